Background: an optimization exercise with open tools, aiming at small area, a short achievable clock period and few clock cycles per item. Do not read the settings as production practice.
RTL that was checked went through simulation tests only; none was proved equivalent to the original.
The runs stand in the order in which they began. Some may have run side by side, so a run need not build on the results above it, and the first need not be the original design.
The series may have gaps, and a smaller design here may also do less where the tests do not look.
Function not checked in runs 2 and 3: the RTL went through the layout flow alone.
The flow treats the clock pin as an ideal source, which a real chip does not have.
Power and IR drop assume default switching activity.

## design.v

```verilog
module buffer_block #(
    parameter DEPTH = 256
) (
    input clk,
    input reset,
    input enable,
    input [7:0] data_in,
    input [12:0] image_width,
    output [7:0] pixel_1,
    output [7:0] pixel_2,
    output [7:0] pixel_3,
    output [7:0] pixel_4,
    output [7:0] pixel_5,
    output [7:0] pixel_6,
    output [7:0] pixel_7,
    output [7:0] pixel_8,
    output [7:0] pixel_9
);
reg [12:0] addr;
reg [7:0] bottom_sr [2:0];
reg [7:0] middle_sr [2:0];
reg [7:0] top_sr    [2:0];
wire [7:0] first_pb_out;
wire [7:0] second_pb_out;
assign pixel_1 = top_sr[2];
assign pixel_2 = top_sr[1];
assign pixel_3 = top_sr[0];
assign pixel_4 = middle_sr[2];
assign pixel_5 = middle_sr[1];
assign pixel_6 = middle_sr[0];
assign pixel_7 = bottom_sr[2];
assign pixel_8 = bottom_sr[1];
assign pixel_9 = bottom_sr[0];
block_ram #(.DEPTH(DEPTH)) first_pixel_buffer (
    .clk(clk),
    .enable(enable),
    .addr(addr),
    .d_in(bottom_sr[2]),
    .d_out(first_pb_out)
);
block_ram #(.DEPTH(DEPTH)) second_pixel_buffer (
    .clk(clk),
    .enable(enable),
    .addr(addr),
    .d_in(middle_sr[2]),
    .d_out(second_pb_out)
);
always @(posedge clk or negedge reset) begin
    if (reset == 1'b0) begin
        addr     <= 13'd0;
    end else if (enable == 1'b1) begin
        if (addr == image_width - 5) begin
            addr <= 13'd0;
        end else begin
            addr <= addr + 13'd1;
        end
    end
end
always @(posedge clk) begin
    if (enable == 1'b1) begin
        {bottom_sr[2], bottom_sr[1], bottom_sr[0]} <= {bottom_sr[1], bottom_sr[0], data_in};
        {middle_sr[2], middle_sr[1], middle_sr[0]} <= {middle_sr[1], middle_sr[0], first_pb_out};
        {top_sr[2], top_sr[1], top_sr[0]}          <= {top_sr[1], top_sr[0], second_pb_out};
    end
end
endmodule
module block_ram #(
    parameter DEPTH = 256
) (
    input clk,
    input enable,
    input [12:0] addr,
    input [7:0] d_in,
    output [7:0] d_out
);
reg [7:0] out_reg;
reg [7:0] mem_block [DEPTH-1:0];
assign d_out = out_reg;
always @(posedge clk) begin
    if (enable == 1'b1) begin
        out_reg <= mem_block[addr[$clog2(DEPTH)-1:0]];
        mem_block[addr[$clog2(DEPTH)-1:0]] <= d_in;
    end
end
endmodule
module convolution (
    input clk,
    input reset,
    input enable,
    input [7:0] pixel_1,
    input [7:0] pixel_2,
    input [7:0] pixel_3,
    input [7:0] pixel_4,
    input [7:0] pixel_5,
    input [7:0] pixel_6,
    input [7:0] pixel_7,
    input [7:0] pixel_8,
    input [7:0] pixel_9,
    input [8:0] kernel_1,
    input [8:0] kernel_2,
    input [8:0] kernel_3,
    input [8:0] kernel_4,
    input [8:0] kernel_5,
    input [8:0] kernel_6,
    input [8:0] kernel_7,
    input [8:0] kernel_8,
    input [8:0] kernel_9,
    output       busy,
    output       data_rdy,
    output [7:0] data_out
);
reg        [3:0] count;
reg signed [8:0] pixel_sel;
reg signed [8:0] kernel_sel;
reg signed [20:0] sum;
reg [7:0] out;
reg       rdy;
wire signed [17:0] mul;
wire signed [20:0] total;
wire [11:0] quotient;
assign data_out = out;
assign data_rdy = rdy;
assign busy = (count != 4'd0);
assign total = sum + {{3{mul[17]}}, mul};
assign quotient = total[11:0] / 12'd9;
multiplier mul_unit (
    .num1(pixel_sel),
    .num2(kernel_sel),
    .out(mul)
);
always @(posedge clk or negedge reset) begin
    if (reset == 1'b0) begin
        count <= 4'd0;
        sum <= 21'd0;
        out <= 8'd0;
        rdy <= 1'b0;
    end else begin
        rdy <= 1'b0;
        if (count == 4'd0) begin
            if (enable == 1'b1) begin
                sum <= 21'd0;
                count <= 4'd1;
            end
        end else if (count < 4'd9) begin
            sum <= total;
            count <= count + 4'd1;
        end else begin
            if (total[20])
                out <= 8'd0;
            else if (total > 21'sd2303)
                out <= 8'd255;
            else
                out <= quotient[7:0];
            rdy <= 1'b1;
            count <= 4'd0;
        end
    end
end
always @(count,
         pixel_1, pixel_2, pixel_3, pixel_4, pixel_5, pixel_6, pixel_7, pixel_8, pixel_9,
         kernel_1, kernel_2, kernel_3, kernel_4, kernel_5, kernel_6, kernel_7, kernel_8, kernel_9)
    begin
    case (count)
        4'd1 : begin
            pixel_sel = {1'b0, pixel_1};
            kernel_sel = kernel_1;
        end
        4'd2 : begin
            pixel_sel = {1'b0, pixel_2};
            kernel_sel = kernel_2;
        end
        4'd3 : begin
            pixel_sel = {1'b0, pixel_3};
            kernel_sel = kernel_3;
        end
        4'd4 : begin
            pixel_sel = {1'b0, pixel_4};
            kernel_sel = kernel_4;
        end
        4'd5 : begin
            pixel_sel = {1'b0, pixel_5};
            kernel_sel = kernel_5;
        end
        4'd6 : begin
            pixel_sel = {1'b0, pixel_6};
            kernel_sel = kernel_6;
        end
        4'd7 : begin
            pixel_sel = {1'b0, pixel_7};
            kernel_sel = kernel_7;
        end
        4'd8 : begin
            pixel_sel = {1'b0, pixel_8};
            kernel_sel = kernel_8;
        end
        4'd9 : begin
            pixel_sel = {1'b0, pixel_9};
            kernel_sel = kernel_9;
        end
        default: begin
            pixel_sel = {1'b0, pixel_1};
            kernel_sel = kernel_1;
        end
    endcase
end
endmodule
module multiplier (
    input  signed [8:0]  num1,
    input  signed [8:0]  num2,
    output signed [17:0] out
);
reg signed [17:0] res;
assign out = res;
always @(*) begin
    res = num1 * num2;
end
endmodule
module image_filter (
    input clk,
    input reset,
    input        in_valid,
    output       in_ready,
    input  [7:0] in_pixel,
    input [12:0] image_width,
    input [10:0] image_height,
    input [8:0] kernel_1,
    input [8:0] kernel_2,
    input [8:0] kernel_3,
    input [8:0] kernel_4,
    input [8:0] kernel_5,
    input [8:0] kernel_6,
    input [8:0] kernel_7,
    input [8:0] kernel_8,
    input [8:0] kernel_9,
    output       out_valid,
    output [7:0] out_pixel
);
reg [12:0] cnt_cols;
reg [10:0] cnt_rows;
wire accept;
wire window_valid;
wire conv_busy;
wire [7:0] pixel_1;
wire [7:0] pixel_2;
wire [7:0] pixel_3;
wire [7:0] pixel_4;
wire [7:0] pixel_5;
wire [7:0] pixel_6;
wire [7:0] pixel_7;
wire [7:0] pixel_8;
wire [7:0] pixel_9;
assign in_ready = ~conv_busy;
assign accept = in_valid & ~conv_busy;
assign window_valid = (cnt_cols >= 13'd2) && (cnt_rows >= 11'd2);
always @(posedge clk or negedge reset) begin
    if (reset == 1'b0) begin
        cnt_cols <= 13'd0;
        cnt_rows <= 11'd0;
    end else if (accept == 1'b1) begin
        if (cnt_cols == image_width - 13'd1) begin
            cnt_cols <= 13'd0;
            if (cnt_rows == image_height - 11'd1)
                cnt_rows <= 11'd0;
            else
                cnt_rows <= cnt_rows + 11'd1;
        end else begin
            cnt_cols <= cnt_cols + 13'd1;
        end
    end
end
buffer_block #(.DEPTH(256)) buffer_unit (
    .clk(clk),
    .reset(reset),
    .enable(accept),
    .data_in(in_pixel),
    .image_width(image_width),
    .pixel_1(pixel_1), .pixel_2(pixel_2), .pixel_3(pixel_3),
    .pixel_4(pixel_4), .pixel_5(pixel_5), .pixel_6(pixel_6),
    .pixel_7(pixel_7), .pixel_8(pixel_8), .pixel_9(pixel_9)
);
convolution conv_unit (
    .clk(clk),
    .reset(reset),
    .enable(accept & window_valid),
    .pixel_1(pixel_1), .pixel_2(pixel_2), .pixel_3(pixel_3),
    .pixel_4(pixel_4), .pixel_5(pixel_5), .pixel_6(pixel_6),
    .pixel_7(pixel_7), .pixel_8(pixel_8), .pixel_9(pixel_9),
    .kernel_1(kernel_1), .kernel_2(kernel_2), .kernel_3(kernel_3),
    .kernel_4(kernel_4), .kernel_5(kernel_5), .kernel_6(kernel_6),
    .kernel_7(kernel_7), .kernel_8(kernel_8), .kernel_9(kernel_9),
    .busy(conv_busy),
    .data_rdy(out_valid),
    .data_out(out_pixel)
);
endmodule
```

## run.sh

```bash
#!/bin/bash
# synth_recipe.tcl (not shown) runs the flow's synth.tcl, then flattens the netlist and writes it again
# the make line also repeats each setting of config.mk as NAME=value (left out here)
make -C /OpenROAD-flow-scripts/flow DESIGN_CONFIG=/design/flow/config.mk WORK_HOME=/design/flow/orfs CLKGATE_MAP_FILE= SYNTH_SCRIPT=/design/flow/synth_recipe.tcl finish
```

## config.mk

```make
export PLATFORM = sky130hd
export DESIGN_NAME = image_filter
export DESIGN_NICKNAME = image_filter
export VERILOG_FILES = /design/flow/design.v
export SDC_FILE = /design/flow/constraint.sdc
export NUM_CORES = 4
export LEC_CHECK = 0
export CAP_MARGIN = 20
export CORE_MARGIN = 2
export CORE_UTILIZATION = 45
export PLACE_DENSITY = 0.6
export SLEW_MARGIN = 20
```

## constraint.sdc

```tcl
create_clock -name core_clock -period 11.5 [get_ports {clk}]
set_input_delay 2.3000 -clock core_clock [delete_from_list [all_inputs] [get_ports {clk}]]
set_output_delay 2.3000 -clock core_clock [all_outputs]
set_load 0.01 [all_outputs]
```

==> results of run 1 <==
-- cells in the mapped netlist (27+ instances only) --
master    instances  area share (%)
edfxtp_1       4184              74
dfrtp_1          71             1.1
inv_1            87            0.19
mux4_2         1302              17
and2_1           29            0.11
buf_1           106            0.24
nor2_1          345            0.77
xor2_1           42            0.22
clkbuf_1        289            0.64
a22oi_1          77            0.34
ha_1             87            0.64
o21ai_0          58            0.17
nand2_1         168            0.37
xnor2_1          73            0.38
nand4_1          54            0.20
nor3_1           30           0.089
a21oi_1          58            0.17
mux2_2           27            0.18
fa_1             44            0.52
nand3_1          83            0.25
nor2b_1          42            0.16
-- worst paths after layout --
path | slack, ns | depth (start not counted) | endpoint | startpoint
max | 0.50 | 38 | conv_unit.out[0]$_DFFE_PN0P_ | kernel_7[5]
min | 0.41 | 0 | buffer_unit.top_sr[1][2]$_DFFE_PP_ | buffer_unit.top_sr[0][2]$_DFFE_PP_
max reg2reg | 0.70 | 42 | conv_unit.out[0]$_DFFE_PN0P_ | conv_unit.count[2]$_DFFE_PN0P_
min reg2reg | 0.41 | 0 | buffer_unit.top_sr[1][2]$_DFFE_PP_ | buffer_unit.top_sr[0][2]$_DFFE_PP_
max in group asynchronous | 9.50 | 1 | buffer_unit.addr[5]$_DFFE_PN0P_ | reset
min in group asynchronous | 1.36 | 1 | conv_unit.sum[1]$_DFFE_PN0P_ | reset
-- cell type report --
type,count,area [um^2]
Fill cell,28800,179000
Clock buffer,538,11400
Timing Repair Buffer,601,5250
Tap cell,4972,6220
Sequential cell,4255,127000
Antenna cell,22,55.1
Inverter,88,335
Multi-Input combinational cell,2818,40300
Clock inverter,256,2330
-- what timing repair did --
item,CTS,global route
endpoints found under the hold margin,0,0
setup buffers,0,3
setup endpoints to repair,0,2
resized for setup,0,5
-- routing by layer --
layer / global-route usage (%) / wire, um
met1: 32.4 / 178000
met2: 37.6 / 215000
met3: 4.47 / 37300
met4: 7.76 / 16400
met5: 0 / 93
-- logic make-up (layout without fill, tap and decap cells) --
kind of cell | count (synthesis) | count (layout) | synth area share [%]
DFF | 4255 | 4255 | 75.5
muxes | 1342 | 1342 | 17.6
and+or+nand+nor | 849 | 849 | 2.34
buffers and inverters | 500 | 1483 | 1.15
AOI/OAI and AO/OA | 376 | 376 | 1.59
adders and majority gates | 133 | 133 | 1.18
xor gates and xnor gates | 118 | 118 | 0.626
other | 0 | 22 | 0
-- metrics by stage --
stage	setup TNS (ns)	utilization [%]	hold WS, ns
floorplan	-1.32	-	0.400
global placement	-0.953	48.1	0.407
detailed placement	-1.01	48.1	0.412
CTS	0	51.8	0.409
global route	0	51.9	0.422
finish	0	51.9	0.408
-- critical path: cells and delay by family --
| family | cells | cell delay (ns) |
|---|---|---|
| adder cells (fa/ha/maj) | 8 | 3.39 |
| multiplexers | 1 | 0.34 |
| XOR/XNOR | 2 | 0.30 |
| AND/OR/NAND/NOR | 13 | 2.37 |
| buffers and inverters | 2 | 0.46 |
| AO/OA/AOI/OAI | 12 | 2.73 |
-- placed cells by master (no fill, tap or decap), types with 30 or more instances in the layout --
| cell | Yosys | layout |
|---|---|---|
| o21ai_0 | 58 | 56 |
| buf_4 | 4 | 437 |
| clkbuf_16 | 0 | 437 |
| dfrtp_1 | 71 | 65 |
| xor2_1 | 42 | 42 |
| edfxtp_1 | 4184 | 4184 |
| nand2_1 | 168 | 165 |
| clkdlybuf4s50_1 | 0 | 124 |
| a21oi_1 | 58 | 55 |
| clkbuf_1 | 289 | 96 |
| bufinv_16 | 0 | 30 |
| xnor2_1 | 73 | 70 |
| ha_1 | 87 | 84 |
| clkinv_1 | 1 | 97 |
| nor2_4 | 0 | 30 |
| nand4_1 | 54 | 54 |
| nand3_1 | 83 | 71 |
| clkinv_2 | 0 | 88 |
| fa_1 | 44 | 42 |
| nor2b_1 | 42 | 39 |
| inv_1 | 87 | 86 |
| mux4_2 | 1302 | 1302 |
| a22oi_1 | 77 | 77 |
| nor2_2 | 1 | 163 |
| nor2_1 | 345 | 153 |
==> qor.yml, run 1 <==
outcome: "no timing/DRC/antenna violations"
critical-path-max-stage-delay_ns: 0.55
cap_violations: 0
syn-cell-area_um2: 169000
pin_count: 126
crit_path_start_kind: "input pin"
syn2layout_area_growth_pct: 14.5
cts_num_sinks: 4255
first_global_vias: 83000
layout-drive-gt1-share_pct: 31.4
grt_usage_pct: 23.4
dieWidth_um: 616
worstSetupEndpointType: "flop"
port_buffers: 125
rsz0062_at_grt: "no"
die-area_um2: 380000
dp_cells: 12700
tightest_slew_ns: 1.44
place_congestion: 0.856
synth_edf_count: 4184
num_vias: 82800
post_dp_cell_area_um2: 179000
setup_violations: 0
crit_type: "in -> reg"
crit_required_ns: 12.40
grt_max_degree: 233
hold_viol_final: 0
initial_core_util_pct: 45.3
period_needed_ns: 11.00
cts_buffers: 431
hold_buffers: 0
drtIter0Drc: 10000
dpl.hpwl_um: 263000
synthCells: 7573
viasPerCell: 6.11
drtPass1Iterations: 6
syn_nets: 7820
ys_seq_area_share_pct: 75.5
wl_per_cell_um: 33.0
fin_crit_sh_pct: 95.7
final_cells: 13600
route.detailed.drc: 0
ys_types: 101
cp_common_cell: "fa_1"
nets: 8442
wirelength_um: 446000
synth-main-ff-cell: "edfxtp_1"
antenna_found_initial: 23
cts_max_level: 5
synth_warnings: 11
ant_nets: 0
ys_ff_latch: 4255
coreArea_um2: 373000
cpMaxStageDelayCell: "fa_1"
pre_cts_ws_ns: -0.507
worst-endpoint-arrival_ns: 11.90
path_max_fanout: 7
num_rows: 224
cts_root_buf: "clkbuf_16"
fin_area_um2: 193000
grt_overflow_total: 0
avgSynthCellArea_um2: 22.3
clock_latency_ns: 1.01
max_freq_ghz: 0.0909
setup_slack_ns: 0.500
clkTransAtPathRegs_ns: 0.06
cts_tree: "yes"
hp-class: "reg -> reg"
slew_violations: 0
skew_ns: 0.0900
relSlewSlack_pct: 4.21
async_reset_ff_share_pct: 1.67
cts.path.max_buffers: 4
dieHeight_um: 616
grt_pass1_wl_um: 632000
Testbench counts, summed over its fixed seeds: cycles 347,508, items 33,706.
Power of run 1 is not shown: default switching activity piles up to over one toggle a cycle in this logic, so the estimate is an artifact.
==> run 2: too many edits to list; what changed since run 1 <==
design.v: 295 -> 4304 lines; modules unchanged: 0
  buffer_block: edited, 66 -> 48 lines
  line_delay: new, 40 lines
  convolution: edited, 121 -> 4109 lines, shown in part
  image_filter: edited, 78 -> 107 lines
  removed: block_ram, multiplier
==> module buffer_block as of run 2 <==
module buffer_block (
    input clk,
    input enable,
    input [7:0] len_sel,       
    input  [7:0] data_in,      
    output [7:0] pixel_1,
    output [7:0] pixel_2,
    output [7:0] pixel_3,
    output [7:0] pixel_4,
    output [7:0] pixel_5,
    output [7:0] pixel_6,
    output [7:0] pixel_7,
    output [7:0] pixel_8
);
reg [7:0] b1, b2;
reg [7:0] m0, m1, m2;
reg [7:0] t0, t1, t2;
wire [7:0] line_a_out;
wire [7:0] line_b_out;
assign pixel_1 = t2;
assign pixel_2 = t1;
assign pixel_3 = t0;
assign pixel_4 = m2;
assign pixel_5 = m1;
assign pixel_6 = m0;
assign pixel_7 = b2;
assign pixel_8 = b1;
line_delay line_a (
    .clk(clk), .enable(enable), .len_sel(len_sel),
    .d_in(b2), .d_out(line_a_out)
);
line_delay line_b (
    .clk(clk), .enable(enable), .len_sel(len_sel),
    .d_in(m2), .d_out(line_b_out)
);
always @(posedge clk) begin
    if (enable == 1'b1) begin
        b1 <= data_in;
        b2 <= b1;
        m0 <= line_a_out;
        m1 <= m0;
        m2 <= m1;
        t0 <= line_b_out;
        t1 <= t0;
        t2 <= t1;
    end
end
endmodule
==> module line_delay as of run 2 <==
module line_delay (
    input clk,
    input enable,
    input [7:0] len_sel,
    input [7:0] d_in,
    output [7:0] d_out
);
reg [7:0] f0, f1;
reg [128*8-1:0] s7;
reg [64*8-1:0]  s6;
reg [32*8-1:0]  s5;
reg [16*8-1:0]  s4;
reg [8*8-1:0]   s3;
reg [4*8-1:0]   s2;
reg [2*8-1:0]   s1;
reg [7:0]       s0;
wire [7:0] o7 = len_sel[7] ? s7[128*8-1 -: 8] : d_in;
wire [7:0] o6 = len_sel[6] ? s6[64*8-1 -: 8]  : o7;
wire [7:0] o5 = len_sel[5] ? s5[32*8-1 -: 8]  : o6;
wire [7:0] o4 = len_sel[4] ? s4[16*8-1 -: 8]  : o5;
wire [7:0] o3 = len_sel[3] ? s3[8*8-1 -: 8]   : f0;
wire [7:0] o2 = len_sel[2] ? s2[4*8-1 -: 8]   : o3;
wire [7:0] o1 = len_sel[1] ? s1[2*8-1 -: 8]   : o2;
wire [7:0] o0 = len_sel[0] ? s0               : o1;
assign d_out = f1;
always @(posedge clk) begin
    if (enable == 1'b1) begin
        s7 <= {s7[127*8-1:0], d_in};
        s6 <= {s6[63*8-1:0], o7};
        s5 <= {s5[31*8-1:0], o6};
        s4 <= {s4[15*8-1:0], o5};
        f0 <= o4;
        s3 <= {s3[7*8-1:0], f0};
        s2 <= {s2[3*8-1:0], o3};
        s1 <= {s1[7:0], o2};
        s0 <= o1;
        f1 <= o0;
    end
end
endmodule
==> module convolution, changes in run 2, first 118 of 4175 lines <==
@@ -22,3 +22,2 @@
     input [8:0] kernel_9,
-    output       busy,
     output       data_rdy,
@@ -26,95 +25,4084 @@
 );
-reg        [3:0] count;
-reg signed [8:0] pixel_sel;
-reg signed [8:0] kernel_sel;
-reg signed [20:0] sum;
+reg v1, v2, v3, v4;
+reg [20:0] sum;
 reg [7:0] out;
-reg       rdy;
-wire signed [17:0] mul;
-wire signed [20:0] total;
-wire [11:0] quotient;
+wire [20:0] row_a;
+wire [20:0] row_b;
+wire [11:0] clipped = sum[11:0];
+wire [22:0] scaled = clipped * 11'd1821;
+assign data_rdy = v4;
 assign data_out = out;
-assign data_rdy = rdy;
-assign busy = (count != 4'd0);
-assign total = sum + {{3{mul[17]}}, mul};
-assign quotient = total[11:0] / 12'd9;
-multiplier mul_unit (
-    .num1(pixel_sel),
-    .num2(kernel_sel),
-    .out(mul)
-);
+wire pp1;
+wire pp2;
+wire pp3;
+wire pp4;
+wire pp5;
+wire pp6;
+wire pp7;
+wire pp8;
+wire pp9;
+wire pp10;
+wire pp11;
+wire pp12;
+wire pp13;
+wire pp14;
+wire pp15;
+wire pp16;
+wire pp17;
+wire pp18;
+wire pp19;
+wire pp20;
+wire pp21;
+wire pp22;
+wire pp23;
+wire pp24;
+wire pp25;
+wire pp26;
+wire pp27;
+wire pp28;
+wire pp29;
+wire pp30;
+wire pp31;
+wire pp32;
+wire pp33;
+wire pp34;
+wire pp35;
+wire pp36;
+wire pp37;
+wire pp38;
+wire pp39;
+wire pp40;
+wire pp41;
+wire pp42;
+wire pp43;
+wire pp44;
+wire pp45;
+wire pp46;
+wire pp47;
+wire pp48;
+wire pp49;
+wire pp50;
+wire pp51;
+wire pp52;
+wire pp53;
+wire pp54;
+wire pp55;
+wire pp56;
+wire pp57;
+wire pp58;
+wire pp59;
+wire pp60;
+wire pp61;
+wire pp62;
+wire pp63;
+wire pp64;
+wire pp65;
+wire pp66;
+wire pp67;
+wire pp68;
+wire pp69;
+wire pp70;
+wire pp71;
+wire pp72;
+wire pp73;
+wire pp74;
+wire pp75;
+wire pp76;
+wire pp77;
+wire pp78;
+wire pp79;
+wire pp80;
+wire pp81;
+wire pp82;
+wire pp83;
+wire pp84;
+wire pp85;
+wire pp86;
==> module image_filter as of run 2 <==
module image_filter (
    input clk,
    input reset,
    input        in_valid,
    output       in_ready,
    input  [7:0] in_pixel,
    input [12:0] image_width,
    input [10:0] image_height,
    input [8:0] kernel_1,
    input [8:0] kernel_2,
    input [8:0] kernel_3,
    input [8:0] kernel_4,
    input [8:0] kernel_5,
    input [8:0] kernel_6,
    input [8:0] kernel_7,
    input [8:0] kernel_8,
    input [8:0] kernel_9,
    output       out_valid,
    output [7:0] out_pixel
);
reg [7:0]  len_sel;
reg [8:0]  last_col;
reg [10:0] last_row;
reg [8:0]  k1, k2, k3, k4, k5, k6, k7, k8, k9;
reg        ready;
reg        pix_vld;
reg [7:0]  pix_in;
reg [8:0]  cnt_cols;
reg [10:0] cnt_rows;
reg        col_ge2;
reg        row_ge2;
wire accept = in_valid & ready;
wire col_last = (cnt_cols == last_col);
wire row_last = (cnt_rows == last_row);
wire [7:0] pixel_1;
wire [7:0] pixel_2;
wire [7:0] pixel_3;
wire [7:0] pixel_4;
wire [7:0] pixel_5;
wire [7:0] pixel_6;
wire [7:0] pixel_7;
wire [7:0] pixel_8;
assign in_ready = ready;
always @(posedge clk) begin
    len_sel  <= image_width[7:0] - 8'd5;
    last_col <= image_width[8:0] - 9'd1;
    last_row <= image_height - 11'd1;
    k1 <= kernel_1; k2 <= kernel_2; k3 <= kernel_3;
    k4 <= kernel_4; k5 <= kernel_5; k6 <= kernel_6;
    k7 <= kernel_7; k8 <= kernel_8; k9 <= kernel_9;
    if (accept == 1'b1)
        pix_in <= in_pixel;
end
always @(posedge clk or negedge reset) begin
    if (reset == 1'b0) begin
        ready    <= 1'b0;
        pix_vld  <= 1'b0;
        cnt_cols <= 9'd0;
        cnt_rows <= 11'd0;
        col_ge2  <= 1'b0;
        row_ge2  <= 1'b0;
    end else begin
        ready   <= 1'b1;
        pix_vld <= accept;
        if (pix_vld == 1'b1) begin
            if (col_last) begin
                cnt_cols <= 9'd0;
                col_ge2  <= 1'b0;
                if (row_last) begin
                    cnt_rows <= 11'd0;
                    row_ge2  <= 1'b0;
                end else begin
                    cnt_rows <= cnt_rows + 11'd1;
                    if (cnt_rows == 11'd1)
                        row_ge2 <= 1'b1;
                end
            end else begin
                cnt_cols <= cnt_cols + 9'd1;
                if (cnt_cols == 9'd1)
                    col_ge2 <= 1'b1;
            end
        end
    end
end
buffer_block buffer_unit (
    .clk(clk),
    .enable(pix_vld),
    .len_sel(len_sel),
    .data_in(pix_in),
    .pixel_1(pixel_1), .pixel_2(pixel_2), .pixel_3(pixel_3),
    .pixel_4(pixel_4), .pixel_5(pixel_5), .pixel_6(pixel_6),
    .pixel_7(pixel_7), .pixel_8(pixel_8)
);
convolution conv_unit (
    .clk(clk),
    .reset(reset),
    .enable(pix_vld & col_ge2 & row_ge2),
    .pixel_1(pixel_1), .pixel_2(pixel_2), .pixel_3(pixel_3),
    .pixel_4(pixel_4), .pixel_5(pixel_5), .pixel_6(pixel_6),
    .pixel_7(pixel_7), .pixel_8(pixel_8), .pixel_9(pix_in),
    .kernel_1(k1), .kernel_2(k2), .kernel_3(k3),
    .kernel_4(k4), .kernel_5(k5), .kernel_6(k6),
    .kernel_7(k7), .kernel_8(k8), .kernel_9(k9),
    .data_rdy(out_valid),
    .data_out(out_pixel)
);
endmodule
==> run 2 against run 1 <==
Net effect: hold slack got worse by 0.076 ns; clock skew fell by 0.036 ns; utilization fell by 0.64 points; area after synthesis fell by 7.7%; setup slack improved by 5.8 ns; routed wire length fell by 44%; non-clock buffer count fell by 438; critical path depth fell by 21; clock-buffer cell count fell by 19; largest cell class unchanged.
==> qor.yml, run 2 <==
synth_warnings: 4  # -7
synth_top_area_share_pct: 80.7  # +6.2 points
layout-drive-gt1-share_pct: 10.0  # -21 points
cpMaxStageDelayCell: "fa_1"
grt_overflow_total: 0  # unchanged
wl_met3_um: 12700  # -66%
pwr-share-comb_pct: 23.3
ys_types: 60  # -41%
cts-resized-gates: 0  # unchanged
crit_family: "adder cells"
tightest_slew_ns: 1.20  # -0.233 ns
cap_violations: 0  # unchanged
critical-path-max-stage-delay_ns: 0.53  # -0.02 ns
slew_violations: 0  # unchanged
worstRegToRegCells: 17  # -60%
fillers: 27100  # -6.1%
max_freq_ghz: 0.191  # +110%
synthCells: 7049  # -6.9%
outcome: "no timing/DRC/antenna violations"
top_layer: "met4"
ys_ff_latch: 4477  # +5.2%
num_rows: 216  # -3.6%
port_buffers: 121  # -3.2%
synth-main-ff-cell: "edfxtp_1"
grt_usage_pct: 14.4  # -9.0 points
pin_count: 126  # unchanged
viasPerCell: 4.76  # -22%
power.static_leakage_uw: 0.0558
path_buf_inv: 6  # +4
hold_viol_final: 0  # unchanged
wl_met1_um: 118000  # -33%
hp-class: "reg -> reg"
whs_endpoint: "conv_unit.t2_2_0$_DFF_P_"
skew_ns: 0.0544  # -0.0356 ns
syn_nets: 7912  # +1.2%
coreArea_um2: 345000  # -7.3%
reg2reg_from: "conv_unit.sum[9]$_DFF_P_"
avgSynthCellArea_um2: 22.1  # -0.89%
synth_common_cells: "edfxtp_1, inv_1, fa_1"
num_vias: 59800  # -28%
layout_commonest_cell: "edfxtp_1"
route.detailed.drc: 0  # unchanged
tns_ns: 0  # unchanged
p_per_area_nw_per_um2: 241
grt_max_degree: 220  # -5.6%
dieWidth_um: 592  # -3.9%
wl_per_cell_um: 19.9  # -40%
cts_buffers: 430  # -0.23%
vdd_ir_drop_max_mv: 0.481
synth_edf_count: 4184  # unchanged
syn-cell-area_um2: 156000  # -7.7%
relSlewSlack_pct: 19.8  # +16 points
dpl.hpwl_um: 153000  # -42%
setup_slack_ns: 6.27  # +5.77 ns
async_reset_ff_share_pct: 0.625  # -1.0 points
cp.depth: 17  # -55%
multi_input_area_um2: 21300  # -47%
ys_seq_area_share_pct: 84.5  # +9.1 points
pre_cts_ws_ns: 6.29  # +6.79 ns
worst-endpoint-arrival_ns: 6.04  # -5.86 ns
p_sw_uw: 12200
r2r-end: "conv_unit.out[4]$_SDFF_PP0_"
syn2layout_area_growth_pct: 13.6
p_sw_share_pct: 28.6
wirelength_um: 250000  # -44%
drtPass1Iterations: 5  # -1
crit_required_ns: 12.31  # -0.09 ns
wl_met2_um: 112000  # -48%
clock_latency_ns: 0.94  # -0.07 ns
layout_common_cells: "edfxtp_1, inv_1, fa_1"
worstSetupEndpointType: "flop"
post-cts-setup-buffers: 0  # unchanged
crit_type: "reg -> reg"
drtIter0Drc: 5558  # -45%
first_global_vias: 62300  # -25%
synth_area_leader_cell: "edfxtp_1"
hold_buffers: 0  # unchanged
period_needed_ns: 5.23  # -5.77 ns
intPower_uw: 30400
clkTransAtPathRegs_ns: 0.06  # about the same
hold_depth: 0  # unchanged
cts_max_level: 5  # unchanged
path_cells: "inv_1, fa_1, inv_1, ha_1, inv_1, fa_1, inv_1, fa_1, inv_1, fa_1, inv_1, ha_1, a21oi_1, o21ai_0, o41a_1, or3_1, a41o_1"
cp_common_cell: "inv_1"
fin_crit_sh_pct: 45.5  # -50 points
grt_pass1_wl_um: 383000  # -39%
pwr-share-clk_pct: 32.2
initial_core_util_pct: 45.1  # -0.20 points
rrSetupSlack_ns: 6.27  # +5.57 ns
place_congestion: 0.850  # -0.74%
cts_root_buf: "clkbuf_16"
ant_nets: 0  # unchanged
synthTopCellsByArea: "edfxtp_1, fa_1, dfxtp_1"
crit_path_start_kind: "flop"
setup_violations: 0  # unchanged
cts.path.max_buffers: 4  # unchanged
synth.most_common_cell: "edfxtp_1"
worstHoldStart: "conv_unit.t1_2_0$_DFF_P_"
cts_num_sinks: 4477  # +5.2%
cts_tree: "yes"
nets: 8460  # +0.21%
seq_power_share_pct: 44.5
ff_latch_area_um2: 132000  # +3.3%
die-area_um2: 351000  # -7.7%
dieHeight_um: 592  # -3.9%
antenna_found_initial: 13  # -43%
path_max_fanout: 5  # -2
rsz0062_at_grt: "no"
## run 2: cell types whose count changed in the layout (fill, tap and decap cells not counted), sizes merged, moves of 101 or more
cell	previous run	this run
mux4	1302	0
fa	44	648
inv	99	696
and2	30	464
buf	477	43
nor2	346	35
dfxtp	0	265
mux2	28	129
## run 2: kinds of logic after synthesis
logic type / synth area share (%)
compound gates: 0.362
xor+xnor: 0.399
fa+ha+maj: 9.13
buf+inv: 1.75
flops: 84.5
mux: 0.946
other cells: 0.00241
simple gates: 2.87
## run 2: power groups by stage
stage / Combinational (uW) / Clock [uW] / Sequential [uW]
2_1_floorplan: 6850 / 0 / 20100
3_3_place_gp: 10300 / 0 / 19300
3_5_place_dp: 10200 / 0 / 19300
4_1_cts: 10300 / 14200 / 19000
5_1_grt: 11700 / 14800 / 19000
6_report: 9920 / 13700 / 18900
## run 2: layout make-up
cell class / count / area share, %
sequential: 4477 / 74.4
multi-input combinational: 1850 / 12.1
clock buffer: 519 / 6.34
tap: 4578 / 3.24
clock inverter: 278 / 1.49
inverter: 675 / 1.43
timing repair buffer: 163 / 1.01
antenna: 15 / 0.0212
## run 2: worst max path at each step
stage / from / to / slack, ns
4_1_cts: conv_unit.sum[7]$_DFF_P_ / conv_unit.out[4]$_SDFF_PP0_ / 6.26
5_1_grt: conv_unit.sum[7]$_DFF_P_ / conv_unit.out[3]$_SDFF_PP0_ / 5.98
3_5_place_dp: conv_unit.sum[7]$_DFF_P_ / conv_unit.out[4]$_SDFF_PP0_ / 6.29
3_3_place_gp: conv_unit.sum[7]$_DFF_P_ / conv_unit.out[4]$_SDFF_PP0_ / 6.28
6_report: conv_unit.sum[9]$_DFF_P_ / conv_unit.out[4]$_SDFF_PP0_ / 6.27
2_1_floorplan: pix_vld$_DFF_PN0_ / cnt_rows[4]$_DFFE_PN0P_ / -18.82
## run 2: worst register-to-register path: stages, from the launching register on
cell     delay, ns
dfxtp_1       0.50
inv_1         0.22
fa_1          0.53
inv_1         0.04
ha_1          0.30
inv_1         0.07
fa_1          0.53
inv_1         0.05
fa_1          0.53
inv_1         0.05
fa_1          0.53
inv_1         0.05
ha_1          0.35
a21oi_1       0.15
o21ai_0       0.18
o41a_1        0.41
or3_1         0.36
a41o_1        0.25
## run 2: stage by stage
step / total power (uW) / hold slack (ns) / std cells / utilization, % / area [um^2]
finish: 42600 / 0.332 / 12600 / 51.2 / 177000
floorplan: 26900 / 0.310 / 7049 / - / 156000
global route: 45600 / 0.347 / 12500 / 51.2 / 177000
global placement: 29500 / 0.325 / 11700 / 47.2 / 163000
CTS: 43400 / 0.337 / 12500 / 51.2 / 177000
detailed placement: 29500 / 0.316 / 11700 / 47.2 / 163000
## run 2: per-layer routing
metal / vias to the layer above / GRT usage (%)
met5: - / 0
met4: 0 / 4.49
met3: 427 / 2.63
met2: 1168 / 21.2
met1: 31400 / 21.9
li1: 26800 / -
==> inputs of run 3 (changes only) <==
--- a/config.mk
+++ b/config.mk
@@ -10,2 +10,4 @@
 export CORE_UTILIZATION = 45
+export CTS_CLUSTER_DIAMETER = 80
+export CTS_CLUSTER_SIZE = 32
 export PLACE_DENSITY = 0.6
==> run 3 against run 2 <==
Net effect: total power decreased by 13%; design area decreased by 4.6%; clock power decreased by 41%; sequential power about the same; largest power group unchanged; non-clock buffer count increased by 2; utilization decreased by 2.3 points; routed wire length decreased by 2.7%; hold slack improved by 0.0053 ns; via count decreased by 3.3%; synthesized cell count unchanged; largest cell class unchanged.
==> qor.yml, run 3 <==
worstSetupEndpointType: "flop"
synth_warnings: 4  # unchanged
clkTransAtPathRegs_ns: 0.11  # +0.05 ns
clock_latency_ns: 0.90  # -0.04 ns
synth-main-ff-cell: "edfxtp_1"
p_per_area_nw_per_um2: 218  # -9.3%
period_needed_ns: 5.23  # -0.00607 ns
first_global_vias: 59300  # -4.9%
cts_tree: "yes"
ys_ff_latch: 4477  # unchanged
hold_buffers: 0  # unchanged
layout-drive-gt1-share_pct: 5.71  # -4.3 points
coreArea_um2: 345000  # unchanged
dpl.hpwl_um: 153000  # unchanged
post_dp_cell_area_um2: 163000  # unchanged
worstRegToRegCells: 17  # unchanged
initial_core_util_pct: 45.1  # unchanged
dieHeight_um: 592  # unchanged
async_reset_ff_share_pct: 0.625  # unchanged
cts-resized-gates: 0  # unchanged
fin_area_um2: 169000  # -4.6%
cts_buffers: 184  # -57%
synth_area_leader_cell: "edfxtp_1"
hold_viol_final: 0  # unchanged
cts_max_level: 4  # -1
tns_ns: 0  # unchanged
synthCells: 7049  # unchanged
syn2layout_area_growth_pct: 8.45
cts.path.max_buffers: 4  # unchanged
wirelength_um: 243000  # -2.7%
hp-class: "reg -> reg"
synthTopCellsByArea: "edfxtp_1, fa_1, dfxtp_1"
synth_edf_count: 4184  # unchanged
crit_required_ns: 12.26  # -0.05 ns
path_max_fanout: 6  # +1
grt_max_degree: 220  # unchanged
setup_violations: 0  # unchanged
fillers: 27700  # +2.4%
layout_common_cells: "edfxtp_1, inv_1, fa_1"
cap_violations: 0  # unchanged
drtIter0Drc: 5807  # +4.5%
fin_crit_sh_pct: 45.4  # -0.053 points
avgSynthCellArea_um2: 22.1  # unchanged
relSlewSlack_pct: 19.7  # -0.072 points
ys_types: 60  # unchanged
nets: 8216  # -2.9%
skew_ns: 0.0640  # +0.00959 ns
vdd_ir_drop_max_mv: 0.483  # +0.41%
synth.most_common_cell: "edfxtp_1"
hold_depth: 0  # unchanged
pin_count: 126  # unchanged
max_freq_ghz: 0.191  # +0.12%
worst-endpoint-arrival_ns: 5.99  # -0.05 ns
cts_root_buf: "clkbuf_16"
power.static_leakage_uw: 0.0518  # -7.1%
antenna_found_initial: 14  # +1
grt_usage_pct: 14.0  # -0.41 points
synth_top_area_share_pct: 80.7  # unchanged
ant_nets: 0  # unchanged
route.detailed.drc: 0  # unchanged
crit_path_start_kind: "flop"
outcome: "no timing/DRC/antenna violations"
die-area_um2: 351000  # unchanged
grt_overflow_total: 0  # unchanged
num_rows: 216  # unchanged
syn-cell-area_um2: 156000  # unchanged
layout_commonest_cell: "edfxtp_1"
cts_num_sinks: 4477  # unchanged
post-cts-setup-buffers: 0  # unchanged
wl_per_cell_um: 20.2  # +1.6%
ys_seq_area_share_pct: 84.5  # unchanged
port_buffers: 121  # unchanged
dieWidth_um: 592  # unchanged
crit_type: "reg -> reg"
slew_violations: 0  # unchanged
place_congestion: 0.850  # unchanged
grt_pass1_wl_um: 371000  # -3.1%
num_vias: 57800  # -3.3%
viasPerCell: 4.81  # +0.94%
tightest_slew_ns: 1.20  # +0.00108 ns
drtPass1Iterations: 5  # unchanged
rsz0062_at_grt: "no"
syn_nets: 7912  # unchanged
synth_common_cells: "edfxtp_1, inv_1, fa_1"
## run 3: cell families (layout without fill, tap and decap cells)
logic type / after synthesis / count (layout) / share of synthesized area, %
flops: 4477 / 4477 / 84.5
simple gates: 817 / 817 / 2.87
fa+ha+maj: 747 / 747 / 9.13
buf+inv: 722 / 1110 / 1.75
mux: 131 / 131 / 0.946
compound gates: 83 / 83 / 0.362
xor+xnor: 71 / 71 / 0.399
other cells: 1 / 14 / 0.00241
## run 3: where the power goes
| part | internal (uW) | leakage (uW) | switching, uW |
|---|---|---|---|
| Combinational | 4050 | 0.0128 | 5870 |
| Sequential | 18500 | 0.0363 | 402 |
| Clock | 3220 | 0.00277 | 4810 |
| Total | 25800 | 0.0518 | 11100 |
## run 3: final timing paths
check                      slack (ns)                           to                     start
min                              0.34     conv_unit.t2_3_0$_DFF_P_  conv_unit.t1_3_0$_DFF_P_
max in group asynchronous        9.34            pix_vld$_DFF_PN0_                     reset
max                              6.27  conv_unit.out[4]$_SDFF_PP0_  conv_unit.sum[7]$_DFF_P_
min reg2reg                      0.34     conv_unit.t2_3_0$_DFF_P_  conv_unit.t1_3_0$_DFF_P_
min in group asynchronous        1.48      cnt_rows[2]$_DFFE_PN0P_                     reset
max reg2reg                      6.27  conv_unit.out[4]$_SDFF_PP0_  conv_unit.sum[7]$_DFF_P_
## run 3: metrics by stage
step / total power [uW] / setup WS [ns] / std cells / utilization, % / hold WS, ns
4_1_cts: 37600 / 6.25 / 12000 / 48.9 / 0.349
3_5_place_dp: 29500 / 6.29 / 11700 / 47.2 / 0.316
5_1_grt: 39600 / 5.97 / 12000 / 48.9 / 0.356
2_1_floorplan: 26900 / -18.82 / 7049 / - / 0.310
6_report: 36900 / 6.27 / 12000 / 48.9 / 0.338
3_3_place_gp: 29500 / 6.28 / 11700 / 47.2 / 0.325
## run 3: final cells by class
type | count | area (um^2) | share of cell area (%)
well taps | 4578 | 5730 | 3.39
clock buffers | 216 | 4850 | 2.87
diodes | 13 | 32.5 | 0.0193
inverters | 675 | 2530 | 1.50
clock inverters | 54 | 911 | 0.539
multi-input cells | 1850 | 21300 | 12.6
flip-flops and latches | 4477 | 132000 | 78.0
repair buffers | 165 | 1820 | 1.08
## run 3: routing by layer
metal | global-route usage (%) | wire length [um] | up-vias
met5 | 0 | 0 | -
met4 | 3.78 | 6800 | 0
met3 | 1.91 | 9860 | 320
met2 | 21.0 | 110000 | 878
met1 | 21.6 | 117000 | 30700
li1 | - | - | 25900
## run 3: worst max-delay path: stages (launching register included)
cell,delay (ns)
dfxtp_1,0.56
inv_1,0.12
fa_1,0.55
inv_1,0.04
ha_1,0.31
inv_1,0.07
fa_1,0.53
inv_1,0.05
fa_1,0.53
inv_1,0.05
fa_1,0.54
inv_1,0.05
ha_1,0.35
a21oi_1,0.15
o21ai_0,0.18
o41a_1,0.41
or3_1,0.36
a41o_1,0.25
==> inputs of run 4 (changes only) <==
--- a/design.v
+++ b/design.v
@@ -113,10 +113,16 @@
 );
-reg v1, v2, v3, v4;
-reg [20:0] sum;
-reg [7:0] out;
+reg v1, v2, v3, v4, v5;
+reg [20:0] sum;         
+reg        sum_neg;     
+reg        sum_big;     
+reg [7:0]  q_a;         
+reg [7:0]  q_b;
+reg        q_c;         
+reg [7:0]  out;
 wire [20:0] row_a;
 wire [20:0] row_b;
-wire [11:0] clipped = sum[11:0];
-wire [22:0] scaled = clipped * 11'd1821;
-assign data_rdy = v4;
+wire [19:0] div_a;
+wire [19:0] div_b;
+wire [12:0] div_low = {1'b0, div_a[11:0]} + {1'b0, div_b[11:0]};
+assign data_rdy = v5;
 assign data_out = out;
@@ -2018,2 +2024,60 @@
 wire c1896;
+wire s1897;
+wire c1898;
+wire s1899;
+wire c1900;
+wire s1901;
+wire c1902;
+wire s1903;
+wire c1904;
+wire s1905;
+wire c1906;
+wire s1907;
+wire c1908;
+wire s1909;
+wire c1910;
+wire s1911;
+wire c1912;
+wire s1913;
+wire c1914;
+wire s1915;
+wire c1916;
+wire s1917;
+wire c1918;
+wire s1919;
+wire c1920;
+wire s1921;
+wire c1922;
+wire s1923;
+wire c1924;
+wire s1925;
+wire c1926;
+wire s1927;
+wire c1928;
+wire s1929;
+wire c1930;
+wire s1931;
+wire c1932;
+wire s1933;
+wire c1934;
+wire s1935;
+wire c1936;
+wire s1937;
+wire c1938;
+wire s1939;
+wire c1940;
+wire s1941;
+wire c1942;
+wire s1943;
+wire c1944;
+wire s1945;
+wire c1946;
+wire s1947;
+wire c1948;
+wire s1949;
+wire c1950;
+wire s1951;
+wire c1952;
+wire s1953;
+wire c1954;
 reg t1_0_0;
@@ -2022,4 +2086,7 @@
 reg t1_2_0;
+reg t1_2_1;
+reg t1_2_2;
 reg t1_3_0;
 reg t1_3_1;
+reg t1_3_2;
 reg t1_4_0;
@@ -2027,2 +2094,5 @@
 reg t1_4_2;
+reg t1_4_3;
+reg t1_4_4;
+reg t1_4_5;
 reg t1_5_0;
@@ -2033,2 +2103,4 @@
 reg t1_5_5;
+reg t1_5_6;
+reg t1_5_7;
 reg t1_6_0;
@@ -2039,2 +2111,6 @@
 reg t1_6_5;
+reg t1_6_6;
+reg t1_6_7;
+reg t1_6_8;
+reg t1_6_9;
 reg t1_7_0;
@@ -2046,2 +2122,5 @@
 reg t1_7_6;
+reg t1_7_7;
+reg t1_7_8;
+reg t1_7_9;
 reg t1_8_0;
@@ -2054,2 +2133,7 @@
 reg t1_8_7;
+reg t1_8_8;
+reg t1_8_9;
+reg t1_8_10;
+reg t1_8_11;
+reg t1_8_12;
 reg t1_9_0;
@@ -2064,2 +2148,6 @@
 reg t1_9_9;
+reg t1_9_10;
+reg t1_9_11;
+reg t1_9_12;
+reg t1_9_13;
 reg t1_10_0;
@@ -2073,2 +2161,8 @@
 reg t1_10_8;
+reg t1_10_9;
+reg t1_10_10;
+reg t1_10_11;
+reg t1_10_12;
+reg t1_10_13;
+reg t1_10_14;
 reg t1_11_0;
@@ -2082,2 +2176,5 @@
 reg t1_11_8;
+reg t1_11_9;
+reg t1_11_10;
+reg t1_11_11;
 reg t1_12_0;
@@ -2090,2 +2187,6 @@
 reg t1_12_7;
+reg t1_12_8;
+reg t1_12_9;
+reg t1_12_10;
+reg t1_12_11;
 reg t1_13_0;
@@ -2097,2 +2198,4 @@
 reg t1_13_6;
+reg t1_13_7;
+reg t1_13_8;
 reg t1_14_0;
@@ -2103,2 +2206,3 @@
 reg t1_14_5;
+reg t1_14_6;
 reg t1_15_0;
@@ -2108,2 +2212,4 @@
 reg t1_15_4;
+reg t1_15_5;
+reg t1_15_6;
 reg t1_16_0;
@@ -2114,3 +2220,2 @@
 reg t1_17_1;
-reg t1_17_2;
 reg t1_18_0;
@@ -2126,12 +2231,23 @@
 reg t2_7_0;
+reg t2_7_1;
+reg t2_7_2;
 reg t2_8_0;
+reg t2_8_1;
 reg t2_9_0;
 reg t2_9_1;
+reg t2_9_2;
 reg t2_10_0;
 reg t2_10_1;
+reg t2_10_2;
 reg t2_11_0;
 reg t2_11_1;
+reg t2_11_2;
 reg t2_12_0;
+reg t2_12_1;
+reg t2_12_2;
+reg t2_12_3;
 reg t2_13_0;
 reg t2_13_1;
+reg t2_13_2;
+reg t2_13_3;
 reg t2_14_0;
@@ -2140,6 +2256,7 @@
 reg t2_15_1;
+reg t2_15_2;
 reg t2_16_0;
+reg t2_16_1;
 reg t2_17_0;
 reg t2_17_1;
-reg t2_17_2;
 reg t2_18_0;
@@ -3819,138 +3936,138 @@
 assign c1672 = (c1548 & c1368) | (c1548 & 1'b1) | (c1368 & 1'b1);
-assign s1673 = s1549 ^ s1095 ^ s1097;
-assign c1674 = (s1549 & s1095) | (s1549 & s1097) | (s1095 & s1097);
-assign s1675 = c1550 ^ s1551 ^ s1553;
-assign c1676 = (c1550 & s1551) | (c1550 & s1553) | (s1551 & s1553);
-assign s1677 = c1552 ^ c1554 ^ s1555;
-assign c1678 = (c1552 & c1554) | (c1552 & s1555) | (c1554 & s1555);
-assign s1679 = s1557 ^ s1559 ^ s1129;
-assign c1680 = (s1557 & s1559) | (s1557 & s1129) | (s1559 & s1129);
-assign s1681 = c1556 ^ c1558 ^ c1560;
-assign c1682 = (c1556 & c1558) | (c1556 & c1560) | (c1558 & c1560);
-assign s1683 = s1561 ^ s1563 ^ s1565;
-assign c1684 = (s1561 & s1563) | (s1561 & s1565) | (s1563 & s1565);
-assign s1685 = c1562 ^ c1564 ^ c1566;
-assign c1686 = (c1562 & c1564) | (c1562 & c1566) | (c1564 & c1566);
-assign s1687 = c1568 ^ s1569 ^ s1571;
-assign c1688 = (c1568 & s1569) | (c1568 & s1571) | (s1569 & s1571);
-assign s1689 = s1573 ^ s1575 ^ s1417;
-assign c1690 = (s1573 & s1575) | (s1573 & s1417) | (s1575 & s1417);
-assign s1691 = c1570 ^ c1572 ^ c1574;
-assign c1692 = (c1570 & c1572) | (c1570 & c1574) | (c1572 & c1574);
-assign s1693 = c1576 ^ s1577 ^ s1579;
-assign c1694 = (c1576 & s1577) | (c1576 & s1579) | (s1577 & s1579);
-assign s1695 = s1581 ^ s1583 ^ s1585;
-assign c1696 = (s1581 & s1583) | (s1581 & s1585) | (s1583 & s1585);
-assign s1697 = c1578 ^ c1580 ^ c1582;
-assign c1698 = (c1578 & c1580) | (c1578 & c1582) | (c1580 & c1582);
-assign s1699 = c1584 ^ c1586 ^ c1588;
-assign c1700 = (c1584 & c1586) | (c1584 & c1588) | (c1586 & c1588);
-assign s1701 = s1589 ^ s1591 ^ s1593;
-assign c1702 = (s1589 & s1591) | (s1589 & s1593) | (s1591 & s1593);
-assign s1703 = s1595 ^ s1597 ^ s1599;
-assign c1704 = (s1595 & s1597) | (s1595 & s1599) | (s1597 & s1599);
-assign s1705 = c1590 ^ c1592 ^ c1594;
-assign c1706 = (c1590 & c1592) | (c1590 & c1594) | (c1592 & c1594);
-assign s1707 = c1596 ^ c1598 ^ c1600;
-assign c1708 = (c1596 & c1598) | (c1596 & c1600) | (c1598 & c1600);
-assign s1709 = c1602 ^ s1603 ^ s1605;
-assign c1710 = (c1602 & s1603) | (c1602 & s1605) | (s1603 & s1605);
-assign s1711 = s1607 ^ s1609 ^ s1611;
-assign c1712 = (s1607 & s1609) | (s1607 & s1611) | (s1609 & s1611);
-assign s1713 = c1604 ^ c1606 ^ c1608;
-assign c1714 = (c1604 & c1606) | (c1604 & c1608) | (c1606 & c1608);
-assign s1715 = c1610 ^ c1612 ^ c1614;
-assign c1716 = (c1610 & c1612) | (c1610 & c1614) | (c1612 & c1614);
-assign s1717 = c1616 ^ s1617 ^ s1619;
-assign c1718 = (c1616 & s1617) | (c1616 & s1619) | (s1617 & s1619);
-assign s1719 = s1621 ^ s1623 ^ s1625;
-assign c1720 = (s1621 & s1623) | (s1621 & s1625) | (s1623 & s1625);
-assign s1721 = s1627 ^ s1495 ^ s1295;
-assign c1722 = (s1627 & s1495) | (s1627 & s1295) | (s1495 & s1295);
-assign s1723 = c1618 ^ c1620 ^ c1622;
-assign c1724 = (c1618 & c1620) | (c1618 & c1622) | (c1620 & c1622);
-assign s1725 = c1624 ^ c1626 ^ c1628;
-assign c1726 = (c1624 & c1626) | (c1624 & c1628) | (c1626 & c1628);
-assign s1727 = s1629 ^ s1631 ^ s1633;
-assign c1728 = (s1629 & s1631) | (s1629 & s1633) | (s1631 & s1633);
-assign s1729 = s1635 ^ s1637 ^ s1639;
-assign c1730 = (s1635 & s1637) | (s1635 & s1639) | (s1637 & s1639);
-assign s1731 = c1630 ^ c1632 ^ c1634;
-assign c1732 = (c1630 & c1632) | (c1630 & c1634) | (c1632 & c1634);
-assign s1733 = c1636 ^ c1638 ^ c1640;
-assign c1734 = (c1636 & c1638) | (c1636 & c1640) | (c1638 & c1640);
-assign s1735 = s1641 ^ s1643 ^ s1645;
-assign c1736 = (s1641 & s1643) | (s1641 & s1645) | (s1643 & s1645);
-assign s1737 = s1647 ^ s1649 ^ s1335;
-assign c1738 = (s1647 & s1649) | (s1647 & s1335) | (s1649 & s1335);
-assign s1739 = c1642 ^ c1644 ^ c1646;
-assign c1740 = (c1642 & c1644) | (c1642 & c1646) | (c1644 & c1646);
-assign s1741 = c1648 ^ c1650 ^ s1651;
-assign c1742 = (c1648 & c1650) | (c1648 & s1651) | (c1650 & s1651);
-assign s1743 = s1653 ^ s1655 ^ s1657;
-assign c1744 = (s1653 & s1655) | (s1653 & s1657) | (s1655 & s1657);
-assign s1745 = c1652 ^ c1654 ^ c1656;
-assign c1746 = (c1652 & c1654) | (c1652 & c1656) | (c1654 & c1656);
-assign s1747 = c1658 ^ s1659 ^ s1661;
-assign c1748 = (c1658 & s1659) | (c1658 & s1661) | (s1659 & s1661);
-assign s1749 = c1660 ^ c1662 ^ c1664;
-assign c1750 = (c1660 & c1662) | (c1660 & c1664) | (c1662 & c1664);
-assign s1751 = s1665 ^ s1667 ^ s1363;
-assign c1752 = (s1665 & s1667) | (s1665 & s1363) | (s1667 & s1363);
-assign s1753 = c1666 ^ c1668 ^ s1669;
-assign c1754 = (c1666 & c1668) | (c1666 & s1669) | (c1668 & s1669);
-assign s1755 = t1_4_0 ^ t1_4_1 ^ t1_4_2;
-assign c1756 = (t1_4_0 & t1_4_1) | (t1_4_0 & t1_4_2) | (t1_4_1 & t1_4_2);
-assign s1757 = t1_5_0 ^ t1_5_1 ^ t1_5_2;
-assign c1758 = (t1_5_0 & t1_5_1) | (t1_5_0 & t1_5_2) | (t1_5_1 & t1_5_2);
-assign s1759 = t1_5_3 ^ t1_5_4 ^ t1_5_5;
-assign c1760 = (t1_5_3 & t1_5_4) | (t1_5_3 & t1_5_5) | (t1_5_4 & t1_5_5);
-assign s1761 = t1_6_0 ^ t1_6_1 ^ t1_6_2;
-assign c1762 = (t1_6_0 & t1_6_1) | (t1_6_0 & t1_6_2) | (t1_6_1 & t1_6_2);
-assign s1763 = t1_6_3 ^ t1_6_4 ^ t1_6_5;
-assign c1764 = (t1_6_3 & t1_6_4) | (t1_6_3 & t1_6_5) | (t1_6_4 & t1_6_5);
-assign s1765 = t1_7_0 ^ t1_7_1 ^ t1_7_2;
-assign c1766 = (t1_7_0 & t1_7_1) | (t1_7_0 & t1_7_2) | (t1_7_1 & t1_7_2);
-assign s1767 = t1_7_3 ^ t1_7_4 ^ t1_7_5;
-assign c1768 = (t1_7_3 & t1_7_4) | (t1_7_3 & t1_7_5) | (t1_7_4 & t1_7_5);
-assign s1769 = t1_8_0 ^ t1_8_1 ^ t1_8_2;
-assign c1770 = (t1_8_0 & t1_8_1) | (t1_8_0 & t1_8_2) | (t1_8_1 & t1_8_2);
-assign s1771 = t1_8_3 ^ t1_8_4 ^ t1_8_5;
-assign c1772 = (t1_8_3 & t1_8_4) | (t1_8_3 & t1_8_5) | (t1_8_4 & t1_8_5);
-assign s1773 = t1_9_0 ^ t1_9_1 ^ t1_9_2;
-assign c1774 = (t1_9_0 & t1_9_1) | (t1_9_0 & t1_9_2) | (t1_9_1 & t1_9_2);
-assign s1775 = t1_9_3 ^ t1_9_4 ^ t1_9_5;
-assign c1776 = (t1_9_3 & t1_9_4) | (t1_9_3 & t1_9_5) | (t1_9_4 & t1_9_5);
-assign s1777 = t1_9_6 ^ t1_9_7 ^ t1_9_8;
-assign c1778 = (t1_9_6 & t1_9_7) | (t1_9_6 & t1_9_8) | (t1_9_7 & t1_9_8);
-assign s1779 = t1_10_0 ^ t1_10_1 ^ t1_10_2;
-assign c1780 = (t1_10_0 & t1_10_1) | (t1_10_0 & t1_10_2) | (t1_10_1 & t1_10_2);
-assign s1781 = t1_10_3 ^ t1_10_4 ^ t1_10_5;
-assign c1782 = (t1_10_3 & t1_10_4) | (t1_10_3 & t1_10_5) | (t1_10_4 & t1_10_5);
-assign s1783 = t1_10_6 ^ t1_10_7 ^ t1_10_8;
-assign c1784 = (t1_10_6 & t1_10_7) | (t1_10_6 & t1_10_8) | (t1_10_7 & t1_10_8);
-assign s1785 = t1_11_0 ^ t1_11_1 ^ t1_11_2;
-assign c1786 = (t1_11_0 & t1_11_1) | (t1_11_0 & t1_11_2) | (t1_11_1 & t1_11_2);
-assign s1787 = t1_11_3 ^ t1_11_4 ^ t1_11_5;
-assign c1788 = (t1_11_3 & t1_11_4) | (t1_11_3 & t1_11_5) | (t1_11_4 & t1_11_5);
-assign s1789 = t1_11_6 ^ t1_11_7 ^ t1_11_8;
-assign c1790 = (t1_11_6 & t1_11_7) | (t1_11_6 & t1_11_8) | (t1_11_7 & t1_11_8);
-assign s1791 = t1_12_0 ^ t1_12_1 ^ t1_12_2;
-assign c1792 = (t1_12_0 & t1_12_1) | (t1_12_0 & t1_12_2) | (t1_12_1 & t1_12_2);
-assign s1793 = t1_12_3 ^ t1_12_4 ^ t1_12_5;
-assign c1794 = (t1_12_3 & t1_12_4) | (t1_12_3 & t1_12_5) | (t1_12_4 & t1_12_5);
-assign s1795 = t1_13_0 ^ t1_13_1 ^ t1_13_2;
-assign c1796 = (t1_13_0 & t1_13_1) | (t1_13_0 & t1_13_2) | (t1_13_1 & t1_13_2);
-assign s1797 = t1_13_3 ^ t1_13_4 ^ t1_13_5;
-assign c1798 = (t1_13_3 & t1_13_4) | (t1_13_3 & t1_13_5) | (t1_13_4 & t1_13_5);
-assign s1799 = t1_14_0 ^ t1_14_1 ^ t1_14_2;
-assign c1800 = (t1_14_0 & t1_14_1) | (t1_14_0 & t1_14_2) | (t1_14_1 & t1_14_2);
-assign s1801 = t1_14_3 ^ t1_14_4 ^ t1_14_5;
-assign c1802 = (t1_14_3 & t1_14_4) | (t1_14_3 & t1_14_5) | (t1_14_4 & t1_14_5);
-assign s1803 = t1_15_0 ^ t1_15_1 ^ t1_15_2;
-assign c1804 = (t1_15_0 & t1_15_1) | (t1_15_0 & t1_15_2) | (t1_15_1 & t1_15_2);
-assign s1805 = t1_16_0 ^ t1_16_1 ^ t1_16_2;
-assign c1806 = (t1_16_0 & t1_16_1) | (t1_16_0 & t1_16_2) | (t1_16_1 & t1_16_2);
-assign s1807 = t1_17_0 ^ t1_17_1 ^ t1_17_2;
-assign c1808 = (t1_17_0 & t1_17_1) | (t1_17_0 & t1_17_2) | (t1_17_1 & t1_17_2);
+assign s1673 = t1_2_0 ^ t1_2_1 ^ t1_2_2;
+assign c1674 = (t1_2_0 & t1_2_1) | (t1_2_0 & t1_2_2) | (t1_2_1 & t1_2_2);
+assign s1675 = t1_3_0 ^ t1_3_1 ^ t1_3_2;
+assign c1676 = (t1_3_0 & t1_3_1) | (t1_3_0 & t1_3_2) | (t1_3_1 & t1_3_2);
+assign s1677 = t1_4_0 ^ t1_4_1 ^ t1_4_2;
+assign c1678 = (t1_4_0 & t1_4_1) | (t1_4_0 & t1_4_2) | (t1_4_1 & t1_4_2);
+assign s1679 = t1_4_3 ^ t1_4_4 ^ t1_4_5;
+assign c1680 = (t1_4_3 & t1_4_4) | (t1_4_3 & t1_4_5) | (t1_4_4 & t1_4_5);
+assign s1681 = t1_5_0 ^ t1_5_1 ^ t1_5_2;
+assign c1682 = (t1_5_0 & t1_5_1) | (t1_5_0 & t1_5_2) | (t1_5_1 & t1_5_2);
+assign s1683 = t1_5_3 ^ t1_5_4 ^ t1_5_5;
+assign c1684 = (t1_5_3 & t1_5_4) | (t1_5_3 & t1_5_5) | (t1_5_4 & t1_5_5);
+assign s1685 = t1_6_0 ^ t1_6_1 ^ t1_6_2;
+assign c1686 = (t1_6_0 & t1_6_1) | (t1_6_0 & t1_6_2) | (t1_6_1 & t1_6_2);
+assign s1687 = t1_6_3 ^ t1_6_4 ^ t1_6_5;
+assign c1688 = (t1_6_3 & t1_6_4) | (t1_6_3 & t1_6_5) | (t1_6_4 & t1_6_5);
+assign s1689 = t1_6_6 ^ t1_6_7 ^ t1_6_8;
+assign c1690 = (t1_6_6 & t1_6_7) | (t1_6_6 & t1_6_8) | (t1_6_7 & t1_6_8);
+assign s1691 = t1_7_0 ^ t1_7_1 ^ t1_7_2;
+assign c1692 = (t1_7_0 & t1_7_1) | (t1_7_0 & t1_7_2) | (t1_7_1 & t1_7_2);
+assign s1693 = t1_7_3 ^ t1_7_4 ^ t1_7_5;
+assign c1694 = (t1_7_3 & t1_7_4) | (t1_7_3 & t1_7_5) | (t1_7_4 & t1_7_5);
+assign s1695 = t1_7_6 ^ t1_7_7 ^ t1_7_8;
+assign c1696 = (t1_7_6 & t1_7_7) | (t1_7_6 & t1_7_8) | (t1_7_7 & t1_7_8);
+assign s1697 = t1_8_0 ^ t1_8_1 ^ t1_8_2;
+assign c1698 = (t1_8_0 & t1_8_1) | (t1_8_0 & t1_8_2) | (t1_8_1 & t1_8_2);
+assign s1699 = t1_8_3 ^ t1_8_4 ^ t1_8_5;
+assign c1700 = (t1_8_3 & t1_8_4) | (t1_8_3 & t1_8_5) | (t1_8_4 & t1_8_5);
+assign s1701 = t1_8_6 ^ t1_8_7 ^ t1_8_8;
+assign c1702 = (t1_8_6 & t1_8_7) | (t1_8_6 & t1_8_8) | (t1_8_7 & t1_8_8);
+assign s1703 = t1_8_9 ^ t1_8_10 ^ t1_8_11;
+assign c1704 = (t1_8_9 & t1_8_10) | (t1_8_9 & t1_8_11) | (t1_8_10 & t1_8_11);
+assign s1705 = t1_9_0 ^ t1_9_1 ^ t1_9_2;
+assign c1706 = (t1_9_0 & t1_9_1) | (t1_9_0 & t1_9_2) | (t1_9_1 & t1_9_2);
+assign s1707 = t1_9_3 ^ t1_9_4 ^ t1_9_5;
+assign c1708 = (t1_9_3 & t1_9_4) | (t1_9_3 & t1_9_5) | (t1_9_4 & t1_9_5);
+assign s1709 = t1_9_6 ^ t1_9_7 ^ t1_9_8;
+assign c1710 = (t1_9_6 & t1_9_7) | (t1_9_6 & t1_9_8) | (t1_9_7 & t1_9_8);
+assign s1711 = t1_9_9 ^ t1_9_10 ^ t1_9_11;
+assign c1712 = (t1_9_9 & t1_9_10) | (t1_9_9 & t1_9_11) | (t1_9_10 & t1_9_11);
+assign s1713 = t1_10_0 ^ t1_10_1 ^ t1_10_2;
+assign c1714 = (t1_10_0 & t1_10_1) | (t1_10_0 & t1_10_2) | (t1_10_1 & t1_10_2);
+assign s1715 = t1_10_3 ^ t1_10_4 ^ t1_10_5;
+assign c1716 = (t1_10_3 & t1_10_4) | (t1_10_3 & t1_10_5) | (t1_10_4 & t1_10_5);
+assign s1717 = t1_10_6 ^ t1_10_7 ^ t1_10_8;
+assign c1718 = (t1_10_6 & t1_10_7) | (t1_10_6 & t1_10_8) | (t1_10_7 & t1_10_8);
+assign s1719 = t1_10_9 ^ t1_10_10 ^ t1_10_11;
+assign c1720 = (t1_10_9 & t1_10_10) | (t1_10_9 & t1_10_11) | (t1_10_10 & t1_10_11);
+assign s1721 = t1_10_12 ^ t1_10_13 ^ t1_10_14;
+assign c1722 = (t1_10_12 & t1_10_13) | (t1_10_12 & t1_10_14) | (t1_10_13 & t1_10_14);
+assign s1723 = t1_11_0 ^ t1_11_1 ^ t1_11_2;
+assign c1724 = (t1_11_0 & t1_11_1) | (t1_11_0 & t1_11_2) | (t1_11_1 & t1_11_2);
+assign s1725 = t1_11_3 ^ t1_11_4 ^ t1_11_5;
+assign c1726 = (t1_11_3 & t1_11_4) | (t1_11_3 & t1_11_5) | (t1_11_4 & t1_11_5);
+assign s1727 = t1_11_6 ^ t1_11_7 ^ t1_11_8;
+assign c1728 = (t1_11_6 & t1_11_7) | (t1_11_6 & t1_11_8) | (t1_11_7 & t1_11_8);
+assign s1729 = t1_11_9 ^ t1_11_10 ^ t1_11_11;
+assign c1730 = (t1_11_9 & t1_11_10) | (t1_11_9 & t1_11_11) | (t1_11_10 & t1_11_11);
+assign s1731 = t1_12_0 ^ t1_12_1 ^ t1_12_2;
+assign c1732 = (t1_12_0 & t1_12_1) | (t1_12_0 & t1_12_2) | (t1_12_1 & t1_12_2);
+assign s1733 = t1_12_3 ^ t1_12_4 ^ t1_12_5;
+assign c1734 = (t1_12_3 & t1_12_4) | (t1_12_3 & t1_12_5) | (t1_12_4 & t1_12_5);
+assign s1735 = t1_12_6 ^ t1_12_7 ^ t1_12_8;
+assign c1736 = (t1_12_6 & t1_12_7) | (t1_12_6 & t1_12_8) | (t1_12_7 & t1_12_8);
+assign s1737 = t1_12_9 ^ t1_12_10 ^ t1_12_11;
+assign c1738 = (t1_12_9 & t1_12_10) | (t1_12_9 & t1_12_11) | (t1_12_10 & t1_12_11);
+assign s1739 = t1_13_0 ^ t1_13_1 ^ t1_13_2;
+assign c1740 = (t1_13_0 & t1_13_1) | (t1_13_0 & t1_13_2) | (t1_13_1 & t1_13_2);
+assign s1741 = t1_13_3 ^ t1_13_4 ^ t1_13_5;
+assign c1742 = (t1_13_3 & t1_13_4) | (t1_13_3 & t1_13_5) | (t1_13_4 & t1_13_5);
+assign s1743 = t1_13_6 ^ t1_13_7 ^ t1_13_8;
+assign c1744 = (t1_13_6 & t1_13_7) | (t1_13_6 & t1_13_8) | (t1_13_7 & t1_13_8);
+assign s1745 = t1_14_0 ^ t1_14_1 ^ t1_14_2;
+assign c1746 = (t1_14_0 & t1_14_1) | (t1_14_0 & t1_14_2) | (t1_14_1 & t1_14_2);
+assign s1747 = t1_14_3 ^ t1_14_4 ^ t1_14_5;
+assign c1748 = (t1_14_3 & t1_14_4) | (t1_14_3 & t1_14_5) | (t1_14_4 & t1_14_5);
+assign s1749 = t1_15_0 ^ t1_15_1 ^ t1_15_2;
+assign c1750 = (t1_15_0 & t1_15_1) | (t1_15_0 & t1_15_2) | (t1_15_1 & t1_15_2);
+assign s1751 = t1_15_3 ^ t1_15_4 ^ t1_15_5;
+assign c1752 = (t1_15_3 & t1_15_4) | (t1_15_3 & t1_15_5) | (t1_15_4 & t1_15_5);
+assign s1753 = t1_16_0 ^ t1_16_1 ^ t1_16_2;
+assign c1754 = (t1_16_0 & t1_16_1) | (t1_16_0 & t1_16_2) | (t1_16_1 & t1_16_2);
+assign s1755 = c1676 ^ s1677 ^ s1679;
+assign c1756 = (c1676 & s1677) | (c1676 & s1679) | (s1677 & s1679);
+assign s1757 = c1678 ^ c1680 ^ s1681;
+assign c1758 = (c1678 & c1680) | (c1678 & s1681) | (c1680 & s1681);
+assign s1759 = s1683 ^ t1_5_6 ^ t1_5_7;
+assign c1760 = (s1683 & t1_5_6) | (s1683 & t1_5_7) | (t1_5_6 & t1_5_7);
+assign s1761 = c1682 ^ c1684 ^ s1685;
+assign c1762 = (c1682 & c1684) | (c1682 & s1685) | (c1684 & s1685);
+assign s1763 = s1687 ^ s1689 ^ t1_6_9;
+assign c1764 = (s1687 & s1689) | (s1687 & t1_6_9) | (s1689 & t1_6_9);
+assign s1765 = c1686 ^ c1688 ^ c1690;
+assign c1766 = (c1686 & c1688) | (c1686 & c1690) | (c1688 & c1690);
+assign s1767 = s1691 ^ s1693 ^ s1695;
+assign c1768 = (s1691 & s1693) | (s1691 & s1695) | (s1693 & s1695);
+assign s1769 = c1692 ^ c1694 ^ c1696;
+assign c1770 = (c1692 & c1694) | (c1692 & c1696) | (c1694 & c1696);
+assign s1771 = s1697 ^ s1699 ^ s1701;
+assign c1772 = (s1697 & s1699) | (s1697 & s1701) | (s1699 & s1701);
+assign s1773 = c1698 ^ c1700 ^ c1702;
+assign c1774 = (c1698 & c1700) | (c1698 & c1702) | (c1700 & c1702);
+assign s1775 = c1704 ^ s1705 ^ s1707;
+assign c1776 = (c1704 & s1705) | (c1704 & s1707) | (s1705 & s1707);
+assign s1777 = s1709 ^ s1711 ^ t1_9_12;
+assign c1778 = (s1709 & s1711) | (s1709 & t1_9_12) | (s1711 & t1_9_12);
+assign s1779 = c1706 ^ c1708 ^ c1710;
+assign c1780 = (c1706 & c1708) | (c1706 & c1710) | (c1708 & c1710);
+assign s1781 = c1712 ^ s1713 ^ s1715;
+assign c1782 = (c1712 & s1713) | (c1712 & s1715) | (s1713 & s1715);
+assign s1783 = s1717 ^ s1719 ^ s1721;
+assign c1784 = (s1717 & s1719) | (s1717 & s1721) | (s1719 & s1721);
+assign s1785 = c1714 ^ c1716 ^ c1718;
+assign c1786 = (c1714 & c1716) | (c1714 & c1718) | (c1716 & c1718);
+assign s1787 = c1720 ^ c1722 ^ s1723;
+assign c1788 = (c1720 & c1722) | (c1720 & s1723) | (c1722 & s1723);
+assign s1789 = s1725 ^ s1727 ^ s1729;
+assign c1790 = (s1725 & s1727) | (s1725 & s1729) | (s1727 & s1729);
+assign s1791 = c1724 ^ c1726 ^ c1728;
+assign c1792 = (c1724 & c1726) | (c1724 & c1728) | (c1726 & c1728);
+assign s1793 = c1730 ^ s1731 ^ s1733;
+assign c1794 = (c1730 & s1731) | (c1730 & s1733) | (s1731 & s1733);
+assign s1795 = c1732 ^ c1734 ^ c1736;
+assign c1796 = (c1732 & c1734) | (c1732 & c1736) | (c1734 & c1736);
+assign s1797 = c1738 ^ s1739 ^ s1741;
+assign c1798 = (c1738 & s1739) | (c1738 & s1741) | (s1739 & s1741);
+assign s1799 = c1740 ^ c1742 ^ c1744;
+assign c1800 = (c1740 & c1742) | (c1740 & c1744) | (c1742 & c1744);
+assign s1801 = s1745 ^ s1747 ^ t1_14_6;
+assign c1802 = (s1745 & s1747) | (s1745 & t1_14_6) | (s1747 & t1_14_6);
+assign s1803 = c1746 ^ c1748 ^ s1749;
+assign c1804 = (c1746 & c1748) | (c1746 & s1749) | (c1748 & s1749);
+assign s1805 = c1750 ^ c1752 ^ s1753;
+assign c1806 = (c1750 & c1752) | (c1750 & s1753) | (c1752 & s1753);
+assign s1807 = c1754 ^ t1_17_0 ^ t1_17_1;
+assign c1808 = (c1754 & t1_17_0) | (c1754 & t1_17_1) | (t1_17_0 & t1_17_1);
 assign s1809 = c1756 ^ s1757 ^ s1759;
@@ -3963,8 +4080,8 @@
 assign c1816 = (c1766 & c1768) | (c1766 & s1769) | (c1768 & s1769);
-assign s1817 = s1771 ^ t1_8_6 ^ t1_8_7;
-assign c1818 = (s1771 & t1_8_6) | (s1771 & t1_8_7) | (t1_8_6 & t1_8_7);
+assign s1817 = s1771 ^ s1703 ^ t1_8_12;
+assign c1818 = (s1771 & s1703) | (s1771 & t1_8_12) | (s1703 & t1_8_12);
 assign s1819 = c1770 ^ c1772 ^ s1773;
 assign c1820 = (c1770 & c1772) | (c1770 & s1773) | (c1772 & s1773);
-assign s1821 = s1775 ^ s1777 ^ t1_9_9;
-assign c1822 = (s1775 & s1777) | (s1775 & t1_9_9) | (s1777 & t1_9_9);
+assign s1821 = s1775 ^ s1777 ^ t1_9_13;
+assign c1822 = (s1775 & s1777) | (s1775 & t1_9_13) | (s1777 & t1_9_13);
 assign s1823 = c1774 ^ c1776 ^ c1778;
@@ -3979,4 +4096,4 @@
 assign c1832 = (c1786 & c1788) | (c1786 & c1790) | (c1788 & c1790);
-assign s1833 = s1791 ^ s1793 ^ t1_12_6;
-assign c1834 = (s1791 & s1793) | (s1791 & t1_12_6) | (s1793 & t1_12_6);
+assign s1833 = s1791 ^ s1793 ^ s1735;
+assign c1834 = (s1791 & s1793) | (s1791 & s1735) | (s1793 & s1735);
 assign s1835 = c1792 ^ c1794 ^ s1795;
@@ -4009,4 +4126,4 @@
 assign c1862 = (c1836 & s1837) | (c1836 & s1801) | (s1837 & s1801);
-assign s1863 = c1838 ^ s1839 ^ t1_15_3;
-assign c1864 = (c1838 & s1839) | (c1838 & t1_15_3) | (s1839 & t1_15_3);
+assign s1863 = c1838 ^ s1839 ^ s1751;
+assign c1864 = (c1838 & s1839) | (c1838 & s1751) | (s1839 & s1751);
 assign s1865 = c1840 ^ s1841 ^ 1'b1;
@@ -4015,26 +4132,26 @@
 assign c1868 = (c1842 & c1806) | (c1842 & s1807) | (c1806 & s1807);
-assign s1869 = c1846 ^ s1847 ^ t1_7_6;
-assign c1870 = (c1846 & s1847) | (c1846 & t1_7_6) | (s1847 & t1_7_6);
-assign s1871 = c1850 ^ s1851 ^ s1821;
-assign c1872 = (c1850 & s1851) | (c1850 & s1821) | (s1851 & s1821);
-assign s1873 = c1852 ^ s1853 ^ s1825;
-assign c1874 = (c1852 & s1853) | (c1852 & s1825) | (s1853 & s1825);
-assign s1875 = c1854 ^ s1855 ^ s1829;
-assign c1876 = (c1854 & s1855) | (c1854 & s1829) | (s1855 & s1829);
-assign s1877 = c1856 ^ s1857 ^ s1833;
-assign c1878 = (c1856 & s1857) | (c1856 & s1833) | (s1857 & s1833);
-assign s1879 = c1858 ^ s1859 ^ s1797;
-assign c1880 = (c1858 & s1859) | (c1858 & s1797) | (s1859 & s1797);
-assign s1881 = c1862 ^ s1863 ^ t1_15_4;
-assign c1882 = (c1862 & s1863) | (c1862 & t1_15_4) | (s1863 & t1_15_4);
-assign s1883 = c1870 ^ c1848 ^ s1849;
-assign c1884 = (c1870 & c1848) | (c1870 & s1849) | (c1848 & s1849);
-assign s1885 = c1876 ^ s1877 ^ t1_12_7;
-assign c1886 = (c1876 & s1877) | (c1876 & t1_12_7) | (s1877 & t1_12_7);
-assign s1887 = c1878 ^ s1879 ^ t1_13_6;
-assign c1888 = (c1878 & s1879) | (c1878 & t1_13_6) | (s1879 & t1_13_6);
-assign s1889 = c1880 ^ c1860 ^ s1861;
-assign c1890 = (c1880 & c1860) | (c1880 & s1861) | (c1860 & s1861);
-assign s1891 = c1882 ^ c1864 ^ s1865;
-assign c1892 = (c1882 & c1864) | (c1882 & s1865) | (c1864 & s1865);
+assign s1869 = t2_12_0 ^ t2_12_1;
+assign c1870 = t2_12_0 & t2_12_1;
+assign s1871 = t2_13_0 ^ t2_13_1 ^ t2_13_2;
+assign c1872 = (t2_13_0 & t2_13_1) | (t2_13_0 & t2_13_2) | (t2_13_1 & t2_13_2);
+assign s1873 = t2_7_0 ^ t2_7_1;
+assign c1874 = t2_7_0 & t2_7_1;
+assign s1875 = t2_8_0 ^ t2_8_1;
+assign c1876 = t2_8_0 & t2_8_1;
+assign s1877 = t2_9_0 ^ t2_9_1 ^ t2_9_2;
+assign c1878 = (t2_9_0 & t2_9_1) | (t2_9_0 & t2_9_2) | (t2_9_1 & t2_9_2);
+assign s1879 = t2_10_0 ^ t2_10_1 ^ t2_10_2;
+assign c1880 = (t2_10_0 & t2_10_1) | (t2_10_0 & t2_10_2) | (t2_10_1 & t2_10_2);
+assign s1881 = t2_11_0 ^ t2_11_1 ^ t2_11_2;
+assign c1882 = (t2_11_0 & t2_11_1) | (t2_11_0 & t2_11_2) | (t2_11_1 & t2_11_2);
+assign s1883 = t2_12_2 ^ t2_12_3 ^ s1869;
+assign c1884 = (t2_12_2 & t2_12_3) | (t2_12_2 & s1869) | (t2_12_3 & s1869);
+assign s1885 = t2_13_3 ^ s1871 ^ c1870;
+assign c1886 = (t2_13_3 & s1871) | (t2_13_3 & c1870) | (s1871 & c1870);
+assign s1887 = t2_14_0 ^ t2_14_1 ^ c1872;
+assign c1888 = (t2_14_0 & t2_14_1) | (t2_14_0 & c1872) | (t2_14_1 & c1872);
+assign s1889 = t2_15_0 ^ t2_15_1 ^ t2_15_2;
+assign c1890 = (t2_15_0 & t2_15_1) | (t2_15_0 & t2_15_2) | (t2_15_1 & t2_15_2);
+assign s1891 = t2_16_0 ^ t2_16_1;
+assign c1892 = t2_16_0 & t2_16_1;
 assign s1893 = t2_17_0 ^ t2_17_1;
@@ -4043,4 +4160,64 @@
 assign c1896 = t2_18_0 & t2_18_1;
-assign row_a = {1'b1, t2_19_0, c1894, t2_17_2, t2_16_0, t2_15_0, t2_14_0, t2_13_0, t2_12_0, t2_11_0, t2_10_0, t2_9_0, t2_8_0, t2_7_0, t2_6_0, t2_5_0, t2_4_0, t2_3_0, t2_2_0, t2_1_0, t2_0_0};
-assign row_b = {1'b0, c1896, s1895, s1893, 1'b0, t2_15_1, t2_14_1, t2_13_1, 1'b0, t2_11_1, t2_10_1, t2_9_1, 1'b0, 1'b0, 1'b0, 1'b0, 1'b0, t2_3_1, 1'b0, t2_1_1, 1'b0};
+assign s1897 = ~sum[0] ^ sum[3];
+assign c1898 = ~sum[0] & sum[3];
+assign s1899 = ~sum[1] ^ sum[4];
+assign c1900 = ~sum[1] & sum[4];
+assign s1901 = ~sum[2] ^ sum[5] ^ ~sum[8];
+assign c1902 = (~sum[2] & sum[5]) | (~sum[2] & ~sum[8]) | (sum[5] & ~sum[8]);
+assign s1903 = sum[0] ^ ~sum[3] ^ sum[6];
+assign c1904 = (sum[0] & ~sum[3]) | (sum[0] & sum[6]) | (~sum[3] & sum[6]);
+assign s1905 = sum[1] ^ ~sum[4] ^ sum[7];
+assign c1906 = (sum[1] & ~sum[4]) | (sum[1] & sum[7]) | (~sum[4] & sum[7]);
+assign s1907 = sum[2] ^ ~sum[5] ^ sum[8];
+assign c1908 = (sum[2] & ~sum[5]) | (sum[2] & sum[8]) | (~sum[5] & sum[8]);
+assign s1909 = sum[3] ^ ~sum[6] ^ sum[9];
+assign c1910 = (sum[3] & ~sum[6]) | (sum[3] & sum[9]) | (~sum[6] & sum[9]);
+assign s1911 = sum[4] ^ ~sum[7] ^ sum[10];
+assign c1912 = (sum[4] & ~sum[7]) | (sum[4] & sum[10]) | (~sum[7] & sum[10]);
+assign s1913 = sum[5] ^ ~sum[8] ^ sum[11];
+assign c1914 = (sum[5] & ~sum[8]) | (sum[5] & sum[11]) | (~sum[8] & sum[11]);
+assign s1915 = sum[6] ^ ~sum[9];
+assign c1916 = sum[6] & ~sum[9];
+assign s1917 = sum[7] ^ ~sum[10];
+assign c1918 = sum[7] & ~sum[10];
+assign s1919 = sum[8] ^ ~sum[11];
+assign c1920 = sum[8] & ~sum[11];
+assign s1921 = sum[0] ^ ~sum[3];
+assign c1922 = sum[0] & ~sum[3];
+assign s1923 = sum[1] ^ ~sum[4] ^ 1'b1;
+assign c1924 = (sum[1] & ~sum[4]) | (sum[1] & 1'b1) | (~sum[4] & 1'b1);
+assign s1925 = sum[2] ^ ~sum[5];
+assign c1926 = sum[2] & ~sum[5];
+assign s1927 = ~sum[6] ^ 1'b1 ^ s1897;
+assign c1928 = (~sum[6] & 1'b1) | (~sum[6] & s1897) | (1'b1 & s1897);
+assign s1929 = ~sum[7] ^ s1899 ^ c1898;
+assign c1930 = (~sum[7] & s1899) | (~sum[7] & c1898) | (s1899 & c1898);
+assign s1931 = 1'b1 ^ s1901 ^ c1900;
+assign c1932 = (1'b1 & s1901) | (1'b1 & c1900) | (s1901 & c1900);
+assign s1933 = ~sum[9] ^ s1903 ^ c1902;
+assign c1934 = (~sum[9] & s1903) | (~sum[9] & c1902) | (s1903 & c1902);
+assign s1935 = ~sum[10] ^ s1905 ^ c1904;
+assign c1936 = (~sum[10] & s1905) | (~sum[10] & c1904) | (s1905 & c1904);
+assign s1937 = ~sum[11] ^ s1907 ^ c1906;
+assign c1938 = (~sum[11] & s1907) | (~sum[11] & c1906) | (s1907 & c1906);
+assign s1939 = 1'b1 ^ s1909 ^ c1908;
+assign c1940 = (1'b1 & s1909) | (1'b1 & c1908) | (s1909 & c1908);
+assign s1941 = 1'b1 ^ s1911 ^ c1910;
+assign c1942 = (1'b1 & s1911) | (1'b1 & c1910) | (s1911 & c1910);
+assign s1943 = 1'b1 ^ s1913 ^ c1912;
+assign c1944 = (1'b1 & s1913) | (1'b1 & c1912) | (s1913 & c1912);
+assign s1945 = 1'b1 ^ s1915 ^ c1914;
+assign c1946 = (1'b1 & s1915) | (1'b1 & c1914) | (s1915 & c1914);
+assign s1947 = 1'b1 ^ s1917 ^ c1916;
+assign c1948 = (1'b1 & s1917) | (1'b1 & c1916) | (s1917 & c1916);
+assign s1949 = 1'b1 ^ s1919 ^ c1918;
+assign c1950 = (1'b1 & s1919) | (1'b1 & c1918) | (s1919 & c1918);
+assign s1951 = sum[9] ^ c1920;
+assign c1952 = sum[9] & c1920;
+assign s1953 = sum[10] ^ 1'b1;
+assign c1954 = sum[10] & 1'b1;
+assign row_a = {1'b1, t2_19_0, s1895, s1893, s1891, s1889, s1887, s1885, s1883, s1881, s1879, s1877, s1875, t2_7_2, t2_6_0, t2_5_0, t2_4_0, t2_3_0, t2_2_0, t2_1_0, t2_0_0};
+assign row_b = {1'b0, c1896, c1894, c1892, c1890, c1888, c1886, c1884, c1882, c1880, c1878, c1876, c1874, s1873, 1'b0, 1'b0, 1'b0, t2_3_1, 1'b0, t2_1_1, 1'b0};
+assign div_a = {s1953, s1951, s1949, s1947, s1945, s1943, s1941, s1939, s1937, s1935, s1933, s1931, s1929, s1927, s1925, s1923, 1'b1, ~sum[2], ~sum[1], ~sum[0]};
+assign div_b = {c1952, c1950, c1948, c1946, c1944, c1942, c1940, c1938, c1936, c1934, c1932, c1930, c1928, c1926, c1924, c1922, s1921, 1'b0, 1'b0, 1'b1};
 always @(posedge clk or negedge reset) begin
@@ -4051,2 +4228,3 @@
         v4 <= 1'b0;
+        v5 <= 1'b0;
     end else begin
@@ -4056,2 +4234,3 @@
         v4 <= v3;
+        v5 <= v4;
     end
@@ -4062,96 +4241,137 @@
     t1_1_1 <= s1087;
-    t1_2_0 <= s1673;
-    t1_3_0 <= c1674;
-    t1_3_1 <= s1675;
-    t1_4_0 <= c1676;
-    t1_4_1 <= s1677;
-    t1_4_2 <= s1679;
-    t1_5_0 <= c1678;
-    t1_5_1 <= c1680;
-    t1_5_2 <= s1681;
-    t1_5_3 <= s1683;
-    t1_5_4 <= s1567;
-    t1_5_5 <= s1151;
-    t1_6_0 <= c1682;
-    t1_6_1 <= c1684;
-    t1_6_2 <= s1685;
-    t1_6_3 <= s1687;
-    t1_6_4 <= s1689;
-    t1_6_5 <= s1419;
-    t1_7_0 <= c1686;
-    t1_7_1 <= c1688;
-    t1_7_2 <= c1690;
-    t1_7_3 <= s1691;
-    t1_7_4 <= s1693;
-    t1_7_5 <= s1695;
-    t1_7_6 <= s1587;
-    t1_8_0 <= c1692;
-    t1_8_1 <= c1694;
-    t1_8_2 <= c1696;
-    t1_8_3 <= s1697;
-    t1_8_4 <= s1699;
-    t1_8_5 <= s1701;
-    t1_8_6 <= s1703;
-    t1_8_7 <= s1601;
-    t1_9_0 <= c1698;
-    t1_9_1 <= c1700;
-    t1_9_2 <= c1702;
-    t1_9_3 <= c1704;
-    t1_9_4 <= s1705;
-    t1_9_5 <= s1707;
-    t1_9_6 <= s1709;
-    t1_9_7 <= s1711;
-    t1_9_8 <= s1613;
-    t1_9_9 <= s1615;
-    t1_10_0 <= c1706;
-    t1_10_1 <= c1708;
-    t1_10_2 <= c1710;
-    t1_10_3 <= c1712;
-    t1_10_4 <= s1713;
-    t1_10_5 <= s1715;
-    t1_10_6 <= s1717;
-    t1_10_7 <= s1719;
-    t1_10_8 <= s1721;
-    t1_11_0 <= c1714;
-    t1_11_1 <= c1716;
-    t1_11_2 <= c1718;
-    t1_11_3 <= c1720;
-    t1_11_4 <= c1722;
-    t1_11_5 <= s1723;
-    t1_11_6 <= s1725;
-    t1_11_7 <= s1727;
-    t1_11_8 <= s1729;
-    t1_12_0 <= c1724;
-    t1_12_1 <= c1726;
-    t1_12_2 <= c1728;
-    t1_12_3 <= c1730;
-    t1_12_4 <= s1731;
-    t1_12_5 <= s1733;
-    t1_12_6 <= s1735;
-    t1_12_7 <= s1737;
-    t1_13_0 <= c1732;
-    t1_13_1 <= c1734;
-    t1_13_2 <= c1736;
-    t1_13_3 <= c1738;
-    t1_13_4 <= s1739;
-    t1_13_5 <= s1741;
-    t1_13_6 <= s1743;
-    t1_14_0 <= c1740;
-    t1_14_1 <= c1742;
-    t1_14_2 <= c1744;
-    t1_14_3 <= s1745;
-    t1_14_4 <= s1747;
-    t1_14_5 <= s1663;
-    t1_15_0 <= c1746;
-    t1_15_1 <= c1748;
-    t1_15_2 <= s1749;
-    t1_15_3 <= s1751;
-    t1_15_4 <= s1365;
-    t1_16_0 <= c1750;
-    t1_16_1 <= c1752;
-    t1_16_2 <= s1753;
+    t1_2_0 <= s1549;
+    t1_2_1 <= s1095;
+    t1_2_2 <= s1097;
+    t1_3_0 <= c1550;
+    t1_3_1 <= s1551;
+    t1_3_2 <= s1553;
+    t1_4_0 <= c1552;
+    t1_4_1 <= c1554;
+    t1_4_2 <= s1555;
+    t1_4_3 <= s1557;
+    t1_4_4 <= s1559;
+    t1_4_5 <= s1129;
+    t1_5_0 <= c1556;
+    t1_5_1 <= c1558;
+    t1_5_2 <= c1560;
+    t1_5_3 <= s1561;
+    t1_5_4 <= s1563;
+    t1_5_5 <= s1565;
+    t1_5_6 <= s1567;
+    t1_5_7 <= s1151;
+    t1_6_0 <= c1562;
+    t1_6_1 <= c1564;
+    t1_6_2 <= c1566;
+    t1_6_3 <= c1568;
+    t1_6_4 <= s1569;
+    t1_6_5 <= s1571;
+    t1_6_6 <= s1573;
+    t1_6_7 <= s1575;
+    t1_6_8 <= s1417;
+    t1_6_9 <= s1419;
+    t1_7_0 <= c1570;
+    t1_7_1 <= c1572;
+    t1_7_2 <= c1574;
+    t1_7_3 <= c1576;
+    t1_7_4 <= s1577;
+    t1_7_5 <= s1579;
+    t1_7_6 <= s1581;
+    t1_7_7 <= s1583;
+    t1_7_8 <= s1585;
+    t1_7_9 <= s1587;
+    t1_8_0 <= c1578;
+    t1_8_1 <= c1580;
+    t1_8_2 <= c1582;
+    t1_8_3 <= c1584;
+    t1_8_4 <= c1586;
+    t1_8_5 <= c1588;
+    t1_8_6 <= s1589;
+    t1_8_7 <= s1591;
+    t1_8_8 <= s1593;
+    t1_8_9 <= s1595;
+    t1_8_10 <= s1597;
+    t1_8_11 <= s1599;
+    t1_8_12 <= s1601;
+    t1_9_0 <= c1590;
+    t1_9_1 <= c1592;
+    t1_9_2 <= c1594;
+    t1_9_3 <= c1596;
+    t1_9_4 <= c1598;
+    t1_9_5 <= c1600;
+    t1_9_6 <= c1602;
+    t1_9_7 <= s1603;
+    t1_9_8 <= s1605;
+    t1_9_9 <= s1607;
+    t1_9_10 <= s1609;
+    t1_9_11 <= s1611;
+    t1_9_12 <= s1613;
+    t1_9_13 <= s1615;
+    t1_10_0 <= c1604;
+    t1_10_1 <= c1606;
+    t1_10_2 <= c1608;
+    t1_10_3 <= c1610;
+    t1_10_4 <= c1612;
+    t1_10_5 <= c1614;
+    t1_10_6 <= c1616;
+    t1_10_7 <= s1617;
+    t1_10_8 <= s1619;
+    t1_10_9 <= s1621;
+    t1_10_10 <= s1623;
+    t1_10_11 <= s1625;
+    t1_10_12 <= s1627;
+    t1_10_13 <= s1495;
+    t1_10_14 <= s1295;
+    t1_11_0 <= c1618;
+    t1_11_1 <= c1620;
+    t1_11_2 <= c1622;
+    t1_11_3 <= c1624;
+    t1_11_4 <= c1626;
+    t1_11_5 <= c1628;
+    t1_11_6 <= s1629;
+    t1_11_7 <= s1631;
+    t1_11_8 <= s1633;
+    t1_11_9 <= s1635;
+    t1_11_10 <= s1637;
+    t1_11_11 <= s1639;
+    t1_12_0 <= c1630;
+    t1_12_1 <= c1632;
+    t1_12_2 <= c1634;
+    t1_12_3 <= c1636;
+    t1_12_4 <= c1638;
+    t1_12_5 <= c1640;
+    t1_12_6 <= s1641;
+    t1_12_7 <= s1643;
+    t1_12_8 <= s1645;
+    t1_12_9 <= s1647;
+    t1_12_10 <= s1649;
+    t1_12_11 <= s1335;
+    t1_13_0 <= c1642;
+    t1_13_1 <= c1644;
+    t1_13_2 <= c1646;
+    t1_13_3 <= c1648;
+    t1_13_4 <= c1650;
+    t1_13_5 <= s1651;
+    t1_13_6 <= s1653;
+    t1_13_7 <= s1655;
+    t1_13_8 <= s1657;
+    t1_14_0 <= c1652;
+    t1_14_1 <= c1654;
+    t1_14_2 <= c1656;
+    t1_14_3 <= c1658;
+    t1_14_4 <= s1659;
+    t1_14_5 <= s1661;
+    t1_14_6 <= s1663;
+    t1_15_0 <= c1660;
+    t1_15_1 <= c1662;
+    t1_15_2 <= c1664;
+    t1_15_3 <= s1665;
+    t1_15_4 <= s1667;
+    t1_15_5 <= s1363;
+    t1_15_6 <= s1365;
+    t1_16_0 <= c1666;
+    t1_16_1 <= c1668;
+    t1_16_2 <= s1669;
     t1_16_3 <= s1367;
-    t1_17_0 <= c1754;
-    t1_17_1 <= c1670;
-    t1_17_2 <= s1671;
+    t1_17_0 <= c1670;
+    t1_17_1 <= s1671;
     t1_18_0 <= c1672;
@@ -4160,5 +4380,5 @@
     t2_1_1 <= t1_1_1;
-    t2_2_0 <= t1_2_0;
-    t2_3_0 <= t1_3_0;
-    t2_3_1 <= t1_3_1;
+    t2_2_0 <= s1673;
+    t2_3_0 <= c1674;
+    t2_3_1 <= s1675;
     t2_4_0 <= s1755;
@@ -4166,21 +4386,33 @@
     t2_6_0 <= s1845;
-    t2_7_0 <= s1869;
-    t2_8_0 <= s1883;
-    t2_9_0 <= c1884;
-    t2_9_1 <= s1871;
-    t2_10_0 <= c1872;
-    t2_10_1 <= s1873;
-    t2_11_0 <= c1874;
-    t2_11_1 <= s1875;
-    t2_12_0 <= s1885;
-    t2_13_0 <= c1886;
-    t2_13_1 <= s1887;
-    t2_14_0 <= c1888;
-    t2_14_1 <= s1889;
-    t2_15_0 <= c1890;
-    t2_15_1 <= s1881;
-    t2_16_0 <= s1891;
-    t2_17_0 <= c1892;
-    t2_17_1 <= c1866;
-    t2_17_2 <= s1867;
+    t2_7_0 <= c1846;
+    t2_7_1 <= s1847;
+    t2_7_2 <= t1_7_9;
+    t2_8_0 <= c1848;
+    t2_8_1 <= s1849;
+    t2_9_0 <= c1850;
+    t2_9_1 <= s1851;
+    t2_9_2 <= s1821;
+    t2_10_0 <= c1852;
+    t2_10_1 <= s1853;
+    t2_10_2 <= s1825;
+    t2_11_0 <= c1854;
+    t2_11_1 <= s1855;
+    t2_11_2 <= s1829;
+    t2_12_0 <= c1856;
+    t2_12_1 <= s1857;
+    t2_12_2 <= s1833;
+    t2_12_3 <= s1737;
+    t2_13_0 <= c1858;
+    t2_13_1 <= s1859;
+    t2_13_2 <= s1797;
+    t2_13_3 <= s1743;
+    t2_14_0 <= c1860;
+    t2_14_1 <= s1861;
+    t2_15_0 <= c1862;
+    t2_15_1 <= s1863;
+    t2_15_2 <= t1_15_6;
+    t2_16_0 <= c1864;
+    t2_16_1 <= s1865;
+    t2_17_0 <= c1866;
+    t2_17_1 <= s1867;
     t2_18_0 <= c1868;
@@ -4189,8 +4421,13 @@
     sum <= row_a + row_b;
-    if (sum[20])
+    sum_neg <= sum[20];
+    sum_big <= ~sum[20] & ((|sum[19:12]) | (sum[11] & (|sum[10:8])));
+    q_a <= div_a[19:12];
+    q_b <= div_b[19:12];
+    q_c <= div_low[12];
+    if (sum_neg)
         out <= 8'd0;
-    else if (sum > 21'd2303)
+    else if (sum_big)
         out <= 8'd255;
     else
-        out <= scaled[21:14];
+        out <= q_a + q_b + {7'd0, q_c};
 end
==> run 4 against run 3 <==
Net effect: utilization hardly changed; first-iteration DRC count is 2.0% lower; synthesized cell count rose by 0.57%; still clean; cell count is essentially flat; largest cell class unchanged.
==> qor.yml, run 4 <==
outcome: "no timing/DRC/antenna violations"
worstHoldStart: "conv_unit.t1_15_6$_DFF_P_"
rsz0062_at_grt: "no"
die-area_um2: 352000  # +0.24%
whs_endpoint: "conv_unit.t2_15_2$_DFF_P_"
cts_root_buf: "clkbuf_16"
synth.most_common_cell: "edfxtp_1"
fillers: 27400  # -1.2%
grt_overflow_total: 0  # unchanged
clock_latency_ns: 0.92  # +0.02 ns
path_cells: "clkdlybuf4s50_1"
syn_nets: 7896  # -0.20%
period_needed_ns: 4.26  # -0.962 ns
clkTransAtPathRegs_ns: 0.11  # about the same
synthTopCellsByArea: "edfxtp_1, fa_1, dfxtp_1"
cpMaxStageDelayCell: "clkdlybuf4s50_1"
cts_num_sinks: 4550  # +1.6%
ff_latch_area_um2: 133000  # +1.1%
synth_common_cells: "edfxtp_1, inv_1, fa_1"
dpl.hpwl_um: 151000  # -1.5%
synth_area_leader_cell: "edfxtp_1"
worst-endpoint-arrival_ns: 1.96  # -4.03 ns
cts.path.max_buffers: 4  # unchanged
cp.depth: 1  # -16
drtIter0Drc: 5690  # -2.0%
viasPerCell: 4.80  # -0.26%
cts_tree: "yes"
ys_seq_area_share_pct: 85.3  # +0.73 points
crit_type: "reg -> out"
initial_core_util_pct: 45.2  # +0.075 points
worstRegToRegCells: 3  # -14
port_buffers: 121  # unchanged
critical-path-max-stage-delay_ns: 0.61  # +0.05 ns
relSlewSlack_pct: 15.1  # -4.6 points
grt_max_degree: 211  # -4.1%
cts_buffers: 184  # unchanged
synthCells: 7089  # +0.57%
tightest_slew_ns: 1.27  # +0.0687 ns
crit_family: "buffers and inverters"
dieWidth_um: 593  # +0.12%
ys_ff_latch: 4550  # +1.6%
avgSynthCellArea_um2: 22.0  # -0.32%
synth_edf_count: 4184  # unchanged
dp_cells: 11700  # +0.017%
ys_types: 54  # -10%
path_max_fanout: 1  # -5
wirelength_um: 238000  # -2.0%
crit_required_ns: 9.20  # -3.06 ns
syn2layout_area_growth_pct: 8.24
antenna_found_initial: 13  # -1
pin_count: 126  # unchanged
power.static_leakage_uw: 0.0519  # +0.19%
first_global_vias: 59100  # -0.25%
fin_crit_sh_pct: 37.1  # -8.4 points
hold_buffers: 0  # unchanged
place_congestion: 0.838  # -1.3%
r2r-end: "buffer_unit.line_a.s7[783]$_DFFE_PP_"
drtPass1Iterations: 6  # +1
hp-class: "reg -> reg"
dieHeight_um: 593  # +0.12%
post-cts-setup-buffers: 0  # unchanged
nets: 8159  # -0.69%
num_rows: 216  # unchanged
coreArea_um2: 346000  # about the same
worstSetupEndpointType: "output port"
ant_nets: 0  # unchanged
skew_ns: 0.0598  # -0.00418 ns
synth_warnings: 4  # unchanged
grt_usage_pct: 13.7  # -0.28 points
reg2reg_from: "pix_vld$_DFF_PN0_"
wl_per_cell_um: 19.8  # -2.0%
vdd_ir_drop_max_mv: 0.225  # -53%
max_freq_ghz: 0.235  # +23%
syn-cell-area_um2: 156000  # +0.24%
synth_top_area_share_pct: 80.5  # -0.20 points
tns_ns: 0  # unchanged
cts_max_level: 4  # unchanged
synth-main-ff-cell: "edfxtp_1"
final_cells: 12000  # +0.091%
setup_slack_ns: 7.24  # +0.962 ns
slew_violations: 0  # unchanged
grt_pass1_wl_um: 365000  # -1.7%
multi_input_area_um2: 20100  # -5.9%
layout_commonest_cell: "edfxtp_1"
hold_depth: 0  # unchanged
layout_common_cells: "edfxtp_1, inv_1, fa_1"
crit_path_start_kind: "flop"
async_reset_ff_share_pct: 0.637  # +0.012 points
hold_viol_final: 0  # unchanged
cts-resized-gates: 0  # unchanged
cap_violations: 0  # unchanged
num_vias: 57700  # -0.17%
pre_cts_ws_ns: 7.47  # +1.18 ns
p_per_area_nw_per_um2: 195  # -11%
layout-drive-gt1-share_pct: 5.85  # +0.14 points
setup_violations: 0  # unchanged
path_buf_inv: 1  # -5
rrSetupSlack_ns: 7.35  # +1.08 ns
route.detailed.drc: 0  # unchanged
-- run 4: cell count changes in the layout (fill, tap and decap cells not counted), moves of 23 or more --
cell | previous run | this run
fa_1 | 648 | 625
and2_1 | 464 | 264
dfxtp_1 | 265 | 336
nand2_1 | 221 | 417
mux2_2 | 129 | 68
ha_1 | 99 | 66
mux2_4 | 0 | 60
-- run 4: report_power, final --
group          total, uW  switching [uW]  internal, uW
combinational       5660            3390          2270
sequential         19300             397         18900
clock               8070            4890          3180
-- run 4: how the worst max path moves through the flow --
stage	from	end	slack [ns]
global placement	pix_vld$_DFF_PN0_	buffer_unit.line_b.s7[430]$_DFFE_PP_	7.60
global route	conv_unit.v5$_DFF_PN0_	out_valid	7.07
finish	conv_unit.v5$_DFF_PN0_	out_valid	7.24
detailed placement	pix_vld$_DFF_PN0_	buffer_unit.line_a.s7[813]$_DFFE_PP_	7.47
floorplan	pix_vld$_DFF_PN0_	cnt_rows[8]$_DFFE_PN0P_	-21.23
CTS	conv_unit.v5$_DFF_PN0_	out_valid	7.03
-- run 4: cell type report --
cell class	count	share of cell area, %
Clock buffer	217	2.84
Clock inverter	68	0.578
Timing Repair Buffer	169	1.03
Sequential cell	4550	78.8
Antenna cell	10	0.0148
Multi-Input combinational cell	1780	11.9
Inverter	667	1.48
Tap cell	4578	3.39
-- run 4: worst reg2reg max path: cells and delay by family (launching register included) --
kind | cells | cell delay [ns]
DFF | 1 | 0.97
buffers and inverters | 3 | 2.47
-- run 4: logic make-up after synthesis --
logic type	count (synthesis)	synth area share, %
AND/OR/NAND/NOR	794	2.46
AO/OA/AOI/OAI	99	0.412
XOR/XNOR	66	0.370
flip-flops	4550	85.3
buffers and inverters	759	1.86
other	1	0.00240
adder cells (fa/ha/maj)	691	8.54
multiplexers	129	1.07
-- run 4: per-layer routing --
metal,vias up,share of wire [%],track usage (%)
li1,25900,-,-
met2,923,45,20.4
met3,306,4.4,2.36
met1,30600,48,20.9
met5,-,0.0055,0
met4,2,2.7,3.80
-- run 4: through the flow --
stage / area (um^2) / hold slack, ns / total power (uW) / utilization (%)
6_report: 169000 / 0.328 / 33000 / 48.9
5_1_grt: 169000 / 0.332 / 34800 / 48.9
4_1_cts: 169000 / 0.327 / 33600 / 48.9
3_5_place_dp: 163000 / 0.314 / 25500 / 47.2
3_3_place_gp: 163000 / 0.320 / 25400 / 47.2
2_1_floorplan: 156000 / 0.310 / 23800 / -
Testbench counts for the RTL of run 4, summed over its fixed seeds: cycles 44,250, items 33,706.
==> inputs of run 5 (changes only) <==
--- a/design.v
+++ b/design.v
@@ -2086,7 +2086,4 @@
 reg t1_2_0;
-reg t1_2_1;
-reg t1_2_2;
 reg t1_3_0;
 reg t1_3_1;
-reg t1_3_2;
 reg t1_4_0;
@@ -2094,5 +2091,2 @@
 reg t1_4_2;
-reg t1_4_3;
-reg t1_4_4;
-reg t1_4_5;
 reg t1_5_0;
@@ -2103,4 +2097,2 @@
 reg t1_5_5;
-reg t1_5_6;
-reg t1_5_7;
 reg t1_6_0;
@@ -2111,6 +2103,2 @@
 reg t1_6_5;
-reg t1_6_6;
-reg t1_6_7;
-reg t1_6_8;
-reg t1_6_9;
 reg t1_7_0;
@@ -2122,5 +2110,2 @@
 reg t1_7_6;
-reg t1_7_7;
-reg t1_7_8;
-reg t1_7_9;
 reg t1_8_0;
@@ -2133,7 +2118,2 @@
 reg t1_8_7;
-reg t1_8_8;
-reg t1_8_9;
-reg t1_8_10;
-reg t1_8_11;
-reg t1_8_12;
 reg t1_9_0;
@@ -2148,6 +2128,2 @@
 reg t1_9_9;
-reg t1_9_10;
-reg t1_9_11;
-reg t1_9_12;
-reg t1_9_13;
 reg t1_10_0;
@@ -2161,8 +2137,2 @@
 reg t1_10_8;
-reg t1_10_9;
-reg t1_10_10;
-reg t1_10_11;
-reg t1_10_12;
-reg t1_10_13;
-reg t1_10_14;
 reg t1_11_0;
@@ -2176,5 +2146,2 @@
 reg t1_11_8;
-reg t1_11_9;
-reg t1_11_10;
-reg t1_11_11;
 reg t1_12_0;
@@ -2187,6 +2154,2 @@
 reg t1_12_7;
-reg t1_12_8;
-reg t1_12_9;
-reg t1_12_10;
-reg t1_12_11;
 reg t1_13_0;
@@ -2198,4 +2161,2 @@
 reg t1_13_6;
-reg t1_13_7;
-reg t1_13_8;
 reg t1_14_0;
@@ -2206,3 +2167,2 @@
 reg t1_14_5;
-reg t1_14_6;
 reg t1_15_0;
@@ -2212,4 +2172,2 @@
 reg t1_15_4;
-reg t1_15_5;
-reg t1_15_6;
 reg t1_16_0;
@@ -2220,2 +2178,3 @@
 reg t1_17_1;
+reg t1_17_2;
 reg t1_18_0;
@@ -3936,138 +3895,138 @@
 assign c1672 = (c1548 & c1368) | (c1548 & 1'b1) | (c1368 & 1'b1);
-assign s1673 = t1_2_0 ^ t1_2_1 ^ t1_2_2;
-assign c1674 = (t1_2_0 & t1_2_1) | (t1_2_0 & t1_2_2) | (t1_2_1 & t1_2_2);
-assign s1675 = t1_3_0 ^ t1_3_1 ^ t1_3_2;
-assign c1676 = (t1_3_0 & t1_3_1) | (t1_3_0 & t1_3_2) | (t1_3_1 & t1_3_2);
-assign s1677 = t1_4_0 ^ t1_4_1 ^ t1_4_2;
-assign c1678 = (t1_4_0 & t1_4_1) | (t1_4_0 & t1_4_2) | (t1_4_1 & t1_4_2);
-assign s1679 = t1_4_3 ^ t1_4_4 ^ t1_4_5;
-assign c1680 = (t1_4_3 & t1_4_4) | (t1_4_3 & t1_4_5) | (t1_4_4 & t1_4_5);
-assign s1681 = t1_5_0 ^ t1_5_1 ^ t1_5_2;
-assign c1682 = (t1_5_0 & t1_5_1) | (t1_5_0 & t1_5_2) | (t1_5_1 & t1_5_2);
-assign s1683 = t1_5_3 ^ t1_5_4 ^ t1_5_5;
-assign c1684 = (t1_5_3 & t1_5_4) | (t1_5_3 & t1_5_5) | (t1_5_4 & t1_5_5);
-assign s1685 = t1_6_0 ^ t1_6_1 ^ t1_6_2;
-assign c1686 = (t1_6_0 & t1_6_1) | (t1_6_0 & t1_6_2) | (t1_6_1 & t1_6_2);
-assign s1687 = t1_6_3 ^ t1_6_4 ^ t1_6_5;
-assign c1688 = (t1_6_3 & t1_6_4) | (t1_6_3 & t1_6_5) | (t1_6_4 & t1_6_5);
-assign s1689 = t1_6_6 ^ t1_6_7 ^ t1_6_8;
-assign c1690 = (t1_6_6 & t1_6_7) | (t1_6_6 & t1_6_8) | (t1_6_7 & t1_6_8);
-assign s1691 = t1_7_0 ^ t1_7_1 ^ t1_7_2;
-assign c1692 = (t1_7_0 & t1_7_1) | (t1_7_0 & t1_7_2) | (t1_7_1 & t1_7_2);
-assign s1693 = t1_7_3 ^ t1_7_4 ^ t1_7_5;
-assign c1694 = (t1_7_3 & t1_7_4) | (t1_7_3 & t1_7_5) | (t1_7_4 & t1_7_5);
-assign s1695 = t1_7_6 ^ t1_7_7 ^ t1_7_8;
-assign c1696 = (t1_7_6 & t1_7_7) | (t1_7_6 & t1_7_8) | (t1_7_7 & t1_7_8);
-assign s1697 = t1_8_0 ^ t1_8_1 ^ t1_8_2;
-assign c1698 = (t1_8_0 & t1_8_1) | (t1_8_0 & t1_8_2) | (t1_8_1 & t1_8_2);
-assign s1699 = t1_8_3 ^ t1_8_4 ^ t1_8_5;
-assign c1700 = (t1_8_3 & t1_8_4) | (t1_8_3 & t1_8_5) | (t1_8_4 & t1_8_5);
-assign s1701 = t1_8_6 ^ t1_8_7 ^ t1_8_8;
-assign c1702 = (t1_8_6 & t1_8_7) | (t1_8_6 & t1_8_8) | (t1_8_7 & t1_8_8);
-assign s1703 = t1_8_9 ^ t1_8_10 ^ t1_8_11;
-assign c1704 = (t1_8_9 & t1_8_10) | (t1_8_9 & t1_8_11) | (t1_8_10 & t1_8_11);
-assign s1705 = t1_9_0 ^ t1_9_1 ^ t1_9_2;
-assign c1706 = (t1_9_0 & t1_9_1) | (t1_9_0 & t1_9_2) | (t1_9_1 & t1_9_2);
-assign s1707 = t1_9_3 ^ t1_9_4 ^ t1_9_5;
-assign c1708 = (t1_9_3 & t1_9_4) | (t1_9_3 & t1_9_5) | (t1_9_4 & t1_9_5);
-assign s1709 = t1_9_6 ^ t1_9_7 ^ t1_9_8;
-assign c1710 = (t1_9_6 & t1_9_7) | (t1_9_6 & t1_9_8) | (t1_9_7 & t1_9_8);
-assign s1711 = t1_9_9 ^ t1_9_10 ^ t1_9_11;
-assign c1712 = (t1_9_9 & t1_9_10) | (t1_9_9 & t1_9_11) | (t1_9_10 & t1_9_11);
-assign s1713 = t1_10_0 ^ t1_10_1 ^ t1_10_2;
-assign c1714 = (t1_10_0 & t1_10_1) | (t1_10_0 & t1_10_2) | (t1_10_1 & t1_10_2);
-assign s1715 = t1_10_3 ^ t1_10_4 ^ t1_10_5;
-assign c1716 = (t1_10_3 & t1_10_4) | (t1_10_3 & t1_10_5) | (t1_10_4 & t1_10_5);
-assign s1717 = t1_10_6 ^ t1_10_7 ^ t1_10_8;
-assign c1718 = (t1_10_6 & t1_10_7) | (t1_10_6 & t1_10_8) | (t1_10_7 & t1_10_8);
-assign s1719 = t1_10_9 ^ t1_10_10 ^ t1_10_11;
-assign c1720 = (t1_10_9 & t1_10_10) | (t1_10_9 & t1_10_11) | (t1_10_10 & t1_10_11);
-assign s1721 = t1_10_12 ^ t1_10_13 ^ t1_10_14;
-assign c1722 = (t1_10_12 & t1_10_13) | (t1_10_12 & t1_10_14) | (t1_10_13 & t1_10_14);
-assign s1723 = t1_11_0 ^ t1_11_1 ^ t1_11_2;
-assign c1724 = (t1_11_0 & t1_11_1) | (t1_11_0 & t1_11_2) | (t1_11_1 & t1_11_2);
-assign s1725 = t1_11_3 ^ t1_11_4 ^ t1_11_5;
-assign c1726 = (t1_11_3 & t1_11_4) | (t1_11_3 & t1_11_5) | (t1_11_4 & t1_11_5);
-assign s1727 = t1_11_6 ^ t1_11_7 ^ t1_11_8;
-assign c1728 = (t1_11_6 & t1_11_7) | (t1_11_6 & t1_11_8) | (t1_11_7 & t1_11_8);
-assign s1729 = t1_11_9 ^ t1_11_10 ^ t1_11_11;
-assign c1730 = (t1_11_9 & t1_11_10) | (t1_11_9 & t1_11_11) | (t1_11_10 & t1_11_11);
-assign s1731 = t1_12_0 ^ t1_12_1 ^ t1_12_2;
-assign c1732 = (t1_12_0 & t1_12_1) | (t1_12_0 & t1_12_2) | (t1_12_1 & t1_12_2);
-assign s1733 = t1_12_3 ^ t1_12_4 ^ t1_12_5;
-assign c1734 = (t1_12_3 & t1_12_4) | (t1_12_3 & t1_12_5) | (t1_12_4 & t1_12_5);
-assign s1735 = t1_12_6 ^ t1_12_7 ^ t1_12_8;
-assign c1736 = (t1_12_6 & t1_12_7) | (t1_12_6 & t1_12_8) | (t1_12_7 & t1_12_8);
-assign s1737 = t1_12_9 ^ t1_12_10 ^ t1_12_11;
-assign c1738 = (t1_12_9 & t1_12_10) | (t1_12_9 & t1_12_11) | (t1_12_10 & t1_12_11);
-assign s1739 = t1_13_0 ^ t1_13_1 ^ t1_13_2;
-assign c1740 = (t1_13_0 & t1_13_1) | (t1_13_0 & t1_13_2) | (t1_13_1 & t1_13_2);
-assign s1741 = t1_13_3 ^ t1_13_4 ^ t1_13_5;
-assign c1742 = (t1_13_3 & t1_13_4) | (t1_13_3 & t1_13_5) | (t1_13_4 & t1_13_5);
-assign s1743 = t1_13_6 ^ t1_13_7 ^ t1_13_8;
-assign c1744 = (t1_13_6 & t1_13_7) | (t1_13_6 & t1_13_8) | (t1_13_7 & t1_13_8);
-assign s1745 = t1_14_0 ^ t1_14_1 ^ t1_14_2;
-assign c1746 = (t1_14_0 & t1_14_1) | (t1_14_0 & t1_14_2) | (t1_14_1 & t1_14_2);
-assign s1747 = t1_14_3 ^ t1_14_4 ^ t1_14_5;
-assign c1748 = (t1_14_3 & t1_14_4) | (t1_14_3 & t1_14_5) | (t1_14_4 & t1_14_5);
-assign s1749 = t1_15_0 ^ t1_15_1 ^ t1_15_2;
-assign c1750 = (t1_15_0 & t1_15_1) | (t1_15_0 & t1_15_2) | (t1_15_1 & t1_15_2);
-assign s1751 = t1_15_3 ^ t1_15_4 ^ t1_15_5;
-assign c1752 = (t1_15_3 & t1_15_4) | (t1_15_3 & t1_15_5) | (t1_15_4 & t1_15_5);
-assign s1753 = t1_16_0 ^ t1_16_1 ^ t1_16_2;
-assign c1754 = (t1_16_0 & t1_16_1) | (t1_16_0 & t1_16_2) | (t1_16_1 & t1_16_2);
-assign s1755 = c1676 ^ s1677 ^ s1679;
-assign c1756 = (c1676 & s1677) | (c1676 & s1679) | (s1677 & s1679);
-assign s1757 = c1678 ^ c1680 ^ s1681;
-assign c1758 = (c1678 & c1680) | (c1678 & s1681) | (c1680 & s1681);
-assign s1759 = s1683 ^ t1_5_6 ^ t1_5_7;
-assign c1760 = (s1683 & t1_5_6) | (s1683 & t1_5_7) | (t1_5_6 & t1_5_7);
-assign s1761 = c1682 ^ c1684 ^ s1685;
-assign c1762 = (c1682 & c1684) | (c1682 & s1685) | (c1684 & s1685);
-assign s1763 = s1687 ^ s1689 ^ t1_6_9;
-assign c1764 = (s1687 & s1689) | (s1687 & t1_6_9) | (s1689 & t1_6_9);
-assign s1765 = c1686 ^ c1688 ^ c1690;
-assign c1766 = (c1686 & c1688) | (c1686 & c1690) | (c1688 & c1690);
-assign s1767 = s1691 ^ s1693 ^ s1695;
-assign c1768 = (s1691 & s1693) | (s1691 & s1695) | (s1693 & s1695);
-assign s1769 = c1692 ^ c1694 ^ c1696;
-assign c1770 = (c1692 & c1694) | (c1692 & c1696) | (c1694 & c1696);
-assign s1771 = s1697 ^ s1699 ^ s1701;
-assign c1772 = (s1697 & s1699) | (s1697 & s1701) | (s1699 & s1701);
-assign s1773 = c1698 ^ c1700 ^ c1702;
-assign c1774 = (c1698 & c1700) | (c1698 & c1702) | (c1700 & c1702);
-assign s1775 = c1704 ^ s1705 ^ s1707;
-assign c1776 = (c1704 & s1705) | (c1704 & s1707) | (s1705 & s1707);
-assign s1777 = s1709 ^ s1711 ^ t1_9_12;
-assign c1778 = (s1709 & s1711) | (s1709 & t1_9_12) | (s1711 & t1_9_12);
-assign s1779 = c1706 ^ c1708 ^ c1710;
-assign c1780 = (c1706 & c1708) | (c1706 & c1710) | (c1708 & c1710);
-assign s1781 = c1712 ^ s1713 ^ s1715;
-assign c1782 = (c1712 & s1713) | (c1712 & s1715) | (s1713 & s1715);
-assign s1783 = s1717 ^ s1719 ^ s1721;
-assign c1784 = (s1717 & s1719) | (s1717 & s1721) | (s1719 & s1721);
-assign s1785 = c1714 ^ c1716 ^ c1718;
-assign c1786 = (c1714 & c1716) | (c1714 & c1718) | (c1716 & c1718);
-assign s1787 = c1720 ^ c1722 ^ s1723;
-assign c1788 = (c1720 & c1722) | (c1720 & s1723) | (c1722 & s1723);
-assign s1789 = s1725 ^ s1727 ^ s1729;
-assign c1790 = (s1725 & s1727) | (s1725 & s1729) | (s1727 & s1729);
-assign s1791 = c1724 ^ c1726 ^ c1728;
-assign c1792 = (c1724 & c1726) | (c1724 & c1728) | (c1726 & c1728);
-assign s1793 = c1730 ^ s1731 ^ s1733;
-assign c1794 = (c1730 & s1731) | (c1730 & s1733) | (s1731 & s1733);
-assign s1795 = c1732 ^ c1734 ^ c1736;
-assign c1796 = (c1732 & c1734) | (c1732 & c1736) | (c1734 & c1736);
-assign s1797 = c1738 ^ s1739 ^ s1741;
-assign c1798 = (c1738 & s1739) | (c1738 & s1741) | (s1739 & s1741);
-assign s1799 = c1740 ^ c1742 ^ c1744;
-assign c1800 = (c1740 & c1742) | (c1740 & c1744) | (c1742 & c1744);
-assign s1801 = s1745 ^ s1747 ^ t1_14_6;
-assign c1802 = (s1745 & s1747) | (s1745 & t1_14_6) | (s1747 & t1_14_6);
-assign s1803 = c1746 ^ c1748 ^ s1749;
-assign c1804 = (c1746 & c1748) | (c1746 & s1749) | (c1748 & s1749);
-assign s1805 = c1750 ^ c1752 ^ s1753;
-assign c1806 = (c1750 & c1752) | (c1750 & s1753) | (c1752 & s1753);
-assign s1807 = c1754 ^ t1_17_0 ^ t1_17_1;
-assign c1808 = (c1754 & t1_17_0) | (c1754 & t1_17_1) | (t1_17_0 & t1_17_1);
+assign s1673 = s1549 ^ s1095 ^ s1097;
+assign c1674 = (s1549 & s1095) | (s1549 & s1097) | (s1095 & s1097);
+assign s1675 = c1550 ^ s1551 ^ s1553;
+assign c1676 = (c1550 & s1551) | (c1550 & s1553) | (s1551 & s1553);
+assign s1677 = c1552 ^ c1554 ^ s1555;
+assign c1678 = (c1552 & c1554) | (c1552 & s1555) | (c1554 & s1555);
+assign s1679 = s1557 ^ s1559 ^ s1129;
+assign c1680 = (s1557 & s1559) | (s1557 & s1129) | (s1559 & s1129);
+assign s1681 = c1556 ^ c1558 ^ c1560;
+assign c1682 = (c1556 & c1558) | (c1556 & c1560) | (c1558 & c1560);
+assign s1683 = s1561 ^ s1563 ^ s1565;
+assign c1684 = (s1561 & s1563) | (s1561 & s1565) | (s1563 & s1565);
+assign s1685 = c1562 ^ c1564 ^ c1566;
+assign c1686 = (c1562 & c1564) | (c1562 & c1566) | (c1564 & c1566);
+assign s1687 = c1568 ^ s1569 ^ s1571;
+assign c1688 = (c1568 & s1569) | (c1568 & s1571) | (s1569 & s1571);
+assign s1689 = s1573 ^ s1575 ^ s1417;
+assign c1690 = (s1573 & s1575) | (s1573 & s1417) | (s1575 & s1417);
+assign s1691 = c1570 ^ c1572 ^ c1574;
+assign c1692 = (c1570 & c1572) | (c1570 & c1574) | (c1572 & c1574);
+assign s1693 = c1576 ^ s1577 ^ s1579;
+assign c1694 = (c1576 & s1577) | (c1576 & s1579) | (s1577 & s1579);
+assign s1695 = s1581 ^ s1583 ^ s1585;
+assign c1696 = (s1581 & s1583) | (s1581 & s1585) | (s1583 & s1585);
+assign s1697 = c1578 ^ c1580 ^ c1582;
+assign c1698 = (c1578 & c1580) | (c1578 & c1582) | (c1580 & c1582);
+assign s1699 = c1584 ^ c1586 ^ c1588;
+assign c1700 = (c1584 & c1586) | (c1584 & c1588) | (c1586 & c1588);
+assign s1701 = s1589 ^ s1591 ^ s1593;
+assign c1702 = (s1589 & s1591) | (s1589 & s1593) | (s1591 & s1593);
+assign s1703 = s1595 ^ s1597 ^ s1599;
+assign c1704 = (s1595 & s1597) | (s1595 & s1599) | (s1597 & s1599);
+assign s1705 = c1590 ^ c1592 ^ c1594;
+assign c1706 = (c1590 & c1592) | (c1590 & c1594) | (c1592 & c1594);
+assign s1707 = c1596 ^ c1598 ^ c1600;
+assign c1708 = (c1596 & c1598) | (c1596 & c1600) | (c1598 & c1600);
+assign s1709 = c1602 ^ s1603 ^ s1605;
+assign c1710 = (c1602 & s1603) | (c1602 & s1605) | (s1603 & s1605);
+assign s1711 = s1607 ^ s1609 ^ s1611;
+assign c1712 = (s1607 & s1609) | (s1607 & s1611) | (s1609 & s1611);
+assign s1713 = c1604 ^ c1606 ^ c1608;
+assign c1714 = (c1604 & c1606) | (c1604 & c1608) | (c1606 & c1608);
+assign s1715 = c1610 ^ c1612 ^ c1614;
+assign c1716 = (c1610 & c1612) | (c1610 & c1614) | (c1612 & c1614);
+assign s1717 = c1616 ^ s1617 ^ s1619;
+assign c1718 = (c1616 & s1617) | (c1616 & s1619) | (s1617 & s1619);
+assign s1719 = s1621 ^ s1623 ^ s1625;
+assign c1720 = (s1621 & s1623) | (s1621 & s1625) | (s1623 & s1625);
+assign s1721 = s1627 ^ s1495 ^ s1295;
+assign c1722 = (s1627 & s1495) | (s1627 & s1295) | (s1495 & s1295);
+assign s1723 = c1618 ^ c1620 ^ c1622;
+assign c1724 = (c1618 & c1620) | (c1618 & c1622) | (c1620 & c1622);
+assign s1725 = c1624 ^ c1626 ^ c1628;
+assign c1726 = (c1624 & c1626) | (c1624 & c1628) | (c1626 & c1628);
+assign s1727 = s1629 ^ s1631 ^ s1633;
+assign c1728 = (s1629 & s1631) | (s1629 & s1633) | (s1631 & s1633);
+assign s1729 = s1635 ^ s1637 ^ s1639;
+assign c1730 = (s1635 & s1637) | (s1635 & s1639) | (s1637 & s1639);
+assign s1731 = c1630 ^ c1632 ^ c1634;
+assign c1732 = (c1630 & c1632) | (c1630 & c1634) | (c1632 & c1634);
+assign s1733 = c1636 ^ c1638 ^ c1640;
+assign c1734 = (c1636 & c1638) | (c1636 & c1640) | (c1638 & c1640);
+assign s1735 = s1641 ^ s1643 ^ s1645;
+assign c1736 = (s1641 & s1643) | (s1641 & s1645) | (s1643 & s1645);
+assign s1737 = s1647 ^ s1649 ^ s1335;
+assign c1738 = (s1647 & s1649) | (s1647 & s1335) | (s1649 & s1335);
+assign s1739 = c1642 ^ c1644 ^ c1646;
+assign c1740 = (c1642 & c1644) | (c1642 & c1646) | (c1644 & c1646);
+assign s1741 = c1648 ^ c1650 ^ s1651;
+assign c1742 = (c1648 & c1650) | (c1648 & s1651) | (c1650 & s1651);
+assign s1743 = s1653 ^ s1655 ^ s1657;
+assign c1744 = (s1653 & s1655) | (s1653 & s1657) | (s1655 & s1657);
+assign s1745 = c1652 ^ c1654 ^ c1656;
+assign c1746 = (c1652 & c1654) | (c1652 & c1656) | (c1654 & c1656);
+assign s1747 = c1658 ^ s1659 ^ s1661;
+assign c1748 = (c1658 & s1659) | (c1658 & s1661) | (s1659 & s1661);
+assign s1749 = c1660 ^ c1662 ^ c1664;
+assign c1750 = (c1660 & c1662) | (c1660 & c1664) | (c1662 & c1664);
+assign s1751 = s1665 ^ s1667 ^ s1363;
+assign c1752 = (s1665 & s1667) | (s1665 & s1363) | (s1667 & s1363);
+assign s1753 = c1666 ^ c1668 ^ s1669;
+assign c1754 = (c1666 & c1668) | (c1666 & s1669) | (c1668 & s1669);
+assign s1755 = t1_4_0 ^ t1_4_1 ^ t1_4_2;
+assign c1756 = (t1_4_0 & t1_4_1) | (t1_4_0 & t1_4_2) | (t1_4_1 & t1_4_2);
+assign s1757 = t1_5_0 ^ t1_5_1 ^ t1_5_2;
+assign c1758 = (t1_5_0 & t1_5_1) | (t1_5_0 & t1_5_2) | (t1_5_1 & t1_5_2);
+assign s1759 = t1_5_3 ^ t1_5_4 ^ t1_5_5;
+assign c1760 = (t1_5_3 & t1_5_4) | (t1_5_3 & t1_5_5) | (t1_5_4 & t1_5_5);
+assign s1761 = t1_6_0 ^ t1_6_1 ^ t1_6_2;
+assign c1762 = (t1_6_0 & t1_6_1) | (t1_6_0 & t1_6_2) | (t1_6_1 & t1_6_2);
+assign s1763 = t1_6_3 ^ t1_6_4 ^ t1_6_5;
+assign c1764 = (t1_6_3 & t1_6_4) | (t1_6_3 & t1_6_5) | (t1_6_4 & t1_6_5);
+assign s1765 = t1_7_0 ^ t1_7_1 ^ t1_7_2;
+assign c1766 = (t1_7_0 & t1_7_1) | (t1_7_0 & t1_7_2) | (t1_7_1 & t1_7_2);
+assign s1767 = t1_7_3 ^ t1_7_4 ^ t1_7_5;
+assign c1768 = (t1_7_3 & t1_7_4) | (t1_7_3 & t1_7_5) | (t1_7_4 & t1_7_5);
+assign s1769 = t1_8_0 ^ t1_8_1 ^ t1_8_2;
+assign c1770 = (t1_8_0 & t1_8_1) | (t1_8_0 & t1_8_2) | (t1_8_1 & t1_8_2);
+assign s1771 = t1_8_3 ^ t1_8_4 ^ t1_8_5;
+assign c1772 = (t1_8_3 & t1_8_4) | (t1_8_3 & t1_8_5) | (t1_8_4 & t1_8_5);
+assign s1773 = t1_9_0 ^ t1_9_1 ^ t1_9_2;
+assign c1774 = (t1_9_0 & t1_9_1) | (t1_9_0 & t1_9_2) | (t1_9_1 & t1_9_2);
+assign s1775 = t1_9_3 ^ t1_9_4 ^ t1_9_5;
+assign c1776 = (t1_9_3 & t1_9_4) | (t1_9_3 & t1_9_5) | (t1_9_4 & t1_9_5);
+assign s1777 = t1_9_6 ^ t1_9_7 ^ t1_9_8;
+assign c1778 = (t1_9_6 & t1_9_7) | (t1_9_6 & t1_9_8) | (t1_9_7 & t1_9_8);
+assign s1779 = t1_10_0 ^ t1_10_1 ^ t1_10_2;
+assign c1780 = (t1_10_0 & t1_10_1) | (t1_10_0 & t1_10_2) | (t1_10_1 & t1_10_2);
+assign s1781 = t1_10_3 ^ t1_10_4 ^ t1_10_5;
+assign c1782 = (t1_10_3 & t1_10_4) | (t1_10_3 & t1_10_5) | (t1_10_4 & t1_10_5);
+assign s1783 = t1_10_6 ^ t1_10_7 ^ t1_10_8;
+assign c1784 = (t1_10_6 & t1_10_7) | (t1_10_6 & t1_10_8) | (t1_10_7 & t1_10_8);
+assign s1785 = t1_11_0 ^ t1_11_1 ^ t1_11_2;
+assign c1786 = (t1_11_0 & t1_11_1) | (t1_11_0 & t1_11_2) | (t1_11_1 & t1_11_2);
+assign s1787 = t1_11_3 ^ t1_11_4 ^ t1_11_5;
+assign c1788 = (t1_11_3 & t1_11_4) | (t1_11_3 & t1_11_5) | (t1_11_4 & t1_11_5);
+assign s1789 = t1_11_6 ^ t1_11_7 ^ t1_11_8;
+assign c1790 = (t1_11_6 & t1_11_7) | (t1_11_6 & t1_11_8) | (t1_11_7 & t1_11_8);
+assign s1791 = t1_12_0 ^ t1_12_1 ^ t1_12_2;
+assign c1792 = (t1_12_0 & t1_12_1) | (t1_12_0 & t1_12_2) | (t1_12_1 & t1_12_2);
+assign s1793 = t1_12_3 ^ t1_12_4 ^ t1_12_5;
+assign c1794 = (t1_12_3 & t1_12_4) | (t1_12_3 & t1_12_5) | (t1_12_4 & t1_12_5);
+assign s1795 = t1_13_0 ^ t1_13_1 ^ t1_13_2;
+assign c1796 = (t1_13_0 & t1_13_1) | (t1_13_0 & t1_13_2) | (t1_13_1 & t1_13_2);
+assign s1797 = t1_13_3 ^ t1_13_4 ^ t1_13_5;
+assign c1798 = (t1_13_3 & t1_13_4) | (t1_13_3 & t1_13_5) | (t1_13_4 & t1_13_5);
+assign s1799 = t1_14_0 ^ t1_14_1 ^ t1_14_2;
+assign c1800 = (t1_14_0 & t1_14_1) | (t1_14_0 & t1_14_2) | (t1_14_1 & t1_14_2);
+assign s1801 = t1_14_3 ^ t1_14_4 ^ t1_14_5;
+assign c1802 = (t1_14_3 & t1_14_4) | (t1_14_3 & t1_14_5) | (t1_14_4 & t1_14_5);
+assign s1803 = t1_15_0 ^ t1_15_1 ^ t1_15_2;
+assign c1804 = (t1_15_0 & t1_15_1) | (t1_15_0 & t1_15_2) | (t1_15_1 & t1_15_2);
+assign s1805 = t1_16_0 ^ t1_16_1 ^ t1_16_2;
+assign c1806 = (t1_16_0 & t1_16_1) | (t1_16_0 & t1_16_2) | (t1_16_1 & t1_16_2);
+assign s1807 = t1_17_0 ^ t1_17_1 ^ t1_17_2;
+assign c1808 = (t1_17_0 & t1_17_1) | (t1_17_0 & t1_17_2) | (t1_17_1 & t1_17_2);
 assign s1809 = c1756 ^ s1757 ^ s1759;
@@ -4080,8 +4039,8 @@
 assign c1816 = (c1766 & c1768) | (c1766 & s1769) | (c1768 & s1769);
-assign s1817 = s1771 ^ s1703 ^ t1_8_12;
-assign c1818 = (s1771 & s1703) | (s1771 & t1_8_12) | (s1703 & t1_8_12);
+assign s1817 = s1771 ^ t1_8_6 ^ t1_8_7;
+assign c1818 = (s1771 & t1_8_6) | (s1771 & t1_8_7) | (t1_8_6 & t1_8_7);
 assign s1819 = c1770 ^ c1772 ^ s1773;
 assign c1820 = (c1770 & c1772) | (c1770 & s1773) | (c1772 & s1773);
-assign s1821 = s1775 ^ s1777 ^ t1_9_13;
-assign c1822 = (s1775 & s1777) | (s1775 & t1_9_13) | (s1777 & t1_9_13);
+assign s1821 = s1775 ^ s1777 ^ t1_9_9;
+assign c1822 = (s1775 & s1777) | (s1775 & t1_9_9) | (s1777 & t1_9_9);
 assign s1823 = c1774 ^ c1776 ^ c1778;
@@ -4096,4 +4055,4 @@
 assign c1832 = (c1786 & c1788) | (c1786 & c1790) | (c1788 & c1790);
-assign s1833 = s1791 ^ s1793 ^ s1735;
-assign c1834 = (s1791 & s1793) | (s1791 & s1735) | (s1793 & s1735);
+assign s1833 = s1791 ^ s1793 ^ t1_12_6;
+assign c1834 = (s1791 & s1793) | (s1791 & t1_12_6) | (s1793 & t1_12_6);
 assign s1835 = c1792 ^ c1794 ^ s1795;
@@ -4126,4 +4085,4 @@
 assign c1862 = (c1836 & s1837) | (c1836 & s1801) | (s1837 & s1801);
-assign s1863 = c1838 ^ s1839 ^ s1751;
-assign c1864 = (c1838 & s1839) | (c1838 & s1751) | (s1839 & s1751);
+assign s1863 = c1838 ^ s1839 ^ t1_15_3;
+assign c1864 = (c1838 & s1839) | (c1838 & t1_15_3) | (s1839 & t1_15_3);
 assign s1865 = c1840 ^ s1841 ^ 1'b1;
@@ -4241,137 +4200,96 @@
     t1_1_1 <= s1087;
-    t1_2_0 <= s1549;
-    t1_2_1 <= s1095;
-    t1_2_2 <= s1097;
-    t1_3_0 <= c1550;
-    t1_3_1 <= s1551;
-    t1_3_2 <= s1553;
-    t1_4_0 <= c1552;
-    t1_4_1 <= c1554;
-    t1_4_2 <= s1555;
-    t1_4_3 <= s1557;
-    t1_4_4 <= s1559;
-    t1_4_5 <= s1129;
-    t1_5_0 <= c1556;
-    t1_5_1 <= c1558;
-    t1_5_2 <= c1560;
-    t1_5_3 <= s1561;
-    t1_5_4 <= s1563;
-    t1_5_5 <= s1565;
-    t1_5_6 <= s1567;
-    t1_5_7 <= s1151;
-    t1_6_0 <= c1562;
-    t1_6_1 <= c1564;
-    t1_6_2 <= c1566;
-    t1_6_3 <= c1568;
-    t1_6_4 <= s1569;
-    t1_6_5 <= s1571;
-    t1_6_6 <= s1573;
-    t1_6_7 <= s1575;
-    t1_6_8 <= s1417;
-    t1_6_9 <= s1419;
-    t1_7_0 <= c1570;
-    t1_7_1 <= c1572;
-    t1_7_2 <= c1574;
-    t1_7_3 <= c1576;
-    t1_7_4 <= s1577;
-    t1_7_5 <= s1579;
-    t1_7_6 <= s1581;
-    t1_7_7 <= s1583;
-    t1_7_8 <= s1585;
-    t1_7_9 <= s1587;
-    t1_8_0 <= c1578;
-    t1_8_1 <= c1580;
-    t1_8_2 <= c1582;
-    t1_8_3 <= c1584;
-    t1_8_4 <= c1586;
-    t1_8_5 <= c1588;
-    t1_8_6 <= s1589;
-    t1_8_7 <= s1591;
-    t1_8_8 <= s1593;
-    t1_8_9 <= s1595;
-    t1_8_10 <= s1597;
-    t1_8_11 <= s1599;
-    t1_8_12 <= s1601;
-    t1_9_0 <= c1590;
-    t1_9_1 <= c1592;
-    t1_9_2 <= c1594;
-    t1_9_3 <= c1596;
-    t1_9_4 <= c1598;
-    t1_9_5 <= c1600;
-    t1_9_6 <= c1602;
-    t1_9_7 <= s1603;
-    t1_9_8 <= s1605;
-    t1_9_9 <= s1607;
-    t1_9_10 <= s1609;
-    t1_9_11 <= s1611;
-    t1_9_12 <= s1613;
-    t1_9_13 <= s1615;
-    t1_10_0 <= c1604;
-    t1_10_1 <= c1606;
-    t1_10_2 <= c1608;
-    t1_10_3 <= c1610;
-    t1_10_4 <= c1612;
-    t1_10_5 <= c1614;
-    t1_10_6 <= c1616;
-    t1_10_7 <= s1617;
-    t1_10_8 <= s1619;
-    t1_10_9 <= s1621;
-    t1_10_10 <= s1623;
-    t1_10_11 <= s1625;
-    t1_10_12 <= s1627;
-    t1_10_13 <= s1495;
-    t1_10_14 <= s1295;
-    t1_11_0 <= c1618;
-    t1_11_1 <= c1620;
-    t1_11_2 <= c1622;
-    t1_11_3 <= c1624;
-    t1_11_4 <= c1626;
-    t1_11_5 <= c1628;
-    t1_11_6 <= s1629;
-    t1_11_7 <= s1631;
-    t1_11_8 <= s1633;
-    t1_11_9 <= s1635;
-    t1_11_10 <= s1637;
-    t1_11_11 <= s1639;
-    t1_12_0 <= c1630;
-    t1_12_1 <= c1632;
-    t1_12_2 <= c1634;
-    t1_12_3 <= c1636;
-    t1_12_4 <= c1638;
-    t1_12_5 <= c1640;
-    t1_12_6 <= s1641;
-    t1_12_7 <= s1643;
-    t1_12_8 <= s1645;
-    t1_12_9 <= s1647;
-    t1_12_10 <= s1649;
-    t1_12_11 <= s1335;
-    t1_13_0 <= c1642;
-    t1_13_1 <= c1644;
-    t1_13_2 <= c1646;
-    t1_13_3 <= c1648;
-    t1_13_4 <= c1650;
-    t1_13_5 <= s1651;
-    t1_13_6 <= s1653;
-    t1_13_7 <= s1655;
-    t1_13_8 <= s1657;
-    t1_14_0 <= c1652;
-    t1_14_1 <= c1654;
-    t1_14_2 <= c1656;
-    t1_14_3 <= c1658;
-    t1_14_4 <= s1659;
-    t1_14_5 <= s1661;
-    t1_14_6 <= s1663;
-    t1_15_0 <= c1660;
-    t1_15_1 <= c1662;
-    t1_15_2 <= c1664;
-    t1_15_3 <= s1665;
-    t1_15_4 <= s1667;
-    t1_15_5 <= s1363;
-    t1_15_6 <= s1365;
-    t1_16_0 <= c1666;
-    t1_16_1 <= c1668;
-    t1_16_2 <= s1669;
+    t1_2_0 <= s1673;
+    t1_3_0 <= c1674;
+    t1_3_1 <= s1675;
+    t1_4_0 <= c1676;
+    t1_4_1 <= s1677;
+    t1_4_2 <= s1679;
+    t1_5_0 <= c1678;
+    t1_5_1 <= c1680;
+    t1_5_2 <= s1681;
+    t1_5_3 <= s1683;
+    t1_5_4 <= s1567;
+    t1_5_5 <= s1151;
+    t1_6_0 <= c1682;
+    t1_6_1 <= c1684;
+    t1_6_2 <= s1685;
+    t1_6_3 <= s1687;
+    t1_6_4 <= s1689;
+    t1_6_5 <= s1419;
+    t1_7_0 <= c1686;
+    t1_7_1 <= c1688;
+    t1_7_2 <= c1690;
+    t1_7_3 <= s1691;
+    t1_7_4 <= s1693;
+    t1_7_5 <= s1695;
+    t1_7_6 <= s1587;
+    t1_8_0 <= c1692;
+    t1_8_1 <= c1694;
+    t1_8_2 <= c1696;
+    t1_8_3 <= s1697;
+    t1_8_4 <= s1699;
+    t1_8_5 <= s1701;
+    t1_8_6 <= s1703;
+    t1_8_7 <= s1601;
+    t1_9_0 <= c1698;
+    t1_9_1 <= c1700;
+    t1_9_2 <= c1702;
+    t1_9_3 <= c1704;
+    t1_9_4 <= s1705;
+    t1_9_5 <= s1707;
+    t1_9_6 <= s1709;
+    t1_9_7 <= s1711;
+    t1_9_8 <= s1613;
+    t1_9_9 <= s1615;
+    t1_10_0 <= c1706;
+    t1_10_1 <= c1708;
+    t1_10_2 <= c1710;
+    t1_10_3 <= c1712;
+    t1_10_4 <= s1713;
+    t1_10_5 <= s1715;
+    t1_10_6 <= s1717;
+    t1_10_7 <= s1719;
+    t1_10_8 <= s1721;
+    t1_11_0 <= c1714;
+    t1_11_1 <= c1716;
+    t1_11_2 <= c1718;
+    t1_11_3 <= c1720;
+    t1_11_4 <= c1722;
+    t1_11_5 <= s1723;
+    t1_11_6 <= s1725;
+    t1_11_7 <= s1727;
+    t1_11_8 <= s1729;
+    t1_12_0 <= c1724;
+    t1_12_1 <= c1726;
+    t1_12_2 <= c1728;
+    t1_12_3 <= c1730;
+    t1_12_4 <= s1731;
+    t1_12_5 <= s1733;
+    t1_12_6 <= s1735;
+    t1_12_7 <= s1737;
+    t1_13_0 <= c1732;
+    t1_13_1 <= c1734;
+    t1_13_2 <= c1736;
+    t1_13_3 <= c1738;
+    t1_13_4 <= s1739;
+    t1_13_5 <= s1741;
+    t1_13_6 <= s1743;
+    t1_14_0 <= c1740;
+    t1_14_1 <= c1742;
+    t1_14_2 <= c1744;
+    t1_14_3 <= s1745;
+    t1_14_4 <= s1747;
+    t1_14_5 <= s1663;
+    t1_15_0 <= c1746;
+    t1_15_1 <= c1748;
+    t1_15_2 <= s1749;
+    t1_15_3 <= s1751;
+    t1_15_4 <= s1365;
+    t1_16_0 <= c1750;
+    t1_16_1 <= c1752;
+    t1_16_2 <= s1753;
     t1_16_3 <= s1367;
-    t1_17_0 <= c1670;
-    t1_17_1 <= s1671;
+    t1_17_0 <= c1754;
+    t1_17_1 <= c1670;
+    t1_17_2 <= s1671;
     t1_18_0 <= c1672;
@@ -4380,5 +4298,5 @@
     t2_1_1 <= t1_1_1;
-    t2_2_0 <= s1673;
-    t2_3_0 <= c1674;
-    t2_3_1 <= s1675;
+    t2_2_0 <= t1_2_0;
+    t2_3_0 <= t1_3_0;
+    t2_3_1 <= t1_3_1;
     t2_4_0 <= s1755;
@@ -4388,3 +4306,3 @@
     t2_7_1 <= s1847;
-    t2_7_2 <= t1_7_9;
+    t2_7_2 <= t1_7_6;
     t2_8_0 <= c1848;
@@ -4403,3 +4321,3 @@
     t2_12_2 <= s1833;
-    t2_12_3 <= s1737;
+    t2_12_3 <= t1_12_7;
     t2_13_0 <= c1858;
@@ -4407,3 +4325,3 @@
     t2_13_2 <= s1797;
-    t2_13_3 <= s1743;
+    t2_13_3 <= t1_13_6;
     t2_14_0 <= c1860;
@@ -4412,3 +4330,3 @@
     t2_15_1 <= s1863;
-    t2_15_2 <= t1_15_6;
+    t2_15_2 <= t1_15_4;
     t2_16_0 <= c1864;
--- a/config.mk
+++ b/config.mk
@@ -10,4 +10,4 @@
 export CORE_UTILIZATION = 45
-export CTS_CLUSTER_DIAMETER = 80
-export CTS_CLUSTER_SIZE = 32
+export CTS_CLUSTER_DIAMETER = 70
+export CTS_CLUSTER_SIZE = 28
 export PLACE_DENSITY = 0.6
==> run 5 against run 4 <==
Net effect: clock skew shrank 0.0038 ns; still clean on timing, DRC and antenna; combinational power fell by 16%; critical path type unchanged; critical path depth stayed put; area after synthesis shrank 0.68%; die area decreased by 0.67%; clock power grew 8.2%; design area about the same; non-clock buffer count is 1 lower; routed wire length shrank 0.41%; global-route usage about the same; register-to-register slack better by 0.14 ns.
==> qor.yml, run 5 <==
ys_seq_area_share_pct: 85.3  # about the same
synth_warnings: 4  # unchanged
worst-endpoint-arrival_ns: 1.81  # -0.15 ns
cts_tree: "yes"
layout-drive-gt1-share_pct: 6.44  # +0.59 points
wl_per_cell_um: 19.8  # about the same
synth_area_leader_cell: "edfxtp_1"
synth_common_cells: "edfxtp_1, inv_1, fa_1"
ys_types: 54  # unchanged
cpMaxStageDelayCell: "clkdlybuf4s50_1"
relSlewSlack_pct: 25.0  # +9.9 points
coreArea_um2: 343000  # -0.77%
vdd_ir_drop_max_mv: 0.153  # -32%
antenna_found_initial: 15  # +2
skew_ns: 0.0561  # -0.00375 ns
p_per_area_nw_per_um2: 192  # -1.5%
crit_required_ns: 9.20  # about the same
synth-main-ff-cell: "edfxtp_1"
hold_buffers: 0  # unchanged
period_needed_ns: 4.11  # -0.155 ns
final_cells: 12000  # -0.37%
synth_edf_count: 4184  # unchanged
slew_violations: 0  # unchanged
dieWidth_um: 591  # -0.34%
tns_ns: 0  # unchanged
crit_family: "buffers and inverters"
max_freq_ghz: 0.243  # +3.8%
nets: 8099  # -0.74%
layout_commonest_cell: "edfxtp_1"
ant_nets: 0  # unchanged
layout_common_cells: "edfxtp_1, inv_1, fa_1"
ys_ff_latch: 4509  # -0.90%
reg2reg_from: "buffer_unit.b2[4]$_DFFE_PP_"
path_cells: "clkdlybuf4s50_1"
post-cts-setup-buffers: 0  # unchanged
initial_core_util_pct: 45.2  # about the same
p_sw_uw: 8210  # -5.4%
port_buffers: 121  # unchanged
setup_violations: 0  # unchanged
pwr-share-clk_pct: 26.9  # +2.4 points
grt_pass1_wl_um: 362000  # -0.63%
die-area_um2: 349000  # -0.67%
dieHeight_um: 591  # -0.34%
hold_viol_final: 0  # unchanged
p_sw_share_pct: 25.3  # -1.0 points
pin_count: 126  # unchanged
dpl.hpwl_um: 148000  # -1.8%
cts.path.max_buffers: 4  # unchanged
syn_nets: 7803  # -1.2%
cts_buffers: 211  # +15%
grt_overflow_total: 0  # unchanged
cts_root_buf: "clkbuf_16"
route.detailed.drc: 0  # unchanged
power.static_leakage_uw: 0.0520  # +0.14%
clock_latency_ns: 0.93  # about the same
cts-resized-gates: 0  # unchanged
critical-path-max-stage-delay_ns: 0.54  # -0.07 ns
seq_power_share_pct: 58.5  # about the same
outcome: "no timing/DRC/antenna violations"
num_vias: 57100  # -1.1%
worstSetupEndpointType: "output port"
place_congestion: 0.816  # -2.6%
path_buf_inv: 1  # unchanged
grt_max_degree: 227  # +7.6%
num_rows: 215  # -0.46%
wirelength_um: 237000  # -0.41%
synth.most_common_cell: "edfxtp_1"
intPower_uw: 24300  # -0.10%
avgSynthCellArea_um2: 22.2  # +0.64%
drtIter0Drc: 5621  # -1.2%
drtPass1Iterations: 5  # -1
worstHoldStart: "conv_unit.t1_1_0$_DFF_P_"
fillers: 27300  # -0.30%
first_global_vias: 57800  # -2.3%
viasPerCell: 4.76  # -0.71%
synthTopCellsByArea: "edfxtp_1, fa_1, dfxtp_1"
grt_usage_pct: 13.7  # about the same
cts_max_level: 4  # unchanged
cts_num_sinks: 4509  # -0.90%
path_max_fanout: 1  # unchanged
hp-class: "reg -> reg"
rsz0062_at_grt: "no"
synth_top_area_share_pct: 81.0  # +0.55 points
clkTransAtPathRegs_ns: 0.10  # about the same
async_reset_ff_share_pct: 0.643  # +0.0058 points
dp_cells: 11600  # -0.94%
post-route-util_pct: 49.3  # +0.39 points
pwr-share-comb_pct: 14.6  # -2.6 points
crit_type: "reg -> out"
syn2layout_area_growth_pct: 8.99
tightest_slew_ns: 1.13  # -0.148 ns
fin_crit_sh_pct: 35.7  # -1.3 points
crit_path_start_kind: "flop"
pre_cts_ws_ns: 7.47  # +0.00380 ns
critPathLaunch: "conv_unit.out[4]$_SDFF_PP0_"
synthCells: 6996  # -1.3%
cap_violations: 0  # unchanged
setup_slack_ns: 7.39  # +0.155 ns
syn-cell-area_um2: 155000  # -0.68%
[run 5: changes by cell type after synthesis, moves of 6 or more]
cell,previous run,this run
inv_1,667,648
clkbuf_1,77,70
xnor2_1,27,36
xor2_1,39,33
nor2b_1,2,9
nand2_1,417,405
dfxtp_1,337,296
[run 5: path summary, 6_finish.rpt]
kind | to | slack (ns) | cells past startpoint
worst min register to register | conv_unit.t2_1_0$_DFF_P_ | 0.34 | 0
worst max-delay path | out_pixel[4] | 7.39 | 1
worst max register to register | conv_unit.t1_8_6$_DFF_P_ | 7.49 | 9
max in group asynchronous | pix_vld$_DFF_PN0_ | 9.39 | 1
worst min-delay path | conv_unit.t2_1_0$_DFF_P_ | 0.34 | 0
min in group asynchronous | ready$_DFF_PN0_ | 1.49 | 1
[run 5: power by group through the flow]
stage	sequential [uW]	clock [uW]	combinational (uW)
floorplan	20200	0	2960
global placement	19400	0	4890
detailed placement	19400	0	4930
CTS	19000	9120	4950
global route	19100	9640	5540
finish	19000	8730	4750
[run 5: final cells by class]
class | count | area (um^2) | area share [%]
antenna | 15 | 37.5 | 0.0222
clock buffer | 258 | 5500 | 3.25
clock inverter | 85 | 1290 | 0.766
inverter | 648 | 2430 | 1.44
multi-input combinational | 1754 | 19900 | 11.8
sequential | 4509 | 132000 | 78.3
tap | 4557 | 5700 | 3.37
timing repair buffer | 168 | 1780 | 1.05
[run 5: cells by family (layout without fill, tap and decap cells)]
logic type	after synthesis	in the layout	share of synthesized area, %
DFF	4509	4509	85.3
adders and majority gates	691	691	8.60
other	1	16	0.00242
AOI/OAI and AO/OA	88	88	0.359
buffers and inverters	733	1159	1.82
muxes	131	131	1.09
xor gates and xnor gates	69	69	0.390
and+or+nand+nor	774	774	2.41
[run 5: metal layers]
layer	vias up	GRT usage (%)	wire length, um
met1	30200	21.4	115000
met4	0	4.19	6670
met3	307	2.03	10400
met5	-	0	0
met2	899	20.0	106000
li1	25700	-	-
[run 5: through the flow]
step	cell area [um^2]	hold WS, ns	power [uW]
floorplan	155000	0.310	23200
detailed placement	162000	0.313	24300
global route	169000	0.344	34300
global placement	162000	0.316	24300
CTS	169000	0.336	33100
finish	169000	0.338	32500
Testbench counts for the RTL of run 5, summed over its fixed seeds: cycles 44,250, items 33,706.
==> inputs of run 6 (changes only) <==
==> flow/run.sh (new file) <==
#!/bin/bash
# Own layout flow: the standard ORFS flow (standard.sh, unchanged
# synthesis, floorplan, power grid, placement, CTS and routing) with
#  - port buffers of type buf_2 instead of the default delay buffer,
#  - repair_timing asked for more setup slack than the clock period needs
#    (the constraints and the clock period stay the design's),
#  - CTS sink clustering set here.
# Each tool's output goes to the ORFS logs under orfs/logs; make's own output
# goes to flow_make.log in this folder.
set -euo pipefail
MARGIN=${MARGIN:-7.4}
bash standard.sh \
  "BUFFER_PORTS_ARGS=-buffer_cell sky130_fd_sc_hd__buf_2" \
  "SETUP_SLACK_MARGIN=$MARGIN" \
  "CTS_ARGS=-sink_clustering_enable -repair_clock_nets -sink_clustering_size 28 -sink_clustering_max_diameter 70" \
  finish > flow_make.log 2>&1
==> standard.sh (new file) <==
#!/bin/bash
# synth_recipe.tcl (not shown) runs the flow's synth.tcl, then flattens the netlist and writes it again
# the make line also repeats each setting of config.mk as NAME=value (left out here)
make -C /OpenROAD-flow-scripts/flow DESIGN_CONFIG=/design/flow/config.mk WORK_HOME=/design/flow/orfs CLKGATE_MAP_FILE= SYNTH_SCRIPT=/design/flow/synth_recipe.tcl "${@:-finish}"
removed: run.sh
==> run 6 against run 5 <==
Net effect: still clean on timing, DRC and antenna; via count decreased by 0.15%; design area decreased by 0.27%; maximum frequency increased by 3.8%; hold slack got worse by 0.0018 ns; global-route usage about the same; utilization decreased by 0.13 points; critical endpoint is now conv_unit.t1_10_7$_DFF_P_; largest power group unchanged; highest routed layer unchanged.
==> qor.yml, run 6 <==
coreArea_um2: 343000  # unchanged
avgSynthCellArea_um2: 22.2  # unchanged
crit_path_start_kind: "flop"
vdd_ir_drop_max_mv: 0.172  # +12%
crit_type: "reg -> reg"
path_max_fanout: 11  # +10
worstSetupEndpointType: "flop"
first_global_vias: 58000  # +0.32%
hold_depth: 0  # unchanged
skew_ns: 0.107  # +0.0504 ns
port_buffers: 121  # unchanged
synth_area_leader_cell: "edfxtp_1"
fin_crit_sh_pct: 34.4  # -1.3 points
wirelength_um: 237000  # -0.23%
p_sw_uw: 8210  # about the same
fillers: 27300  # +0.19%
die-area_um2: 349000  # unchanged
top_usage_layer: "met1"
num_rows: 215  # unchanged
slew_violations: 0  # unchanged
crit_family: "adder cells"
clkTransAtPathRegs_ns: 0.10  # about the same
hp-class: "reg -> reg"
ys_ff_latch: 4509  # unchanged
p_per_area_nw_per_um2: 193  # +0.41%
rsz0062_at_grt: "no"
synth_common_cells: "edfxtp_1, inv_1, fa_1"
grt_use_met3_pct: 2.28  # +0.25 points
layout_commonest_cell: "edfxtp_1"
hold_buffers: 0  # unchanged
layout-drive-gt1-share_pct: 8.06  # +1.6 points
worstRegToRegCells: 8  # -1
met1_usage_pct: 21.1  # -0.24 points
grt_pass1_wl_um: 361000  # -0.37%
critical-path-max-stage-delay_ns: 0.79  # +0.25 ns
drtPass1Iterations: 7  # +2
syn-cell-area_um2: 155000  # unchanged
cts_num_sinks: 4509  # unchanged
tightest_slew_ns: 1.15  # +0.0229 ns
seq_power_share_pct: 58.5  # about the same
grtUsageMet2_pct: 19.9  # -0.12 points
place_congestion: 0.815  # -0.18%
synthTopCellsByArea: "edfxtp_1, fa_1, dfxtp_1"
p_sw_share_pct: 25.2  # -0.030 points
cap_violations: 0  # unchanged
synth_warnings: 4  # unchanged
synth-main-ff-cell: "edfxtp_1"
syn_nets: 7803  # unchanged
synthCells: 6996  # unchanged
synth_edf_count: 4184  # unchanged
pwr-share-clk_pct: 27.2  # +0.3 points
synth_top_area_share_pct: 81.0  # unchanged
post-route-util_pct: 49.1  # -0.13 points
num_vias: 57000  # -0.15%
cp.depth: 8  # +7
cts_root_buf: "clkbuf_16"
dieWidth_um: 591  # unchanged
layout_common_cells: "edfxtp_1, inv_1, fa_1"
grt_usage_pct: 13.6  # -0.048 points
dieHeight_um: 591  # unchanged
viasPerCell: 4.75  # -0.18%
drtIter0Drc: 5282  # -6.0%
nets: 8104  # +0.062%
path_buf_inv: 2  # +1
worst-endpoint-arrival_ns: 4.73  # +2.92 ns
syn2layout_area_growth_pct: 8.69
cts_max_level: 4  # unchanged
dpl.hpwl_um: 148000  # -0.11%
pin_count: 126  # unchanged
antenna_found_initial: 14  # -1
cp_common_cell: "fa_1"
setup_violations: 0  # unchanged
max_freq_ghz: 0.253  # +3.8%
async_reset_ff_share_pct: 0.643  # unchanged
cts_tree: "yes"
cpMaxStageDelayCell: "edfxtp_1"
outcome: "no timing/DRC/antenna violations"
route.detailed.drc: 0  # unchanged
intPower_uw: 24300  # +0.18%
ys_types: 54  # unchanged
tns_ns: 0  # unchanged
wl_per_cell_um: 19.7  # -0.26%
grt_max_degree: 214  # -5.7%
initial_core_util_pct: 45.2  # unchanged
ys_seq_area_share_pct: 85.3  # unchanged
hold_viol_final: 0  # unchanged
relSlewSlack_pct: 23.4  # -1.5 points
cts_buffers: 213  # +0.95%
path_cells: "and2_1, fa_1, inv_1, fa_1, inv_1, fa_1, fa_1, fa_1"
grt_overflow_total: 0  # unchanged
period_needed_ns: 3.96  # -0.152 ns
synth.most_common_cell: "edfxtp_1"
cts.path.max_buffers: 4  # unchanged
clock_latency_ns: 0.98  # +0.05 ns
pwr-share-comb_pct: 14.3  # -0.3 points
fin_total_pwr_uw: 32600  # +0.14%
power.static_leakage_uw: 0.0521  # +0.16%
crit_required_ns: 12.28  # +3.08 ns
ant_nets: 0  # unchanged
==> run 6: cell counts after synthesis <==
No cell type changed its count.
==> run 6: logic make-up after synthesis <==
logic type               count (synthesis)  share of synthesized area (%)
flip-flops                            4509                           85.3
AND/OR/NAND/NOR                        774                           2.41
buffers and inverters                  733                           1.82
adder cells (fa/ha/maj)                691                           8.60
multiplexers                           131                           1.09
AO/OA/AOI/OAI                           88                          0.359
XOR/XNOR                                69                          0.390
other                                    1                        0.00242
==> run 6: layout make-up <==
class                      count  area [um^2]  share of cell area (%)
inverter                     648         2430                    1.44
clock buffer                 271         5660                    3.36
clock inverter                76         1250                   0.744
multi-input combinational   1754        19900                    11.8
tap                         4557         5700                    3.38
sequential                  4509       132000                    78.5
antenna                       12         30.0                  0.0178
timing repair buffer         171         1200                   0.711
==> run 6: repair_timing <==
action,4_1_cts,5_1_grt
resized for setup,3,3
setup endpoints to repair,136,180
buffers inserted,0,2
endpoints found under the hold margin,0,0
cloned,0,0
==> run 6: power by group through the flow <==
stage	clock, uW	combinational, uW	sequential (uW)
CTS	9260	4830	19100
finish	8860	4660	19000
global route	9750	5420	19100
global placement	0	4800	19400
floorplan	0	2960	20200
detailed placement	0	4810	19400
==> run 6: stage by stage <==
step / area [um^2] / hold WS (ns) / worst slack [ns] / instances
after CTS: 168000 / 0.339 / 7.48 / 12000
after detailed placement: 161000 / 0.312 / 7.19 / 11600
after floorplan: 155000 / 0.310 / -20.58 / 6996
after global placement: 161000 / 0.320 / 7.39 / 11600
final: 169000 / 0.336 / 7.54 / 12000
after global routing: 169000 / 0.349 / 7.42 / 12000
==> run 6: worst paths after layout <==
kind                                             start                   endpoint  slack, ns
hold / removal                conv_unit.t1_1_0$_DFF_P_   conv_unit.t2_1_0$_DFF_P_       0.34
setup / recovery           buffer_unit.b2[4]$_DFFE_PP_  conv_unit.t1_10_7$_DFF_P_       7.54
min in group asynchronous                        reset            ready$_DFF_PN0_       1.43
hold reg to reg               conv_unit.t1_1_0$_DFF_P_   conv_unit.t2_1_0$_DFF_P_       0.34
setup reg to reg           buffer_unit.b2[4]$_DFFE_PP_  conv_unit.t1_10_7$_DFF_P_       7.54
max in group asynchronous                        reset          pix_vld$_DFF_PN0_       9.48
==> run 6: layer usage <==
layer | wire length, um | vias up
li1 | - | 25700
met1 | 115000 | 30100
met2 | 104000 | 869
met3 | 10300 | 317
met4 | 7510 | 0
met5 | 0 | -
==> inputs of run 7 (changes only) <==
==> design.v: back to that of run 4 <==
--- a/flow/run.sh
+++ b/flow/run.sh
@@ -4,2 +4,3 @@
 #  - port buffers of type buf_2 instead of the default delay buffer,
+#  - a fanout limit for repair_design (flow/pre_resize.tcl),
 #  - repair_timing asked for more setup slack than the clock period needs
@@ -10,5 +11,6 @@
 set -euo pipefail
-MARGIN=${MARGIN:-7.4}
+MARGIN=${MARGIN:-7.9}
 bash standard.sh \
   "BUFFER_PORTS_ARGS=-buffer_cell sky130_fd_sc_hd__buf_2" \
+  "PRE_RESIZE_TCL=$PWD/flow/pre_resize.tcl" \
   "SETUP_SLACK_MARGIN=$MARGIN" \
==> flow/pre_resize.tcl (new file) <==
# Fanout limit for repair_design, so that high-fanout nets (the line buffer
# shift enable) get a balanced buffer tree. Timing constraints are unchanged.
set_max_fanout 20 [current_design]
==> run 7 against run 6 <==
Net effect: sequential power is essentially flat; largest cell class unchanged; global-route usage grew 0.50 points; clock power shrank 3.3%; clock-buffer cell count is the same; non-clock buffer count grew 240; setup slack gained 0.12 ns.
==> qor.yml, run 7 <==
outcome: "no timing/DRC/antenna violations"
crit_family: "flip-flops"
p_per_area_nw_per_um2: 195  # +0.92%
worst-endpoint-arrival_ns: 1.54  # -3.19 ns
cts_tree: "yes"
period_needed_ns: 3.84  # -0.122 ns
final_cells: 12300  # +2.9%
grt_max_degree: 30  # -86%
cts_num_sinks: 4550  # +0.91%
cpMaxStageDelayCell: "dfrtp_2"
pre_cts_ws_ns: -1.53  # -8.72 ns
cts_max_level: 4  # unchanged
synth_common_cells: "edfxtp_1, inv_1, fa_1"
setup_slack_ns: 7.66  # +0.122 ns
synthTopCellsByArea: "edfxtp_1, fa_1, dfxtp_1"
synth-compound-area-share_pct: 0.412  # +0.053 points
critical-path-max-stage-delay_ns: 0.46  # -0.33 ns
path_buf_inv: 1  # -1
ant_nets: 0  # unchanged
max_freq_ghz: 0.261  # +3.2%
synth_top_family_by_area: "adder cells"
yosys.area_share.simple_pct: 2.46  # +0.052 points
relSlewSlack_pct: 32.9  # +9.5 points
drtPass1Iterations: 5  # -2
syn_nets: 7896  # +1.2%
whs_ns: 0.322  # -0.0147 ns
synth_adder_area_share_pct: 8.54  # -0.058 points
wirelength_um: 246000  # +4.0%
synth_mux_area_share_pct: 1.07  # -0.020 points
place_congestion: 0.831  # +2.0%
dieWidth_um: 593  # +0.34%
first_global_vias: 60400  # +4.2%
antenna_found_initial: 17  # +3
num_vias: 58900  # +3.3%
power.static_leakage_uw: 0.0538  # +3.3%
wl_per_cell_um: 20.0  # +1.1%
fin_crit_sh_pct: 33.3  # -1.1 points
syn-cell-area_um2: 156000  # +0.68%
vdd_ir_drop_max_mv: 0.186  # +8.5%
hold_viol_final: 0  # unchanged
layout_commonest_cell: "edfxtp_1"
synth_edf_count: 4184  # unchanged
initial_core_util_pct: 45.2  # about the same
dieHeight_um: 593  # +0.34%
hp-class: "reg -> reg"
skew_ns: 0.0888  # -0.0177 ns
layout-drive-gt1-share_pct: 9.58  # +1.5 points
port_buffers: 121  # unchanged
ys_seq_area_share_pct: 85.3  # about the same
die-area_um2: 352000  # +0.68%
synth.most_common_cell: "edfxtp_1"
path_max_fanout: 1  # -10
cts_root_buf: "clkbuf_16"
coreArea_um2: 346000  # +0.78%
layout_common_cells: "edfxtp_1, inv_1, fa_1"
dpl.hpwl_um: 165000  # +12%
clkTransAtPathRegs_ns: 0.10  # about the same
drtIter0Drc: 5139  # -2.7%
async_reset_ff_share_pct: 0.637  # -0.0058 points
cts_buffers: 207  # -2.8%
synth_warnings: 4  # unchanged
hold_buffers: 0  # unchanged
rsz0062_at_grt: "yes"
ys_types: 54  # unchanged
dp_cells: 12000  # +3.0%
setup_violations: 0  # unchanged
synth-main-ff-cell: "edfxtp_1"
grt_usage_pct: 14.1  # +0.50 points
synthCells: 7089  # +1.3%
syn2layout_area_growth_pct: 9.82
post-route-util_pct: 49.6  # +0.46 points
ys_ff_latch: 4550  # +0.91%
pin_count: 126  # unchanged
path_cells: "buf_6"
num_rows: 216  # +0.47%
cts.path.max_buffers: 4  # unchanged
clock_latency_ns: 0.95  # -0.03 ns
crit_required_ns: 9.20  # -3.08 ns
slew_violations: 0  # unchanged
grt_pass1_wl_um: 376000  # +4.3%
worstSetupEndpointType: "output port"
avgSynthCellArea_um2: 22.0  # -0.64%
viasPerCell: 4.78  # +0.47%
synth_top_area_share_pct: 80.5  # -0.55 points
grt_overflow_total: 0  # unchanged
route.detailed.drc: 0  # unchanged
synth-xor-area-share_pct: 0.370  # -0.019 points
crit_type: "reg -> out"
cap_violations: 0  # unchanged
nets: 8424  # +3.9%
crit_path_start_kind: "flop"
synth_area_leader_cell: "edfxtp_1"
tightest_slew_ns: 1.00  # -0.144 ns
## run 7: cell types whose count changed after synthesis, moves of 4 or more
cell      delta
dfxtp_1     +41
clkbuf_1     +7
nor2b_1      -7
nand2b_1     +5
xnor2_1      -9
a22o_1       +4
inv_1       +19
xor2_1       +6
nand2_1     +12
a21oi_1      +4
## run 7: final timing paths
path                                                  endpoint  cells past startpoint  slack (ns)                     start
max                                                  out_valid                      1        7.66    conv_unit.v5$_DFF_PN0_
min                                   conv_unit.sum[0]$_DFF_P_                      0        0.32  conv_unit.t2_0_0$_DFF_P_
max reg2reg                buffer_unit.line_a.s4[51]$_DFFE_PP_                      7        8.04         pix_vld$_DFF_PN0_
min reg2reg                           conv_unit.sum[0]$_DFF_P_                      0        0.32  conv_unit.t2_0_0$_DFF_P_
max in group asynchronous                    pix_vld$_DFF_PN0_                      2        9.43                     reset
min in group asynchronous                  col_ge2$_DFFE_PN0P_                      1        1.22                     reset
## run 7: report_power, final
part           switching, uW  internal (uW)
logic                   3310           2260
registers                413          18900
clock network           4990           3580
total                   8710          24700
## run 7: per-layer routing
metal	global-route usage (%)	wire (um)	share of wire (%)	up-vias
li1	-	-	-	26500
met1	21.9	119000	48	31100
met2	21.2	110000	45	1015
met3	2.18	11000	4.5	311
met4	3.37	5780	2.3	0
met5	0	0	0	-
## run 7: final cells by class
type | instances | area [um^2]
Inverter | 667 | 2500
Multi-Input combinational cell | 1780 | 20100
Sequential cell | 4550 | 133000
Timing Repair Buffer | 411 | 3470
Antenna cell | 15 | 37.5
Tap cell | 4578 | 5730
Clock inverter | 68 | 941
Clock buffer | 271 | 5530
Fill cell | 27300 | 174000
## run 7: cells by family after synthesis
family	count (synthesis)
compound gates	99
xor+xnor	66
fa+ha+maj	691
buf+inv	759
flops	4550
mux	129
other cells	1
simple gates	794
## run 7: repair_timing
| action | 4_1_cts | 5_1_grt |
|---|---|---|
| endpoints found under the hold margin | 0 | 0 |
| buffers inserted | 0 | 3 |
| setup endpoints to repair | 3672 | 2265 |
| pin swaps | 0 | 0 |
| gates cloned | 0 | 0 |
| gates resized for setup | 682 | 178 |
## run 7: through the flow
stage / instance area [um^2] / power, uW / setup TNS [ns]
global placement: 163000 / 25200 / 0
CTS: 171000 / 34000 / 0
global route: 171000 / 35300 / 0
floorplan: 156000 / 23800 / -
finish: 171000 / 33400 / 0
detailed placement: 165000 / 25400 / -73.65
Testbench counts for the RTL of run 7, summed over its fixed seeds: cycles 44,250, items 33,706.
==> inputs of run 8 (changes only) <==
==> flow/run.sh (replaced) <==
#!/bin/bash
set -euo pipefail
MARGIN=${MARGIN:-7.75}
bash standard.sh \
  "SYNTH_ARGS=-noabc" \
  "BUFFER_PORTS_ARGS=-buffer_cell sky130_fd_sc_hd__buf_2" \
  "PRE_RESIZE_TCL=$PWD/flow/pre_resize.tcl" \
  "SETUP_SLACK_MARGIN=$MARGIN" \
  "CTS_ARGS=-sink_clustering_enable -repair_clock_nets -sink_clustering_size 28 -sink_clustering_max_diameter 70 -dont_use_dummy_load" \
  finish > flow_make.log 2>&1
==> flow/pre_resize.tcl (replaced) <==
# Fanout limit for repair_design, so that high-fanout nets (the line buffer
# shift enable) get a balanced buffer tree. Timing constraints are unchanged.
set_max_fanout 32 [current_design]
==> run 8 against run 7 <==
Net effect: still clean; synthesized cell count down 7.1%; global-route usage down 0.16 points; first-iteration DRC count down 6.7%; critical endpoint is now in_ready.
==> qor.yml, run 8 <==
num_vias: 56700  # -3.8%
cts_buffers: 212  # +2.4%
synth_area_leader_cell: "edfxtp_1"
wirelength_um: 243000  # -1.3%
worst-endpoint-arrival_ns: 1.43  # -0.11 ns
place_congestion: 0.804  # -3.3%
crit_required_ns: 9.20  # about the same
outcome: "no timing/DRC/antenna violations"
cpMaxStageDelayCell: "dfrtp_1"
post-cts-setup-buffers: 0  # unchanged
fin_area_um2: 168000  # -2.0%
synth-main-ff-cell: "edfxtp_1"
ant_nets: 0  # unchanged
avgSynthCellArea_um2: 23.5  # +6.8%
coreArea_um2: 343000  # -0.77%
synth.most_common_cell: "edfxtp_1"
cts_num_sinks: 4550  # unchanged
ys_ff_latch: 4550  # unchanged
path_buf_inv: 1  # unchanged
syn2layout_area_growth_pct: 8.41
post_dp_cell_area_um2: 162000  # -1.5%
dieWidth_um: 591  # -0.36%
rsz0062_at_grt: "yes"
skew_ns: 0.137  # +0.0479 ns
fin_crit_sh_pct: 32.5  # -0.88 points
cts_max_level: 4  # unchanged
critical-path-max-stage-delay_ns: 0.37  # -0.09 ns
tightest_slew_ns: 0.952  # -0.0528 ns
max_freq_ghz: 0.268  # +2.7%
path_max_fanout: 2  # +1
synth_warnings: 4  # unchanged
fillers: 27100  # -0.94%
num_rows: 215  # -0.46%
cts.path.max_buffers: 4  # unchanged
syn-cell-area_um2: 155000  # -0.73%
wl_per_cell_um: 20.9  # +4.6%
synth_common_cells: "edfxtp_1, fa_1, and2_1"
syn_nets: 7399  # -6.3%
slew_violations: 0  # unchanged
synth_top_area_share_pct: 81.1  # +0.59 points
hold_viol_final: 0  # unchanged
dpl.hpwl_um: 158000  # -4.3%
cts_tree: "yes"
vdd_ir_drop_max_mv: 0.238  # +28%
antenna_found_initial: 17  # unchanged
power.static_leakage_uw: 0.0510  # -5.1%
grt_overflow_total: 0  # unchanged
p_per_area_nw_per_um2: 194  # -0.52%
clkTransAtPathRegs_ns: 0.10  # about the same
async_reset_ff_share_pct: 0.637  # unchanged
period_needed_ns: 3.73  # -0.101 ns
hp-class: "reg -> reg"
layout_common_cells: "edfxtp_1, fa_1, and2_1"
ys_types: 61  # +13%
initial_core_util_pct: 45.2  # about the same
hold_buffers: 0  # unchanged
relSlewSlack_pct: 36.3  # +3.4 points
worstSetupEndpointType: "output port"
setup_slack_ns: 7.77  # +0.101 ns
drtIter0Drc: 4793  # -6.7%
die-area_um2: 349000  # -0.73%
cap_violations: 0  # unchanged
crit_type: "reg -> out"
dieHeight_um: 591  # -0.36%
rrSetupSlack_ns: 7.96  # -0.08 ns
synth_edf_count: 4184  # unchanged
port_buffers: 121  # unchanged
nets: 7874  # -6.5%
viasPerCell: 4.87  # +1.9%
layout_commonest_cell: "edfxtp_1"
route.detailed.drc: 0  # unchanged
pin_count: 126  # unchanged
synthCells: 6588  # -7.1%
crit_family: "flip-flops"
ys_seq_area_share_pct: 85.9  # +0.63 points
synthTopCellsByArea: "edfxtp_1, fa_1, dfxtp_1"
drtPass1Iterations: 7  # +2
setup_violations: 0  # unchanged
first_global_vias: 58300  # -3.4%
cts_root_buf: "clkbuf_16"
layout-drive-gt1-share_pct: 9.26  # -0.32 points
pre_cts_ws_ns: 3.60  # +5.13 ns
grt_max_degree: 33  # +10%
path_cells: "buf_2"
grt_usage_pct: 14.0  # -0.16 points
tns_ns: 0  # unchanged
clock_latency_ns: 0.95  # about the same
crit_path_start_kind: "flop"
grt_pass1_wl_um: 369000  # -2.1%
-- run 8: cell count changes after synthesis, moves of 5 or more --
cell / before / now
clkbuf_1: 77 / 26
and2_1: 265 / 534
nand3_1: 15 / 9
o21bai_1: 2 / 8
or3_1: 1 / 6
nand2_1: 417 / 147
xnor2_1: 27 / 34
nor3_1: 14 / 19
xor2_1: 39 / 30
nand2b_1: 12 / 7
inv_1: 667 / 217
-- run 8: cell families after synthesis --
| family | after synthesis | share of synthesized area [%] |
|---|---|---|
| compound gates | 98 | 0.418 |
| xor+xnor | 64 | 0.362 |
| fa+ha+maj | 695 | 8.65 |
| buf+inv | 261 | 0.676 |
| flops | 4550 | 85.9 |
| mux | 132 | 1.10 |
| other cells | 1 | 0.00242 |
| simple gates | 787 | 2.89 |
-- run 8: report_power, final --
part / switching [uW] / internal (uW) / total [uW] / leakage [uW]
combinational: 3060 / 2320 / 5380 / 0.0115
sequential: 454 / 18900 / 19300 / 0.0369
clock: 4590 / 3290 / 7880 / 0.00261
-- run 8: repair_timing --
item,4_1_cts,5_1_grt
setup endpoints to repair,2556,739
gates cloned,0,0
gates resized for setup,169,22
-- run 8: area by class of cell --
type,instances,area (um^2),share of cell area [%]
antenna,22,55.1,0.0328
clock buffer,212,5310,3.16
inverter,217,815,0.485
multi-input combinational,1777,20800,12.4
sequential,4550,133000,79.3
tap,4557,5700,3.39
timing repair buffer,305,2180,1.30
-- run 8: final timing paths --
kind / startpoint / cells after the start / to
max in group asynchronous: reset / 1 / pix_vld$_DFF_PN0_
hold / removal: buffer_unit.line_b.s7[0]$_DFFE_PP_ / 0 / buffer_unit.line_b.s7[8]$_DFFE_PP_
hold reg to reg: buffer_unit.line_b.s7[0]$_DFFE_PP_ / 0 / buffer_unit.line_b.s7[8]$_DFFE_PP_
setup reg to reg: pix_vld$_DFF_PN0_ / 7 / buffer_unit.line_a.s7[243]$_DFFE_PP_
min in group asynchronous: reset / 1 / ready$_DFF_PN0_
setup / recovery: ready$_DFF_PN0_ / 1 / in_ready
-- run 8: metal layers --
layer	track usage (%)	part of all wire [%]
met1	21.2	48
met2	21.6	46
met3	1.76	3.7
met4	3.68	2.5
met5	0	0.0033
-- run 8: metrics by stage --
| step | utilization, % | hold WS (ns) | instances | total power, uW |
|---|---|---|---|---|
| 6_report | 49.0 | 0.326 | 11600 | 32600 |
| 5_1_grt | 49.0 | 0.335 | 11600 | 34300 |
| 4_1_cts | 49.0 | 0.316 | 11600 | 33200 |
| 3_5_place_dp | 47.4 | 0.315 | 11400 | 25300 |
| 3_3_place_gp | 47.1 | 0.317 | 11300 | 25200 |
| 2_1_floorplan | - | 0.310 | 6588 | 23700 |
==> inputs of run 9 (changes only) <==
--- a/config.mk
+++ b/config.mk
@@ -9,6 +9,6 @@
 export CORE_MARGIN = 2
-export CORE_UTILIZATION = 45
+export CORE_UTILIZATION = 65
 export CTS_CLUSTER_DIAMETER = 70
 export CTS_CLUSTER_SIZE = 28
-export PLACE_DENSITY = 0.6
+export PLACE_DENSITY = 0.75
 export SLEW_MARGIN = 20
==> run 9 against run 8 <==
Net effect: die area shrank 31%; register-to-register slack is essentially flat; routed wire length grew 12%; first-iteration DRC count grew 17%; critical path depth is the same; design area shrank 1.3%; via count grew 2.6%; utilization grew 21 points; setup slack gained 0.075 ns; synthesized cell count is the same; critical path type unchanged; largest power group unchanged.
==> qor.yml, run 9 <==
first_global_vias: 61600  # +5.6%
seq_power_share_pct: 59.8  # +0.5 points
period_needed_ns: 3.66  # -0.0750 ns
cpMaxStageDelayCell: "dfrtp_1"
clock_latency_ns: 0.87  # -0.08 ns
rrSetupSlack_ns: 7.96  # about the same
pwr-share-clk_pct: 23.8  # -0.4 points
synth-main-ff-cell: "edfxtp_1"
layout_commonest_cell: "edfxtp_1"
async_reset_ff_share_pct: 0.637  # unchanged
layout-drive-gt1-share_pct: 9.05  # -0.22 points
grt_overflow_total: 0  # unchanged
cp.depth: 1  # unchanged
crit_required_ns: 9.20  # about the same
ys_seq_area_share_pct: 85.9  # unchanged
relSlewSlack_pct: 32.1  # -4.2 points
cts_max_level: 4  # unchanged
skew_ns: 0.127  # -0.00954 ns
syn_nets: 7399  # unchanged
initial_core_util_pct: 65.3  # +20 points
vdd_ir_drop_max_mv: 0.216  # -9.5%
synth_area_leader_cell: "edfxtp_1"
nets: 7865  # -0.11%
crit_family: "flip-flops"
crit_path_start_kind: "flop"
cap_violations: 0  # unchanged
dieWidth_um: 492  # -17%
grt_pass1_wl_um: 404000  # +9.5%
synth_warnings: 4  # unchanged
pwr-share-comb_pct: 16.4  # about the same
tightest_slew_ns: 1.02  # +0.0663 ns
layout_common_cells: "edfxtp_1, fa_1, and2_1"
path_max_fanout: 2  # unchanged
ys_ff_latch: 4550  # unchanged
wirelength_um: 272000  # +12%
setup_slack_ns: 7.84  # +0.0750 ns
intPower_uw: 24200  # -0.98%
route.detailed.drc: 0  # unchanged
num_vias: 58100  # +2.6%
antenna_found_initial: 14  # -3
drtIter0Drc: 5617  # +17%
critPathLaunch: "ready$_DFF_PN0_"
place_congestion: 0.851  # +5.9%
power.static_leakage_uw: 0.0509  # -0.29%
reg2reg_from: "pix_vld$_DFF_PN0_"
worstSetupEndpointType: "output port"
drtPass1Iterations: 5  # -2
coreArea_um2: 237000  # -31%
die-area_um2: 242000  # -31%
endpoint: "in_ready"
clkTransAtPathRegs_ns: 0.10  # about the same
p_sw_share_pct: 25.0  # +0.10 points
num_rows: 179  # -17%
outcome: "no timing/DRC/antenna violations"
viasPerCell: 5.69  # +17%
cts_tree: "yes"
top_usage_layer: "met2"
cts_buffers: 200  # -5.7%
hold_viol_final: 0  # unchanged
avgSynthCellArea_um2: 23.5  # unchanged
port_buffers: 121  # unchanged
synthTopCellsByArea: "edfxtp_1, fa_1, dfxtp_1"
grt_use_met3_pct: 2.74  # +0.98 points
worstRegToRegCells: 8  # +1
syn-cell-area_um2: 155000  # unchanged
hp-class: "reg -> reg"
wl_per_cell_um: 26.6  # +27%
p_sw_uw: 8070  # -0.42%
synth.most_common_cell: "edfxtp_1"
critical-path-max-stage-delay_ns: 0.37  # about the same
grt_max_degree: 33  # unchanged
cts.path.max_buffers: 3  # -1
setup_violations: 0  # unchanged
cts_num_sinks: 4550  # unchanged
ys_types: 61  # unchanged
dieHeight_um: 492  # -17%
syn2layout_area_growth_pct: 7.04
dpl.hpwl_um: 163000  # +3.1%
fillers: 13700  # -49%
grt_usage_pct: 23.0  # +9.0 points
path_buf_inv: 1  # unchanged
synth_common_cells: "edfxtp_1, fa_1, and2_1"
crit_type: "reg -> out"
synthCells: 6588  # unchanged
path_cells: "buf_2"
pin_count: 126  # unchanged
r2r-end: "buffer_unit.line_a.s7[84]$_DFFE_PP_"
p_per_area_nw_per_um2: 195  # +0.43%
pre_cts_ws_ns: 4.25  # +0.654 ns
synth_top_area_share_pct: 81.1  # unchanged
rsz0062_at_grt: "no"
worst-endpoint-arrival_ns: 1.36  # -0.07 ns
grtUsageMet2_pct: 37.6  # +16 points
tns_ns: 0  # unchanged
slew_violations: 0  # unchanged
met1_usage_pct: 33.2  # +12 points
synth_edf_count: 4184  # unchanged
fin_crit_sh_pct: 31.8  # -0.65 points
ant_nets: 0  # unchanged
cts_root_buf: "clkbuf_16"
max_freq_ghz: 0.273  # +2.0%
run 9: stage by stage:
step / std cells / power (uW) / cell area, um^2 / hold WS (ns) / util (%)
floorplan: 6588 / 23700 / 155000 / 0.310 / -
global placement: 9878 / 24800 / 160000 / 0.318 / 67.3
detailed placement: 10000 / 25000 / 161000 / 0.315 / 67.7
CTS: 10200 / 32700 / 166000 / 0.280 / 69.8
global route: 10200 / 33700 / 166000 / 0.289 / 69.9
finish: 10200 / 32300 / 166000 / 0.292 / 69.9
run 9: worst min path at each step:
| stage | cells after the start | to | start | slack (ns) |
|---|---|---|---|---|
| final | 0 | conv_unit.t2_1_0$_DFF_P_ | conv_unit.t1_1_0$_DFF_P_ | 0.29 |
| after detailed placement | 0 | conv_unit.t2_0_0$_DFF_P_ | conv_unit.t1_0_0$_DFF_P_ | 0.31 |
| after CTS | 0 | conv_unit.t2_1_0$_DFF_P_ | conv_unit.t1_1_0$_DFF_P_ | 0.28 |
| after global routing | 0 | conv_unit.t2_1_0$_DFF_P_ | conv_unit.t1_1_0$_DFF_P_ | 0.29 |
| after global placement | 0 | conv_unit.t2_15_2$_DFF_P_ | conv_unit.t1_15_6$_DFF_P_ | 0.32 |
| after floorplan | 0 | conv_unit.sum[0]$_DFF_P_ | conv_unit.t2_0_0$_DFF_P_ | 0.31 |
run 9: power by group through the flow:
stage	clock network, uW	logic, uW	registers (uW)
2_1_floorplan	0	3220	20500
3_3_place_gp	0	5180	19700
3_5_place_dp	0	5360	19700
4_1_cts	7920	5400	19300
5_1_grt	8360	5980	19400
6_report	7690	5290	19300
run 9: logic make-up (layout without fill, tap and decap cells):
logic type	after synthesis	count (layout)	synth area share [%]
compound gates	98	98	0.418
fa+ha+maj	695	695	8.65
buf+inv	261	725	0.676
simple gates	787	787	2.89
other cells	1	8	0.00242
xor+xnor	64	64	0.362
flops	4550	4550	85.9
mux	132	132	1.10
run 9: cell type report:
class                           instances  area [um^2]  area share, %
Tap cell                             3167         3960           2.39
Inverter                              217          815          0.491
Sequential cell                      4550       133000           80.3
Multi-Input combinational cell       1777        20800           12.5
Timing Repair Buffer                  308         2140           1.29
Clock buffer                          200         5000           3.02
Antenna cell                            7         17.5         0.0106
run 9: routing by layer:
metal  vias up  wire length [um]
li1      25200                 -
met1     31000            114000
met2      1541            136000
met3       415             11700
met4         0              9780
met5         -                 0
run 9: timing repair:
action,4_1_cts,5_1_grt
buffers inserted,1,0
endpoints found under the setup margin,2553,962
hold buffers,0,0
gates resized for setup,157,27
==> inputs of run 10 (changes only) <==
--- a/design.v
+++ b/design.v
@@ -4459,2 +4459,3 @@
 reg        ready;
+reg        ready_out;
 reg        pix_vld;
@@ -4476,3 +4477,3 @@
 wire [7:0] pixel_8;
-assign in_ready = ready;
+assign in_ready = ready_out;
 always @(posedge clk) begin
@@ -4484,2 +4485,3 @@
     k7 <= kernel_7; k8 <= kernel_8; k9 <= kernel_9;
+    ready_out <= reset;
     if (accept == 1'b1)
--- a/flow/run.sh
+++ b/flow/run.sh
@@ -6,3 +6,6 @@
   "BUFFER_PORTS_ARGS=-buffer_cell sky130_fd_sc_hd__buf_2" \
+  "PRE_GLOBAL_PLACE_TCL=$PWD/flow/dont_use_delay.tcl" \
   "PRE_RESIZE_TCL=$PWD/flow/pre_resize.tcl" \
+  "PRE_CTS_TCL=$PWD/flow/dont_use_delay.tcl" \
+  "PRE_GLOBAL_ROUTE_TCL=$PWD/flow/dont_use_delay.tcl" \
   "SETUP_SLACK_MARGIN=$MARGIN" \
==> flow/dont_use_delay.tcl (new file) <==
# Keep the delay cells out of buffering and repair, so that fanout trees and
# port buffers are built from plain buffers. Timing constraints are unchanged.
set_dont_use [get_lib_cells {sky130_fd_sc_hd__clkdlybuf4s* sky130_fd_sc_hd__dlygate4sd* sky130_fd_sc_hd__dlymetal6s*}]
==> flow/pre_resize.tcl (replaced) <==
# Fanout limit for repair_design, so that high-fanout nets (the line buffer
# shift enables) get a balanced buffer tree. Timing constraints are unchanged.
source [file join [file dirname [info script]] dont_use_delay.tcl]
set_max_fanout 32 [current_design]
==> run 10 against run 9 <==
Net effect: still clean on timing, DRC and antenna; non-clock buffer count grew 9; via count shrank 0.32%; clock-buffer cell count shrank 6; setup slack gained 0.022 ns; die area is essentially flat; synthesized cell count is essentially flat; global-route usage shrank 0.29 points; maximum frequency grew 0.60%; sequential power is essentially flat; critical path depth is the same; highest routed layer unchanged.
==> qor.yml, run 10 <==
outcome: "no timing/DRC/antenna violations"
cpMaxStageDelayCell: "dfxtp_1"
dieHeight_um: 492  # about the same
grt_usage_pct: 22.7  # -0.29 points
hold_viol_final: 0  # unchanged
route.detailed.drc: 0  # unchanged
syn-cell-area_um2: 155000  # about the same
num_vias: 58000  # -0.32%
synth_warnings: 4  # unchanged
ant_nets: 0  # unchanged
crit_required_ns: 9.20  # about the same
synth-main-ff-cell: "edfxtp_1"
ys_ff_latch: 4551  # +0.022%
p_per_area_nw_per_um2: 194  # -0.50%
layout_common_cells: "edfxtp_1, fa_1, and2_1"
antenna_found_initial: 13  # -1
async_reset_ff_share_pct: 0.637  # about the same
avgSynthCellArea_um2: 23.5  # about the same
cts_num_sinks: 4551  # +0.022%
coreArea_um2: 237000  # unchanged
cts-resized-gates: 84  # -46%
fin_crit_sh_pct: 31.6  # -0.19 points
cp.depth: 1  # unchanged
whs_ns: 0.278  # -0.0140 ns
wl_per_cell_um: 26.3  # -1.2%
grt_overflow_total: 0  # unchanged
layout_commonest_cell: "edfxtp_1"
viasPerCell: 5.66  # -0.44%
period_needed_ns: 3.64  # -0.0216 ns
synthTopCellsByArea: "edfxtp_1, fa_1, dfxtp_1"
tightest_slew_ns: 1.15  # +0.132 ns
cts_tree: "yes"
synth_common_cells: "edfxtp_1, fa_1, and2_1"
ys_seq_area_share_pct: 85.9  # about the same
slew_violations: 0  # unchanged
synth_area_leader_cell: "edfxtp_1"
clkTransAtPathRegs_ns: 0.10  # about the same
num_rows: 179  # unchanged
rsz0062_at_grt: "no"
power.static_leakage_uw: 0.0508  # -0.13%
clock_latency_ns: 0.88  # about the same
dpl.hpwl_um: 161000  # -1.0%
hp-class: "reg -> reg"
worstSetupEndpointType: "output port"
crit_family: "flip-flops"
layout-drive-gt1-share_pct: 8.94  # -0.10 points
synth_edf_count: 4184  # unchanged
worstRegToRegCells: 9  # +1
cts_buffers: 194  # -3.0%
crit_type: "reg -> out"
syn2layout_area_growth_pct: 6.90
setup_violations: 0  # unchanged
ys_types: 61  # unchanged
place_congestion: 0.840  # -1.3%
die-area_um2: 242000  # about the same
critical-path-max-stage-delay_ns: 0.33  # -0.04 ns
hold_buffers: 0  # unchanged
synth_top_area_share_pct: 81.1  # about the same
initial_core_util_pct: 65.3  # about the same
pin_count: 126  # unchanged
dieWidth_um: 492  # about the same
skew_ns: 0.130  # +0.00290 ns
drtPass1Iterations: 8  # +3
cap_violations: 0  # unchanged
drtIter0Drc: 5345  # -4.8%
path_cells: "buf_2"
grt_max_degree: 33  # unchanged
worst-endpoint-arrival_ns: 1.34  # -0.02 ns
post-cts-setup-buffers: 0  # -1
relSlewSlack_pct: 23.3  # -8.8 points
tns_ns: 0  # unchanged
fillers: 13800  # +0.85%
wirelength_um: 269000  # -1.1%
path_max_fanout: 1  # -1
path_buf_inv: 1  # unchanged
first_global_vias: 61700  # +0.26%
max_freq_ghz: 0.275  # +0.60%
synth.most_common_cell: "edfxtp_1"
vdd_ir_drop_max_mv: 0.246  # +14%
port_buffers: 121  # unchanged
syn_nets: 7400  # +0.014%
hold_depth: 0  # unchanged
synthCells: 6589  # +0.015%
crit_path_start_kind: "flop"
nets: 7869  # +0.051%
grt_pass1_wl_um: 400000  # -0.94%
[run 10: cell types whose count changed in the layout (fill, tap and decap cells not counted), moves of 4 or more]
| cell | delta |
|---|---|
| clkdlybuf4s15_2 | -11 |
| clkbuf_16 | -6 |
| buf_2 | +22 |
| clkbuf_2 | +5 |
| buf_4 | -22 |
| buf_6 | +5 |
| buf_8 | +4 |
| diode_2 | +8 |
| buf_1 | +15 |
[run 10: metal layers]
metal	wire, um	up-vias	track usage, %
li1	-	25200	-
met1	115000	30900	32.7
met2	134000	1436	37.0
met3	10900	412	2.76
met4	10300	0	7.84
met5	0	-	0
[run 10: stage by stage]
stage	cells	util, %	power [uW]	setup slack, ns	area (um^2)
after floorplan	6589	-	23700	-20.71	155000
after global placement	9879	67.3	24700	7.35	160000
after detailed placement	10000	67.6	25000	4.15	160000
after CTS	10200	69.7	32400	7.72	166000
after global routing	10200	69.8	33600	7.75	166000
final	10200	69.8	32100	7.86	166000
[run 10: path summary, 6_finish.rpt]
| kind | end | startpoint | slack [ns] |
|---|---|---|---|
| setup / recovery | out_pixel[2] | conv_unit.out[2]$_SDFF_PP0_ | 7.86 |
| hold reg to reg | conv_unit.t2_1_1$_DFF_P_ | conv_unit.t1_1_1$_DFF_P_ | 0.28 |
| setup reg to reg | buffer_unit.line_b.s7[516]$_DFFE_PP_ | pix_vld$_DFF_PN0_ | 7.96 |
| max in group asynchronous | pix_vld$_DFF_PN0_ | reset | 9.51 |
| min in group asynchronous | cnt_cols[5]$_DFFE_PN0P_ | reset | 1.47 |
| hold / removal | conv_unit.t2_1_1$_DFF_P_ | conv_unit.t1_1_1$_DFF_P_ | 0.28 |
[run 10: cells by family (layout without fill, tap and decap cells)]
family          count (synthesis)  count (layout)  synth area share (%)
mux                           132             132                  1.10
compound gates                 98              98                 0.418
xor+xnor                       64              64                 0.362
fa+ha+maj                     695             695                  8.65
other cells                     1              16               0.00242
buf+inv                       261             728                 0.676
flops                        4551            4551                  85.9
simple gates                  787             787                  2.89
[run 10: where the power goes]
group | internal [uW] | switching (uW) | leakage, uW
Clock | 3020 | 4550 | 0.00239
Combinational | 2220 | 2990 | 0.0115
Sequential | 18900 | 460 | 0.0369
Total | 24100 | 8000 | 0.0508
[run 10: area by class of cell]
type                            count  area [um^2]  area share, %
Multi-Input combinational cell   1777        20800           12.6
Tap cell                         3167         3960           2.39
Inverter                          217          815          0.492
Timing Repair Buffer              317         2060           1.25
Antenna cell                       15         37.5         0.0227
Clock buffer                      194         4850           2.93
Sequential cell                  4551       133000           80.4
Testbench counts for the RTL of run 10, summed over its fixed seeds: cycles 44,250, items 33,706.

afterwards: timing with drivers on the ports:
The flow's constraints put no driver on any port. The routed layouts listed below were extracted and timed again, unchanged, in two steps. Step 1 assumes that a clkbuf_16 drives the clock port and a buf_2 every other input. Step 2, shift: input delay + t, output delay - t, t = (earliest + latest rising clock arrival at the registers) / 2. This alone moves slack from input paths to output paths. Three values: ideal, step 1, step 2; two values: the first two.
run | t, ns | slack for setup (ns) | worst slew at a driven data input, ns
run 1 | 1.069 | 0.500 / 0.576 / -0.493 | 0.12
run 2 | 1.016 | 6.269 / 6.269 / 6.269 | 0.07
run 3 | 0.979 | 6.275 / 6.275 / 6.275 | 0.07
run 4 | 1.004 | 7.236 / 7.129 / 7.353 | 0.07
run 5 | 1.000 | 7.391 / 7.289 / 7.490 | 0.04
run 6 | 1.012 | 7.543 / 7.543 / 7.543 | 0.07
run 7 | 0.992 | 7.665 / 7.570 / 7.916 | 0.10
run 8 | 0.981 | 7.766 / 7.663 / 7.959 | 0.05
run 9 | 0.915 | 7.841 / 7.741 / 7.958 | 0.05
run 10 | 0.921 | 7.862 / 7.762 / 7.509 | 0.05
Met with ideal ports but missed after step 2: setup timing in run 1. For run 1, which loses most, drivers alone change the setup slack by +0.076 ns; drivers and shift together by -0.993 ns.
